Source: an optimization exercise on an open RTL-to-GDS flow (aim: a short achievable clock period and few clock cycles). Production flows keep margins and buffers that such runs may drop. Function was checked by simulation only, so behaviour that the tests miss may differ from the original. Runs are listed by start time; runs that overlapped did not see each other's results, and the first one shown may already differ from the original design. The series may have gaps, and a smaller design here may also do less where the tests do not look. Power and IR drop assume default switching activity.

==> design/flow/design.v <==
`timescale 1ns / 1ps
module add_32(    input [31:0] a, 
				  input [31:0] b, 
				  output [31:0]c
    );
    assign c=a+b;
endmodule
`timescale 1ns / 1ps
module MUX2T1_32(input[31:0]I0,
				 input[31:0]I1,
				 input s,
				 output[31:0]o
    );
    assign o = s ? I1 : I0;
endmodule
`timescale 1ns / 1ps
module MUX8T1_32(
    input [2:0]s,
    input [31:0]I0, I1, I2, I3, I4, I5, I6, I7, 
    output [31:0]o
    );
    wire s0 = s == 3'b000;
    wire s1 = s == 3'b001;
    wire s2 = s == 3'b010;
    wire s3 = s == 3'b011;
    wire s4 = s == 3'b100;
    wire s5 = s == 3'b101;
    wire s6 = s == 3'b110;
    wire s7 = s == 3'b111;
    assign o  = {32{s0}} & I0 |
                {32{s1}} & I1 |
                {32{s2}} & I2 |
                {32{s3}} & I3 |
                {32{s4}} & I4 |
                {32{s5}} & I5 |
                {32{s6}} & I6 |
                {32{s7}} & I7;
endmodule
`timescale 1ns / 1ps
module REG32(
                    input clk,
					input rst,
					input CE,
					input [31:0]D,
					output reg[31:0]Q
					);
	always @(posedge clk or posedge rst)
		if (rst)  Q <= 32'h00000000;
		else if (CE) Q <= D;
endmodule
`timescale 1ns / 1ps
module cmp_32(  input [31:0] a,
                input [31:0] b,
                input [2:0] ctrl,
                output c
    );
    localparam cmp_EQ  = 3'b001;
    localparam cmp_NE  = 3'b010;
    localparam cmp_LT  = 3'b011;
    localparam cmp_LTU = 3'b100;
    localparam cmp_GE  = 3'b101;
    localparam cmp_GEU = 3'b110;
    wire res_EQ  = a == b;
    wire res_NE  = ~res_EQ;
    wire res_LT  = (a[31] & ~b[31]) || (~(a[31] ^ b[31]) && a < b);
    wire res_LTU = a < b;
    wire res_GE  = ~res_LT;
    wire res_GEU = ~res_LTU;
    wire EQ  = ctrl == cmp_EQ ; 
    wire NE  = ctrl == cmp_NE ; 
    wire LT  = ctrl == cmp_LT ; 
    wire LTU = ctrl == cmp_LTU;
    wire GE  = ctrl == cmp_GE ; 
    wire GEU = ctrl == cmp_GEU;
    assign c = EQ  & res_EQ  |
               NE  & res_NE  |
               LT  & res_LT  |
               LTU & res_LTU |
               GE  & res_GE  |
               GEU & res_GEU ;
endmodule
`timescale 1ns / 1ps
module ImmGen(
            input  wire [2:0] ImmSel,
            input  wire [31:0] inst_field,
            output[31:0] Imm_out
    );
    parameter Imm_type_I = 3'b001;
    parameter Imm_type_B = 3'b010;
    parameter Imm_type_J = 3'b011;
    parameter Imm_type_S = 3'b100;
    parameter Imm_type_U = 3'b101;
    wire I = ImmSel == Imm_type_I;
    wire B = ImmSel == Imm_type_B;
    wire J = ImmSel == Imm_type_J;
    wire S = ImmSel == Imm_type_S;
    wire U = ImmSel == Imm_type_U;
    wire[31:0] Imm_I = {{20{inst_field[31]}}, inst_field[31:20]};
    wire[31:0] Imm_B = {{20{inst_field[31]}}, inst_field[7], inst_field[30:25], inst_field[11:8], 1'b0};
    wire[31:0] Imm_J = {{12{inst_field[31]}}, inst_field[19:12], inst_field[20], inst_field[30:21],1'b0};
    wire[31:0] Imm_S = {{20{inst_field[31]}}, inst_field[31:25], inst_field[11:7]};
    wire[31:0] Imm_U = {inst_field[31:12], 12'b0};
    assign Imm_out = {32{I}} & Imm_I |
                     {32{B}} & Imm_B |
                     {32{J}} & Imm_J |
                     {32{S}} & Imm_S |
                     {32{U}} & Imm_U ;
endmodule
`timescale 1ns / 1ps
module     Regs(input clk,
				input rst,
				input [4:0] R_addr_A, 
				input [4:0] R_addr_B, 
				input [4:0] Wt_addr, 
				input [31:0]Wt_data, 
				input L_S, 
				output [31:0] rdata_A, 
				output [31:0] rdata_B
			  );
reg [31:0] register [1:31]; 				 
integer i;
	assign rdata_A = (R_addr_A == 0)? 0 : register[R_addr_A]; 	  
	assign rdata_B = (R_addr_B == 0)? 0 : register[R_addr_B];     
	always @(posedge clk or posedge rst) 
      begin
		if (rst) 	 begin 			 
		    for (i=1; i<32; i=i+1)
		    register[i] <= 0;	 
		end 
		else begin
		     if ((Wt_addr != 0) && (L_S == 1)) 	 
		     register[Wt_addr] <= Wt_data;
		end
	end
endmodule
`timescale 1ns / 1ps
module    REG_IF_IS(input clk,                                       
                    input rst,
                    input EN,                                        
                    input flush,                                     
                    input [31:0] PCOUT,                              
                    input [31:0] IR,                                 
                    output reg[31:0] IR_IS,                          
                    output reg[31:0] PCurrent_IS                     
                );
    always @(posedge clk or posedge rst) begin
        if(rst) begin
             IR_IS <= 32'h00000000;                             
             PCurrent_IS <= 32'h00000000;                      
            end
        else if(EN)begin
            if(flush)begin
                IR_IS <= 32'h00000000;               
            end
            else begin
                IR_IS <= IR;                        
                PCurrent_IS <= PCOUT;  end          
            end
    end
endmodule
`timescale 1ns / 1ps
module FU_ALU(
    input clk, rst, EN,
    input[3:0] ALUControl,
    input[31:0] ALUA, ALUB,
    output[31:0] res,
    output zero, overflow,
    output finish
);
    reg state;
    assign finish = state == 1'b1;
    reg[3:0] Control;
    reg[31:0] A, B;
    always@(posedge clk or posedge rst) begin
        if (rst) state <= 0;
        else if(EN & ~state) state <= 1;
        else state <= 0;
    end
    always@(posedge clk) begin
        if(EN & ~state) begin  
            A <= ALUA;
            B <= ALUB;
            Control <= ALUControl;
        end
    end
    localparam ALU_ADD  = 4'b0001;
    localparam ALU_SUB  = 4'b0010;
    localparam ALU_AND  = 4'b0011;
    localparam ALU_OR   = 4'b0100;
    localparam ALU_XOR  = 4'b0101;
    localparam ALU_SLL  = 4'b0110;
    localparam ALU_SRL  = 4'b0111;
    localparam ALU_SLT  = 4'b1000;
    localparam ALU_SLTU = 4'b1001;
    localparam ALU_SRA  = 4'b1010;
    localparam ALU_Ap4  = 4'b1011;
    localparam ALU_Bout = 4'b1100;
    wire[4:0] shamt = B[4:0];
    wire[32:0] res_subu = {1'b0,A} - {1'b0,B};
    wire[31:0] res_ADD  = A + B;
    wire[31:0] res_SUB  = A - B;
    wire[31:0] res_AND  = A & B;
    wire[31:0] res_OR   = A | B;
    wire[31:0] res_XOR  = A ^ B;
    wire[31:0] res_SLL  = A << shamt;
    wire[31:0] res_SRL  = A >> shamt;
    wire add_of = A[31] & B[31] & ~res_ADD[31] |  
                  ~A[31] & ~B[31] & res_ADD[31];  
    wire sub_of = ~A[31] & B[31] & res_SUB[31] |  
                  A[31] & ~B[31] & ~res_SUB[31];  
    wire[31:0] res_SLT  = {31'b0, res_SUB[31] ^ sub_of};
    wire[31:0] res_SLTU = {31'b0, res_subu[32]};
    wire[31:0] res_SRA  = {{32{A[31]}}, A} >> shamt;
    wire[31:0] res_Ap4  = A + 4;
    wire[31:0] res_Bout = B;
    wire ADD  = Control == ALU_ADD ;
    wire SUB  = Control == ALU_SUB ;
    wire AND  = Control == ALU_AND ;
    wire OR   = Control == ALU_OR  ;
    wire XOR  = Control == ALU_XOR ;
    wire SLL  = Control == ALU_SLL ;
    wire SRL  = Control == ALU_SRL ;
    wire SLT  = Control == ALU_SLT ;
    wire SLTU = Control == ALU_SLTU;
    wire SRA  = Control == ALU_SRA ;
    wire Ap4  = Control == ALU_Ap4 ;
    wire Bout = Control == ALU_Bout;
    assign zero = ~|res;
    assign overflow = (Control == ALU_ADD && add_of) | 
                    (Control == ALU_SUB && sub_of);
    assign res = {32{ADD }} & res_ADD  |
                 {32{SUB }} & res_SUB  |
                 {32{AND }} & res_AND  |
                 {32{OR  }} & res_OR   |
                 {32{XOR }} & res_XOR  |
                 {32{SLL }} & res_SLL  |
                 {32{SRL }} & res_SRL  |
                 {32{SLT }} & res_SLT  |
                 {32{SLTU}} & res_SLTU |
                 {32{SRA }} & res_SRA  |
                 {32{Ap4 }} & res_Ap4  |
                 {32{Bout}} & res_Bout ;
endmodule
`timescale 1ns / 1ps
module FU_mem(
    input clk, rst, EN, mem_w,
    input[2:0] bhw,
    input[31:0] rs1_data, rs2_data, imm,
    output[31:0] mem_data,
    output finish,
    output[31:0] dmem_addr,
    output[31:0] dmem_wdata,
    output dmem_we,
    output[1:0] dmem_size,
    input[31:0] dmem_rdata
);
    reg[1:0] state;
    assign finish = state[0] == 1'b1;
    reg mem_w_reg;
    reg[2:0] bhw_reg;
    reg[31:0] rs1_data_reg, rs2_data_reg, imm_reg;
    always@(posedge clk or posedge rst) begin
        if (rst) state <= 0;
        else if(EN & ~|state) state <= 2'b10;
        else state <= {1'b0, state[1]};
    end
    always@(posedge clk or posedge rst) begin
        if (rst) begin
            mem_w_reg <= 0;
            bhw_reg <= 0;
            rs1_data_reg <= 0;
            rs2_data_reg <= 0;
            imm_reg <= 0;
        end
        else if(EN & ~|state) begin
            mem_w_reg <= mem_w;
            bhw_reg <= bhw;
            rs1_data_reg <= rs1_data;
            rs2_data_reg <= rs2_data;
            imm_reg <= imm;
        end
    end
    wire[31:0] addr;
    add_32 add(.a(rs1_data_reg),.b(imm_reg),.c(addr));
    wire in_range = ~|addr[31:7];
    assign dmem_addr = addr;
    assign dmem_wdata = rs2_data_reg;
    assign dmem_size = bhw_reg[1:0];
    assign dmem_we = mem_w_reg & state[1] & in_range;
    assign mem_data = ~in_range ? 32'b0 :
        bhw_reg[1] ? dmem_rdata :
        bhw_reg[0] ? {bhw_reg[2] ? 16'b0 : {16{dmem_rdata[15]}}, dmem_rdata[15:0]} :
        {bhw_reg[2] ? 24'b0 : {24{dmem_rdata[7]}}, dmem_rdata[7:0]};
endmodule
`timescale 1ns / 1ps
module FU_mul(
    input clk, rst, EN,
    input[2:0] op,       
    input[31:0] A, B,
    output[31:0] res,
    output finish
);
    reg[6:0] state;
    assign finish = state[0] == 1'b1;
    reg[2:0] op_reg;
    reg[31:0] A_reg, B_reg;
    always@(posedge clk or posedge rst) begin
        if (rst) state <= 0;
        else if(EN & ~|state) state <= 7'b100_0000;
        else state <= {1'b0, state[6:1]};
    end
    always@(posedge clk) begin
        if(EN & ~|state) begin
            A_reg <= A;
            B_reg <= B;
            op_reg <= op;
        end
    end
    wire signed[32:0] a_ext = {~op_reg[2] & A_reg[31], A_reg};
    wire signed[32:0] b_ext = {~op_reg[1] & B_reg[31], B_reg};
    wire signed[65:0] prod = a_ext * b_ext;
    reg[63:0] mulres;
    always@(posedge clk) mulres <= prod[63:0];
    assign res = op_reg[0] ? mulres[63:32] : mulres[31:0];
endmodule
`timescale 1ns / 1ps
module FU_div(
    input clk, rst, EN,
    input[1:0] op,       
    input[31:0] A, B,
    output[31:0] res,
    output finish
);
    reg state;
    reg[5:0] cnt;
    reg[31:0] quo, rem, dvs;
    reg neg_q, neg_r, is_rem;
    assign finish = state & cnt[5];
    wire sign_a = ~op[0] & A[31];
    wire sign_b = ~op[0] & B[31];
    wire[31:0] abs_a = sign_a ? -A : A;
    wire[31:0] abs_b = sign_b ? -B : B;
    wire[32:0] trial = {rem, quo[31]} - {1'b0, dvs};
    always@(posedge clk or posedge rst) begin
        if (rst) state <= 0;
        else if(EN & ~state) state <= 1;
        else if(finish) state <= 0;
    end
    always@(posedge clk) begin
        if(EN & ~state) begin
            quo <= abs_a;
            rem <= 0;
            dvs <= abs_b;
            neg_q <= (sign_a ^ sign_b) & |B;
            neg_r <= sign_a;
            is_rem <= op[1];
            cnt <= 0;
        end
        else if(state & ~cnt[5]) begin
            if (~trial[32]) begin
                rem <= trial[31:0];
                quo <= {quo[30:0], 1'b1};
            end
            else begin
                rem <= {rem[30:0], quo[31]};
                quo <= {quo[30:0], 1'b0};
            end
            cnt <= cnt + 1;
        end
    end
    wire[31:0] q_out = neg_q ? -quo : quo;
    wire[31:0] r_out = neg_r ? -rem : rem;
    assign res = is_rem ? r_out : q_out;
endmodule
`timescale 1ns / 1ps
module FU_jump(
	input clk, rst, EN, JALR,
	input[3:0] cmp_ctrl,
	input[31:0] rs1_data, rs2_data, imm, PC,
	output[31:0] PC_jump, PC_wb,
	output is_jump, finish
);
	wire cmp_res;
    reg state;
    assign finish = state == 1'b1;
	reg JALR_reg;
	reg[3:0] cmp_ctrl_reg;
	reg[31:0] rs1_data_reg, rs2_data_reg, imm_reg, PC_reg;
	always@(posedge clk or posedge rst) begin
        if (rst) state <= 0;
        else if(EN & ~state) state <= 1;
        else state <= 0;
    end
	always@(posedge clk) begin
        if(EN & ~state) begin  
			JALR_reg <= JALR;
			cmp_ctrl_reg <= cmp_ctrl;
            rs1_data_reg <= rs1_data;
            rs2_data_reg <= rs2_data;
            imm_reg <= imm;
			PC_reg <= PC;
        end
    end
	cmp_32 cmp(.a(rs1_data_reg),.b(rs2_data_reg),.ctrl(cmp_ctrl_reg[3:1]),.c(cmp_res));
	add_32 a(.a(JALR_reg ? rs1_data_reg : PC_reg),.b(imm_reg),.c(PC_jump));
	add_32 b(.a(PC_reg),.b(32'd4),.c(PC_wb));
	assign is_jump = cmp_ctrl_reg[0] | cmp_res;
endmodule
`timescale 1ns / 1ps
module CtrlUnit(
    input clk,
    input rst,
    input[31:0] PC,
    input[31:0] inst,
    input[31:0] imm,
    input ALU_done,
    input MEM_done,
    input MUL_done,
    input DIV_done,
    input JUMP_done,
    input is_jump,
    output IS_en,
    output[2:0] ImmSel,
    output reg ALU_en, MEM_en, MUL_en, DIV_en, JUMP_en,
    output reg[31:0] PC_ctrl,
    output reg[31:0] imm_ctrl,
    output reg[4:0] rs1_ctrl, rs2_ctrl, 
    output reg[4:0] JUMP_op,
    output reg[3:0] ALU_op,
    output reg ALU_use_PC,
    output reg ALU_use_imm,
    output reg MEM_we,
    output reg[2:0] MEM_bhw,
    output reg[2:0] MUL_op,
    output reg[1:0] DIV_op,
    output reg[2:0] write_sel,
    output reg reg_write,
    output reg[4:0] rd_ctrl
);
    integer i;
    reg[31:0] FUS[1:5];
    reg[31:0] IMM[1:5];
    reg[2:0] RRS[0:31];
    reg[31:0] PCR[1:5];
    wire RO_en;
    wire normal_stall;
    reg ctrl_stall, IS_flush;
    wire jump_stall;
    wire[6:0] funct7 = inst[31:25];
    wire[2:0] funct3 = inst[14:12];
    wire[6:0] opcode = inst[6:0];
    wire[4:0] rd = inst[11:7];
    wire[4:0] rs1 = inst[19:15];
    wire[4:0] rs2 = inst[24:20];
    wire Rop = opcode == 7'b0110011;
    wire Iop = opcode == 7'b0010011;
    wire Bop = opcode == 7'b1100011;
    wire Lop = opcode == 7'b0000011;
    wire Sop = opcode == 7'b0100011;
    wire funct7_0  = funct7 == 7'h0;
    wire funct7_1  = funct7 == 7'h1;
    wire funct7_32 = funct7 == 7'h20;
    wire funct3_0 = funct3 == 3'h0;
    wire funct3_1 = funct3 == 3'h1;
    wire funct3_2 = funct3 == 3'h2;
    wire funct3_3 = funct3 == 3'h3;
    wire funct3_4 = funct3 == 3'h4;
    wire funct3_5 = funct3 == 3'h5;
    wire funct3_6 = funct3 == 3'h6;
    wire funct3_7 = funct3 == 3'h7;
    wire ADD  = Rop & funct3_0 & funct7_0;
    wire SUB  = Rop & funct3_0 & funct7_32;
    wire SLL  = Rop & funct3_1 & funct7_0;
    wire SLT  = Rop & funct3_2 & funct7_0;
    wire SLTU = Rop & funct3_3 & funct7_0;
    wire XOR  = Rop & funct3_4 & funct7_0;
    wire SRL  = Rop & funct3_5 & funct7_0;
    wire SRA  = Rop & funct3_5 & funct7_32;
    wire OR   = Rop & funct3_6 & funct7_0;
    wire AND  = Rop & funct3_7 & funct7_0;
    wire MUL    = Rop & funct3_0 & funct7_1;
    wire MULH   = Rop & funct3_1 & funct7_1;
    wire MULHSU = Rop & funct3_2 & funct7_1;
    wire MULHU  = Rop & funct3_3 & funct7_1;
    wire DIV    = Rop & funct3_4 & funct7_1;
    wire DIVU   = Rop & funct3_5 & funct7_1;
    wire REM    = Rop & funct3_6 & funct7_1;
    wire REMU    = Rop & funct3_7 & funct7_1;
    wire ADDI  = Iop & funct3_0;	
    wire SLTI  = Iop & funct3_2;
    wire SLTIU = Iop & funct3_3;
    wire XORI  = Iop & funct3_4;
    wire ORI   = Iop & funct3_6;
    wire ANDI  = Iop & funct3_7;
    wire SLLI  = Iop & funct3_1 & funct7_0;
    wire SRLI  = Iop & funct3_5 & funct7_0;
    wire SRAI  = Iop & funct3_5 & funct7_32;
    wire BEQ = Bop & funct3_0;
    wire BNE = Bop & funct3_1;
    wire BLT = Bop & funct3_4;
    wire BGE = Bop & funct3_5;
    wire BLTU = Bop & funct3_6;
    wire BGEU = Bop & funct3_7;
    wire LB =  Lop & funct3_0;
    wire LH =  Lop & funct3_1;
    wire LW =  Lop & funct3_2;
    wire LBU = Lop & funct3_4;
    wire LHU = Lop & funct3_5;
    wire SB = Sop & funct3_0;
    wire SH = Sop & funct3_1;
    wire SW = Sop & funct3_2;
    wire LUI   = opcode == 7'b0110111;
    wire AUIPC = opcode == 7'b0010111;
    wire JAL  =  opcode == 7'b1101111;
    wire JALR = (opcode == 7'b1100111) && funct3_0;
    wire R_valid = AND | OR | ADD | XOR | SLL | SRL | SRA | SUB | SLT | SLTU 
        | MUL | MULH | MULHSU | MULHU | DIV | DIVU | REM | REMU;
    wire I_valid = ANDI | ORI | ADDI | XORI | SLLI | SRLI | SRAI | SLTI | SLTIU;
    wire B_valid = BEQ | BNE | BLT | BGE | BLTU | BGEU;
    wire L_valid = LW | LH | LB | LHU | LBU;
    wire S_valid = SW | SH | SB;
    wire use_ALU = AND | OR | ADD | XOR | SLL | SRL | SRA | SUB | SLT | SLTU
        | I_valid | LUI | AUIPC;
    wire use_MEM = L_valid | S_valid;
    wire use_MUL = MUL | MULH | MULHSU | MULHU;
    wire use_DIV = DIV | DIVU | REM | REMU;
    wire use_JUMP = B_valid | JAL | JALR;
    wire[2:0] use_FU = {3{use_ALU}}  & 3'd1  |
                       {3{use_MEM}}  & 3'd2  |
                       {3{use_MUL}}  & 3'd3  |
                       {3{use_DIV}}  & 3'd4  |
                       {3{use_JUMP}} & 3'd5 ;
    assign normal_stall = (FUS[3'd1][0] & use_ALU)|
                          (FUS[3'd2][0] & use_MEM)|
                          (FUS[3'd3][0] & use_MUL)|
                          (FUS[3'd4][0] & use_DIV)|
                          (FUS[3'd5][0] & use_JUMP)|
                          (FUS[3'd1][10:6] == rd && FUS[3'd1][0])|
                          (FUS[3'd2][10:6] == rd && FUS[3'd2][0])|
                          (FUS[3'd3][10:6] == rd && FUS[3'd3][0])|
                          (FUS[3'd4][10:6] == rd && FUS[3'd4][0])|
                          (FUS[3'd5][10:6] == rd && FUS[3'd5][0]);            
    assign IS_en = IS_flush | ~normal_stall & ~ctrl_stall;
    assign RO_en = ~IS_flush & ~normal_stall & ~ctrl_stall;
    always @ (posedge clk or posedge rst) begin
        if (rst) begin
            ctrl_stall <= 0;
        end
        else begin
            if (RO_en & (use_FU == 3'd5)) begin
                ctrl_stall <= 1;
            end
            else if (JUMP_done) begin
                ctrl_stall <= 0;
            end
        end
    end
    always @ (posedge clk or posedge rst) begin
        if (rst) begin
            IS_flush <= 0;
        end
        else if (JUMP_done & is_jump) begin
            IS_flush <= 1;
        end
        else begin
            IS_flush <= 0;
        end
    end
    assign jump_stall = FUS[3'd5][0] & (~JUMP_done);
    wire[4:0] op = {5{ADD}}          & 5'b0_0001    |
                   {5{SUB}}          & 5'b0_0010    |
                   {5{AND}}          & 5'b0_0011    |
                   {5{OR}}           & 5'b0_0100     |
                   {5{XOR}}          & 5'b0_0101    |
                   {5{SLL}}          & 5'b0_0110    |
                   {5{SRL}}          & 5'b0_0111    |
                   {5{SLT}}          & 5'b0_1000    |
                   {5{SLTU}}         & 5'b0_1001   |
                   {5{SRA}}          & 5'b0_1010    |
                   {5{LUI}}          & 5'b1_1100    |
                   {5{AUIPC}}        & 5'b1_1011  |
                   {5{ADDI}}         & 5'b1_0001   |
                   {5{ANDI}}         & 5'b1_0011   |
                   {5{ORI}}          & 5'b1_0100    |
                   {5{XORI}}         & 5'b1_0101   |
                   {5{SLLI}}         & 5'b1_0110   |
                   {5{SRLI}}         & 5'b1_0111   |
                   {5{SLTI}}         & 5'b1_1000   |
                   {5{SLTIU}}        & 5'b1_1001  |
                   {5{SRAI}}         & 5'b1_1010   |
                   {5{LB}}           & 5'b0_000_0     |
                   {5{LH}}           & 5'b0_001_0     |
                   {5{LW}}           & 5'b0_010_0     |
                   {5{LBU}}          & 5'b0_100_0    |
                   {5{LHU}}          & 5'b0_101_0    |
                   {5{SB}}           & 5'b0_000_1     |
                   {5{SH}}           & 5'b0_001_1     |
                   {5{SW}}           & 5'b0_010_1     |
                   {5{MUL}}          & 5'b00_00_0    |
                   {5{MULH}}         & 5'b00_00_1   |
                   {5{MULHSU}}       & 5'b00_01_1 |
                   {5{MULHU}}        & 5'b00_11_1  |
                   {5{DIV}}          & 5'b000_00    |
                   {5{DIVU}}         & 5'b000_01   |
                   {5{REM}}          & 5'b000_10    |
                   {5{REMU}}         & 5'b000_11   |
                   {5{BEQ}}          & 5'b0_001_0   |
                   {5{BNE}}          & 5'b0_010_0   |
                   {5{BLT}}          & 5'b0_011_0   |
                   {5{BGE}}          & 5'b0_101_0   |
                   {5{BLTU}}         & 5'b0_100_0  |
                   {5{BGEU}}         & 5'b0_110_0  |
                   {5{JAL}}          & 5'b0_000_1   |
                   {5{JALR}}         & 5'b1_000_1  ;
    wire[4:0] dst = {5{R_valid | I_valid | L_valid | LUI | AUIPC | JAL | JALR}} & rd;
    wire[4:0] src1 = {5{R_valid | I_valid | S_valid | L_valid | B_valid | JALR}} & rs1;
    wire[4:0] src2 = {5{R_valid | S_valid | B_valid}} & rs2;
    assign ImmSel = {3{JALR | L_valid | I_valid}} & 3'b001 |
                    {3{B_valid}}                  & 3'b010 |
                    {3{JAL}}                      & 3'b011 |
                    {3{S_valid}}                  & 3'b100 |
                    {3{LUI | AUIPC}}              & 3'b101 ;
    wire ALU_WAR = (FUS[3'd1][10:6]==0)|(
        (FUS[3'd3][15:11] != FUS[3'd1][10:6] | !FUS[3'd3][27])  &     
        (FUS[3'd3][20:16] != FUS[3'd1][10:6] | !FUS[3'd3][28])  &     
        (FUS[3'd4][15:11] != FUS[3'd1][10:6] | !FUS[3'd4][27])  &     
        (FUS[3'd4][20:16] != FUS[3'd1][10:6] | !FUS[3'd4][28])  &     
        (FUS[3'd5][15:11]!= FUS[3'd1][10:6] | !FUS[3'd5][27])  &     
        (FUS[3'd5][20:16]!= FUS[3'd1][10:6] | !FUS[3'd5][28])  &    
        (FUS[3'd2][15:11] != FUS[3'd1][10:6] | !FUS[3'd2][27])  &     
        (FUS[3'd2][20:16] != FUS[3'd1][10:6] | !FUS[3'd2][28])
    );
    wire MEM_WAR = (
        (FUS[3'd1][15:11]  != FUS[3'd2][10:6] | !FUS[3'd1][27]) &     
        (FUS[3'd1][20:16]  != FUS[3'd2][10:6] | !FUS[3'd1][28]) &     
        (FUS[3'd3][15:11]  != FUS[3'd2][10:6] | !FUS[3'd3][27]) &     
        (FUS[3'd3][20:16]  != FUS[3'd2][10:6] | !FUS[3'd3][28]) &     
        (FUS[3'd4][15:11]  != FUS[3'd2][10:6] | !FUS[3'd4][27]) &     
        (FUS[3'd4][20:16]  != FUS[3'd2][10:6] | !FUS[3'd4][28]) &     
        (FUS[3'd5][15:11] != FUS[3'd2][10:6] | !FUS[3'd5][27]) &     
        (FUS[3'd5][20:16] != FUS[3'd2][10:6] | !FUS[3'd5][28])       
    );
    wire MUL_WAR = (
        (FUS[3'd1][15:11] != FUS[3'd3][10:6] | !FUS[3'd1][27]) &      
        (FUS[3'd1][20:16] != FUS[3'd3][10:6] | !FUS[3'd1][28]) &      
        (FUS[3'd2][15:11] != FUS[3'd3][10:6] | !FUS[3'd2][27]) &      
        (FUS[3'd2][20:16] != FUS[3'd3][10:6] | !FUS[3'd2][28]) &      
        (FUS[3'd4][15:11] != FUS[3'd3][10:6] | !FUS[3'd4][27]) &      
        (FUS[3'd4][20:16] != FUS[3'd3][10:6] | !FUS[3'd4][28]) &      
        (FUS[3'd5][15:11]!= FUS[3'd3][10:6] | !FUS[3'd5][27]) &      
        (FUS[3'd5][20:16]!= FUS[3'd3][10:6] | !FUS[3'd5][28])        
    );
    wire DIV_WAR = (
        (FUS[3'd1][15:11] != FUS[3'd4][10:6] | !FUS[3'd1][27]) &       
        (FUS[3'd1][20:16] != FUS[3'd4][10:6] | !FUS[3'd1][28]) &       
        (FUS[3'd2][15:11] != FUS[3'd4][10:6] | !FUS[3'd2][27]) &       
        (FUS[3'd2][20:16] != FUS[3'd4][10:6] | !FUS[3'd2][28]) &       
        (FUS[3'd3][15:11] != FUS[3'd4][10:6] | !FUS[3'd3][27]) &       
        (FUS[3'd3][20:16] != FUS[3'd4][10:6] | !FUS[3'd3][28]) &       
        (FUS[3'd5][15:11]!= FUS[3'd4][10:6] | !FUS[3'd5][27]) &       
        (FUS[3'd5][20:16]!= FUS[3'd4][10:6] | !FUS[3'd5][28])         
    );
    wire JUMP_WAR =(
        (FUS[3'd1][15:11] != FUS[3'd5][10:6] | !FUS[3'd1][27]) &       
        (FUS[3'd1][20:16] != FUS[3'd5][10:6] | !FUS[3'd1][28]) &       
        (FUS[3'd2][15:11] != FUS[3'd5][10:6] | !FUS[3'd2][27]) &       
        (FUS[3'd2][20:16] != FUS[3'd5][10:6] | !FUS[3'd2][28]) &       
        (FUS[3'd3][15:11] != FUS[3'd5][10:6] | !FUS[3'd3][27]) &       
        (FUS[3'd3][20:16] != FUS[3'd5][10:6] | !FUS[3'd3][28]) &       
        (FUS[3'd4][15:11] != FUS[3'd5][10:6] | !FUS[3'd4][27]) &       
        (FUS[3'd4][20:16] != FUS[3'd5][10:6] | !FUS[3'd4][28])         
    );
    wire[2:0] wb_fu = (FUS[3'd5][29] & JUMP_WAR) ? 3'd5 :
                      (FUS[3'd1][29] & ALU_WAR)   ? 3'd1  :
                      (FUS[3'd2][29] & MEM_WAR)   ? 3'd2  :
                      (FUS[3'd3][29] & MUL_WAR)   ? 3'd3  :
                      (FUS[3'd4][29] & DIV_WAR)   ? 3'd4  : 3'd0;
    wire[2:0] fu1 = (RRS[src1] == wb_fu) ? 3'b0 : RRS[src1];
    wire[2:0] fu2 = (RRS[src2] == wb_fu) ? 3'b0 : RRS[src2];
    wire rdy1 = ~|fu1;
    wire rdy2 = ~|fu2;
    always @ (posedge clk or posedge rst) begin
        if (rst) begin
            for (i = 0; i < 32; i = i + 1) begin
                RRS[i] <= 3'b0;
            end
            for (i = 1; i <= 5; i = i + 1) begin
                FUS[i] <= 32'b0;
                IMM[i] <= 32'b0;
                PCR[i] <= 32'b0;
            end
        end
        else begin
            if (RO_en) begin
                if (|dst) RRS[dst] <= use_FU;
                FUS[use_FU][0] <= 1'b1;
                FUS[use_FU][5:1] <= op;                              
                FUS[use_FU][10:6] <= dst;
                FUS[use_FU][15:11] <= src1;
                FUS[use_FU][20:16] <= src2;
                FUS[use_FU][23:21] <= fu1;
                FUS[use_FU][26:24] <= fu2;
                FUS[use_FU][27] <= rdy1;
                FUS[use_FU][28] <= rdy2;
                FUS[use_FU][29] <= 0;
                IMM[use_FU] <= imm;
                PCR[use_FU] <= PC;
            end
            if (FUS[3'd5][27] & FUS[3'd5][28]) begin
                FUS[3'd5][27] <= 1'b0;
                FUS[3'd5][28] <= 1'b0;
            end
            else if (FUS[3'd1][27] & FUS[3'd1][28]) begin              
                FUS[3'd1][27] <= 0;                          
                FUS[3'd1][28] <= 0;
            end
            else if (FUS[3'd2][27] & FUS[3'd2][28]) begin              
                FUS[3'd2][27] <= 0;                          
                FUS[3'd2][28] <= 0;
            end
            else if (FUS[3'd3][27] & FUS[3'd3][28]) begin              
                FUS[3'd3][27] <= 0;                          
                FUS[3'd3][28] <= 0;
            end
            else if (FUS[3'd4][27] & FUS[3'd4][28]) begin              
                FUS[3'd4][27] <= 0;                          
                FUS[3'd4][28] <= 0;
            end
            if(!FUS[3'd1][29]) FUS[3'd1][29] <= ALU_done;    
            if(!FUS[3'd2][29]) FUS[3'd2][29] <= MEM_done;                            
            if(!FUS[3'd3][29]) FUS[3'd3][29] <= MUL_done;
            if(!FUS[3'd4][29]) FUS[3'd4][29] <= DIV_done;
            if(!FUS[3'd5][29]) FUS[3'd5][29] <= JUMP_done;
            if (FUS[3'd5][29] & JUMP_WAR) begin
                FUS[3'd5] <= 32'b0;
                RRS[FUS[3'd5][10:6]] <= 3'b0;
                if (FUS[3'd1][23:21] == 3'd5) begin FUS[3'd1][27] <= 1; FUS[3'd1][23:21] <= 0; end            
                if (FUS[3'd2][23:21] == 3'd5) begin FUS[3'd2][27] <= 1; FUS[3'd2][23:21] <= 0; end            
                if (FUS[3'd3][23:21] == 3'd5) begin FUS[3'd3][27] <= 1; FUS[3'd3][23:21] <= 0; end            
                if (FUS[3'd4][23:21] == 3'd5) begin FUS[3'd4][27] <= 1; FUS[3'd4][23:21] <= 0; end            
                if (FUS[3'd1][26:24] == 3'd5) begin FUS[3'd1][28] <= 1; FUS[3'd1][26:24] <= 0; end            
                if (FUS[3'd2][26:24] == 3'd5) begin FUS[3'd2][28] <= 1; FUS[3'd2][26:24] <= 0; end            
                if (FUS[3'd3][26:24] == 3'd5) begin FUS[3'd3][28] <= 1; FUS[3'd3][26:24] <= 0; end            
                if (FUS[3'd4][26:24] == 3'd5) begin FUS[3'd4][28] <= 1; FUS[3'd4][26:24] <= 0; end 
                FUS[3'd5][0] <= 0;           
            end
            else if (FUS[3'd1][29] & ALU_WAR) begin
                FUS[3'd1] <= 32'b0;
                RRS[FUS[3'd1][10:6]] <= 3'b0;
                if (FUS[3'd5][23:21] == 3'd1) begin FUS[3'd5][27] <= 1; FUS[3'd5][23:21] <= 0; end            
                if (FUS[3'd2][23:21] == 3'd1) begin FUS[3'd2][27] <= 1; FUS[3'd2][23:21] <= 0; end            
                if (FUS[3'd3][23:21] == 3'd1) begin FUS[3'd3][27] <= 1; FUS[3'd3][23:21] <= 0; end            
                if (FUS[3'd4][23:21] == 3'd1) begin FUS[3'd4][27] <= 1; FUS[3'd4][23:21] <= 0; end            
                if (FUS[3'd5][26:24] == 3'd1) begin FUS[3'd5][28] <= 1; FUS[3'd5][26:24] <= 0; end            
                if (FUS[3'd2][26:24] == 3'd1) begin FUS[3'd2][28] <= 1; FUS[3'd2][26:24] <= 0; end            
                if (FUS[3'd3][26:24] == 3'd1) begin FUS[3'd3][28] <= 1; FUS[3'd3][26:24] <= 0; end            
                if (FUS[3'd4][26:24] == 3'd1) begin FUS[3'd4][28] <= 1; FUS[3'd4][26:24] <= 0; end 
                FUS[3'd1][0] <= 0;           
            end
            else if (FUS[3'd2][29] & MEM_WAR) begin
                FUS[3'd2] <= 32'b0;
                RRS[FUS[3'd2][10:6]] <= 3'b0;
                if (FUS[3'd5][23:21] == 3'd2) begin FUS[3'd5][27] <= 1; FUS[3'd5][23:21] <= 0; end            
                if (FUS[3'd1][23:21] == 3'd2) begin FUS[3'd1][27] <= 1; FUS[3'd1][23:21] <= 0; end            
                if (FUS[3'd3][23:21] == 3'd2) begin FUS[3'd3][27] <= 1; FUS[3'd3][23:21] <= 0; end            
                if (FUS[3'd4][23:21] == 3'd2) begin FUS[3'd4][27] <= 1; FUS[3'd4][23:21] <= 0; end            
                if (FUS[3'd5][26:24] == 3'd2) begin FUS[3'd5][28] <= 1; FUS[3'd5][26:24] <= 0; end            
                if (FUS[3'd1][26:24] == 3'd2) begin FUS[3'd1][28] <= 1; FUS[3'd1][26:24] <= 0; end            
                if (FUS[3'd3][26:24] == 3'd2) begin FUS[3'd3][28] <= 1; FUS[3'd3][26:24] <= 0; end            
                if (FUS[3'd4][26:24] == 3'd2) begin FUS[3'd4][28] <= 1; FUS[3'd4][26:24] <= 0; end 
                FUS[3'd2][0] <= 0;           
            end
            else if (FUS[3'd3][29] & MUL_WAR) begin
                FUS[3'd3] <= 32'b0;
                RRS[FUS[3'd3][10:6]] <= 3'b0;
                if (FUS[3'd5][23:21] == 3'd3) begin FUS[3'd5][27] <= 1; FUS[3'd5][23:21] <= 0; end            
                if (FUS[3'd2][23:21] == 3'd3) begin FUS[3'd2][27] <= 1; FUS[3'd2][23:21] <= 0; end            
                if (FUS[3'd1][23:21] == 3'd3) begin FUS[3'd1][27] <= 1; FUS[3'd1][23:21] <= 0; end            
                if (FUS[3'd4][23:21] == 3'd3) begin FUS[3'd4][27] <= 1; FUS[3'd4][23:21] <= 0; end            
                if (FUS[3'd5][26:24] == 3'd3) begin FUS[3'd5][28] <= 1; FUS[3'd5][26:24] <= 0; end            
                if (FUS[3'd2][26:24] == 3'd3) begin FUS[3'd2][28] <= 1; FUS[3'd2][26:24] <= 0; end            
                if (FUS[3'd1][26:24] == 3'd3) begin FUS[3'd1][28] <= 1; FUS[3'd1][26:24] <= 0; end            
                if (FUS[3'd4][26:24] == 3'd3) begin FUS[3'd4][28] <= 1; FUS[3'd4][26:24] <= 0; end  
                FUS[3'd3][0] <= 0;          
            end
            else if (FUS[3'd4][29] & DIV_WAR) begin
                FUS[3'd4] <= 32'b0;
                RRS[FUS[3'd4][10:6]] <= 3'b0;
                if (FUS[3'd5][23:21] == 3'd4) begin FUS[3'd5][27] <= 1; FUS[3'd5][23:21] <= 0; end            
                if (FUS[3'd2][23:21] == 3'd4) begin FUS[3'd2][27] <= 1; FUS[3'd2][23:21] <= 0; end            
                if (FUS[3'd3][23:21] == 3'd4) begin FUS[3'd3][27] <= 1; FUS[3'd3][23:21] <= 0; end            
                if (FUS[3'd1][23:21] == 3'd4) begin FUS[3'd1][27] <= 1; FUS[3'd1][23:21] <= 0; end            
                if (FUS[3'd5][26:24] == 3'd4) begin FUS[3'd5][28] <= 1; FUS[3'd5][26:24] <= 0; end            
                if (FUS[3'd2][26:24] == 3'd4) begin FUS[3'd2][28] <= 1; FUS[3'd2][26:24] <= 0; end            
                if (FUS[3'd3][26:24] == 3'd4) begin FUS[3'd3][28] <= 1; FUS[3'd3][26:24] <= 0; end            
                if (FUS[3'd1][26:24] == 3'd4) begin FUS[3'd1][28] <= 1; FUS[3'd1][26:24] <= 0; end  
                FUS[3'd4][0] <= 0;          
            end
        end
    end
    always @ (*) begin
        ALU_en = 0;
        MEM_en = 0;
        MUL_en = 0;
        DIV_en = 0;
        JUMP_en = 0;
        rs1_ctrl = 0;
        rs2_ctrl = 0;
        PC_ctrl = 0;
        imm_ctrl = 0;
        JUMP_op = 0;
        ALU_op = 0;
        ALU_use_PC = 0;
        ALU_use_imm = 0;
        MEM_we = 0;
        MEM_bhw = 0;
        MUL_op = 0;
        DIV_op = 0;
        if (FUS[3'd5][27] & FUS[3'd5][28]) begin
            ALU_en = 1'b0;
            MEM_en = 1'b0;
            MUL_en = 1'b0;
            DIV_en = 1'b0;
            JUMP_en = 1'b1;
            JUMP_op = FUS[3'd5][5:1];
            rs1_ctrl = FUS[3'd5][15:11];
            rs2_ctrl = FUS[3'd5][20:16];
            PC_ctrl = PCR[3'd5];
            imm_ctrl = IMM[3'd5];
        end
        else if (FUS[3'd1][27] & FUS[3'd1][28]) begin
            ALU_en = 1'b1;
            MEM_en = 1'b0;
            MUL_en = 1'b0;
            DIV_en = 1'b0;
            JUMP_en = 1'b0;
            ALU_op = FUS[3'd1][5:1] == 5'b1_1011 ? 
                      4'b0001 : FUS[3'd1][1+3:1];
            rs1_ctrl = FUS[3'd1][15:11];
            rs2_ctrl = FUS[3'd1][20:16];
            ALU_use_PC = FUS[3'd1][5:1] == 5'b1_1011;
            ALU_use_imm = FUS[3'd1][5];
            PC_ctrl = PCR[3'd1];
            imm_ctrl = IMM[3'd1];
        end
        else if (FUS[3'd2][27] & FUS[3'd2][28]) begin
            ALU_en = 1'b0;
            MEM_en = 1'b1;
            MUL_en = 1'b0;
            DIV_en = 1'b0;
            JUMP_en = 1'b0;
            MEM_we = FUS[3'd2][1];
            MEM_bhw = FUS[3'd2][1+3:1+1];
            rs1_ctrl = FUS[3'd2][15:11];
            rs2_ctrl = FUS[3'd2][20:16];    
            imm_ctrl = IMM[3'd2];
        end
        else if (FUS[3'd3][27] & FUS[3'd3][28]) begin
            ALU_en = 1'b0;
            MEM_en = 1'b0;
            MUL_en = 1'b1;
            DIV_en = 1'b0;
            JUMP_en = 1'b0;
            MUL_op = FUS[3'd3][1+2:1];
            rs1_ctrl = FUS[3'd3][15:11];
            rs2_ctrl = FUS[3'd3][20:16];
        end
        else if (FUS[3'd4][27] & FUS[3'd4][28]) begin
            ALU_en = 1'b0;
            MEM_en = 1'b0;
            MUL_en = 1'b0;
            DIV_en = 1'b1;
            JUMP_en = 1'b0;
            DIV_op = FUS[3'd4][1+1:1];
            rs1_ctrl = FUS[3'd4][15:11];
            rs2_ctrl = FUS[3'd4][20:16];
        end
    end
    always @ (*) begin
        write_sel = 0;
        reg_write = 0;
        rd_ctrl = 0;
        if (FUS[3'd5][29] & JUMP_WAR) begin
            write_sel = 3'd4;
            reg_write = 1'b1;
            rd_ctrl = FUS[3'd5][10:6];
        end
        else if (FUS[3'd1][29] & ALU_WAR) begin
            write_sel = 3'd0;
            reg_write = 1'b1;
            rd_ctrl = FUS[3'd1][10:6];
        end
        else if (FUS[3'd2][29] & MEM_WAR) begin
            write_sel = 3'd1;
            reg_write = 1'b1;
            rd_ctrl = FUS[3'd2][10:6];
        end
        else if (FUS[3'd3][29] & MUL_WAR) begin
            write_sel = 3'd2;
            reg_write = 1'b1;
            rd_ctrl = FUS[3'd3][10:6];
        end
        else if (FUS[3'd4][29] & DIV_WAR) begin
            write_sel = 3'd3;
            reg_write = 1'b1;
            rd_ctrl = FUS[3'd4][10:6];
        end
    end
endmodule
`timescale 1ns / 1ps
module  RV32core(
        input clk,   
        input rst,   
        output[31:0] imem_addr,
        input[31:0] imem_data,
        output[31:0] dmem_addr,
        output[31:0] dmem_wdata,
        output dmem_we,
        output[1:0] dmem_size,
        input[31:0] dmem_rdata
    );
    wire PC_EN_IF, IS_EN, FU_ALU_EN, FU_mem_EN, FU_mul_EN, FU_div_EN, FU_jump_EN;
    wire RegWrite_ctrl, ALUSrcA_ctrl, ALUSrcB_ctrl, mem_w_ctrl;
    wire[2:0] ImmSel_ctrl, bhw_ctrl, DatatoReg_ctrl, MUL_op_ctrl;
    wire[1:0] DIV_op_ctrl;
    wire[3:0] ALUControl_ctrl;
    wire[4:0] Jump_ctrl;
    wire[4:0] rs1_addr_ctrl, rs2_addr_ctrl, rd_ctrl;
    wire[31:0] PC_ctrl, imm_ctrl;
    wire [31:0] PC_IF, next_PC_IF, PC_4_IF, inst_IF;
    wire[31:0]inst_IS, PC_IS, Imm_out_IS;
    wire[31:0]rs1_data_RO, rs2_data_RO, ALUA_RO, ALUB_RO;
    wire FU_ALU_finish, FU_mem_finish, FU_mul_finish, FU_div_finish, FU_jump_finish, is_jump_FU;
    wire[31:0]ALUout_FU, mem_data_FU, mulres_FU, divres_FU, PC_jump_FU, PC_wb_FU;
    wire[31:0]ALUout_WB, mem_data_WB, mulres_WB, divres_WB, PC_wb_WB, wt_data_WB;
    assign PC_EN_IF = IS_EN | FU_jump_finish & is_jump_FU;
    REG32 REG_PC(.clk(clk),.rst(rst),.CE(PC_EN_IF),.D(next_PC_IF),.Q(PC_IF));
    add_32 add_IF(.a(PC_IF),.b(32'd4),.c(PC_4_IF));
    MUX2T1_32 mux_IF(.I0(PC_4_IF),.I1(PC_jump_FU),.s(FU_jump_finish & is_jump_FU),.o(next_PC_IF));
    assign imem_addr = PC_IF;
    assign inst_IF = imem_data;
    REG_IF_IS reg_IF_IS(.clk(clk),.rst(rst),.EN(IS_EN),
        .flush(1'b0),.PCOUT(PC_IF),.IR(inst_IF),
        .IR_IS(inst_IS),.PCurrent_IS(PC_IS));
    ImmGen imm_gen(.ImmSel(ImmSel_ctrl),.inst_field(inst_IS),.Imm_out(Imm_out_IS));
    CtrlUnit ctrl(.clk(clk),.rst(rst),.PC(PC_IS),.inst(inst_IS),.imm(Imm_out_IS),
        .ALU_done(FU_ALU_finish),.MEM_done(FU_mem_finish),.MUL_done(FU_mul_finish),.DIV_done(FU_div_finish),.JUMP_done(FU_jump_finish),.is_jump(is_jump_FU),
        .IS_en(IS_EN),.ImmSel(ImmSel_ctrl),.ALU_en(FU_ALU_EN),
        .MEM_en(FU_mem_EN),.MUL_en(FU_mul_EN),.DIV_en(FU_div_EN),.JUMP_en(FU_jump_EN),
        .PC_ctrl(PC_ctrl),.imm_ctrl(imm_ctrl),.rs1_ctrl(rs1_addr_ctrl),.rs2_ctrl(rs2_addr_ctrl),
        .JUMP_op(Jump_ctrl),.ALU_op(ALUControl_ctrl),.ALU_use_PC(ALUSrcA_ctrl),.ALU_use_imm(ALUSrcB_ctrl),
        .MEM_we(mem_w_ctrl),.MEM_bhw(bhw_ctrl),.MUL_op(MUL_op_ctrl),.DIV_op(DIV_op_ctrl),
        .write_sel(DatatoReg_ctrl),.reg_write(RegWrite_ctrl),.rd_ctrl(rd_ctrl)    
    );
    Regs register(.clk(clk),.rst(rst),
        .R_addr_A(rs1_addr_ctrl),.rdata_A(rs1_data_RO),
        .R_addr_B(rs2_addr_ctrl),.rdata_B(rs2_data_RO),
        .L_S(RegWrite_ctrl),.Wt_addr(rd_ctrl),.Wt_data(wt_data_WB));
    MUX2T1_32 mux_imm_ALU_RO_A(.I0(rs1_data_RO),.I1(PC_ctrl),.s(ALUSrcA_ctrl),.o(ALUA_RO));
    MUX2T1_32 mux_imm_ALU_RO_B(.I0(rs2_data_RO),.I1(imm_ctrl),.s(ALUSrcB_ctrl),.o(ALUB_RO));
    FU_ALU alu(.clk(clk),.rst(rst),.EN(FU_ALU_EN),.finish(FU_ALU_finish),
        .ALUControl(ALUControl_ctrl),.ALUA(ALUA_RO),.ALUB(ALUB_RO),.res(ALUout_FU),
        .zero(),.overflow());
    FU_mem mem(.clk(clk),.rst(rst),.EN(FU_mem_EN),.finish(FU_mem_finish),
        .mem_w(mem_w_ctrl),.bhw(bhw_ctrl),.rs1_data(rs1_data_RO),.rs2_data(rs2_data_RO),
        .imm(imm_ctrl),.mem_data(mem_data_FU),
        .dmem_addr(dmem_addr),.dmem_wdata(dmem_wdata),.dmem_we(dmem_we),
        .dmem_size(dmem_size),.dmem_rdata(dmem_rdata));
    FU_mul mu(.clk(clk),.rst(rst),.EN(FU_mul_EN),.finish(FU_mul_finish),.op(MUL_op_ctrl),
        .A(rs1_data_RO),.B(rs2_data_RO),.res(mulres_FU));
    FU_div du(.clk(clk),.rst(rst),.EN(FU_div_EN),.finish(FU_div_finish),.op(DIV_op_ctrl),
        .A(rs1_data_RO),.B(rs2_data_RO),.res(divres_FU));
    FU_jump ju(.clk(clk),.rst(rst),.EN(FU_jump_EN),.finish(FU_jump_finish),
        .JALR(Jump_ctrl[4]),.cmp_ctrl(Jump_ctrl[3:0]),.rs1_data(rs1_data_RO),.rs2_data(rs2_data_RO),
        .imm(imm_ctrl),.PC(PC_ctrl),.PC_jump(PC_jump_FU),.PC_wb(PC_wb_FU),.is_jump(is_jump_FU));
    REG32 reg_WB_ALU(.clk(clk),.rst(rst),.CE(FU_ALU_finish),.D(ALUout_FU),.Q(ALUout_WB));
    REG32 reg_WB_mem(.clk(clk),.rst(rst),.CE(FU_mem_finish),.D(mem_data_FU),.Q(mem_data_WB));
    REG32 reg_WB_mul(.clk(clk),.rst(rst),.CE(FU_mul_finish),.D(mulres_FU),.Q(mulres_WB));
    REG32 reg_WB_div(.clk(clk),.rst(rst),.CE(FU_div_finish),.D(divres_FU),.Q(divres_WB));
    REG32 reg_WB_jump(.clk(clk),.rst(rst),.CE(FU_jump_finish),.D(PC_wb_FU),.Q(PC_wb_WB));
    MUX8T1_32 mux_DtR(.s(DatatoReg_ctrl),.I0(ALUout_WB),.I1(mem_data_WB),.I2(mulres_WB),.I3(divres_WB),
        .I4(PC_wb_WB),.I5(32'd0),.I6(32'd0),.I7(32'd0),.o(wt_data_WB));
endmodule
==> design/flow/run.sh <==
#!/bin/bash
# synth_recipe.tcl (not shown) runs the flow's synth.tcl, then flattens the netlist and writes it again
# the make line also repeats each setting of config.mk as NAME=value (left out here)
make -C /OpenROAD-flow-scripts/flow DESIGN_CONFIG=/design/flow/config.mk WORK_HOME=/design/flow/orfs CLKGATE_MAP_FILE= SYNTH_SCRIPT=/design/flow/synth_recipe.tcl finish
==> design/flow/config.mk <==
export PLATFORM = sky130hd
export DESIGN_NAME = RV32core
export DESIGN_NICKNAME = RV32core
export VERILOG_FILES = /design/flow/design.v
export SDC_FILE = /design/flow/constraint.sdc
export NUM_CORES = 4
export LEC_CHECK = 0
export CAP_MARGIN = 20
export CELL_PAD_IN_SITES_DETAIL_PLACEMENT = 1
export CELL_PAD_IN_SITES_GLOBAL_PLACEMENT = 2
export CORE_MARGIN = 2
export CORE_UTILIZATION = 35
export PLACE_DENSITY = 0.55
export SLEW_MARGIN = 20
==> design/flow/constraint.sdc <==
create_clock -name core_clock -period 12.0 [get_ports {clk}]
set_input_delay 2.4000 -clock core_clock [delete_from_list [all_inputs] [get_ports {clk}]]
set_output_delay 2.4000 -clock core_clock [all_outputs]
set_load 0.01 [all_outputs]
==> summary.md, run 1 <==
| Metric | Value |
|---|---|
| Row count | `246` |
| Clk Latency, worst-skew pair | `1010 ps` |
| CP Max Fanout | `25` |
| Post-CTS Resized | `0` |
| Post-DP HPWL | `645 mm` |
| Fmax | `97.3 MHz` |
| Post-Syn Instances | `16810` |
| Num CTS Buffers | `286` |
| Core ar. | `448000 um^2` |
| Asr flop ratio synth | `80.1%` |
| Register clock-pin slew on the reported worst setup and hold paths | `60 ps` |
| Gr usage total | `39.1%` |
| Post-synthesis cell type count | `101` |
| Vias | `141713` |
| Drt initial violations | `15503` |
| First-pass GRT wire length | `1240 mm` |
| R2R Path End | `mu.mulres[61]` |
| Post-synth EDFFs | `335` |
| Crit end category | `output port` |
| Worst Skew | `103 ps` |
| Routed Antenna Nets | `0` |
| Max reg flops | `992` |
| Hold Crit Class | `flop to flop` |
| Vias in the first global route | `146087` |
| Slew Limit Fails | `0` |
| Initial core utilization | `35.1%` |
| CTS Root Cell | `clkbuf_16` |
| CP required | `9600 ps` |
| Die X | `674 um` |
| Final min period | `10280 ps` |
| Vias per cell | `6.20` |
| Worst R2R Path Depth | `26` |
| Crit path DAT | `7880 ps` |
| WHS Endpoint | `mu.state[0]` |
| Most frequent cells in the layout | `nand2_1, dfrtp_1, inv_1, fa_1, nor2_1` |
| TritonCTS clock tree | `done` |
| #FFs+latches synth | `2199` |
| Nets | `18239` |
| Final hold vios | `0` |
| Max cap viols | `0` |
| Die area | `454000 um^2` |
| Largest net degree at the start of global routing | `167` |
| Synth Flop Type | `dfrtp_1` |
| R2R Setup Slk | `2280 ps` |
| TNS Setup | `0 ps` |
| Worst-Margin Slew | `1280 ps` |
| Seq/Total Area, Yosys | `35.8%` |
| Crit start category | `flop` |
| Total Wirelength | `902 mm` |
| Initial antenna violation count | `108` |
| Die H | `674 um` |
| Drt drc | `0` |
| Commonest non-fill, non-tap cell in the layout | `nand2_1` |
| Slew HR | `14.3%` |
| H-tree levels | `5` |
| Gr ovfl total | `0` |
| Share of layout cells above drive strength 1 | `11.7%` |
| Post-CTS Setup Bufs | `0` |
| Syn_nets | `18450` |
| Worst-case clock buffer depth | `4` |
| # fillers | `50253` |
| Min-Delay Startpoint | `mu.state[1]` |
| Ports | `165` |
| WL/cell | `39.5 um` |
| RePlAce Congestion | `0.961` |
| Tcrit/Tclk final | `85.7%` |
| Port buffer count | `164` |
| Synthesized area | `157000 um^2` |
| Area grow syn2layout | `12.9%` |
| Unrepaired setup endpoints after global routing | `false` |
| FF-to-FF Start | `mu.A_reg[31]` |
| CTS Hold Bufs | `0` |
| CTS sink cnt | `2199` |
| Status | `timing/DRC/antenna clean` |
| Syn avg cell area | `9.34 um^2` |
| YS warnings | `14` |
| Final setup viols | `0` |
| Initial DRT Pass Iterations | `8` |
| CP Class | `flop to output port` |
| WHS Path Cells | `0` |
[metrics by stage]
| stage | area (um^2) | hold WS (ps) | utilization [%] | setup slack (ps) | std cells |
|---|---|---|---|---|---|
| global route | 177000 | 400 | 39.6 | 1340 | 22791 |
| finish | 177000 | 388 | 39.6 | 1720 | 22860 |
| global placement | 167000 | 360 | 37.3 | 2440 | 22249 |
| detailed placement | 167000 | 375 | 37.4 | 2250 | 22256 |
| CTS | 177000 | 391 | 39.5 | 1640 | 22772 |
| floorplan | 157000 | 430 | - | -14840 | 16810 |
[critical path, cell delays in order, from the launching register on]
cell             delay, ps
dfrtp_1                360
ha_1                   200
inv_1                   70
fa_1                   400
nor2b_1                180
o31a_1                 210
o221a_2                260
o22ai_1                120
a31oi_1                520
a21oi_1                200
o21ai_0                240
xor2_1                 250
or4_1                  570
nor4_1                 180
nand4b_1               270
nor4_2                 760
nand3_2                920
nor2_1                 620
clkdlybuf4s50_1        630
[logic make-up (layout without fill, tap and decap cells)]
family,count (synthesis),count (layout),synth area share (%)
buffers and inverters,2526,2543,6.08
XOR/XNOR,596,596,3.32
flip-flops,2199,2199,35.8
multiplexers,886,886,6.30
AND/OR/NAND/NOR,5282,5282,15.1
AO/OA/AOI/OAI,3747,3747,15.5
adder cells (fa/ha/maj),1574,1574,17.9
other,0,81,0
[worst max path at each step]
stage / from / end / slack, ps / depth (start not counted)
2_1_floorplan: rst / REG_PC.Q[0] / -14840 / 1
3_3_place_gp: mu.B_reg[0] / mu.mulres[61] / 2440 / 28
3_5_place_dp: mu.A_reg[31] / mu.mulres[61] / 2250 / 26
4_1_cts: mem.rs1_data_reg[0] / dmem_we / 1640 / 18
5_1_grt: mem.rs1_data_reg[0] / dmem_we / 1340 / 18
6_report: mem.rs1_data_reg[0] / dmem_we / 1720 / 18
[synth_stat cells (all sizes together), types with 84 or more instances]
library cell,number,area [um^2]
buf,230,932
and3,132,826
mux2,611,6880
o21ai,899,4500
nand2b,84,526
and2,310,1940
a22o,148,1300
a21o,123,923
nor4,147,932
a221oi,130,1140
clkbuf,1016,3810
nand3,363,1820
xor2,293,2570
nand2,2451,9200
nor3,207,1040
ha,444,5560
fa,1130,22600
dfrtp,1762,44100
xnor2,303,2650
edfxtp,335,10100
nand4,216,1350
nor2,1097,4120
inv,1278,4800
dfxtp,102,2040
a22oi,542,4080
a21oi,1043,5220
mux2i,254,2540
[area by class of cell]
class | instances | area [um^2] | share of cell area [%]
Multi-Input combinational cell | 12085 | 92700 | 52.3
Sequential cell | 2199 | 56200 | 31.7
Antenna cell | 81 | 203 | 0.114
Clock buffer | 409 | 8510 | 4.80
Tap cell | 5952 | 7450 | 4.20
Timing Repair Buffer | 747 | 6290 | 3.55
Clock inverter | 107 | 1250 | 0.703
Inverter | 1280 | 4810 | 2.71
[per-layer routing]
layer	vias up	share of wire (%)	GRT usage, %
met5	-	0.033	0
met4	42	7.5	24.9
met3	2344	7.8	8.37
met2	7188	45	61.1
met1	74680	40	49.2
li1	57459	-	-
Testbench counts, summed over its fixed seeds: cycles 180,475.
Power of run 1 is left out: the tool's default activity adds up to more than one toggle a clock period on the data nets, which glitch-free logic cannot reach.
==> run 2, diff against run 1 <==
--- a/design/flow/design.v
+++ b/design/flow/design.v
@@ -295,31 +295,155 @@
 `timescale 1ns / 1ps
-module FU_mul(
-    input clk, rst, EN,
-    input[2:0] op,       
-    input[31:0] A, B,
-    output[31:0] res,
-    output finish
+module mul_csa1(
+    input[31:0] a, b,
+    input sa, sb,           
+    output[511:0] rows
 );
-    reg[6:0] state;
-    assign finish = state[0] == 1'b1;
-    reg[2:0] op_reg;
-    reg[31:0] A_reg, B_reg;
-    always@(posedge clk or posedge rst) begin
-        if (rst) state <= 0;
-        else if(EN & ~|state) state <= 7'b100_0000;
-        else state <= {1'b0, state[6:1]};
-    end
-    always@(posedge clk) begin
-        if(EN & ~|state) begin
-            A_reg <= A;
-            B_reg <= B;
-            op_reg <= op;
-        end
-    end
-    wire signed[32:0] a_ext = {~op_reg[2] & A_reg[31], A_reg};
-    wire signed[32:0] b_ext = {~op_reg[1] & B_reg[31], B_reg};
-    wire signed[65:0] prod = a_ext * b_ext;
-    reg[63:0] mulres;
-    always@(posedge clk) mulres <= prod[63:0];
-    assign res = op_reg[0] ? mulres[63:32] : mulres[31:0];
+    wire[63:0] A = {{32{sa & a[31]}}, a};
+    wire b32 = sb & b[31];
+    wire [63:0] pp0 = {64{b[0]}} & (A << 0);
+    wire [63:0] pp1 = {64{b[1]}} & (A << 1);
+    wire [63:0] pp2 = {64{b[2]}} & (A << 2);
+    wire [63:0] pp3 = {64{b[3]}} & (A << 3);
+    wire [63:0] pp4 = {64{b[4]}} & (A << 4);
+    wire [63:0] pp5 = {64{b[5]}} & (A << 5);
+    wire [63:0] pp6 = {64{b[6]}} & (A << 6);
+    wire [63:0] pp7 = {64{b[7]}} & (A << 7);
+    wire [63:0] pp8 = {64{b[8]}} & (A << 8);
+    wire [63:0] pp9 = {64{b[9]}} & (A << 9);
+    wire [63:0] pp10 = {64{b[10]}} & (A << 10);
+    wire [63:0] pp11 = {64{b[11]}} & (A << 11);
+    wire [63:0] pp12 = {64{b[12]}} & (A << 12);
+    wire [63:0] pp13 = {64{b[13]}} & (A << 13);
+    wire [63:0] pp14 = {64{b[14]}} & (A << 14);
+    wire [63:0] pp15 = {64{b[15]}} & (A << 15);
+    wire [63:0] pp16 = {64{b[16]}} & (A << 16);
+    wire [63:0] pp17 = {64{b[17]}} & (A << 17);
+    wire [63:0] pp18 = {64{b[18]}} & (A << 18);
+    wire [63:0] pp19 = {64{b[19]}} & (A << 19);
+    wire [63:0] pp20 = {64{b[20]}} & (A << 20);
+    wire [63:0] pp21 = {64{b[21]}} & (A << 21);
+    wire [63:0] pp22 = {64{b[22]}} & (A << 22);
+    wire [63:0] pp23 = {64{b[23]}} & (A << 23);
+    wire [63:0] pp24 = {64{b[24]}} & (A << 24);
+    wire [63:0] pp25 = {64{b[25]}} & (A << 25);
+    wire [63:0] pp26 = {64{b[26]}} & (A << 26);
+    wire [63:0] pp27 = {64{b[27]}} & (A << 27);
+    wire [63:0] pp28 = {64{b[28]}} & (A << 28);
+    wire [63:0] pp29 = {64{b[29]}} & (A << 29);
+    wire [63:0] pp30 = {64{b[30]}} & (A << 30);
+    wire [63:0] pp31 = {64{b[31]}} & (A << 31);
+    wire [63:0] pp32 = {64{b32}} & ~(A << 32);
+    wire [63:0] pp33 = {63'd0, b32};
+    wire [63:0] l0_s0 = pp0 ^ pp1 ^ pp2;
+    wire [63:0] l0_c0_m = (pp0 & pp1) | (pp0 & pp2) | (pp1 & pp2);
+    wire [63:0] l0_c0 = {l0_c0_m[62:0], 1'b0};
+    wire [63:0] l0_s1 = pp3 ^ pp4 ^ pp5;
+    wire [63:0] l0_c1_m = (pp3 & pp4) | (pp3 & pp5) | (pp4 & pp5);
+    wire [63:0] l0_c1 = {l0_c1_m[62:0], 1'b0};
+    wire [63:0] l0_s2 = pp6 ^ pp7 ^ pp8;
+    wire [63:0] l0_c2_m = (pp6 & pp7) | (pp6 & pp8) | (pp7 & pp8);
+    wire [63:0] l0_c2 = {l0_c2_m[62:0], 1'b0};
+    wire [63:0] l0_s3 = pp9 ^ pp10 ^ pp11;
+    wire [63:0] l0_c3_m = (pp9 & pp10) | (pp9 & pp11) | (pp10 & pp11);
+    wire [63:0] l0_c3 = {l0_c3_m[62:0], 1'b0};
+    wire [63:0] l0_s4 = pp12 ^ pp13 ^ pp14;
+    wire [63:0] l0_c4_m = (pp12 & pp13) | (pp12 & pp14) | (pp13 & pp14);
+    wire [63:0] l0_c4 = {l0_c4_m[62:0], 1'b0};
+    wire [63:0] l0_s5 = pp15 ^ pp16 ^ pp17;
+    wire [63:0] l0_c5_m = (pp15 & pp16) | (pp15 & pp17) | (pp16 & pp17);
+    wire [63:0] l0_c5 = {l0_c5_m[62:0], 1'b0};
+    wire [63:0] l0_s6 = pp18 ^ pp19 ^ pp20;
+    wire [63:0] l0_c6_m = (pp18 & pp19) | (pp18 & pp20) | (pp19 & pp20);
+    wire [63:0] l0_c6 = {l0_c6_m[62:0], 1'b0};
+    wire [63:0] l0_s7 = pp21 ^ pp22 ^ pp23;
+    wire [63:0] l0_c7_m = (pp21 & pp22) | (pp21 & pp23) | (pp22 & pp23);
+    wire [63:0] l0_c7 = {l0_c7_m[62:0], 1'b0};
+    wire [63:0] l0_s8 = pp24 ^ pp25 ^ pp26;
+    wire [63:0] l0_c8_m = (pp24 & pp25) | (pp24 & pp26) | (pp25 & pp26);
+    wire [63:0] l0_c8 = {l0_c8_m[62:0], 1'b0};
+    wire [63:0] l0_s9 = pp27 ^ pp28 ^ pp29;
+    wire [63:0] l0_c9_m = (pp27 & pp28) | (pp27 & pp29) | (pp28 & pp29);
+    wire [63:0] l0_c9 = {l0_c9_m[62:0], 1'b0};
+    wire [63:0] l0_s10 = pp30 ^ pp31 ^ pp32;
+    wire [63:0] l0_c10_m = (pp30 & pp31) | (pp30 & pp32) | (pp31 & pp32);
+    wire [63:0] l0_c10 = {l0_c10_m[62:0], 1'b0};
+    wire [63:0] l1_s0 = l0_s0 ^ l0_c0 ^ l0_s1;
+    wire [63:0] l1_c0_m = (l0_s0 & l0_c0) | (l0_s0 & l0_s1) | (l0_c0 & l0_s1);
+    wire [63:0] l1_c0 = {l1_c0_m[62:0], 1'b0};
+    wire [63:0] l1_s1 = l0_c1 ^ l0_s2 ^ l0_c2;
+    wire [63:0] l1_c1_m = (l0_c1 & l0_s2) | (l0_c1 & l0_c2) | (l0_s2 & l0_c2);
+    wire [63:0] l1_c1 = {l1_c1_m[62:0], 1'b0};
+    wire [63:0] l1_s2 = l0_s3 ^ l0_c3 ^ l0_s4;
+    wire [63:0] l1_c2_m = (l0_s3 & l0_c3) | (l0_s3 & l0_s4) | (l0_c3 & l0_s4);
+    wire [63:0] l1_c2 = {l1_c2_m[62:0], 1'b0};
+    wire [63:0] l1_s3 = l0_c4 ^ l0_s5 ^ l0_c5;
+    wire [63:0] l1_c3_m = (l0_c4 & l0_s5) | (l0_c4 & l0_c5) | (l0_s5 & l0_c5);
+    wire [63:0] l1_c3 = {l1_c3_m[62:0], 1'b0};
+    wire [63:0] l1_s4 = l0_s6 ^ l0_c6 ^ l0_s7;
+    wire [63:0] l1_c4_m = (l0_s6 & l0_c6) | (l0_s6 & l0_s7) | (l0_c6 & l0_s7);
+    wire [63:0] l1_c4 = {l1_c4_m[62:0], 1'b0};
+    wire [63:0] l1_s5 = l0_c7 ^ l0_s8 ^ l0_c8;
+    wire [63:0] l1_c5_m = (l0_c7 & l0_s8) | (l0_c7 & l0_c8) | (l0_s8 & l0_c8);
+    wire [63:0] l1_c5 = {l1_c5_m[62:0], 1'b0};
+    wire [63:0] l1_s6 = l0_s9 ^ l0_c9 ^ l0_s10;
+    wire [63:0] l1_c6_m = (l0_s9 & l0_c9) | (l0_s9 & l0_s10) | (l0_c9 & l0_s10);
+    wire [63:0] l1_c6 = {l1_c6_m[62:0], 1'b0};
+    wire [63:0] l2_s0 = l1_s0 ^ l1_c0 ^ l1_s1;
+    wire [63:0] l2_c0_m = (l1_s0 & l1_c0) | (l1_s0 & l1_s1) | (l1_c0 & l1_s1);
+    wire [63:0] l2_c0 = {l2_c0_m[62:0], 1'b0};
+    wire [63:0] l2_s1 = l1_c1 ^ l1_s2 ^ l1_c2;
+    wire [63:0] l2_c1_m = (l1_c1 & l1_s2) | (l1_c1 & l1_c2) | (l1_s2 & l1_c2);
+    wire [63:0] l2_c1 = {l2_c1_m[62:0], 1'b0};
+    wire [63:0] l2_s2 = l1_s3 ^ l1_c3 ^ l1_s4;
+    wire [63:0] l2_c2_m = (l1_s3 & l1_c3) | (l1_s3 & l1_s4) | (l1_c3 & l1_s4);
+    wire [63:0] l2_c2 = {l2_c2_m[62:0], 1'b0};
+    wire [63:0] l2_s3 = l1_c4 ^ l1_s5 ^ l1_c5;
+    wire [63:0] l2_c3_m = (l1_c4 & l1_s5) | (l1_c4 & l1_c5) | (l1_s5 & l1_c5);
+    wire [63:0] l2_c3 = {l2_c3_m[62:0], 1'b0};
+    wire [63:0] l2_s4 = l1_s6 ^ l1_c6 ^ l0_c10;
+    wire [63:0] l2_c4_m = (l1_s6 & l1_c6) | (l1_s6 & l0_c10) | (l1_c6 & l0_c10);
+    wire [63:0] l2_c4 = {l2_c4_m[62:0], 1'b0};
+    wire [63:0] l3_s0 = l2_s0 ^ l2_c0 ^ l2_s1;
+    wire [63:0] l3_c0_m = (l2_s0 & l2_c0) | (l2_s0 & l2_s1) | (l2_c0 & l2_s1);
+    wire [63:0] l3_c0 = {l3_c0_m[62:0], 1'b0};
+    wire [63:0] l3_s1 = l2_c1 ^ l2_s2 ^ l2_c2;
+    wire [63:0] l3_c1_m = (l2_c1 & l2_s2) | (l2_c1 & l2_c2) | (l2_s2 & l2_c2);
+    wire [63:0] l3_c1 = {l3_c1_m[62:0], 1'b0};
+    wire [63:0] l3_s2 = l2_s3 ^ l2_c3 ^ l2_s4;
+    wire [63:0] l3_c2_m = (l2_s3 & l2_c3) | (l2_s3 & l2_s4) | (l2_c3 & l2_s4);
+    wire [63:0] l3_c2 = {l3_c2_m[62:0], 1'b0};
+    assign rows = {pp33, l2_c4, l3_c2, l3_s2, l3_c1, l3_s1, l3_c0, l3_s0};
+endmodule
+module mul_csa2(
+    input[511:0] rows,
+    output[63:0] s, c
+);
+    wire [63:0] r0 = rows[63:0];
+    wire [63:0] r1 = rows[127:64];
+    wire [63:0] r2 = rows[191:128];
+    wire [63:0] r3 = rows[255:192];
+    wire [63:0] r4 = rows[319:256];
+    wire [63:0] r5 = rows[383:320];
+    wire [63:0] r6 = rows[447:384];
+    wire [63:0] r7 = rows[511:448];
+    wire [63:0] l4_s0 = r0 ^ r1 ^ r2;
+    wire [63:0] l4_c0_m = (r0 & r1) | (r0 & r2) | (r1 & r2);
+    wire [63:0] l4_c0 = {l4_c0_m[62:0], 1'b0};
+    wire [63:0] l4_s1 = r3 ^ r4 ^ r5;
+    wire [63:0] l4_c1_m = (r3 & r4) | (r3 & r5) | (r4 & r5);
+    wire [63:0] l4_c1 = {l4_c1_m[62:0], 1'b0};
+    wire [63:0] l5_s0 = l4_s0 ^ l4_c0 ^ l4_s1;
+    wire [63:0] l5_c0_m = (l4_s0 & l4_c0) | (l4_s0 & l4_s1) | (l4_c0 & l4_s1);
+    wire [63:0] l5_c0 = {l5_c0_m[62:0], 1'b0};
+    wire [63:0] l5_s1 = l4_c1 ^ r6 ^ r7;
+    wire [63:0] l5_c1_m = (l4_c1 & r6) | (l4_c1 & r7) | (r6 & r7);
+    wire [63:0] l5_c1 = {l5_c1_m[62:0], 1'b0};
+    wire [63:0] l6_s0 = l5_s0 ^ l5_c0 ^ l5_s1;
+    wire [63:0] l6_c0_m = (l5_s0 & l5_c0) | (l5_s0 & l5_s1) | (l5_c0 & l5_s1);
+    wire [63:0] l6_c0 = {l6_c0_m[62:0], 1'b0};
+    wire [63:0] l7_s0 = l6_s0 ^ l6_c0 ^ l5_c1;
+    wire [63:0] l7_c0_m = (l6_s0 & l6_c0) | (l6_s0 & l5_c1) | (l6_c0 & l5_c1);
+    wire [63:0] l7_c0 = {l7_c0_m[62:0], 1'b0};
+    assign s = l7_s0;
+    assign c = l7_c0;
 endmodule
@@ -921,63 +1045,402 @@
     );
-    wire PC_EN_IF, IS_EN, FU_ALU_EN, FU_mem_EN, FU_mul_EN, FU_div_EN, FU_jump_EN;
-    wire RegWrite_ctrl, ALUSrcA_ctrl, ALUSrcB_ctrl, mem_w_ctrl;
-    wire[2:0] ImmSel_ctrl, bhw_ctrl, DatatoReg_ctrl, MUL_op_ctrl;
-    wire[1:0] DIV_op_ctrl;
-    wire[3:0] ALUControl_ctrl;
-    wire[4:0] Jump_ctrl;
-    wire[4:0] rs1_addr_ctrl, rs2_addr_ctrl, rd_ctrl;
-    wire[31:0] PC_ctrl, imm_ctrl;
-    wire [31:0] PC_IF, next_PC_IF, PC_4_IF, inst_IF;
-    wire[31:0]inst_IS, PC_IS, Imm_out_IS;
-    wire[31:0]rs1_data_RO, rs2_data_RO, ALUA_RO, ALUB_RO;
-    wire FU_ALU_finish, FU_mem_finish, FU_mul_finish, FU_div_finish, FU_jump_finish, is_jump_FU;
-    wire[31:0]ALUout_FU, mem_data_FU, mulres_FU, divres_FU, PC_jump_FU, PC_wb_FU;
-    wire[31:0]ALUout_WB, mem_data_WB, mulres_WB, divres_WB, PC_wb_WB, wt_data_WB;
-    assign PC_EN_IF = IS_EN | FU_jump_finish & is_jump_FU;
-    REG32 REG_PC(.clk(clk),.rst(rst),.CE(PC_EN_IF),.D(next_PC_IF),.Q(PC_IF));
-    add_32 add_IF(.a(PC_IF),.b(32'd4),.c(PC_4_IF));
-    MUX2T1_32 mux_IF(.I0(PC_4_IF),.I1(PC_jump_FU),.s(FU_jump_finish & is_jump_FU),.o(next_PC_IF));
-    assign imem_addr = PC_IF;
-    assign inst_IF = imem_data;
-    REG_IF_IS reg_IF_IS(.clk(clk),.rst(rst),.EN(IS_EN),
-        .flush(1'b0),.PCOUT(PC_IF),.IR(inst_IF),
-        .IR_IS(inst_IS),.PCurrent_IS(PC_IS));
-    ImmGen imm_gen(.ImmSel(ImmSel_ctrl),.inst_field(inst_IS),.Imm_out(Imm_out_IS));
-    CtrlUnit ctrl(.clk(clk),.rst(rst),.PC(PC_IS),.inst(inst_IS),.imm(Imm_out_IS),
-        .ALU_done(FU_ALU_finish),.MEM_done(FU_mem_finish),.MUL_done(FU_mul_finish),.DIV_done(FU_div_finish),.JUMP_done(FU_jump_finish),.is_jump(is_jump_FU),
-        .IS_en(IS_EN),.ImmSel(ImmSel_ctrl),.ALU_en(FU_ALU_EN),
-        .MEM_en(FU_mem_EN),.MUL_en(FU_mul_EN),.DIV_en(FU_div_EN),.JUMP_en(FU_jump_EN),
-        .PC_ctrl(PC_ctrl),.imm_ctrl(imm_ctrl),.rs1_ctrl(rs1_addr_ctrl),.rs2_ctrl(rs2_addr_ctrl),
-        .JUMP_op(Jump_ctrl),.ALU_op(ALUControl_ctrl),.ALU_use_PC(ALUSrcA_ctrl),.ALU_use_imm(ALUSrcB_ctrl),
-        .MEM_we(mem_w_ctrl),.MEM_bhw(bhw_ctrl),.MUL_op(MUL_op_ctrl),.DIV_op(DIV_op_ctrl),
-        .write_sel(DatatoReg_ctrl),.reg_write(RegWrite_ctrl),.rd_ctrl(rd_ctrl)    
-    );
-    Regs register(.clk(clk),.rst(rst),
-        .R_addr_A(rs1_addr_ctrl),.rdata_A(rs1_data_RO),
-        .R_addr_B(rs2_addr_ctrl),.rdata_B(rs2_data_RO),
-        .L_S(RegWrite_ctrl),.Wt_addr(rd_ctrl),.Wt_data(wt_data_WB));
-    MUX2T1_32 mux_imm_ALU_RO_A(.I0(rs1_data_RO),.I1(PC_ctrl),.s(ALUSrcA_ctrl),.o(ALUA_RO));
-    MUX2T1_32 mux_imm_ALU_RO_B(.I0(rs2_data_RO),.I1(imm_ctrl),.s(ALUSrcB_ctrl),.o(ALUB_RO));
-    FU_ALU alu(.clk(clk),.rst(rst),.EN(FU_ALU_EN),.finish(FU_ALU_finish),
-        .ALUControl(ALUControl_ctrl),.ALUA(ALUA_RO),.ALUB(ALUB_RO),.res(ALUout_FU),
-        .zero(),.overflow());
-    FU_mem mem(.clk(clk),.rst(rst),.EN(FU_mem_EN),.finish(FU_mem_finish),
-        .mem_w(mem_w_ctrl),.bhw(bhw_ctrl),.rs1_data(rs1_data_RO),.rs2_data(rs2_data_RO),
-        .imm(imm_ctrl),.mem_data(mem_data_FU),
-        .dmem_addr(dmem_addr),.dmem_wdata(dmem_wdata),.dmem_we(dmem_we),
-        .dmem_size(dmem_size),.dmem_rdata(dmem_rdata));
-    FU_mul mu(.clk(clk),.rst(rst),.EN(FU_mul_EN),.finish(FU_mul_finish),.op(MUL_op_ctrl),
-        .A(rs1_data_RO),.B(rs2_data_RO),.res(mulres_FU));
-    FU_div du(.clk(clk),.rst(rst),.EN(FU_div_EN),.finish(FU_div_finish),.op(DIV_op_ctrl),
-        .A(rs1_data_RO),.B(rs2_data_RO),.res(divres_FU));
-    FU_jump ju(.clk(clk),.rst(rst),.EN(FU_jump_EN),.finish(FU_jump_finish),
-        .JALR(Jump_ctrl[4]),.cmp_ctrl(Jump_ctrl[3:0]),.rs1_data(rs1_data_RO),.rs2_data(rs2_data_RO),
-        .imm(imm_ctrl),.PC(PC_ctrl),.PC_jump(PC_jump_FU),.PC_wb(PC_wb_FU),.is_jump(is_jump_FU));
-    REG32 reg_WB_ALU(.clk(clk),.rst(rst),.CE(FU_ALU_finish),.D(ALUout_FU),.Q(ALUout_WB));
-    REG32 reg_WB_mem(.clk(clk),.rst(rst),.CE(FU_mem_finish),.D(mem_data_FU),.Q(mem_data_WB));
-    REG32 reg_WB_mul(.clk(clk),.rst(rst),.CE(FU_mul_finish),.D(mulres_FU),.Q(mulres_WB));
-    REG32 reg_WB_div(.clk(clk),.rst(rst),.CE(FU_div_finish),.D(divres_FU),.Q(divres_WB));
-    REG32 reg_WB_jump(.clk(clk),.rst(rst),.CE(FU_jump_finish),.D(PC_wb_FU),.Q(PC_wb_WB));
-    MUX8T1_32 mux_DtR(.s(DatatoReg_ctrl),.I0(ALUout_WB),.I1(mem_data_WB),.I2(mulres_WB),.I3(divres_WB),
-        .I4(PC_wb_WB),.I5(32'd0),.I6(32'd0),.I7(32'd0),.o(wt_data_WB));
+    reg [31:0] pc_f;
+    assign imem_addr = pc_f;
+    reg        d_v;
+    reg [31:0] d_ir, d_pc;
+    reg        d_fhit, d_ft, d_fact;      
+    reg [31:0] d_ftgt;                    
+    reg        e_v, e_wen;
+    reg [4:0]  e_rd;
+    reg [31:0] e_a, e_b, e_sd, e_c, e_tgt, e_pc4;
+    reg        e_fa_em, e_fa_mw, e_fb_em, e_fb_mw, e_fs_em, e_fs_mw;
+    reg        e_sub, e_r_sum, e_r_slt, e_r_sltu, e_r_xor, e_r_or, e_r_and, e_r_sll, e_r_sr, e_r_pass;
+    reg        e_sra;
+    reg        e_ld, e_st, e_br, e_jal, e_jalr, e_mul, e_div, e_pred;
+    reg [31:0] e_pc;
+    reg        e_jp;                      
+    reg [31:0] e_jc;                      
+    reg [2:0]  e_f3;
+    reg        m_v, m_wen, m_ld, m_mul, m_mulhi, m_inr, m_we;
+    reg [4:0]  m_rd;
+    reg [2:0]  m_f3;
+    reg [31:0] m_res, m_sd;
+    reg [511:0] m_rows;
+    reg        m_bu, m_bt;                
+    reg [31:0] m_bpc, m_btgt;
+    reg        w_v, w_wen, w_mul, w_mulhi;
+    reg [4:0]  w_rd;
+    reg [31:0] w_res;
+    reg [63:0] w_ms, w_mc;
+    reg [31:0] rf [1:31];
+    reg [31:1] rf_ok;
+    reg [127:0] bp_v;
+    reg [57:0]  bp_e [0:127];             
+    always @(posedge clk or posedge rst) begin
+        if (rst) bp_v <= 128'd0;
+        else if (m_bu) bp_v[m_bpc[8:2]] <= 1'b1;
+    end
+    always @(posedge clk) begin
+        if (m_bu) bp_e[m_bpc[8:2]] <= {m_bt, m_btgt, m_bpc[31:9], m_bpc[1:0]};
+    end
+    wire [6:0]  f_i = pc_f[8:2];
+    genvar h;
+    generate
+        for (h = 0; h < 64; h = h + 1) begin : bt1
+            wire [58:0] x = f_i[0] ? {bp_v[2*h+1], bp_e[2*h+1]} : {bp_v[2*h], bp_e[2*h]};
+        end
+        for (h = 0; h < 32; h = h + 1) begin : bt2
+            wire [58:0] x = f_i[1] ? bt1[2*h+1].x : bt1[2*h].x;
+        end
+        for (h = 0; h < 16; h = h + 1) begin : bt3
+            wire [58:0] x = f_i[2] ? bt2[2*h+1].x : bt2[2*h].x;
+        end
+        for (h = 0; h < 8; h = h + 1) begin : bt4
+            wire [58:0] x = f_i[3] ? bt3[2*h+1].x : bt3[2*h].x;
+        end
+        for (h = 0; h < 4; h = h + 1) begin : bt5
+            wire [58:0] x = f_i[4] ? bt4[2*h+1].x : bt4[2*h].x;
+        end
+        for (h = 0; h < 2; h = h + 1) begin : bt6
+            wire [58:0] x = f_i[5] ? bt5[2*h+1].x : bt5[2*h].x;
+        end
+    endgenerate
+    wire [58:0] f_e = f_i[6] ? bt6[1].x : bt6[0].x;
+    wire        f_v     = f_e[58];
+    wire        f_t     = f_e[57];
+    wire        f_act   = f_v & f_t;
+    wire [31:0] f_tgt   = f_e[56:25];
+    wire        f_tagok = f_e[24:0] == {pc_f[31:9], pc_f[1:0]};
+    wire [63:0] w_prod = w_ms + w_mc;
+    wire [31:0] w_val = w_mul ? (w_mulhi ? w_prod[63:32] : w_prod[31:0]) : w_res;
+    wire        w_we = w_v & w_wen;
+    always @(posedge clk or posedge rst) begin
+        if (rst) rf_ok <= 31'd0;
+        else if (w_we) rf_ok[w_rd] <= 1'b1;
+    end
+    always @(posedge clk) begin
+        if (w_we) rf[w_rd] <= w_val;
+    end
+    wire [6:0] opc = d_ir[6:0];
+    wire [2:0] f3  = d_ir[14:12];
+    wire [4:0] rd  = d_ir[11:7];
+    wire [4:0] rs1 = d_ir[19:15];
+    wire [4:0] rs2 = d_ir[24:20];
+    wire is_lui   = opc == 7'b0110111;
+    wire is_auipc = opc == 7'b0010111;
+    wire is_jal   = opc == 7'b1101111;
+    wire is_jalr  = opc == 7'b1100111;
+    wire is_br    = opc == 7'b1100011;
+    wire is_ld    = opc == 7'b0000011;
+    wire is_st    = opc == 7'b0100011;
+    wire is_opi   = opc == 7'b0010011;
+    wire is_op    = opc == 7'b0110011;
+    wire is_md    = is_op & d_ir[25];
+    wire is_mul   = is_md & ~f3[2];
+    wire is_div   = is_md & f3[2];
+    wire is_alu   = is_opi | (is_op & ~d_ir[25]);
+    wire [31:0] imm_i = {{20{d_ir[31]}}, d_ir[31:20]};
+    wire [31:0] imm_s = {{20{d_ir[31]}}, d_ir[31:25], d_ir[11:7]};
+    wire [31:0] imm_b = {{19{d_ir[31]}}, d_ir[31], d_ir[7], d_ir[30:25], d_ir[11:8], 1'b0};
+    wire [31:0] imm_u = {d_ir[31:12], 12'b0};
+    wire [31:0] imm_j = {{11{d_ir[31]}}, d_ir[31], d_ir[19:12], d_ir[20], d_ir[30:21], 1'b0};
+    wire use1 = ~(is_lui | is_auipc | is_jal);
+    wire use2 = is_op | is_st | is_br;
+    wire wrd  = is_lui | is_auipc | is_jal | is_jalr | is_ld | is_opi | is_op;
+    wire wen  = wrd & (rd != 5'd0);
+    genvar g;
+    generate
+        for (g = 0; g < 16; g = g + 1) begin : ra1
+            wire [32:0] p = (g == 0) ? (rs1[0] ? {rf_ok[1], rf[1]} : 33'd0) :
+                            (rs1[0] ? {rf_ok[2*g+1], rf[2*g+1]} : {rf_ok[2*g], rf[2*g]});
+            wire [32:0] q = (g == 0) ? (rs2[0] ? {rf_ok[1], rf[1]} : 33'd0) :
+                            (rs2[0] ? {rf_ok[2*g+1], rf[2*g+1]} : {rf_ok[2*g], rf[2*g]});
+        end
+        for (g = 0; g < 8; g = g + 1) begin : ra2
+            wire [32:0] p = rs1[1] ? ra1[2*g+1].p : ra1[2*g].p;
+            wire [32:0] q = rs2[1] ? ra1[2*g+1].q : ra1[2*g].q;
+        end
+        for (g = 0; g < 4; g = g + 1) begin : ra3
+            wire [32:0] p = rs1[2] ? ra2[2*g+1].p : ra2[2*g].p;
+            wire [32:0] q = rs2[2] ? ra2[2*g+1].q : ra2[2*g].q;
+        end
+        for (g = 0; g < 2; g = g + 1) begin : ra4
+            wire [32:0] p = rs1[3] ? ra3[2*g+1].p : ra3[2*g].p;
+            wire [32:0] q = rs2[3] ? ra3[2*g+1].q : ra3[2*g].q;
+        end
+    endgenerate
+    wire [32:0] rfp = rs1[4] ? ra4[1].p : ra4[0].p;
+    wire [32:0] rfq = rs2[4] ? ra4[1].q : ra4[0].q;
+    wire [31:0] rf1 = rfp[31:0] & {32{rfp[32]}};
+    wire [31:0] rf2 = rfq[31:0] & {32{rfq[32]}};
+    wire wt1 = w_we & (w_rd == rs1);
+    wire wt2 = w_we & (w_rd == rs2);
+    wire [31:0] rv1 = wt1 ? w_val : rf1;
+    wire [31:0] rv2 = wt2 ? w_val : rf2;
+    wire fe1 = e_v & e_wen & (e_rd == rs1);
+    wire fe2 = e_v & e_wen & (e_rd == rs2);
+    wire fm1 = m_v & m_wen & (m_rd == rs1);
+    wire fm2 = m_v & m_wen & (m_rd == rs2);
+    wire slow_e = e_ld | e_mul;
+    wire hz = d_v & ((e_v & slow_e & e_wen & ((use1 & e_rd == rs1) | (use2 & e_rd == rs2))) |
+                     (m_v & m_mul & m_wen & ((use1 & m_rd == rs1) | (use2 & m_rd == rs2))));
+    wire pred_br = d_fhit ? d_ft : (d_ir[31] | f3[0]);
+    wire pred_d  = is_jal | (is_br & pred_br);
+    wire [31:0] d_off = is_auipc ? imm_u : is_jal ? imm_j : imm_b;
+    wire [31:0] d_tgt = d_pc + d_off;
+    wire [31:0] d_pc4 = d_pc + 32'd4;
+    wire e_busy;
+    wire [31:0] div_out;
+    wire [31:0] ea = e_fa_em ? m_res : e_fa_mw ? w_res : e_a;
+    wire [31:0] eb = e_fb_em ? m_res : e_fb_mw ? w_res : e_b;
+    wire [31:0] es = e_fs_em ? m_res : e_fs_mw ? w_res : e_sd;
+    wire [31:0] ebx = e_sub ? ~eb : eb;
+    wire [32:0] esum33 = {1'b0, ea} + {1'b0, ebx} + {32'd0, e_sub};
+    wire [31:0] esum = esum33[31:0];
+    wire e_eq  = ea == eb;
+    wire e_ltu = ~esum33[32];
+    wire e_lt  = (ea[31] ^ eb[31]) ? ea[31] : esum[31];
+    wire [31:0] e_shl = ea << eb[4:0];
+    wire [63:0] e_shr64 = {{32{e_sra & ea[31]}}, ea} >> eb[4:0];
+    wire [31:0] e_shr = e_shr64[31:0];
+    wire [31:0] e_res = ({32{e_r_sum}}  & esum) |
+                        ({32{e_r_slt}}  & {31'd0, e_lt}) |
+                        ({32{e_r_sltu}} & {31'd0, e_ltu}) |
+                        ({32{e_r_xor}}  & (ea ^ eb)) |
+                        ({32{e_r_or}}   & (ea | eb)) |
+                        ({32{e_r_and}}  & (ea & eb)) |
+                        ({32{e_r_sll}}  & e_shl) |
+                        ({32{e_r_sr}}   & e_shr) |
+                        ({32{e_r_pass}} & e_c) |
+                        ({32{e_div}}    & div_out);
+    wire e_cond  = e_f3[2] ? (e_f3[1] ? e_ltu : e_lt) : e_eq;
+    wire e_taken = e_cond ^ e_f3[0];
+    wire e_jok   = e_jp & (ea == e_jc);
+    wire redir_e = e_v & ((e_jalr & ~e_jok) | (e_br & (e_taken ^ e_pred)));
+    wire [31:0] tgt_e = e_jalr ? esum : (e_taken ? e_tgt : e_pc4);
+    wire [511:0] mul_rows;
+    mul_csa1 mul1(.a(ea), .b(eb), .sa(~(e_f3[1] & e_f3[0])), .sb(~e_f3[1]), .rows(mul_rows));
+    reg [1:0]  dv_st;            
+    reg [31:0] dv_a, dv_b;       
+    reg [5:0]  dv_k;             
+    reg [4:0]  dv_n;             
+    reg [31:0] dv_q, dv_r;
+    reg [33:0] dv_d3;
+    reg        dv_nq, dv_nr, dv_rem;
+    wire e_dv = e_v & e_div;
+    wire dv_sa = ~e_f3[0] & ea[31];
+    wire dv_sb = ~e_f3[0] & eb[31];
+    wire [31:0] dv_ma = dv_sa ? -ea : ea;
+    wire [31:0] dv_mb = dv_sb ? -eb : eb;
+    wire [5:0] lza_raw, lzb_raw;
+    lzc32 lzc_a(.x(dv_sa ? ~ea : ea), .n(lza_raw));
+    lzc32 lzc_b(.x(dv_sb ? ~eb : eb), .n(lzb_raw));
+    wire [5:0] lza = (dv_sa && lza_raw != 6'd0) ? lza_raw - 6'd1 : lza_raw;
+    wire [5:0] lzb = (dv_sb && lzb_raw == 6'd32) ? 6'd31 : lzb_raw;    
+    wire [6:0] kraw = {1'b0, lzb} - {1'b0, lza} + 7'd1;
+    wire dv_bz = ~|eb;
+    wire [5:0] kc = (kraw[6] | dv_bz) ? 6'd0 : kraw[5:0];
+    wire [5:0] ke = kc + {5'd0, kc[0]};       
+    wire [33:0] dv_r4 = {dv_r, dv_q[31:30]};
+    wire [34:0] dv_t1 = {1'b0, dv_r4} - {3'd0, dv_b};
+    wire [34:0] dv_t2 = {1'b0, dv_r4} - {2'd0, dv_b, 1'b0};
+    wire [34:0] dv_t3 = {1'b0, dv_r4} - {1'b0, dv_d3};
+    wire [63:0] dv_sh = {32'd0, dv_a} << (6'd32 - dv_k);
+    assign e_busy = e_dv & (dv_st != 2'd3);
+    wire [31:0] dv_qo = dv_nq ? -dv_q : dv_q;
+    wire [31:0] dv_ro = dv_nr ? -dv_r : dv_r;
+    assign div_out = dv_rem ? dv_ro : dv_qo;
+    always @(posedge clk or posedge rst) begin
+        if (rst) dv_st <= 2'd0;
+        else case (dv_st)
+            2'd0: if (e_dv) dv_st <= (ke == 6'd0) ? 2'd3 : 2'd1;
+            2'd1: dv_st <= 2'd2;
+            2'd2: if (dv_n == 5'd1) dv_st <= 2'd3;
+            default: dv_st <= 2'd0;
+        endcase
+    end
+    always @(posedge clk) begin
+        case (dv_st)
+            2'd0: begin
+                dv_r <= dv_ma;
+                dv_q <= {32{dv_bz}};
+                dv_a <= dv_ma;
+                dv_b <= dv_mb;
+                dv_k <= ke;
+                dv_nq <= (dv_sa ^ dv_sb) & |eb;
+                dv_nr <= dv_sa;
+                dv_rem <= e_f3[1];
+            end
+            2'd1: begin
+                dv_r <= dv_sh[63:32];
+                dv_q <= dv_sh[31:0];
+                dv_n <= dv_k[5:1];
+                dv_d3 <= {2'd0, dv_b} + {1'b0, dv_b, 1'b0};
+            end
+            2'd2: begin
+                dv_n <= dv_n - 5'd1;
+                if (~dv_t3[34]) begin
+                    dv_r <= dv_t3[31:0];
+                    dv_q <= {dv_q[29:0], 2'd3};
+                end
+                else if (~dv_t2[34]) begin
+                    dv_r <= dv_t2[31:0];
+                    dv_q <= {dv_q[29:0], 2'd2};
+                end
+                else if (~dv_t1[34]) begin
+                    dv_r <= dv_t1[31:0];
+                    dv_q <= {dv_q[29:0], 2'd1};
+                end
+                else begin
+                    dv_r <= dv_r4[31:0];
+                    dv_q <= {dv_q[29:0], 2'd0};
+                end
+            end
+            default: ;
+        endcase
+    end
+    wire [31:0] m_ld_val =
+        ~m_inr ? 32'd0 :
+        m_f3[1] ? dmem_rdata :
+        m_f3[0] ? {m_f3[2] ? 16'd0 : {16{dmem_rdata[15]}}, dmem_rdata[15:0]} :
+                  {m_f3[2] ? 24'd0 : {24{dmem_rdata[7]}}, dmem_rdata[7:0]};
+    wire [63:0] m_ms, m_mc;
+    mul_csa2 mul2(.rows(m_rows), .s(m_ms), .c(m_mc));
+    assign dmem_addr  = m_res;
+    assign dmem_wdata = m_sd;
+    assign dmem_size  = m_f3[1:0];
+    assign dmem_we    = m_we;
+    wire stall_d = e_busy | hz;
+    wire redir_d = d_v & ~stall_d & ((is_jal | is_br) ? ((pred_d ^ d_fact) | (pred_d & ~d_fhit)) :
+                                     (~is_jalr & d_fact));
+    wire [31:0] tgt_d = pred_d ? d_tgt : d_pc4;
+    always @(posedge clk or posedge rst) begin
+        if (rst) begin
+            pc_f <= 32'd0;
+            d_v <= 1'b0;
+        end
+        else if (redir_e) begin
+            pc_f <= tgt_e;
+            d_v <= 1'b0;
+        end
+        else if (~stall_d) begin
+            if (redir_d) begin
+                pc_f <= tgt_d;
+                d_v <= 1'b0;
+            end
+            else begin
+                pc_f <= f_act ? f_tgt : pc_f + 32'd4;
+                d_v <= 1'b1;
+            end
+        end
+    end
+    always @(posedge clk) begin
+        if (~redir_e & ~stall_d & ~redir_d) begin
+            d_ir <= imem_data;
+            d_pc <= pc_f;
+            d_fhit <= f_v & f_tagok;
+            d_ft <= f_t;
+            d_fact <= f_act;
+            d_ftgt <= f_tgt;
+        end
+    end
+    always @(posedge clk or posedge rst) begin
+        if (rst) e_v <= 1'b0;
+        else if (~e_busy) e_v <= d_v & ~hz & ~redir_e;
+    end
+    always @(posedge clk) begin
+        if (~e_busy) begin
+            e_wen <= wen;
+            e_rd <= rd;
+            e_a <= rv1;
+            e_b <= use2 & ~is_st ? rv2 : is_st ? imm_s : imm_i;
+            e_sd <= rv2;
+            e_c <= is_lui ? imm_u : is_auipc ? d_tgt : d_pc4;
+            e_tgt <= d_tgt;
+            e_pc4 <= d_pc4;
+            e_fa_em <= use1 & fe1;
+            e_fa_mw <= use1 & fm1;
+            e_fb_em <= use2 & ~is_st & fe2;
+            e_fb_mw <= use2 & ~is_st & fm2;
+            e_fs_em <= fe2;
+            e_fs_mw <= fm2;
+            e_sub <= is_br | (is_op & f3 == 3'd0 & d_ir[30]) | ((is_op | is_opi) & f3[2:1] == 2'b01);
+            e_r_sum <= is_ld | is_st | (is_alu & f3 == 3'd0);
+            e_r_slt <= is_alu & f3 == 3'd2;
+            e_r_sltu <= is_alu & f3 == 3'd3;
+            e_r_xor <= is_alu & f3 == 3'd4;
+            e_r_or <= is_alu & f3 == 3'd6;
+            e_r_and <= is_alu & f3 == 3'd7;
+            e_r_sll <= is_alu & f3 == 3'd1;
+            e_r_sr <= is_alu & f3 == 3'd5;
+            e_r_pass <= is_lui | is_auipc | is_jal | is_jalr;
+            e_sra <= d_ir[30];
+            e_ld <= is_ld;
+            e_st <= is_st;
+            e_br <= is_br;
+            e_jalr <= is_jalr;
+            e_mul <= is_mul;
+            e_div <= is_div;
+            e_pred <= pred_br;
+            e_jal <= is_jal;
+            e_pc <= d_pc;
+            e_jp <= d_fact & d_fhit;
+            e_jc <= d_ftgt - imm_i;
+            e_f3 <= f3;
+        end
+    end
+    always @(posedge clk or posedge rst) begin
+        if (rst) begin
+            m_v <= 1'b0;
+            m_we <= 1'b0;
+            m_bu <= 1'b0;
+        end
+        else begin
+            m_v <= e_v & ~e_busy;
+            m_bu <= e_v & (e_br | e_jal | e_jalr);
+            m_we <= e_v & ~e_busy & e_st & ~|esum[31:7];
+        end
+    end
+    always @(posedge clk) begin
+        m_wen <= e_wen;
+        m_rd <= e_rd;
+        m_ld <= e_ld;
+        m_mul <= e_mul;
+        m_mulhi <= e_f3 != 3'd0;
+        m_inr <= ~|esum[31:7];
+        m_f3 <= e_f3;
+        m_res <= e_res;
+        m_sd <= es;
+        m_rows <= mul_rows;
+        m_bt <= e_taken | e_jal | e_jalr;
+        m_bpc <= e_pc;
+        m_btgt <= e_jalr ? esum : e_tgt;
+    end
+    always @(posedge clk or posedge rst) begin
+        if (rst) w_v <= 1'b0;
+        else w_v <= m_v;
+    end
+    always @(posedge clk) begin
+        w_wen <= m_wen;
+        w_rd <= m_rd;
+        w_mul <= m_mul;
+        w_mulhi <= m_mulhi;
+        w_res <= m_ld ? m_ld_val : m_res;
+        w_ms <= m_ms;
+        w_mc <= m_mc;
+    end
+endmodule
+module lzc32(
+    input [31:0] x,
+    output [5:0] n
+);
+    wire n16 = ~|x[31:16];
+    wire [15:0] y16 = n16 ? x[15:0] : x[31:16];
+    wire n8 = ~|y16[15:8];
+    wire [7:0] y8 = n8 ? y16[7:0] : y16[15:8];
+    wire n4 = ~|y8[7:4];
+    wire [3:0] y4 = n4 ? y8[3:0] : y8[7:4];
+    wire n2 = ~|y4[3:2];
+    wire [1:0] y2 = n2 ? y4[1:0] : y4[3:2];
+    wire n1 = ~y2[1];
+    assign n = (x == 32'd0) ? 6'd32 : {1'b0, n16, n8, n4, n2, n1};
 endmodule
--- a/design/flow/config.mk
+++ b/design/flow/config.mk
@@ -7,2 +7,3 @@
 export LEC_CHECK = 0
+export ABC_CLOCK_PERIOD_IN_PS = 3000
 export CAP_MARGIN = 20
==> summary.md, run 2 <==
| Metric | Value |
|---|---|
| Stage at which the flow ended | `1_2_yosys` |
| YS warnings | `1` |
| Status | `did not finish` |
| Log Error | `ERROR: TCL interpreter returned an error: Source files actually used in the design:` |
Testbench counts for the RTL of run 2, summed over its fixed seeds: cycles 53,419.
==> run 3, diff against run 2 <==
--- a/design/flow/design.v
+++ b/design/flow/design.v
@@ -1076,9 +1076,10 @@
     reg [127:0] bp_v;
-    reg [57:0]  bp_e [0:127];             
+    reg [7:0]   bp_e [0:127];             
+    wire m_bloc = (m_btgt[31:9] == m_bpc[31:9]) & (m_btgt[1:0] == 2'd0) & (m_bpc[1:0] == 2'd0);
     always @(posedge clk or posedge rst) begin
         if (rst) bp_v <= 128'd0;
-        else if (m_bu) bp_v[m_bpc[8:2]] <= 1'b1;
+        else if (m_bu & m_bloc) bp_v[m_bpc[8:2]] <= 1'b1;
     end
     always @(posedge clk) begin
-        if (m_bu) bp_e[m_bpc[8:2]] <= {m_bt, m_btgt, m_bpc[31:9], m_bpc[1:0]};
+        if (m_bu & m_bloc) bp_e[m_bpc[8:2]] <= {m_bt, m_btgt[8:2]};
     end
@@ -1088,26 +1089,25 @@
         for (h = 0; h < 64; h = h + 1) begin : bt1
-            wire [58:0] x = f_i[0] ? {bp_v[2*h+1], bp_e[2*h+1]} : {bp_v[2*h], bp_e[2*h]};
+            wire [8:0] x = f_i[0] ? {bp_v[2*h+1], bp_e[2*h+1]} : {bp_v[2*h], bp_e[2*h]};
         end
         for (h = 0; h < 32; h = h + 1) begin : bt2
-            wire [58:0] x = f_i[1] ? bt1[2*h+1].x : bt1[2*h].x;
+            wire [8:0] x = f_i[1] ? bt1[2*h+1].x : bt1[2*h].x;
         end
         for (h = 0; h < 16; h = h + 1) begin : bt3
-            wire [58:0] x = f_i[2] ? bt2[2*h+1].x : bt2[2*h].x;
+            wire [8:0] x = f_i[2] ? bt2[2*h+1].x : bt2[2*h].x;
         end
         for (h = 0; h < 8; h = h + 1) begin : bt4
-            wire [58:0] x = f_i[3] ? bt3[2*h+1].x : bt3[2*h].x;
+            wire [8:0] x = f_i[3] ? bt3[2*h+1].x : bt3[2*h].x;
         end
         for (h = 0; h < 4; h = h + 1) begin : bt5
-            wire [58:0] x = f_i[4] ? bt4[2*h+1].x : bt4[2*h].x;
+            wire [8:0] x = f_i[4] ? bt4[2*h+1].x : bt4[2*h].x;
         end
         for (h = 0; h < 2; h = h + 1) begin : bt6
-            wire [58:0] x = f_i[5] ? bt5[2*h+1].x : bt5[2*h].x;
+            wire [8:0] x = f_i[5] ? bt5[2*h+1].x : bt5[2*h].x;
         end
     endgenerate
-    wire [58:0] f_e = f_i[6] ? bt6[1].x : bt6[0].x;
-    wire        f_v     = f_e[58];
-    wire        f_t     = f_e[57];
+    wire [8:0]  f_e = f_i[6] ? bt6[1].x : bt6[0].x;
+    wire        f_v     = f_e[8] & (pc_f[1:0] == 2'd0);
+    wire        f_t     = f_e[7];
     wire        f_act   = f_v & f_t;
-    wire [31:0] f_tgt   = f_e[56:25];
-    wire        f_tagok = f_e[24:0] == {pc_f[31:9], pc_f[1:0]};
+    wire [31:0] f_tgt   = {pc_f[31:9], f_e[6:0], 2'b00};
     wire [63:0] w_prod = w_ms + w_mc;
@@ -1223,3 +1223,3 @@
     reg [31:0] dv_a, dv_b;       
-    reg [5:0]  dv_k;             
+    reg [5:0]  dv_lza, dv_lzb;   
     reg [4:0]  dv_n;             
@@ -1233,2 +1233,3 @@
     wire [31:0] dv_mb = dv_sb ? -eb : eb;
+    wire dv_bz = ~|eb;
     wire [5:0] lza_raw, lzb_raw;
@@ -1238,6 +1239,6 @@
     wire [5:0] lzb = (dv_sb && lzb_raw == 6'd32) ? 6'd31 : lzb_raw;    
-    wire [6:0] kraw = {1'b0, lzb} - {1'b0, lza} + 7'd1;
-    wire dv_bz = ~|eb;
-    wire [5:0] kc = (kraw[6] | dv_bz) ? 6'd0 : kraw[5:0];
-    wire [5:0] ke = kc + {5'd0, kc[0]};       
+    wire [6:0] dv_s  = 7'd31 - {1'b0, dv_lzb} + {1'b0, dv_lza};
+    wire [5:0] dv_sc = dv_s[5] ? 6'd32 : {1'b0, dv_s[4:1], 1'b0};
+    wire [63:0] dv_sh = {32'd0, dv_a} << dv_sc;
+    wire [4:0] dv_nn = 5'd16 - dv_sc[5:1];
     wire [33:0] dv_r4 = {dv_r, dv_q[31:30]};
@@ -1246,3 +1247,2 @@
     wire [34:0] dv_t3 = {1'b0, dv_r4} - {1'b0, dv_d3};
-    wire [63:0] dv_sh = {32'd0, dv_a} << (6'd32 - dv_k);
     assign e_busy = e_dv & (dv_st != 2'd3);
@@ -1254,4 +1254,4 @@
         else case (dv_st)
-            2'd0: if (e_dv) dv_st <= (ke == 6'd0) ? 2'd3 : 2'd1;
-            2'd1: dv_st <= 2'd2;
+            2'd0: if (e_dv) dv_st <= dv_bz ? 2'd3 : 2'd1;
+            2'd1: dv_st <= dv_s[5] ? 2'd3 : 2'd2;
             2'd2: if (dv_n == 5'd1) dv_st <= 2'd3;
@@ -1264,7 +1264,8 @@
                 dv_r <= dv_ma;
-                dv_q <= {32{dv_bz}};
+                dv_q <= 32'hffffffff;
                 dv_a <= dv_ma;
                 dv_b <= dv_mb;
-                dv_k <= ke;
-                dv_nq <= (dv_sa ^ dv_sb) & |eb;
+                dv_lza <= lza;
+                dv_lzb <= lzb;
+                dv_nq <= (dv_sa ^ dv_sb) & ~dv_bz;
                 dv_nr <= dv_sa;
@@ -1275,3 +1276,3 @@
                 dv_q <= dv_sh[31:0];
-                dv_n <= dv_k[5:1];
+                dv_n <= dv_nn;
                 dv_d3 <= {2'd0, dv_b} + {1'b0, dv_b, 1'b0};
@@ -1339,3 +1340,3 @@
             d_pc <= pc_f;
-            d_fhit <= f_v & f_tagok;
+            d_fhit <= f_v;
             d_ft <= f_t;
--- a/design/flow/config.mk
+++ b/design/flow/config.mk
@@ -12,4 +12,6 @@
 export CORE_MARGIN = 2
-export CORE_UTILIZATION = 35
-export PLACE_DENSITY = 0.55
+export CORE_UTILIZATION = 45
+export PLACE_DENSITY = 0.6
+export SETUP_SLACK_MARGIN = 5
 export SLEW_MARGIN = 20
+export SYNTH_MEMORY_MAX_BITS = 16384
==> summary.md, run 3 <==
| Metric | Value |
|---|---|
| Max cap viols | `0` |
| Initial DRT Pass Iterations | `5` |
| Max reg flops | `1024` |
| YS warnings | `1` |
| Slew Limit Fails | `0` |
| Final hold vios | `0` |
| Most frequent cells in the layout | `edfxtp_1, nor2_1, inv_1, fa_1, mux4_2` |
| Unrepaired setup endpoints after global routing | `false` |
| Hold Crit Class | `flop to flop` |
| Vias per cell | `6.17` |
| WHS Endpoint | `m_bpc[12]` |
| TNS Setup | `0 ps` |
| Nets | `16937` |
| R2R Path End | `pc_f[28]` |
| First-pass GRT wire length | `1090 mm` |
| Row count | `240` |
| #FFs+latches synth | `3370` |
| Die H | `660 um` |
| CP Max Fanout | `36` |
| DP Worst Slack | `3710 ps` |
| Worst R2R Path Depth | `19` |
| CTS Hold Bufs | `0` |
| Area contributors post-synth | `edfxtp_1, fa_1, mux4_2` |
| Crit end category | `flop` |
| Initial core utilization | `45.3%` |
| H-tree levels | `5` |
| Total Wirelength | `778 mm` |
| Asr flop ratio synth | `5.91%` |
| RePlAce Congestion | `0.979` |
| Post-synth top cells | `edfxtp_1, nor2_1, inv_1` |
| Slowest stage cell, crit path | `buf_4` |
| Worst-case clock buffer depth | `4` |
| Ports | `165` |
| Cell-by-cell trace of the critical path | `clkbuf_8 > mux2i_1 > o21a_2 > buf_4 > inv_2 > ha_1 > a21oi_1 > nor3b_1 > o31ai_1 > a211o_1 > o31ai_2 > o21ai_1 > mux2i_1 > a211o_2 > buf_6 > nand4b_1 > o221ai_4 > clkbuf_8 > mux2_1` |
| Crit path DAT | `7590 ps` |
| CTS Root Cell | `clkbuf_16` |
| WHS Path Cells | `0` |
| FF-to-FF Start | `e_fa_mw` |
| Largest net degree at the start of global routing | `160` |
| Worst-Margin Slew | `1280 ps` |
| Final setup viols | `0` |
| Post-synthesis cell type count | `103` |
| Critical Path Start | `e_fa_mw` |
| Gr usage total | `35.6%` |
| Syn_nets | `16903` |
| Seq/Total Area, Yosys | `48.6%` |
| Core ar. | `428000 um^2` |
| Routed Antenna Nets | `0` |
| Initial antenna violation count | `62` |
| Synthesized area | `194000 um^2` |
| Post-Syn Instances | `15171` |
| CP Class | `flop to flop` |
| Port buffer count | `164` |
| Syn avg cell area | `12.8 um^2` |
| Num CTS Buffers | `370` |
| Post-layout util | `50.4%` |
| Drt drc | `0` |
| CTS sink cnt | `3370` |
| Vias in the first global route | `139948` |
| Most common cell in the netlist | `edfxtp_1` |
| Worst setup margin | `5220 ps` |
| WL/cell | `36.5 um` |
| Clk Latency, worst-skew pair | `1010 ps` |
| Register clock-pin slew on the reported worst setup and hold paths | `60 ps` |
| Tcrit/Tclk final | `56.5%` |
| Crit start category | `flop` |
| Delay of the slowest critical-path stage | `720 ps` |
| Slew HR | `13.8%` |
| Share of layout cells above drive strength 1 | `14.2%` |
| Drt initial violations | `13028` |
| Post-synth EDFFs | `2560` |
| Status | `timing/DRC/antenna clean` |
| Top-area cell type share of the netlist area | `39.7%` |
| Cell taking the most area after synthesis | `edfxtp_1` |
| Die X | `660 um` |
| TritonCTS clock tree | `done` |
| Gr ovfl total | `0` |
| Synth Flop Type | `edfxtp_1` |
| Vias | `131591` |
| Post-DP HPWL | `553 mm` |
| Min-Delay Startpoint | `e_pc[12]` |
| CP required | `12810 ps` |
| Commonest non-fill, non-tap cell in the layout | `edfxtp_1` |
| Fmax | `147 MHz` |
| Worst Skew | `104 ps` |
| Area grow syn2layout | `11.3%` |
| R2R Setup Slk | `5220 ps` |
| Final min period | `6780 ps` |
| Die area | `436000 um^2` |
[run 3: kinds of logic (layout without fill, tap and decap cells)]
group / Yosys count / count (layout) / share of synthesized area [%]
other: 0 / 114 / 0
DFF: 3370 / 3370 / 48.6
muxes: 1381 / 1381 / 13.5
AOI/OAI and AO/OA: 2446 / 2448 / 8.16
buffers and inverters: 2463 / 2804 / 4.84
adders and majority gates: 1666 / 1666 / 15.2
xor gates and xnor gates: 545 / 545 / 2.46
and+or+nand+nor: 3300 / 3300 / 7.29
[run 3: per-layer routing]
metal	wire, um	share of wire [%]	track usage, %
met1	302000	39	45.5
met2	362000	47	56.7
met3	54300	7.0	5.86
met4	59000	7.6	22.4
met5	227	0.029	0
[run 3: repair_timing]
action | CTS | global route
setup endpoints to repair | 113 | 108
setup buffers | 7 | 3
cloned | 0 | 2
pin swaps | 0 | 2
resized for setup | 18 | 12
[run 3: layout make-up]
class                      instances  area [um^2]
antenna                          114          285
multi-input combinational       9340        91200
fill                           42813       212000
sequential                      3370        94100
tap                             5687         7120
timing repair buffer             531         4550
clock buffer                     448         9800
inverter                        1592         6010
clock inverter                   233         2560
[run 3: worst max-delay path by stage]
stage / endpoint / slack (ps) / cells past startpoint
6_report: pc_f[28] / 5220 / 19
5_1_grt: pc_f[28] / 5050 / 20
4_1_cts: pc_f[10] / 5030 / 21
3_5_place_dp: pc_f[31] / 3710 / 20
3_3_place_gp: pc_f[31] / 3600 / 20
2_1_floorplan: d_fact / 4910 / 27
[run 3: critical path: cells and delay by family (launching register included)]
family	cells	cell delay [ps]
DFF	1	330
and+or+nand+nor	2	470
muxes	3	860
buffers and inverters	5	2510
AOI/OAI and AO/OA	8	1740
adders and majority gates	1	520
[run 3: stage by stage]
stage               hold slack, ps  std cells  area [um^2]
floorplan                      310      15171       194000
global placement               317      20504       203000
detailed placement             319      20507       203000
CTS                            325      21195       215000
global route                   345      21301       216000
finish                         334      21315       216000
Testbench counts for the RTL of run 3, summed over its fixed seeds: cycles 53,700.
Power of run 3 is not shown: the default activity estimate is doubtful for this run.
==> run 4, diff against run 3 <==
--- a/design/flow/design.v
+++ b/design/flow/design.v
@@ -1051,2 +1051,3 @@
     reg [31:0] d_ftgt;                    
+    reg [31:0] d_off, d_pc4;              
     reg        e_v, e_wen;
@@ -1055,2 +1056,3 @@
     reg        e_fa_em, e_fa_mw, e_fb_em, e_fb_mw, e_fs_em, e_fs_mw;
+    reg        e_xa_em, e_xa_mw, e_xb_em, e_xb_mw;    
     reg        e_sub, e_r_sum, e_r_slt, e_r_sltu, e_r_xor, e_r_or, e_r_and, e_r_sll, e_r_sr, e_r_pass;
@@ -1062,3 +1064,3 @@
     reg [2:0]  e_f3;
-    reg        m_v, m_wen, m_ld, m_mul, m_mulhi, m_inr, m_we;
+    reg        m_v, m_wen, m_ld, m_mul, m_mulhi, m_we;
     reg [4:0]  m_rd;
@@ -1142,5 +1144,3 @@
     wire [31:0] imm_s = {{20{d_ir[31]}}, d_ir[31:25], d_ir[11:7]};
-    wire [31:0] imm_b = {{19{d_ir[31]}}, d_ir[31], d_ir[7], d_ir[30:25], d_ir[11:8], 1'b0};
     wire [31:0] imm_u = {d_ir[31:12], 12'b0};
-    wire [31:0] imm_j = {{11{d_ir[31]}}, d_ir[31], d_ir[19:12], d_ir[20], d_ir[30:21], 1'b0};
     wire use1 = ~(is_lui | is_auipc | is_jal);
@@ -1187,5 +1187,3 @@
     wire pred_d  = is_jal | (is_br & pred_br);
-    wire [31:0] d_off = is_auipc ? imm_u : is_jal ? imm_j : imm_b;
     wire [31:0] d_tgt = d_pc + d_off;
-    wire [31:0] d_pc4 = d_pc + 32'd4;
     wire e_busy;
@@ -1195,2 +1193,4 @@
     wire [31:0] es = e_fs_em ? m_res : e_fs_mw ? w_res : e_sd;
+    wire [31:0] xa = e_xa_em ? m_res : e_xa_mw ? w_res : e_a;
+    wire [31:0] xb = e_xb_em ? m_res : e_xb_mw ? w_res : e_b;
     wire [31:0] ebx = e_sub ? ~eb : eb;
@@ -1220,3 +1220,3 @@
     wire [511:0] mul_rows;
-    mul_csa1 mul1(.a(ea), .b(eb), .sa(~(e_f3[1] & e_f3[0])), .sb(~e_f3[1]), .rows(mul_rows));
+    mul_csa1 mul1(.a(xa), .b(xb), .sa(~(e_f3[1] & e_f3[0])), .sb(~e_f3[1]), .rows(mul_rows));
     reg [1:0]  dv_st;            
@@ -1229,10 +1229,10 @@
     wire e_dv = e_v & e_div;
-    wire dv_sa = ~e_f3[0] & ea[31];
-    wire dv_sb = ~e_f3[0] & eb[31];
-    wire [31:0] dv_ma = dv_sa ? -ea : ea;
-    wire [31:0] dv_mb = dv_sb ? -eb : eb;
-    wire dv_bz = ~|eb;
+    wire dv_sa = ~e_f3[0] & xa[31];
+    wire dv_sb = ~e_f3[0] & xb[31];
+    wire [31:0] dv_ma = dv_sa ? -xa : xa;
+    wire [31:0] dv_mb = dv_sb ? -xb : xb;
+    wire dv_bz = ~|xb;
     wire [5:0] lza_raw, lzb_raw;
-    lzc32 lzc_a(.x(dv_sa ? ~ea : ea), .n(lza_raw));
-    lzc32 lzc_b(.x(dv_sb ? ~eb : eb), .n(lzb_raw));
+    lzc32 lzc_a(.x(dv_sa ? ~xa : xa), .n(lza_raw));
+    lzc32 lzc_b(.x(dv_sb ? ~xb : xb), .n(lzb_raw));
     wire [5:0] lza = (dv_sa && lza_raw != 6'd0) ? lza_raw - 6'd1 : lza_raw;
@@ -1301,2 +1301,3 @@
     end
+    wire m_inr = ~|m_res[31:7];
     wire [31:0] m_ld_val =
@@ -1311,3 +1312,8 @@
     assign dmem_size  = m_f3[1:0];
-    assign dmem_we    = m_we;
+    assign dmem_we    = m_we & m_inr;
+    wire [31:0] f_pc4 = pc_f + 32'd4;
+    wire [6:0]  f_opc = imem_data[6:0];
+    wire [31:0] f_off = (f_opc == 7'b0010111) ? {imem_data[31:12], 12'b0} :
+                        (f_opc == 7'b1101111) ? {{11{imem_data[31]}}, imem_data[31], imem_data[19:12], imem_data[20], imem_data[30:21], 1'b0} :
+                        {{19{imem_data[31]}}, imem_data[31], imem_data[7], imem_data[30:25], imem_data[11:8], 1'b0};
     wire stall_d = e_busy | hz;
@@ -1331,3 +1337,3 @@
             else begin
-                pc_f <= f_act ? f_tgt : pc_f + 32'd4;
+                pc_f <= f_act ? f_tgt : f_pc4;
                 d_v <= 1'b1;
@@ -1337,5 +1343,7 @@
     always @(posedge clk) begin
-        if (~redir_e & ~stall_d & ~redir_d) begin
+        if (~stall_d) begin
             d_ir <= imem_data;
             d_pc <= pc_f;
+            d_pc4 <= f_pc4;
+            d_off <= f_off;
             d_fhit <= f_v;
@@ -1366,2 +1374,6 @@
             e_fs_mw <= fm2;
+            e_xa_em <= is_md & fe1;
+            e_xa_mw <= is_md & fm1;
+            e_xb_em <= is_md & fe2;
+            e_xb_mw <= is_md & fm2;
             e_sub <= is_br | (is_op & f3 == 3'd0 & d_ir[30]) | ((is_op | is_opi) & f3[2:1] == 2'b01);
@@ -1400,3 +1412,3 @@
             m_bu <= e_v & (e_br | e_jal | e_jalr);
-            m_we <= e_v & ~e_busy & e_st & ~|esum[31:7];
+            m_we <= e_v & ~e_busy & e_st;
         end
@@ -1409,3 +1421,2 @@
         m_mulhi <= e_f3 != 3'd0;
-        m_inr <= ~|esum[31:7];
         m_f3 <= e_f3;
==> summary.md, run 4 <==
| Metric | Value |
|---|---|
| Initial core utilization | `45.2%` |
| RePlAce Congestion | `0.945` |
| Sequential Power Share | `31.8%` |
| Worst-Margin Slew | `1230 ps` |
| Ports | `165` |
| Total Wirelength | `784 mm` |
| Post-layout util | `50.3%` |
| Vias in the first global route | `142481` |
| Sw frac | `42.3%` |
| P_sw | `23.3 mW` |
| Final Power | `55.1 mW` |
| Initial antenna violation count | `45` |
| Die X | `667 um` |
| Commonest non-fill, non-tap cell in the layout | `edfxtp_1` |
| Post-Synth Simple-Gate Area | `8.00%` |
| R2R Setup Slk | `5320 ps` |
| Final setup viols | `0` |
| # fillers | `43692` |
| Share of layout cells above drive strength 1 | `14.2%` |
| TritonCTS clock tree | `done` |
| TNS Setup | `0 ps` |
| Worst-case clock buffer depth | `4` |
| Met1 wire length | `323 mm` |
| Nets | `17371` |
| Clk Latency, worst-skew pair | `1030 ps` |
| Asr flop ratio synth | `5.80%` |
| Post-synthesis cell type count | `113` |
| Fmax | `150 MHz` |
| YS warnings | `1` |
| Tcrit/Tclk final | `55.7%` |
| Combinational share of power | `46.1%` |
| Max cap viols | `0` |
| Row count | `243` |
| Top-area cell type share of the netlist area | `39.8%` |
| Drt initial violations | `13985` |
| Worst Skew | `103 ps` |
| Largest net degree at the start of global routing | `167` |
| PwrDens | `250 nW/um^2` |
| Routed Antenna Nets | `0` |
| Final hold slack | `328 ps` |
| Hold Crit Class | `flop to flop` |
| Core ar. | `438000 um^2` |
| Port buffer count | `164` |
| Num CTS Buffers | `384` |
| Cell Int Power | `31.8 mW` |
| Drt drc | `0` |
| Largest family of logic cells by synthesized area | `adder cells` |
| Worst VDD drop | `0.000344 V` |
| Final min period | `6680 ps` |
| DR top layer | `met5` |
| First-pass GRT wire length | `1100 mm` |
| Met3 WL | `59.3 mm` |
| Die area | `445000 um^2` |
| CP Class | `flop to flop` |
| Clock power share | `22.1%` |
| Register clock-pin slew on the reported worst setup and hold paths | `60 ps` |
| Crit path DAT | `7540 ps` |
| Xor/xnor share of the synthesized area | `2.38%` |
| CTS Root Cell | `clkbuf_16` |
| Slew Limit Fails | `0` |
| Post-DP HPWL | `555 mm` |
| Seq/Total Area, Yosys | `48.5%` |
| Final hold vios | `0` |
| H-tree levels | `5` |
| Post-CTS Setup Bufs | `0` |
| Syn avg cell area | `12.7 um^2` |
| Crit start category | `flop` |
| P_leak | `84.0 nW` |
| Unrepaired setup endpoints after global routing | `false` |
| Most frequent cells in the layout | `edfxtp_1, nor2_1, inv_1, fa_1, nand2_1` |
| Max reg flops | `1024` |
| Crit end category | `flop` |
| Gr ovfl total | `0` |
| Synthesized area | `198000 um^2` |
| CP required | `12860 ps` |
| Post-Syn Instances | `15609` |
| Status | `timing/DRC/antenna clean` |
| Slew HR | `15.9%` |
| Synth Flop Type | `edfxtp_1` |
| Most common cell in the netlist | `edfxtp_1` |
| Area contributors post-synth | `edfxtp_1, fa_1, mux4_2` |
| Die H | `667 um` |
| Post-synth EDFFs | `2624` |
| Post-synth top cells | `edfxtp_1, nor2_1, inv_1` |
| #FFs+latches synth | `3433` |
| Compound-Gate Fraction of Synth Area | `7.78%` |
| WL/cell | `35.8 um` |
| Synth Area in Adders | `14.8%` |
| Vias per cell | `6.18` |
| Cell taking the most area after synthesis | `edfxtp_1` |
| Met2 wire length | `356 mm` |
| CP Max Fanout | `41` |
| Area grow syn2layout | `11.4%` |
| Mux contribution to synthesized area | `13.8%` |
| Gr usage total | `35.0%` |
| Initial DRT Pass Iterations | `8` |
| Vias | `135188` |
| CTS sink cnt | `3433` |
| Syn_nets | `17339` |
==> run 4: cell count changes in the layout (fill, tap and decap cells not counted), moves of 51 or more <==
cell / previous run / this run
mux2i_1: 316 / 400
nand2_1: 853 / 995
a21o_1: 246 / 185
nor2_1: 1633 / 1684
diode_2: 114 / 21
edfxtp_1: 2560 / 2624
o21bai_1: 127 / 205
==> run 4: area by class of cell <==
cell class | instances | area (um^2) | share of cell area [%]
Antenna cell | 21 | 52.6 | 0.0238
Sequential cell | 3433 | 96000 | 43.5
Clock buffer | 507 | 10400 | 4.73
Timing Repair Buffer | 551 | 4760 | 2.16
Inverter | 1544 | 5810 | 2.63
Multi-Input combinational cell | 9727 | 93700 | 42.5
Tap cell | 5880 | 7360 | 3.34
Clock inverter | 211 | 2460 | 1.12
==> run 4: power groups by stage <==
stage,logic [mW],clock network [mW],registers [mW]
global route,27.5,12.7,17.7
floorplan,15.5,0,16.8
detailed placement,25.1,0,17.8
CTS,25.3,12.4,17.5
finish,25.4,12.2,17.5
global placement,24.6,0,17.7
==> run 4: worst paths after layout <==
kind / startpoint / endpoint / cells after the start
hold reg to reg: m_mulhi / w_mulhi / 0
hold / removal: m_mulhi / w_mulhi / 0
setup reg to reg: e_fb_mw / pc_f[17] / 23
min in group asynchronous: rst / dv_st[1] / 2
setup / recovery: e_fb_mw / pc_f[17] / 23
max in group asynchronous: rst / bp_v[103] / 5
==> run 4: logic make-up (layout without fill, tap and decap cells) <==
family                     after synthesis  after routing
AOI/OAI and AO/OA                     2406           2407
xor gates and xnor gates               536            536
adders and majority gates             1664           1664
buffers and inverters                 2450           2813
DFF                                   3433           3433
muxes                                 1478           1478
other                                    0             21
and+or+nand+nor                       3642           3642
==> run 4: worst max-delay path, stage by stage (launching register included) <==
cell	delay, ps
edfxtp_1	360
buf_6	390
mux2_2	430
o21ai_4	120
buf_4	380
buf_4	380
nor2_1	110
a21oi_1	200
fa_1	250
nor2b_1	70
o31a_1	360
o211ai_1	280
a21oi_1	120
nor2_1	290
a211o_1	210
a32o_1	260
nor2_1	110
o31ai_2	400
a21oi_4	50
buf_6	250
xnor3_1	280
a22oi_4	390
buf_6	360
mux2_2	380
==> run 4: timing repair <==
item	in CTS	in global routing
pin swaps	1	0
setup endpoints to repair	1	25
gates resized for setup	0	5
hold buffers	0	0
cloned	1	0
==> run 4: through the flow <==
| stage | instance area, um^2 | std cells | setup WS (ps) |
|---|---|---|---|
| 6_report | 221000 | 21874 | 5320 |
| 5_1_grt | 221000 | 21859 | 5030 |
| 4_1_cts | 220000 | 21848 | 5040 |
| 3_5_place_dp | 207000 | 21129 | 4990 |
| 3_3_place_gp | 207000 | 21126 | 5020 |
| 2_1_floorplan | 198000 | 15609 | 6040 |
==> run 4: metal layers <==
layer  global-route usage, %  vias up
met4                    17.0       14
li1                        -    55900
met5                   0.336        -
met2                    54.3     5768
met3                    6.14     1366
met1                    47.9    72140
Testbench counts for the RTL of run 4, summed over its fixed seeds: cycles 53,700.
==> run 5, diff against run 4 <==
--- a/design/flow/design.v
+++ b/design/flow/design.v
@@ -298,3 +298,3 @@
     input sa, sb,           
-    output[511:0] rows
+    output[703:0] rows
 );
@@ -405,15 +405,6 @@
     wire [63:0] l2_c4 = {l2_c4_m[62:0], 1'b0};
-    wire [63:0] l3_s0 = l2_s0 ^ l2_c0 ^ l2_s1;
-    wire [63:0] l3_c0_m = (l2_s0 & l2_c0) | (l2_s0 & l2_s1) | (l2_c0 & l2_s1);
-    wire [63:0] l3_c0 = {l3_c0_m[62:0], 1'b0};
-    wire [63:0] l3_s1 = l2_c1 ^ l2_s2 ^ l2_c2;
-    wire [63:0] l3_c1_m = (l2_c1 & l2_s2) | (l2_c1 & l2_c2) | (l2_s2 & l2_c2);
-    wire [63:0] l3_c1 = {l3_c1_m[62:0], 1'b0};
-    wire [63:0] l3_s2 = l2_s3 ^ l2_c3 ^ l2_s4;
-    wire [63:0] l3_c2_m = (l2_s3 & l2_c3) | (l2_s3 & l2_s4) | (l2_c3 & l2_s4);
-    wire [63:0] l3_c2 = {l3_c2_m[62:0], 1'b0};
-    assign rows = {pp33, l2_c4, l3_c2, l3_s2, l3_c1, l3_s1, l3_c0, l3_s0};
+    assign rows = {pp33, l2_c4, l2_s4, l2_c3, l2_s3, l2_c2, l2_s2, l2_c1, l2_s1, l2_c0, l2_s0};
 endmodule
 module mul_csa2(
-    input[511:0] rows,
+    input[703:0] rows,
     output[63:0] s, c
@@ -428,7 +419,19 @@
     wire [63:0] r7 = rows[511:448];
-    wire [63:0] l4_s0 = r0 ^ r1 ^ r2;
-    wire [63:0] l4_c0_m = (r0 & r1) | (r0 & r2) | (r1 & r2);
+    wire [63:0] r8 = rows[575:512];
+    wire [63:0] r9 = rows[639:576];
+    wire [63:0] r10 = rows[703:640];
+    wire [63:0] l3_s0 = r0 ^ r1 ^ r2;
+    wire [63:0] l3_c0_m = (r0 & r1) | (r0 & r2) | (r1 & r2);
+    wire [63:0] l3_c0 = {l3_c0_m[62:0], 1'b0};
+    wire [63:0] l3_s1 = r3 ^ r4 ^ r5;
+    wire [63:0] l3_c1_m = (r3 & r4) | (r3 & r5) | (r4 & r5);
+    wire [63:0] l3_c1 = {l3_c1_m[62:0], 1'b0};
+    wire [63:0] l3_s2 = r6 ^ r7 ^ r8;
+    wire [63:0] l3_c2_m = (r6 & r7) | (r6 & r8) | (r7 & r8);
+    wire [63:0] l3_c2 = {l3_c2_m[62:0], 1'b0};
+    wire [63:0] l4_s0 = l3_s0 ^ l3_c0 ^ l3_s1;
+    wire [63:0] l4_c0_m = (l3_s0 & l3_c0) | (l3_s0 & l3_s1) | (l3_c0 & l3_s1);
     wire [63:0] l4_c0 = {l4_c0_m[62:0], 1'b0};
-    wire [63:0] l4_s1 = r3 ^ r4 ^ r5;
-    wire [63:0] l4_c1_m = (r3 & r4) | (r3 & r5) | (r4 & r5);
+    wire [63:0] l4_s1 = l3_c1 ^ l3_s2 ^ l3_c2;
+    wire [63:0] l4_c1_m = (l3_c1 & l3_s2) | (l3_c1 & l3_c2) | (l3_s2 & l3_c2);
     wire [63:0] l4_c1 = {l4_c1_m[62:0], 1'b0};
@@ -437,4 +440,4 @@
     wire [63:0] l5_c0 = {l5_c0_m[62:0], 1'b0};
-    wire [63:0] l5_s1 = l4_c1 ^ r6 ^ r7;
-    wire [63:0] l5_c1_m = (l4_c1 & r6) | (l4_c1 & r7) | (r6 & r7);
+    wire [63:0] l5_s1 = l4_c1 ^ r9 ^ r10;
+    wire [63:0] l5_c1_m = (l4_c1 & r9) | (l4_c1 & r10) | (r9 & r10);
     wire [63:0] l5_c1 = {l5_c1_m[62:0], 1'b0};
@@ -1057,2 +1060,3 @@
     reg        e_xa_em, e_xa_mw, e_xb_em, e_xb_mw;    
+    reg        e_ca_em, e_ca_mw, e_cb_em, e_cb_mw;    
     reg        e_sub, e_r_sum, e_r_slt, e_r_sltu, e_r_xor, e_r_or, e_r_and, e_r_sll, e_r_sr, e_r_pass;
@@ -1068,3 +1072,3 @@
     reg [31:0] m_res, m_sd;
-    reg [511:0] m_rows;
+    reg [703:0] m_rows;
     reg        m_bu, m_bt;                
@@ -1185,5 +1189,5 @@
                      (m_v & m_mul & m_wen & ((use1 & m_rd == rs1) | (use2 & m_rd == rs2))));
+    wire [31:0] d_tgt = d_pc + d_off;
     wire pred_br = d_fhit ? d_ft : (d_ir[31] | f3[0]);
     wire pred_d  = is_jal | (is_br & pred_br);
-    wire [31:0] d_tgt = d_pc + d_off;
     wire e_busy;
@@ -1198,5 +1202,9 @@
     wire [31:0] esum = esum33[31:0];
-    wire e_eq  = ea == eb;
-    wire e_ltu = ~esum33[32];
-    wire e_lt  = (ea[31] ^ eb[31]) ? ea[31] : esum[31];
+    wire e_ltu_s = ~esum33[32];
+    wire e_lt_s  = (ea[31] ^ eb[31]) ? ea[31] : esum[31];
+    wire [31:0] ca = e_ca_em ? m_res : e_ca_mw ? w_res : e_a;
+    wire [31:0] cb = e_cb_em ? m_res : e_cb_mw ? w_res : e_b;
+    wire e_eq  = ca == cb;
+    wire e_ltu = ca < cb;
+    wire e_lt  = (ca[31] ^ cb[31]) ? ca[31] : (ca[30:0] < cb[30:0]);
     wire [31:0] e_shl = ea << eb[4:0];
@@ -1205,4 +1213,4 @@
     wire [31:0] e_res = ({32{e_r_sum}}  & esum) |
-                        ({32{e_r_slt}}  & {31'd0, e_lt}) |
-                        ({32{e_r_sltu}} & {31'd0, e_ltu}) |
+                        ({32{e_r_slt}}  & {31'd0, e_lt_s}) |
+                        ({32{e_r_sltu}} & {31'd0, e_ltu_s}) |
                         ({32{e_r_xor}}  & (ea ^ eb)) |
@@ -1218,4 +1226,4 @@
     wire redir_e = e_v & ((e_jalr & ~e_jok) | (e_br & (e_taken ^ e_pred)));
-    wire [31:0] tgt_e = e_jalr ? esum : (e_taken ? e_tgt : e_pc4);
-    wire [511:0] mul_rows;
+    wire [31:0] tgt_e = e_jalr ? esum : (e_pred ? e_pc4 : e_tgt);
+    wire [703:0] mul_rows;
     mul_csa1 mul1(.a(xa), .b(xb), .sa(~(e_f3[1] & e_f3[0])), .sb(~e_f3[1]), .rows(mul_rows));
@@ -1224,2 +1232,3 @@
     reg [5:0]  dv_lza, dv_lzb;   
+    reg        dv_na, dv_nb;     
     reg [4:0]  dv_n;             
@@ -1237,5 +1246,5 @@
     lzc32 lzc_b(.x(dv_sb ? ~xb : xb), .n(lzb_raw));
-    wire [5:0] lza = (dv_sa && lza_raw != 6'd0) ? lza_raw - 6'd1 : lza_raw;
-    wire [5:0] lzb = (dv_sb && lzb_raw == 6'd32) ? 6'd31 : lzb_raw;    
-    wire [6:0] dv_s  = 7'd31 - {1'b0, dv_lzb} + {1'b0, dv_lza};
+    wire [5:0] lza = (dv_na && dv_lza != 6'd0) ? dv_lza - 6'd1 : dv_lza;
+    wire [5:0] lzb = (dv_nb && dv_lzb == 6'd32) ? 6'd31 : dv_lzb;      
+    wire [6:0] dv_s  = 7'd31 - {1'b0, lzb} + {1'b0, lza};
     wire [5:0] dv_sc = dv_s[5] ? 6'd32 : {1'b0, dv_s[4:1], 1'b0};
@@ -1267,4 +1276,6 @@
                 dv_b <= dv_mb;
-                dv_lza <= lza;
-                dv_lzb <= lzb;
+                dv_lza <= lza_raw;
+                dv_lzb <= lzb_raw;
+                dv_na <= dv_sa;
+                dv_nb <= dv_sb;
                 dv_nq <= (dv_sa ^ dv_sb) & ~dv_bz;
@@ -1378,2 +1389,6 @@
             e_xb_mw <= is_md & fm2;
+            e_ca_em <= is_br & fe1;
+            e_ca_mw <= is_br & fm1;
+            e_cb_em <= is_br & fe2;
+            e_cb_mw <= is_br & fm2;
             e_sub <= is_br | (is_op & f3 == 3'd0 & d_ir[30]) | ((is_op | is_opi) & f3[2:1] == 2'b01);
==> summary.md, run 5 <==
| Metric | Value |
|---|---|
| Status | `timing/DRC/antenna clean` |
| Vias in the first global route | `147180` |
| Crit path capture | `dv_r[3]` |
| Initial core utilization | `45.1%` |
| Syn avg cell area | `12.6 um^2` |
| YS warnings | `1` |
| TNS Setup | `0 ps` |
| Crit end category | `flop` |
| PwrDens | `261 nW/um^2` |
| H-tree levels | `5` |
| Core ar. | `448000 um^2` |
| Die area | `454000 um^2` |
| Tcrit/Tclk final | `54.7%` |
| CP Max Fanout | `30` |
| CTS Hold Bufs | `0` |
| Slew HR | `18.0%` |
| Synth Flop Type | `edfxtp_1` |
| Crit start category | `flop` |
| Num CTS Buffers | `393` |
| Post-synth top cells | `edfxtp_1, nor2_1, inv_1` |
| Compound-Gate Fraction of Synth Area | `8.42%` |
| Post-synthesis cell type count | `119` |
| #FFs+latches synth | `3529` |
| Met1 wire length | `319 mm` |
| Most common cell in the netlist | `edfxtp_1` |
| Post-DP HPWL | `563 mm` |
| R2R Setup Slk | `5440 ps` |
| Largest net degree at the start of global routing | `160` |
| Largest family of logic cells by synthesized area | `adder cells` |
| Mux contribution to synthesized area | `13.5%` |
| Final hold vios | `0` |
| Nets | `17820` |
| Worst R2R Path Depth | `21` |
| Post-synth EDFFs | `2629` |
| Unrepaired setup endpoints after global routing | `true` |
| Worst VDD drop | `0.000361 V` |
| Syn_nets | `17789` |
| Met3 WL | `55.8 mm` |
| Area contributors post-synth | `edfxtp_1, fa_1, mux4_2` |
| Row count | `246` |
| Routed Antenna Nets | `0` |
| First-pass GRT wire length | `1120 mm` |
| Xor/xnor share of the synthesized area | `2.40%` |
| Gr usage total | `34.8%` |
| R2R Path End | `dv_r[3]` |
| Fmax | `152 MHz` |
| Initial DRT Pass Iterations | `6` |
| Die H | `674 um` |
| CP required | `12700 ps` |
| Max reg flops | `1024` |
| Initial antenna violation count | `56` |
| Area grow syn2layout | `11.1%` |
| Clk Latency, worst-skew pair | `1030 ps` |
| P_leak | `87.3 nW` |
| CP Class | `flop to flop` |
| Post-Syn Instances | `16027` |
| Post-Synth Simple-Gate Area | `7.48%` |
| Post-layout util | `50.1%` |
| Worst-case clock buffer depth | `4` |
| Share of layout cells above drive strength 1 | `14.1%` |
| Die X | `674 um` |
| Drt initial violations | `15002` |
| Gr ovfl total | `0` |
| Hold Crit Class | `flop to flop` |
| Drt drc | `0` |
| Vias per cell | `6.21` |
| Worst Skew | `90.4 ps` |
| RePlAce Congestion | `0.954` |
| Synth Area in Adders | `14.7%` |
| Max cap viols | `0` |
| Register clock-pin slew on the reported worst setup and hold paths | `60 ps` |
| Cell taking the most area after synthesis | `edfxtp_1` |
| CTS Root Cell | `clkbuf_16` |
| Commonest non-fill, non-tap cell in the layout | `edfxtp_1` |
| CTS sink cnt | `3529` |
| Port buffer count | `164` |
| Synthesized area | `202000 um^2` |
| Crit path DAT | `7270 ps` |
| Final setup viols | `0` |
| Met2 wire length | `369 mm` |
| Worst-Margin Slew | `1230 ps` |
| Top-area cell type share of the netlist area | `39.1%` |
| TritonCTS clock tree | `done` |
| Final Power | `58.7 mW` |
| WL/cell | `35.5 um` |
| Final min period | `6560 ps` |
| Seq/Total Area, Yosys | `48.5%` |
| Critical Path Start | `dv_lzb[0]` |
| Vias | `138841` |
| Most frequent cells in the layout | `edfxtp_1, nor2_1, inv_1, fa_1, mux4_2` |
| FF-to-FF Start | `dv_lzb[0]` |
| Total Wirelength | `795 mm` |
| Slew Limit Fails | `0` |
| DR top layer | `met5` |
| Ports | `165` |
| Asr flop ratio synth | `5.64%` |
-- run 5: logic make-up (layout without fill, tap and decap cells) --
| family | after synthesis | count (layout) |
|---|---|---|
| buffers and inverters | 2566 | 2926 |
| AND/OR/NAND/NOR | 3521 | 3521 |
| other | 0 | 34 |
| adder cells (fa/ha/maj) | 1696 | 1696 |
| XOR/XNOR | 551 | 551 |
| AO/OA/AOI/OAI | 2645 | 2645 |
| multiplexers | 1519 | 1519 |
| flip-flops | 3529 | 3529 |
-- run 5: per-layer routing --
| metal | global-route usage (%) | vias up |
|---|---|---|
| met5 | 0 | - |
| met4 | 18.7 | 20 |
| met2 | 55.4 | 5955 |
| met3 | 5.16 | 1630 |
| li1 | - | 57396 |
| met1 | 46.4 | 73840 |
-- run 5: metrics by stage --
step | worst slack [ps] | cell area [um^2] | cells | hold slack [ps]
floorplan | 6570 | 202000 | 16027 | 310
global placement | 5270 | 211000 | 21610 | 325
detailed placement | 5210 | 211000 | 21612 | 324
CTS | 5210 | 224000 | 22336 | 342
global route | 4990 | 224000 | 22358 | 345
finish | 5440 | 224000 | 22373 | 342
-- run 5: report_power, final --
group	internal, mW	switching, mW
sequential	15.9	1.97
clock	6.99	5.30
combinational	10.1	18.4
total	33.0	25.7
-- run 5: worst min-delay path by stage --
stage | from | endpoint | slack (ps) | cells past startpoint
3_3_place_gp | e_pc[28] | m_bpc[28] | 320 | 0
4_1_cts | e_pc[29] | m_bpc[29] | 340 | 0
5_1_grt | e_pc[5] | m_bpc[5] | 350 | 0
3_5_place_dp | m_mulhi | w_mulhi | 320 | 0
2_1_floorplan | m_mulhi | w_mulhi | 310 | 0
6_report | e_pc[14] | m_bpc[14] | 340 | 0
-- run 5: layout make-up --
| type | count | area (um^2) |
|---|---|---|
| antenna | 34 | 85.1 |
| clock buffer | 515 | 10700 |
| clock inverter | 209 | 2160 |
| fill | 44926 | 223000 |
| inverter | 1602 | 6020 |
| multi-input combinational | 9932 | 95000 |
| sequential | 3529 | 98000 |
| tap | 5952 | 7450 |
| timing repair buffer | 600 | 5060 |
-- run 5: worst max-delay path: stages, from the launching register on --
cell      delay [ps]
edfxtp_1         410
or3_1            420
nor4_1           600
nor2_1           140
ha_1             320
ha_1             170
inv_1             80
fa_1             520
inv_1             90
a21o_1           110
a21oi_1           90
xor2_1           410
xor2_2           170
buf_4            410
nor2_2            50
buf_4            270
inv_4            410
mux2i_1          280
mux2i_1          250
mux4_2           550
a221oi_1         390
o41ai_1          140
-- run 5: timing repair --
item                                    4_1_cts  5_1_grt
endpoints found under the setup margin        0        4
resized for setup                             0        2
setup buffers                                 0        2
Testbench counts for the RTL of run 5, summed over its fixed seeds: cycles 53,700.
==> run 6, diff against run 5 <==
--- a/design/flow/config.mk
+++ b/design/flow/config.mk
@@ -12,4 +12,4 @@
 export CORE_MARGIN = 2
-export CORE_UTILIZATION = 45
-export PLACE_DENSITY = 0.6
+export CORE_UTILIZATION = 60
+export PLACE_DENSITY = 0.7
 export SETUP_SLACK_MARGIN = 5
==> summary.md, run 6 <==
| Metric | Value |
|---|---|
| Post-synth top cells | `edfxtp_1, nor2_1, inv_1` |
| CTS Hold Bufs | `0` |
| Syn avg cell area | `12.6 um^2` |
| Asr flop ratio synth | `5.64%` |
| Gr usage total | `68.3%` |
| H-tree levels | `5` |
| Cell taking the most area after synthesis | `edfxtp_1` |
| CTS sink cnt | `3529` |
| Status | `did not finish` |
| Largest net degree at the start of global routing | `184` |
| Die H | `584 um` |
| RePlAce Congestion | `0.997` |
| Initial antenna violation count | `147` |
| YS warnings | `1` |
| Post-DP HPWL | `558 mm` |
| Ports | `165` |
| Post-Syn Instances | `16027` |
| #FFs+latches synth | `3529` |
| Row count | `213` |
| Top-area cell type share of the netlist area | `39.1%` |
| Port buffer count | `164` |
| Post-synth EDFFs | `2629` |
| Seq/Total Area, Yosys | `48.5%` |
| Die X | `584 um` |
| Syn_nets | `17789` |
| Post-CTS Setup Bufs | `0` |
| Gr ovfl total | `85` |
| Log Error | `[ERROR GRT-0232] Routing congestion too high. Check the congestion heatmap in the GUI.` |
| Most common cell in the netlist | `edfxtp_1` |
| Stage at which the flow ended | `5_1_grt` |
| Post-synthesis cell type count | `119` |
| Post-CTS Resized | `0` |
| Initial core utilization | `60.1%` |
| Synth Flop Type | `edfxtp_1` |
| Synthesized area | `202000 um^2` |
| Worst endpoint after global-route timing repair | `pc_f[16]$_DFFE_PP0P_/D` |
| Area contributors post-synth | `edfxtp_1, fa_1, mux4_2` |
| CTS Root Cell | `clkbuf_16` |
| Worst ep type | `register data pin` |
| Num CTS Buffers | `374` |
| Worst-case clock buffer depth | `4` |
run 6: layer usage:
metal	overflow	global-route usage [%]
met2	19	84.6
met5	5	29.6
met4	36	63.9
met3	23	52.6
met1	2	69.8
run 6: worst max path at each step:
stage | startpoint | to | slack, ps | cells past startpoint
after floorplan | dv_st[0] | pc_f[2] | 6570 | 7
after global placement | dv_lzb[0] | dv_q[18] | 5570 | 20
after detailed placement | dv_lzb[0] | dv_q[18] | 5640 | 20
after CTS | pc_f[2] | imem_addr[2] | 5390 | 3
run 6: logic make-up after synthesis:
logic type / share of synthesized area, %
simple gates: 7.48
compound gates: 8.42
flops: 48.5
buf+inv: 4.95
fa+ha+maj: 14.7
xor+xnor: 2.40
mux: 13.5
run 6: through the flow:
step | setup WS [ps] | cell area, um^2 | hold WS [ps] | cells | utilization, %
2_1_floorplan | 6570 | 202000 | 310 | 16027 | -
3_3_place_gp | 5570 | 209000 | 314 | 19999 | 62.2
3_5_place_dp | 5640 | 209000 | 313 | 20000 | 62.2
4_1_cts | 5390 | 222000 | 327 | 20695 | 66.0
==> run 7, diff against run 6 <==
--- a/design/flow/design.v
+++ b/design/flow/design.v
@@ -1123,3 +1123,6 @@
         if (rst) rf_ok <= 31'd0;
-        else if (w_we) rf_ok[w_rd] <= 1'b1;
+        else begin
+            if (w_we) rf_ok[w_rd] <= 1'b1;
+            if (dv_we) rf_ok[dv_rd] <= 1'b1;
+        end
     end
@@ -1127,2 +1130,3 @@
         if (w_we) rf[w_rd] <= w_val;
+        if (dv_we) rf[dv_rd] <= div_out;
     end
@@ -1192,3 +1196,2 @@
     wire pred_d  = is_jal | (is_br & pred_br);
-    wire e_busy;
     wire [31:0] div_out;
@@ -1220,4 +1223,3 @@
                         ({32{e_r_sr}}   & e_shr) |
-                        ({32{e_r_pass}} & e_c) |
-                        ({32{e_div}}    & div_out);
+                        ({32{e_r_pass}} & e_c);
     wire e_cond  = e_f3[2] ? (e_f3[1] ? e_ltu : e_lt) : e_eq;
@@ -1237,2 +1239,4 @@
     reg        dv_nq, dv_nr, dv_rem;
+    reg [4:0]  dv_rd;
+    reg        dv_wen;
     wire e_dv = e_v & e_div;
@@ -1256,3 +1260,3 @@
     wire [34:0] dv_t3 = {1'b0, dv_r4} - {1'b0, dv_d3};
-    assign e_busy = e_dv & (dv_st != 2'd3);
+    wire dv_we = (dv_st == 2'd3) & dv_wen;
     wire [31:0] dv_qo = dv_nq ? -dv_q : dv_q;
@@ -1283,2 +1287,4 @@
                 dv_rem <= e_f3[1];
+                dv_rd <= e_rd;
+                dv_wen <= e_wen;
             end
@@ -1329,3 +1335,8 @@
                         {{19{imem_data[31]}}, imem_data[31], imem_data[7], imem_data[30:25], imem_data[11:8], 1'b0};
-    wire stall_d = e_busy | hz;
+    wire dv_pend = dv_st != 2'd0;
+    wire [4:0] dv_drd = dv_pend ? dv_rd : e_rd;
+    wire dv_dwen = dv_pend ? dv_wen : e_wen;
+    wire hzd = d_v & (dv_pend | (e_v & e_div)) &
+               (is_div | (dv_dwen & ((use1 & rs1 == dv_drd) | (use2 & rs2 == dv_drd) | (wen & rd == dv_drd))));
+    wire stall_d = hz | hzd;
     wire redir_d = d_v & ~stall_d & ((is_jal | is_br) ? ((pred_d ^ d_fact) | (pred_d & ~d_fhit)) :
@@ -1367,6 +1378,6 @@
         if (rst) e_v <= 1'b0;
-        else if (~e_busy) e_v <= d_v & ~hz & ~redir_e;
+        else e_v <= d_v & ~stall_d & ~redir_e;
     end
     always @(posedge clk) begin
-        if (~e_busy) begin
+        begin
             e_wen <= wen;
@@ -1425,5 +1436,5 @@
         else begin
-            m_v <= e_v & ~e_busy;
+            m_v <= e_v & ~e_div;
             m_bu <= e_v & (e_br | e_jal | e_jalr);
-            m_we <= e_v & ~e_busy & e_st;
+            m_we <= e_v & e_st;
         end
--- a/design/flow/config.mk
+++ b/design/flow/config.mk
@@ -12,4 +12,4 @@
 export CORE_MARGIN = 2
-export CORE_UTILIZATION = 60
-export PLACE_DENSITY = 0.7
+export CORE_UTILIZATION = 45
+export PLACE_DENSITY = 0.6
 export SETUP_SLACK_MARGIN = 5
==> summary.md, run 7 <==
| Metric | Value |
|---|---|
| CTS sink cnt | `3535` |
| Cell taking the most area after synthesis | `edfxtp_1` |
| Delay-heaviest family, CP | `simple AND/OR/NAND/NOR gates` |
| Asr flop ratio synth | `5.63%` |
| CP Max Fanout | `43` |
| Worst Skew | `103 ps` |
| Routed Antenna Nets | `0` |
| Area grow syn2layout | `11.4%` |
| TNS Setup | `0 ps` |
| Worst path bufs/invs | `4` |
| Slew HR | `12.5%` |
| Delay of the slowest critical-path stage | `620 ps` |
| Worst-Margin Slew | `1310 ps` |
| Max reg flops | `1024` |
| Drt drc | `0` |
| Most common cell in the netlist | `edfxtp_1` |
| Clk Latency, worst-skew pair | `1030 ps` |
| Register clock-pin slew on the reported worst setup and hold paths | `60 ps` |
| Die area | `474000 um^2` |
| Initial core utilization | `45.2%` |
| Worst-case clock buffer depth | `4` |
| CP Class | `flop to flop` |
| CTS Hold Bufs | `0` |
| Unrepaired setup endpoints after global routing | `false` |
| Top-area cell type share of the netlist area | `33.3%` |
| Initial DRT Pass Iterations | `6` |
| Area contributors post-synth | `edfxtp_1, fa_1, mux4_2` |
| Total Wirelength | `870 mm` |
| Syn avg cell area | `11.5 um^2` |
| FF-to-FF Start | `dv_lzb[0]` |
| Initial antenna violation count | `78` |
| Post-synthesis cell type count | `111` |
| P_leak | `91.3 nW` |
| Min-Delay Startpoint | `e_pc[13]` |
| Worst R2R Path Depth | `20` |
| Vias per cell | `6.25` |
| Share of layout cells above drive strength 1 | `14.1%` |
| Post-CTS Resized | `0` |
| Max cap viols | `0` |
| Vias | `154814` |
| Port buffer count | `164` |
| Crit start category | `flop` |
| Critical Path Start | `dv_lzb[0]` |
| YS warnings | `1` |
| Final Power | `63.5 mW` |
| R2R Path End | `dv_r[3]` |
| Crit path capture | `dv_r[3]` |
| Commonest non-fill, non-tap cell in the layout | `edfxtp_1` |
| Vias in the first global route | `156485` |
| Tcrit/Tclk final | `54.8%` |
| Slowest stage cell, crit path | `xor2_1` |
| Nets | `19957` |
| Final hold vios | `0` |
| TritonCTS clock tree | `done` |
| Worst VDD drop | `0.000340 V` |
| Post-Syn Instances | `18413` |
| RePlAce Congestion | `0.962` |
| PwrDens | `270 nW/um^2` |
| Post-CTS Setup Bufs | `0` |
| Ports | `165` |
| # fillers | `48008` |
| Status | `timing/DRC/antenna clean` |
| Slew Limit Fails | `0` |
| Critical path depth | `20` |
| Post-synth top cells | `edfxtp_1, nor2_1, nand2_1` |
| Cell-by-cell trace of the critical path | `or3_1 > nor4_1 > nor2_1 > ha_1 > ha_1 > inv_1 > fa_2 > inv_1 > a21o_1 > a21oi_1 > xor2_1 > xor2_4 > buf_4 > nor2_4 > inv_2 > mux4_2 > a221oi_1 > a2111oi_0 > a211o_1 > a311o_1` |
| Die H | `689 um` |
| Num CTS Buffers | `404` |
| Core ar. | `467000 um^2` |
| Final setup viols | `0` |
| Drt initial violations | `17896` |
| H-tree levels | `5` |
| Most frequent cells in the layout | `edfxtp_1, nor2_1, nand2_1, inv_1, fa_1` |
| CTS Root Cell | `clkbuf_16` |
| Largest net degree at the start of global routing | `122` |
| Crit end category | `flop` |
| Row count | `251` |
| #FFs+latches synth | `3535` |
| CP required | `12710 ps` |
| First-pass GRT wire length | `1220 mm` |
| Fmax | `152 MHz` |
| Synth Flop Type | `edfxtp_1` |
| Syn_nets | `20189` |
| Crit path DAT | `7280 ps` |
| Post-synth EDFFs | `2339` |
| Post-DP HPWL | `608 mm` |
| Die X | `689 um` |
| WL/cell | `35.1 um` |
| Final min period | `6570 ps` |
| Seq/Total Area, Yosys | `45.1%` |
| Synthesized area | `211000 um^2` |
| Gr ovfl total | `0` |
| Gr usage total | `36.4%` |
| R2R Setup Slk | `5430 ps` |
| Hold Crit Class | `flop to flop` |
## run 7: changes by cell type after synthesis, sizes merged, moves of 207 or more
cell	delta
clkbuf	+411
dfxtp	+296
edfxtp	-290
nand2	+640
nor2	+207
o21ai	+695
## run 7: cell type report
type | count | area [um^2] | share of cell area, %
clock inverters | 223 | 2140 | 0.911
inverters | 1586 | 5970 | 2.54
well taps | 6198 | 7750 | 3.30
multi-input cells | 11932 | 106000 | 45.3
clock buffers | 525 | 11100 | 4.73
diodes | 49 | 123 | 0.0522
flip-flops and latches | 3535 | 95300 | 40.5
repair buffers | 722 | 6240 | 2.66
## run 7: worst min-delay path by stage
stage	to	slack (ps)	depth (start not counted)
finish	m_bpc[13]	300	0
global route	m_bpc[13]	300	0
CTS	m_bpc[13]	270	0
detailed placement	m_bpc[10]	310	0
global placement	m_bpc[31]	310	0
floorplan	m_bpc[10]	310	0
## run 7: per-stage QoR
step / instances / utilization, % / hold WS (ps) / setup slack (ps) / instance area [um^2]
detailed placement: 23966 / 47.4 / 313 / 5600 / 221000
global route: 24750 / 50.3 / 295 / 5260 / 235000
global placement: 23955 / 47.4 / 310 / 5560 / 221000
floorplan: 18413 / - / 310 / 5820 / 211000
CTS: 24714 / 50.3 / 271 / 5550 / 235000
finish: 24770 / 50.3 / 297 / 5430 / 235000
## run 7: logic make-up (layout without fill, tap and decap cells)
group	count (synthesis)	after routing	share of synthesized area (%)
and+or+nand+nor	4484	4484	9.03
other	0	49	0
muxes	1693	1693	13.9
xor gates and xnor gates	539	539	2.24
DFF	3535	3535	45.1
AOI/OAI and AO/OA	3506	3506	10.3
adders and majority gates	1710	1710	14.2
buffers and inverters	2946	3056	5.33
## run 7: per-layer routing
| layer | up-vias | track usage (%) | share of wire, % |
|---|---|---|---|
| met3 | 1561 | 7.14 | 9.0 |
| met2 | 6995 | 55.0 | 44 |
| met4 | 28 | 14.0 | 4.5 |
| met5 | - | 0 | 0.021 |
| met1 | 81451 | 51.8 | 42 |
| li1 | 64779 | - | - |
## run 7: power breakdown
| part | internal, mW | leakage (nW) | switching (mW) |
|---|---|---|---|
| registers | 15.8 | 32.7 | 1.93 |
| logic | 11.7 | 52.2 | 21.5 |
| clock network | 7.06 | 6.47 | 5.53 |
| total | 34.5 | 91.3 | 29.0 |
## run 7: worst register-to-register path: stages, from the launching register on
cell and delay (ps):
edfxtp_1 400, or3_1 420, nor4_1 570, nor2_1 100, ha_1 320, ha_1 170
inv_1 70, fa_2 430, inv_1 80, a21o_1 110, a21oi_1 70, xor2_1 620
xor2_4 120, buf_4 320, nor2_4 560, inv_2 220, mux4_2 520, a221oi_1 450
a2111oi_0 180, a211o_1 310, a311o_1 270
Testbench counts for the RTL of run 7, summed over its fixed seeds: cycles 52,807.
==> run 8, diff against run 7 <==
--- a/design/flow/design.v
+++ b/design/flow/design.v
@@ -1055,2 +1055,3 @@
     reg [31:0] d_off, d_pc4;              
+    reg [31:1] d_oh1, d_oh2;              
     reg        e_v, e_wen;
@@ -1060,2 +1061,3 @@
     reg        e_xa_em, e_xa_mw, e_xb_em, e_xb_mw;    
+    reg        e_da_em, e_da_mw, e_db_em, e_db_mw;    
     reg        e_ca_em, e_ca_mw, e_cb_em, e_cb_mw;    
@@ -1081,36 +1083,33 @@
     reg [31:1] rf_ok;
-    reg [127:0] bp_v;
-    reg [7:0]   bp_e [0:127];             
+    reg [63:0]  bp_v;
+    reg [8:0]   bp_e [0:63];              
     wire m_bloc = (m_btgt[31:9] == m_bpc[31:9]) & (m_btgt[1:0] == 2'd0) & (m_bpc[1:0] == 2'd0);
     always @(posedge clk or posedge rst) begin
-        if (rst) bp_v <= 128'd0;
-        else if (m_bu & m_bloc) bp_v[m_bpc[8:2]] <= 1'b1;
+        if (rst) bp_v <= 64'd0;
+        else if (m_bu & m_bloc) bp_v[m_bpc[7:2]] <= 1'b1;
     end
     always @(posedge clk) begin
-        if (m_bu & m_bloc) bp_e[m_bpc[8:2]] <= {m_bt, m_btgt[8:2]};
+        if (m_bu & m_bloc) bp_e[m_bpc[7:2]] <= {m_bpc[8], m_bt, m_btgt[8:2]};
     end
-    wire [6:0]  f_i = pc_f[8:2];
+    wire [5:0]  f_i = pc_f[7:2];
     genvar h;
     generate
-        for (h = 0; h < 64; h = h + 1) begin : bt1
-            wire [8:0] x = f_i[0] ? {bp_v[2*h+1], bp_e[2*h+1]} : {bp_v[2*h], bp_e[2*h]};
+        for (h = 0; h < 32; h = h + 1) begin : bt1
+            wire [9:0] x = f_i[0] ? {bp_v[2*h+1], bp_e[2*h+1]} : {bp_v[2*h], bp_e[2*h]};
         end
-        for (h = 0; h < 32; h = h + 1) begin : bt2
-            wire [8:0] x = f_i[1] ? bt1[2*h+1].x : bt1[2*h].x;
+        for (h = 0; h < 16; h = h + 1) begin : bt2
+            wire [9:0] x = f_i[1] ? bt1[2*h+1].x : bt1[2*h].x;
         end
-        for (h = 0; h < 16; h = h + 1) begin : bt3
-            wire [8:0] x = f_i[2] ? bt2[2*h+1].x : bt2[2*h].x;
+        for (h = 0; h < 8; h = h + 1) begin : bt3
+            wire [9:0] x = f_i[2] ? bt2[2*h+1].x : bt2[2*h].x;
         end
-        for (h = 0; h < 8; h = h + 1) begin : bt4
-            wire [8:0] x = f_i[3] ? bt3[2*h+1].x : bt3[2*h].x;
+        for (h = 0; h < 4; h = h + 1) begin : bt4
+            wire [9:0] x = f_i[3] ? bt3[2*h+1].x : bt3[2*h].x;
         end
-        for (h = 0; h < 4; h = h + 1) begin : bt5
-            wire [8:0] x = f_i[4] ? bt4[2*h+1].x : bt4[2*h].x;
-        end
-        for (h = 0; h < 2; h = h + 1) begin : bt6
-            wire [8:0] x = f_i[5] ? bt5[2*h+1].x : bt5[2*h].x;
+        for (h = 0; h < 2; h = h + 1) begin : bt5
+            wire [9:0] x = f_i[4] ? bt4[2*h+1].x : bt4[2*h].x;
         end
     endgenerate
-    wire [8:0]  f_e = f_i[6] ? bt6[1].x : bt6[0].x;
-    wire        f_v     = f_e[8] & (pc_f[1:0] == 2'd0);
+    wire [9:0]  f_e = f_i[5] ? bt5[1].x : bt5[0].x;
+    wire        f_v     = f_e[9] & (f_e[8] == pc_f[8]) & (pc_f[1:0] == 2'd0);
     wire        f_t     = f_e[7];
@@ -1157,2 +1156,4 @@
     wire wen  = wrd & (rd != 5'd0);
+    wire [31:1] rsel1 = d_oh1 & rf_ok;
+    wire [31:1] rsel2 = d_oh2 & rf_ok;
     genvar g;
@@ -1160,24 +1161,20 @@
         for (g = 0; g < 16; g = g + 1) begin : ra1
-            wire [32:0] p = (g == 0) ? (rs1[0] ? {rf_ok[1], rf[1]} : 33'd0) :
-                            (rs1[0] ? {rf_ok[2*g+1], rf[2*g+1]} : {rf_ok[2*g], rf[2*g]});
-            wire [32:0] q = (g == 0) ? (rs2[0] ? {rf_ok[1], rf[1]} : 33'd0) :
-                            (rs2[0] ? {rf_ok[2*g+1], rf[2*g+1]} : {rf_ok[2*g], rf[2*g]});
+            wire [31:0] p = (g == 0 ? 32'd0 : {32{rsel1[2*g]}} & rf[2*g]) | ({32{rsel1[2*g+1]}} & rf[2*g+1]);
+            wire [31:0] q = (g == 0 ? 32'd0 : {32{rsel2[2*g]}} & rf[2*g]) | ({32{rsel2[2*g+1]}} & rf[2*g+1]);
         end
         for (g = 0; g < 8; g = g + 1) begin : ra2
-            wire [32:0] p = rs1[1] ? ra1[2*g+1].p : ra1[2*g].p;
-            wire [32:0] q = rs2[1] ? ra1[2*g+1].q : ra1[2*g].q;
+            wire [31:0] p = ra1[2*g].p | ra1[2*g+1].p;
+            wire [31:0] q = ra1[2*g].q | ra1[2*g+1].q;
         end
         for (g = 0; g < 4; g = g + 1) begin : ra3
-            wire [32:0] p = rs1[2] ? ra2[2*g+1].p : ra2[2*g].p;
-            wire [32:0] q = rs2[2] ? ra2[2*g+1].q : ra2[2*g].q;
+            wire [31:0] p = ra2[2*g].p | ra2[2*g+1].p;
+            wire [31:0] q = ra2[2*g].q | ra2[2*g+1].q;
         end
         for (g = 0; g < 2; g = g + 1) begin : ra4
-            wire [32:0] p = rs1[3] ? ra3[2*g+1].p : ra3[2*g].p;
-            wire [32:0] q = rs2[3] ? ra3[2*g+1].q : ra3[2*g].q;
+            wire [31:0] p = ra3[2*g].p | ra3[2*g+1].p;
+            wire [31:0] q = ra3[2*g].q | ra3[2*g+1].q;
         end
     endgenerate
-    wire [32:0] rfp = rs1[4] ? ra4[1].p : ra4[0].p;
-    wire [32:0] rfq = rs2[4] ? ra4[1].q : ra4[0].q;
-    wire [31:0] rf1 = rfp[31:0] & {32{rfp[32]}};
-    wire [31:0] rf2 = rfq[31:0] & {32{rfq[32]}};
+    wire [31:0] rf1 = ra4[0].p | ra4[1].p;
+    wire [31:0] rf2 = ra4[0].q | ra4[1].q;
     wire wt1 = w_we & (w_rd == rs1);
@@ -1231,3 +1228,4 @@
     mul_csa1 mul1(.a(xa), .b(xb), .sa(~(e_f3[1] & e_f3[0])), .sb(~e_f3[1]), .rows(mul_rows));
-    reg [1:0]  dv_st;            
+    localparam DV_IDLE = 3'd0, DV_PREP = 3'd1, DV_SHFT = 3'd2, DV_ITER = 3'd3, DV_FIN = 3'd4;
+    reg [2:0]  dv_st;
     reg [31:0] dv_a, dv_b;       
@@ -1235,2 +1233,3 @@
     reg        dv_na, dv_nb;     
+    reg [5:0]  dv_sc;            
     reg [4:0]  dv_n;             
@@ -1241,11 +1240,13 @@
     reg        dv_wen;
+    wire [31:0] da = e_da_em ? m_res : e_da_mw ? w_res : e_a;
+    wire [31:0] db = e_db_em ? m_res : e_db_mw ? w_res : e_b;
     wire e_dv = e_v & e_div;
-    wire dv_sa = ~e_f3[0] & xa[31];
-    wire dv_sb = ~e_f3[0] & xb[31];
-    wire [31:0] dv_ma = dv_sa ? -xa : xa;
-    wire [31:0] dv_mb = dv_sb ? -xb : xb;
-    wire dv_bz = ~|xb;
+    wire dv_sa = ~e_f3[0] & da[31];
+    wire dv_sb = ~e_f3[0] & db[31];
+    wire [31:0] dv_ma = dv_sa ? -da : da;
+    wire [31:0] dv_mb = dv_sb ? -db : db;
+    wire dv_bz = ~|db;
     wire [5:0] lza_raw, lzb_raw;
-    lzc32 lzc_a(.x(dv_sa ? ~xa : xa), .n(lza_raw));
-    lzc32 lzc_b(.x(dv_sb ? ~xb : xb), .n(lzb_raw));
+    lzc32 lzc_a(.x(dv_sa ? ~da : da), .n(lza_raw));
+    lzc32 lzc_b(.x(dv_sb ? ~db : db), .n(lzb_raw));
     wire [5:0] lza = (dv_na && dv_lza != 6'd0) ? dv_lza - 6'd1 : dv_lza;
@@ -1253,5 +1254,4 @@
     wire [6:0] dv_s  = 7'd31 - {1'b0, lzb} + {1'b0, lza};
-    wire [5:0] dv_sc = dv_s[5] ? 6'd32 : {1'b0, dv_s[4:1], 1'b0};
+    wire [5:0] dv_scn = dv_s[5] ? 6'd32 : {1'b0, dv_s[4:1], 1'b0};
     wire [63:0] dv_sh = {32'd0, dv_a} << dv_sc;
-    wire [4:0] dv_nn = 5'd16 - dv_sc[5:1];
     wire [33:0] dv_r4 = {dv_r, dv_q[31:30]};
@@ -1260,3 +1260,3 @@
     wire [34:0] dv_t3 = {1'b0, dv_r4} - {1'b0, dv_d3};
-    wire dv_we = (dv_st == 2'd3) & dv_wen;
+    wire dv_we = (dv_st == DV_FIN) & dv_wen;
     wire [31:0] dv_qo = dv_nq ? -dv_q : dv_q;
@@ -1265,8 +1265,9 @@
     always @(posedge clk or posedge rst) begin
-        if (rst) dv_st <= 2'd0;
+        if (rst) dv_st <= DV_IDLE;
         else case (dv_st)
-            2'd0: if (e_dv) dv_st <= dv_bz ? 2'd3 : 2'd1;
-            2'd1: dv_st <= dv_s[5] ? 2'd3 : 2'd2;
-            2'd2: if (dv_n == 5'd1) dv_st <= 2'd3;
-            default: dv_st <= 2'd0;
+            DV_IDLE: if (e_dv) dv_st <= dv_bz ? DV_FIN : DV_PREP;
+            DV_PREP: dv_st <= DV_SHFT;
+            DV_SHFT: dv_st <= (dv_n == 5'd0) ? DV_FIN : DV_ITER;
+            DV_ITER: if (dv_n == 5'd1) dv_st <= DV_FIN;
+            default: dv_st <= DV_IDLE;
         endcase
@@ -1275,3 +1276,3 @@
         case (dv_st)
-            2'd0: begin
+            DV_IDLE: begin
                 dv_r <= dv_ma;
@@ -1290,9 +1291,12 @@
             end
-            2'd1: begin
+            DV_PREP: begin
+                dv_sc <= dv_scn;
+                dv_n <= 5'd16 - dv_scn[5:1];
+                dv_d3 <= {2'd0, dv_b} + {1'b0, dv_b, 1'b0};
+            end
+            DV_SHFT: begin
                 dv_r <= dv_sh[63:32];
                 dv_q <= dv_sh[31:0];
-                dv_n <= dv_nn;
-                dv_d3 <= {2'd0, dv_b} + {1'b0, dv_b, 1'b0};
             end
-            2'd2: begin
+            DV_ITER: begin
                 dv_n <= dv_n - 5'd1;
@@ -1332,2 +1336,6 @@
     wire [6:0]  f_opc = imem_data[6:0];
+    wire [31:0] f_oh1w = 32'd1 << imem_data[19:15];
+    wire [31:0] f_oh2w = 32'd1 << imem_data[24:20];
+    wire [31:1] f_oh1 = f_oh1w[31:1];
+    wire [31:1] f_oh2 = f_oh2w[31:1];
     wire [31:0] f_off = (f_opc == 7'b0010111) ? {imem_data[31:12], 12'b0} :
@@ -1335,3 +1343,3 @@
                         {{19{imem_data[31]}}, imem_data[31], imem_data[7], imem_data[30:25], imem_data[11:8], 1'b0};
-    wire dv_pend = dv_st != 2'd0;
+    wire dv_pend = dv_st != DV_IDLE;
     wire [4:0] dv_drd = dv_pend ? dv_rd : e_rd;
@@ -1370,2 +1378,4 @@
             d_off <= f_off;
+            d_oh1 <= f_oh1;
+            d_oh2 <= f_oh2;
             d_fhit <= f_v;
@@ -1396,6 +1406,10 @@
             e_fs_mw <= fm2;
-            e_xa_em <= is_md & fe1;
-            e_xa_mw <= is_md & fm1;
-            e_xb_em <= is_md & fe2;
-            e_xb_mw <= is_md & fm2;
+            e_xa_em <= is_mul & fe1;
+            e_xa_mw <= is_mul & fm1;
+            e_xb_em <= is_mul & fe2;
+            e_xb_mw <= is_mul & fm2;
+            e_da_em <= is_div & fe1;
+            e_da_mw <= is_div & fm1;
+            e_db_em <= is_div & fe2;
+            e_db_mw <= is_div & fm2;
             e_ca_em <= is_br & fe1;
--- a/design/flow/config.mk
+++ b/design/flow/config.mk
@@ -12,4 +12,4 @@
 export CORE_MARGIN = 2
-export CORE_UTILIZATION = 45
-export PLACE_DENSITY = 0.6
+export CORE_UTILIZATION = 60
+export PLACE_DENSITY = 0.7
 export SETUP_SLACK_MARGIN = 5
==> summary.md, run 8 <==
| Metric | Value |
|---|---|
| Syn_nets | `20250` |
| Status | `did not finish` |
| Log Error | `[ERROR GPL-0301] Utilization 100.469 % exceeds 100%.` |
| Synth Flop Type | `edfxtp_1` |
| Synthesized area | `190000 um^2` |
| Stage at which the flow ended | `3_1_place_gp_skip_io` |
| Cell taking the most area after synthesis | `edfxtp_1` |
| Area contributors post-synth | `edfxtp_1, fa_1, dfxtp_1` |
| Top-area cell type share of the netlist area | `30.9%` |
| #FFs+latches synth | `3095` |
| Syn avg cell area | `10.3 um^2` |
| Die H | `567 um` |
| Seq/Total Area, Yosys | `43.3%` |
| Post-synth top cells | `edfxtp_1, nor2_1, nand2_1` |
| YS warnings | `1` |
| Post-Syn Instances | `18477` |
| Asr flop ratio synth | `4.39%` |
| Most common cell in the netlist | `edfxtp_1` |
| Die X | `567 um` |
| Initial core utilization | `60.4%` |
| Post-synth EDFFs | `1958` |
| Post-synthesis cell type count | `126` |
| Row count | `206` |
run 8: changes by cell type after synthesis, moves of 100 or more:
cell	delta
a221oi_1	+263
a22o_1	+236
a22oi_1	+365
buf_1	-105
clkbuf_1	+112
edfxtp_1	-381
mux4_2	-765
nor2_1	-100
o21ai_0	+294
o21ai_1	-186
run 8: cell families after synthesis:
logic type / Yosys count / synth area share [%]
AOI/OAI and AO/OA: 4408 / 15.2
xor gates and xnor gates: 537 / 2.47
adders and majority gates: 1707 / 15.7
buffers and inverters: 2995 / 6.06
DFF: 3095 / 43.3
muxes: 872 / 6.02
and+or+nand+nor: 4863 / 11.3
Testbench counts for the RTL of run 8, summed over its fixed seeds: cycles 53,005.
==> run 9, diff against run 8 <==
--- a/design/flow/design.v
+++ b/design/flow/design.v
@@ -1050,2 +1050,3 @@
     assign imem_addr = pc_f;
+    reg [5:0]  f_ix;                      
     reg        d_v;
@@ -1053,4 +1054,3 @@
     reg        d_fhit, d_ft, d_fact;      
-    reg [31:0] d_ftgt;                    
-    reg [31:0] d_off, d_pc4;              
+    reg [6:0]  d_ftgt;                    
     reg [31:1] d_oh1, d_oh2;              
@@ -1059,6 +1059,9 @@
     reg [31:0] e_a, e_b, e_sd, e_c, e_tgt, e_pc4;
-    reg        e_fa_em, e_fa_mw, e_fb_em, e_fb_mw, e_fs_em, e_fs_mw;
-    reg        e_xa_em, e_xa_mw, e_xb_em, e_xb_mw;    
-    reg        e_da_em, e_da_mw, e_db_em, e_db_mw;    
-    reg        e_ca_em, e_ca_mw, e_cb_em, e_cb_mw;    
+    reg        e_fa_em, e_fb_em, e_fs_em;        
+    reg        e_la_em, e_lb_em;                 
+    reg        e_sa_em;                          
+    reg [31:0] e_bx;                             
+    reg        e_xa_em, e_xb_em;    
+    reg        e_da_em, e_db_em;    
+    reg        e_ca_em, e_cb_em;    
     reg        e_sub, e_r_sum, e_r_slt, e_r_sltu, e_r_xor, e_r_or, e_r_and, e_r_sll, e_r_sr, e_r_pass;
@@ -1077,2 +1080,6 @@
     reg [31:0] m_bpc, m_btgt;
+    reg [31:0] m_addr;                    
+    reg        w_bu, w_bt;                
+    reg [8:2]  w_bpc;
+    reg [6:0]  w_btgt;
     reg        w_v, w_wen, w_mul, w_mulhi;
@@ -1087,9 +1094,19 @@
     always @(posedge clk or posedge rst) begin
+        if (rst) w_bu <= 1'b0;
+        else w_bu <= m_bu & m_bloc;
+    end
+    always @(posedge clk) begin
+        w_bt <= m_bt;
+        w_bpc <= m_bpc[8:2];
+        w_btgt <= m_btgt[8:2];
+    end
+    always @(posedge clk or posedge rst) begin
         if (rst) bp_v <= 64'd0;
-        else if (m_bu & m_bloc) bp_v[m_bpc[7:2]] <= 1'b1;
+        else if (w_bu) bp_v[w_bpc[7:2]] <= 1'b1;
     end
     always @(posedge clk) begin
-        if (m_bu & m_bloc) bp_e[m_bpc[7:2]] <= {m_bpc[8], m_bt, m_btgt[8:2]};
+        if (w_bu) bp_e[w_bpc[7:2]] <= {w_bpc[8], w_bt, w_btgt};
     end
-    wire [5:0]  f_i = pc_f[7:2];
+    wire [5:0]  f_i = f_ix;
+    wire [5:0]  f_j = pc_f[7:2];
     genvar h;
@@ -1097,22 +1114,28 @@
         for (h = 0; h < 32; h = h + 1) begin : bt1
-            wire [9:0] x = f_i[0] ? {bp_v[2*h+1], bp_e[2*h+1]} : {bp_v[2*h], bp_e[2*h]};
+            wire [2:0] x = f_i[0] ? {bp_v[2*h+1], bp_e[2*h+1][8:7]} : {bp_v[2*h], bp_e[2*h][8:7]};
+            wire [6:0] y = f_j[0] ? bp_e[2*h+1][6:0] : bp_e[2*h][6:0];
         end
         for (h = 0; h < 16; h = h + 1) begin : bt2
-            wire [9:0] x = f_i[1] ? bt1[2*h+1].x : bt1[2*h].x;
+            wire [2:0] x = f_i[1] ? bt1[2*h+1].x : bt1[2*h].x;
+            wire [6:0] y = f_j[1] ? bt1[2*h+1].y : bt1[2*h].y;
         end
         for (h = 0; h < 8; h = h + 1) begin : bt3
-            wire [9:0] x = f_i[2] ? bt2[2*h+1].x : bt2[2*h].x;
+            wire [2:0] x = f_i[2] ? bt2[2*h+1].x : bt2[2*h].x;
+            wire [6:0] y = f_j[2] ? bt2[2*h+1].y : bt2[2*h].y;
         end
         for (h = 0; h < 4; h = h + 1) begin : bt4
-            wire [9:0] x = f_i[3] ? bt3[2*h+1].x : bt3[2*h].x;
+            wire [2:0] x = f_i[3] ? bt3[2*h+1].x : bt3[2*h].x;
+            wire [6:0] y = f_j[3] ? bt3[2*h+1].y : bt3[2*h].y;
         end
         for (h = 0; h < 2; h = h + 1) begin : bt5
-            wire [9:0] x = f_i[4] ? bt4[2*h+1].x : bt4[2*h].x;
+            wire [2:0] x = f_i[4] ? bt4[2*h+1].x : bt4[2*h].x;
+            wire [6:0] y = f_j[4] ? bt4[2*h+1].y : bt4[2*h].y;
         end
     endgenerate
-    wire [9:0]  f_e = f_i[5] ? bt5[1].x : bt5[0].x;
-    wire        f_v     = f_e[9] & (f_e[8] == pc_f[8]) & (pc_f[1:0] == 2'd0);
-    wire        f_t     = f_e[7];
+    wire [2:0]  f_d = f_i[5] ? bt5[1].x : bt5[0].x;
+    wire [6:0]  f_g = f_j[5] ? bt5[1].y : bt5[0].y;
+    wire        f_v     = f_d[2] & (f_d[1] == pc_f[8]) & (pc_f[1:0] == 2'd0);
+    wire        f_t     = f_d[0];
     wire        f_act   = f_v & f_t;
-    wire [31:0] f_tgt   = {pc_f[31:9], f_e[6:0], 2'b00};
+    wire [31:0] f_tgt   = {pc_f[31:9], f_g, 2'b00};
     wire [63:0] w_prod = w_ms + w_mc;
@@ -1181,4 +1204,4 @@
     wire wt2 = w_we & (w_rd == rs2);
-    wire [31:0] rv1 = wt1 ? w_val : rf1;
-    wire [31:0] rv2 = wt2 ? w_val : rf2;
+    wire [31:0] rv1 = wt1 ? w_res : rf1;
+    wire [31:0] rv2 = wt2 ? w_res : rf2;
     wire fe1 = e_v & e_wen & (e_rd == rs1);
@@ -1189,4 +1212,10 @@
     wire hz = d_v & ((e_v & slow_e & e_wen & ((use1 & e_rd == rs1) | (use2 & e_rd == rs2))) |
-                     (m_v & m_mul & m_wen & ((use1 & m_rd == rs1) | (use2 & m_rd == rs2))));
-    wire [31:0] d_tgt = d_pc + d_off;
+                     (m_v & m_mul & m_wen & ((use1 & m_rd == rs1) | (use2 & m_rd == rs2))) |
+                     (w_v & w_mul & w_wen & ((use1 & w_rd == rs1) | (use2 & w_rd == rs2))));
+    wire [31:0] d_tu = d_pc + imm_u;
+    wire [31:0] d_tj = d_pc + {{11{d_ir[31]}}, d_ir[31], d_ir[19:12], d_ir[20], d_ir[30:21], 1'b0};
+    wire [31:0] d_tb = d_pc + {{19{d_ir[31]}}, d_ir[31], d_ir[7], d_ir[30:25], d_ir[11:8], 1'b0};
+    wire [31:0] d_tgt = is_auipc ? d_tu : is_jal ? d_tj : d_tb;
+    wire [31:0] d_pc4 = d_pc + 32'd4;
+    wire d_sub = is_br | (is_op & f3 == 3'd0 & d_ir[30]) | ((is_op | is_opi) & f3[2:1] == 2'b01);
     wire pred_br = d_fhit ? d_ft : (d_ir[31] | f3[0]);
@@ -1194,14 +1223,15 @@
     wire [31:0] div_out;
-    wire [31:0] ea = e_fa_em ? m_res : e_fa_mw ? w_res : e_a;
-    wire [31:0] eb = e_fb_em ? m_res : e_fb_mw ? w_res : e_b;
-    wire [31:0] es = e_fs_em ? m_res : e_fs_mw ? w_res : e_sd;
-    wire [31:0] xa = e_xa_em ? m_res : e_xa_mw ? w_res : e_a;
-    wire [31:0] xb = e_xb_em ? m_res : e_xb_mw ? w_res : e_b;
-    wire [31:0] ebx = e_sub ? ~eb : eb;
-    wire [32:0] esum33 = {1'b0, ea} + {1'b0, ebx} + {32'd0, e_sub};
+    wire [31:0] aa = e_fa_em ? m_res : e_a;
+    wire [31:0] ab = e_fb_em ? (m_res ^ {32{e_sub}}) : e_bx;
+    wire [31:0] ea = e_la_em ? m_res : e_a;
+    wire [31:0] eb = e_lb_em ? m_res : e_b;
+    wire [31:0] es = e_fs_em ? m_res : e_sd;
+    wire [31:0] xa = e_xa_em ? m_res : e_a;
+    wire [31:0] xb = e_xb_em ? m_res : e_b;
+    wire [32:0] esum33 = {1'b0, aa} + {1'b0, ab} + {32'd0, e_sub};
     wire [31:0] esum = esum33[31:0];
     wire e_ltu_s = ~esum33[32];
-    wire e_lt_s  = (ea[31] ^ eb[31]) ? ea[31] : esum[31];
-    wire [31:0] ca = e_ca_em ? m_res : e_ca_mw ? w_res : e_a;
-    wire [31:0] cb = e_cb_em ? m_res : e_cb_mw ? w_res : e_b;
+    wire e_lt_s  = (aa[31] ^ ab[31]) ? esum[31] : aa[31];    
+    wire [31:0] ca = e_ca_em ? m_res : e_a;
+    wire [31:0] cb = e_cb_em ? m_res : e_b;
     wire e_eq  = ca == cb;
@@ -1221,2 +1251,11 @@
                         ({32{e_r_pass}} & e_c);
+    wire [31:0] sa = e_sa_em ? m_res : e_a;
+    wire [7:0]  st_lo = {1'b0, sa[6:0]} + {1'b0, e_b[6:0]};
+    wire [24:0] st_x = sa[31:7];
+    wire [24:0] st_y = e_b[31:7];
+    wire [24:0] st_or  = st_x | st_y;
+    wire [24:0] st_and = st_x & st_y;
+    wire st_z0 = (st_x ^ st_y) == {st_or[23:0], 1'b0};
+    wire st_z1 = ~(st_x ^ st_y) == {st_and[23:0], 1'b0};
+    wire st_inr = st_lo[7] ? st_z1 : st_z0;
     wire e_cond  = e_f3[2] ? (e_f3[1] ? e_ltu : e_lt) : e_eq;
@@ -1240,4 +1279,4 @@
     reg        dv_wen;
-    wire [31:0] da = e_da_em ? m_res : e_da_mw ? w_res : e_a;
-    wire [31:0] db = e_db_em ? m_res : e_db_mw ? w_res : e_b;
+    wire [31:0] da = e_da_em ? m_res : e_a;
+    wire [31:0] db = e_db_em ? m_res : e_b;
     wire e_dv = e_v & e_div;
@@ -1322,3 +1361,3 @@
     end
-    wire m_inr = ~|m_res[31:7];
+    wire m_inr = ~|m_addr[31:7];
     wire [31:0] m_ld_val =
@@ -1328,10 +1367,13 @@
                   {m_f3[2] ? 24'd0 : {24{dmem_rdata[7]}}, dmem_rdata[7:0]};
+    wire [31:0] m_fwd = m_ld ? m_ld_val : m_res;
+    wire [31:0] av1 = fm1 ? m_fwd : rv1;
+    wire [31:0] av2 = fm2 ? m_fwd : rv2;
+    wire [31:0] d_bv = use2 & ~is_st ? av2 : is_st ? imm_s : imm_i;
     wire [63:0] m_ms, m_mc;
     mul_csa2 mul2(.rows(m_rows), .s(m_ms), .c(m_mc));
-    assign dmem_addr  = m_res;
+    assign dmem_addr  = m_addr;
     assign dmem_wdata = m_sd;
     assign dmem_size  = m_f3[1:0];
-    assign dmem_we    = m_we & m_inr;
+    assign dmem_we    = m_we;
     wire [31:0] f_pc4 = pc_f + 32'd4;
-    wire [6:0]  f_opc = imem_data[6:0];
     wire [31:0] f_oh1w = 32'd1 << imem_data[19:15];
@@ -1340,5 +1382,2 @@
     wire [31:1] f_oh2 = f_oh2w[31:1];
-    wire [31:0] f_off = (f_opc == 7'b0010111) ? {imem_data[31:12], 12'b0} :
-                        (f_opc == 7'b1101111) ? {{11{imem_data[31]}}, imem_data[31], imem_data[19:12], imem_data[20], imem_data[30:21], 1'b0} :
-                        {{19{imem_data[31]}}, imem_data[31], imem_data[7], imem_data[30:25], imem_data[11:8], 1'b0};
     wire dv_pend = dv_st != DV_IDLE;
@@ -1352,2 +1391,13 @@
     wire [31:0] tgt_d = pred_d ? d_tgt : d_pc4;
+    wire f_s_e = redir_e;
+    wire f_s_d = ~redir_e & ~stall_d & redir_d;
+    wire f_s_t = ~redir_e & ~stall_d & ~redir_d & f_act;
+    wire f_s_4 = ~redir_e & ~stall_d & ~redir_d & ~f_act;
+    wire f_s_h = ~redir_e & stall_d;
+    wire [5:0] f_ix_n = ({6{f_s_e}} & tgt_e[7:2]) | ({6{f_s_d}} & tgt_d[7:2]) |
+                        ({6{f_s_t}} & f_tgt[7:2]) | ({6{f_s_4}} & f_pc4[7:2]) | ({6{f_s_h}} & f_ix);
+    always @(posedge clk or posedge rst) begin
+        if (rst) f_ix <= 6'd0;
+        else f_ix <= f_ix_n;
+    end
     always @(posedge clk or posedge rst) begin
@@ -1376,4 +1426,2 @@
             d_pc <= pc_f;
-            d_pc4 <= f_pc4;
-            d_off <= f_off;
             d_oh1 <= f_oh1;
@@ -1383,3 +1431,3 @@
             d_fact <= f_act;
-            d_ftgt <= f_tgt;
+            d_ftgt <= f_tgt[8:2];
         end
@@ -1394,5 +1442,6 @@
             e_rd <= rd;
-            e_a <= rv1;
-            e_b <= use2 & ~is_st ? rv2 : is_st ? imm_s : imm_i;
-            e_sd <= rv2;
+            e_a <= av1;
+            e_b <= d_bv;
+            e_bx <= d_bv ^ {32{d_sub}};
+            e_sd <= av2;
             e_c <= is_lui ? imm_u : is_auipc ? d_tgt : d_pc4;
@@ -1401,20 +1450,14 @@
             e_fa_em <= use1 & fe1;
-            e_fa_mw <= use1 & fm1;
             e_fb_em <= use2 & ~is_st & fe2;
-            e_fb_mw <= use2 & ~is_st & fm2;
             e_fs_em <= fe2;
-            e_fs_mw <= fm2;
+            e_la_em <= use1 & fe1 & ~(is_ld | is_st);
+            e_lb_em <= use2 & ~is_st & fe2 & ~is_br;
+            e_sa_em <= is_st & fe1;
             e_xa_em <= is_mul & fe1;
-            e_xa_mw <= is_mul & fm1;
             e_xb_em <= is_mul & fe2;
-            e_xb_mw <= is_mul & fm2;
             e_da_em <= is_div & fe1;
-            e_da_mw <= is_div & fm1;
             e_db_em <= is_div & fe2;
-            e_db_mw <= is_div & fm2;
             e_ca_em <= is_br & fe1;
-            e_ca_mw <= is_br & fm1;
             e_cb_em <= is_br & fe2;
-            e_cb_mw <= is_br & fm2;
-            e_sub <= is_br | (is_op & f3 == 3'd0 & d_ir[30]) | ((is_op | is_opi) & f3[2:1] == 2'b01);
+            e_sub <= d_sub;
             e_r_sum <= is_ld | is_st | (is_alu & f3 == 3'd0);
@@ -1439,3 +1482,3 @@
             e_jp <= d_fact & d_fhit;
-            e_jc <= d_ftgt - imm_i;
+            e_jc <= {d_pc[31:9], d_ftgt, 2'b00} - imm_i;
             e_f3 <= f3;
@@ -1452,3 +1495,3 @@
             m_bu <= e_v & (e_br | e_jal | e_jalr);
-            m_we <= e_v & e_st;
+            m_we <= e_v & e_st & st_inr;
         end
@@ -1468,2 +1511,3 @@
         m_btgt <= e_jalr ? esum : e_tgt;
+        m_addr <= esum;
     end
==> design/flow/flow/run.sh (new file) <==
#!/bin/bash
set -euo pipefail
echo "export SETUP_SLACK_MARGIN = 8" >> config.mk
echo "export BUFFER_PORTS_ARGS = -buffer_cell sky130_fd_sc_hd__buf_4" >> config.mk
bash standard.sh > standard.log 2>&1
==> design/flow/standard.sh (new file) <==
#!/bin/bash
# synth_recipe.tcl (not shown) runs the flow's synth.tcl, then flattens the netlist and writes it again
# the make line also repeats each setting of config.mk as NAME=value (left out here)
make -C /OpenROAD-flow-scripts/flow DESIGN_CONFIG=/design/flow/config.mk WORK_HOME=/design/flow/orfs CLKGATE_MAP_FILE= SYNTH_SCRIPT=/design/flow/synth_recipe.tcl "${@:-finish}"
--- a/design/flow/config.mk
+++ b/design/flow/config.mk
@@ -12,6 +12,7 @@
 export CORE_MARGIN = 2
-export CORE_UTILIZATION = 60
-export PLACE_DENSITY = 0.7
-export SETUP_SLACK_MARGIN = 5
+export CORE_UTILIZATION = 50
+export PLACE_DENSITY = 0.62
 export SLEW_MARGIN = 20
 export SYNTH_MEMORY_MAX_BITS = 16384
+export SETUP_SLACK_MARGIN = 8
+export BUFFER_PORTS_ARGS = -buffer_cell sky130_fd_sc_hd__buf_4
removed: design/flow/run.sh
==> summary.md, run 9 <==
| Metric | Value |
|---|---|
| TNS Setup | `0 ps` |
| Crit path DAT | `5250 ps` |
| Vias in the first global route | `167857` |
| Unrepaired setup endpoints after global routing | `true` |
| Crit start category | `flop` |
| Post-Syn Instances | `18722` |
| YS warnings | `1` |
| Worst setup margin | `7590 ps` |
| Post-synth EDFFs | `1898` |
| WL/cell | `40.1 um` |
| CP Max Fanout | `7` |
| DP Worst Slack | `6420 ps` |
| Delay-heaviest family, CP | `compound AO/OA/AOI/OAI gates` |
| CTS sink cnt | `3115` |
| CP required | `12840 ps` |
| Gr usage total | `48.3%` |
| Hold Crit Class | `flop to flop` |
| Initial antenna violation count | `99` |
| Routed Antenna Nets | `0` |
| # fillers | `40057` |
| Area contributors post-synth | `edfxtp_1, fa_1, dfxtp_1` |
| Post-DP HPWL | `629 mm` |
| Slew Limit Fails | `0` |
| Slew HR | `7.09%` |
| PwrDens | `234 nW/um^2` |
| Seq/Total Area, Yosys | `42.7%` |
| Syn_nets | `20571` |
| Port buffer count | `164` |
| #FFs+latches synth | `3115` |
| CP Class | `flop to flop` |
| Worst-Margin Slew | `1380 ps` |
| Num CTS Buffers | `356` |
| Area grow syn2layout | `15.6%` |
| Clk Latency, worst-skew pair | `1040 ps` |
| Most common cell in the netlist | `edfxtp_1` |
| Worst path bufs/invs | `4` |
| Crit end category | `flop` |
| Drt drc | `0` |
| CTS Root Cell | `clkbuf_16` |
| H-tree levels | `5` |
| Max reg flops | `992` |
| Status | `timing/DRC/antenna clean` |
| Initial DRT Pass Iterations | `11` |
| Post-synth top cells | `edfxtp_1, nor2_1, nand2_1` |
| Commonest non-fill, non-tap cell in the layout | `edfxtp_1` |
| Cell taking the most area after synthesis | `edfxtp_1` |
| Final min period | `4410 ps` |
| Vias per cell | `7.02` |
| Most frequent cells in the layout | `edfxtp_1, nor2_1, nand2_1, inv_1, o21ai_0` |
| Post-synthesis cell type count | `112` |
| Synthesized area | `192000 um^2` |
| Final hold slack | `267 ps` |
| Top-area cell type share of the netlist area | `29.7%` |
| RePlAce Congestion | `1.04` |
| Total Wirelength | `973 mm` |
| Ports | `165` |
| Share of layout cells above drive strength 1 | `16.7%` |
| Slowest stage cell, crit path | `edfxtp_1` |
| P_leak | `88.8 nW` |
| Synth Flop Type | `edfxtp_1` |
| Asr flop ratio synth | `4.59%` |
| Row count | `227` |
| Tcrit/Tclk final | `36.8%` |
| Die area | `389000 um^2` |
| Worst-case clock buffer depth | `4` |
| Drt initial violations | `27249` |
| Worst Skew | `97.5 ps` |
| TritonCTS clock tree | `done` |
| Core ar. | `382000 um^2` |
| Die H | `624 um` |
| Nets | `20679` |
| Syn avg cell area | `10.3 um^2` |
| CTS Hold Bufs | `0` |
| Delay of the slowest critical-path stage | `440 ps` |
| Max cap viols | `0` |
| Die X | `624 um` |
| First-pass GRT wire length | `1320 mm` |
| Vias | `170447` |
| Largest net degree at the start of global routing | `79` |
| Cell-by-cell trace of the critical path | `buf_12 > and4b_2 > nand3_4 > clkinv_8 > nand2_4 > o21ai_2 > ha_2 > fa_2 > a21o_1 > a22oi_2 > a21oi_2 > a221o_1 > o22ai_4 > buf_12 > o21ai_4 > a211oi_4 > buf_6 > o2111a_1 > a211oi_2 > a211oi_1 > a211oi_1` |
| Final setup viols | `0` |
| Worst VDD drop | `0.000179 V` |
| Post-layout util | `58.1%` |
| Initial core utilization | `50.2%` |
| Register clock-pin slew on the reported worst setup and hold paths | `60 ps` |
| Final hold vios | `0` |
| Gr ovfl total | `0` |
| Fmax | `227 MHz` |
==> run 9: stage by stage <==
| step | power, mW | std cells | area [um^2] |
|---|---|---|---|
| 2_1_floorplan | 27.7 | 18722 | 192000 |
| 3_3_place_gp | 35.8 | 23053 | 200000 |
| 3_5_place_dp | 36.3 | 23055 | 200000 |
| 4_1_cts | 49.4 | 23977 | 218000 |
| 5_1_grt | 53.6 | 24223 | 222000 |
| 6_report | 51.9 | 24285 | 222000 |
==> run 9: what timing repair did <==
item / CTS / global route
gates cloned: 24 / 22
gates resized for setup: 599 / 580
setup buffers: 255 / 153
setup endpoints to repair: 1911 / 1311
pin swaps: 122 / 179
==> run 9: final timing paths <==
check | startpoint | slack [ps] | depth (start not counted) | endpoint
worst max register to register | d_ir[5] | 7590 | 21 | pc_f[29]
worst max-delay path | d_ir[5] | 7590 | 21 | pc_f[29]
min in group asynchronous | rst | 1560 | 2 | m_we
max in group asynchronous | rst | 8440 | 4 | pc_f[22]
worst min-delay path | e_pc[14] | 270 | 0 | m_bpc[14]
worst min register to register | e_pc[14] | 270 | 0 | m_bpc[14]
==> run 9: cell type report <==
class                   count  area [um^2]  share of cell area (%)
diodes                    132          330                   0.149
clock buffers             466         9980                    4.50
clock inverters           177         2020                   0.909
inverters                1665         6300                    2.84
multi-input cells       12585       104000                    46.9
flip-flops and latches   3115        82200                    37.1
well taps                5038         6300                    2.84
repair buffers           1104        10600                    4.79
repair inverters            3         15.0                 0.00676
==> run 9: per-layer routing <==
layer,track usage (%),vias to the layer above,share of wire (%)
met1,59.2,85458,35
met4,36.4,42,9.6
met5,0.593,-,0.054
met2,69.5,14015,41
met3,17.6,4591,14
li1,-,66341,-
==> run 9: kinds of logic after synthesis <==
| family | count (synthesis) | synth area share (%) |
|---|---|---|
| and+or+nand+nor | 4894 | 11.3 |
| AOI/OAI and AO/OA | 4407 | 15.1 |
| DFF | 3115 | 42.7 |
| buffers and inverters | 3033 | 6.03 |
| adders and majority gates | 1783 | 16.1 |
| muxes | 843 | 5.84 |
| xor gates and xnor gates | 647 | 2.96 |
==> run 9: power breakdown <==
part           total (mW)  internal [mW]  switching (mW)
sequential           15.2           13.5            1.65
clock                11.6           6.59            5.00
combinational        25.2           8.86            16.3
total                51.9           29.0            23.0
Testbench counts for the RTL of run 9, summed over its fixed seeds: cycles 53,476.

separate check: timing with driven ports:
No port has a modelled driver above. Below, the same layouts with a new extraction and two added sets of constraints. Step 1 assumes that a clkbuf_16 drives the clock port and a buf_2 every other input. Step 2 adds t to the input delays and takes it off the output delays; t is the mean of the earliest and latest rising clock arrival at the registers after step 1. Input paths then give back, and output paths get back, about the clock's delay inside the block. a / b / c = ideal / step 1 / step 2; a / b = the first two.
run	t (ns)	slack for setup (ns)	worst setup path after step 2	slew at the worst register clock pin (ns)	pins driven straight from the clock port
run 1	1.090	1.720 / 1.584 / 2.281	register to register	0.07 / 0.07	1
run 3	1.073	5.220 / 5.220 / 5.220	register to register	0.08 / 0.08	1
run 4	1.117	5.322 / 5.322 / 5.322	register to register	0.08 / 0.08	1
run 5	1.110	5.438 / 5.438 / 5.438	register to register	0.07 / 0.07	1
run 7	1.113	5.428 / 5.428 / 5.428	register to register	0.07 / 0.07	1
run 9	1.120	7.589 / 7.589 / 7.255	input to register	0.07 / 0.07	1
After both steps setup and hold are still met in every run listed. For run 9, which loses most, drivers alone change the setup slack by 0.000 ns; drivers and shift together by -0.334 ns.
